This is an optimization exercise on Yosys and OpenROAD, whose aim is small area and few clock cycles, not a production implementation.
Where RTL was checked, it was by simulation tests only, not by an equivalence proof against the original.
Runs are listed by start time; runs that overlapped did not see each other's results, and the first one shown may already differ from the original design.
Not every run is shown, and edits may drop behaviour that the tests do not exercise.
The RTL of runs 2, 4 to 9 and 20 was laid out without a check of its function.
The clock cells of runs 14 to 17 and 19 to 22 come from the design's own scripts or RTL, not from TritonCTS.
No driver is modelled on the clock port, so clock power and skew are understated where the tree is cut down; a real chip needs a root buffer or a tree.
Power is estimated from default activity; no workload was simulated.

==> design.v <==
module Fetch (
    input  logic        clk,
    input  logic        reset,
    input  logic        redirect_valid,
    input  logic [31:0] redirect_pc,
    input  logic        advance,       
    output logic [31:0] pc_o
);
    logic [31:2] pc;
    always_ff @(posedge clk) begin
        if (reset)
            pc <= '0;
        else if (redirect_valid)
            pc <= redirect_pc[31:2];
        else if (advance)
            pc <= pc + 30'd1;
    end
    assign pc_o = {pc, 2'b00};
endmodule
`timescale 1ns / 1ps
`timescale 1ns / 1ps
module decode (
    input logic [31:0] inst,  
    output logic [4:0]  rs1,
    output logic [4:0]  rs2,
    output logic [4:0]  rd, 
    output logic [31:0] imm,  
    output logic ALUSrc,
    output logic [2:0]  ALUOp,
    output logic branch,
    output logic jump,
    output logic MemRead,
    output logic MemWrite,
    output logic RegWrite,
    output logic MemToReg
);
    logic [6:0] opcode;
    logic [2:0] funct3;
    logic [6:0] funct7;
    logic [4:0]  inst_rd;
    logic [4:0]  inst_rs1;
    logic [4:0]  inst_rs2;
    assign opcode = inst[6:0];
    assign inst_rd = inst[11:7];  
    assign funct3 = inst[14:12];
    assign inst_rs1 = inst[19:15];  
    assign inst_rs2 = inst[24:20];  
    assign funct7 = inst[31:25];
    localparam opcode_LUI   = 7'b0110111;
    localparam opcode_ITYPE = 7'b0010011;
    localparam opcode_RTYPE = 7'b0110011;
    localparam opcode_LOAD  = 7'b0000011;
    localparam opcode_STORE = 7'b0100011;
    localparam opcode_BRANCH = 7'b1100011;
    localparam opcode_JALR  = 7'b1100111;
    localparam funct3_ADDI  = 3'b000;
    localparam funct3_SLTIU = 3'b011;
    localparam funct3_ORI   = 3'b110;
    always_comb begin
        ALUSrc    = 1'b0;
        ALUOp     = 3'b111;  
        branch    = 1'b0;
        jump      = 1'b0;
        MemRead   = 1'b0;
        MemWrite  = 1'b0;
        RegWrite  = 1'b0;
        MemToReg  = 1'b0;
        imm       = 32'b0;
        rs1       = 5'b0;
        rs2       = 5'b0;
        rd        = 5'b0;
        case (opcode)
            opcode_LUI: begin
                RegWrite  = 1'b1;
                ALUOp     = 3'b100;
                rd        = inst_rd;  
            end
            opcode_ITYPE: begin  
                RegWrite  = 1'b1;
                ALUSrc    = 1'b1;
                ALUOp     = 3'b010;
                rd        = inst_rd;  
                rs1       = inst_rs1;  
            end
            opcode_RTYPE: begin  
                RegWrite  = 1'b1;
                ALUSrc    = 1'b0;
                ALUOp     = 3'b001;
                rd        = inst_rd;  
                rs1       = inst_rs1;  
                rs2       = inst_rs2;  
            end
            opcode_LOAD: begin  
                RegWrite  = 1'b1;
                ALUSrc    = 1'b1;
                MemRead   = 1'b1;
                MemToReg  = 1'b1;
                ALUOp     = 3'b000;
                rd        = inst_rd;  
                rs1       = inst_rs1;  
            end
            opcode_STORE: begin  
                ALUSrc    = 1'b1;
                MemWrite  = 1'b1;
                ALUOp     = 3'b000;
                rs1       = inst_rs1;  
                rs2       = inst_rs2;  
            end
            opcode_BRANCH: begin  
                ALUSrc    = 1'b0;
                ALUOp     = 3'b011;
                rs1       = inst_rs1;  
                rs2       = inst_rs2;  
                if (funct3 == 3'b001) begin 
                    branch = 1'b1;
                end
            end
            opcode_JALR: begin
                RegWrite  = 1'b1;
                ALUSrc    = 1'b1;
                jump      = 1'b1;
                ALUOp     = 3'b101;
                rd        = inst_rd;  
                rs1       = inst_rs1;  
            end
            default: begin
            end
        endcase
        case (opcode)
            opcode_LUI:
                imm = { inst[31:12], 12'b0 };
            opcode_ITYPE:
                if (funct3 == funct3_ORI) begin
                    imm = { 20'b0, inst[31:20] };
                end else begin
                    imm = { {20{inst[31]}}, inst[31:20] };
                end
            opcode_LOAD,
            opcode_JALR:
                imm = { {20{inst[31]}}, inst[31:20] };
            opcode_STORE:
                imm = { {20{inst[31]}}, inst[31:25], inst[11:7] };
            opcode_BRANCH:
                imm = { {19{inst[31]}}, inst[31], inst[7], inst[30:25], inst[11:8], 1'b0 };
            default:
                imm = 32'b0;
        endcase
    end
endmodule
module frontend (
    input  logic        clk,
    input  logic        reset,
    input  logic        redirect_valid,
    input  logic [31:0] redirect_pc,
    output logic [8:0]  icache_addr,
    input  logic [31:0] icache_rdata,
    output logic        valid_out,
    input  logic        ready_out,
    output logic [31:0] pc_out,
    output logic [4:0]  rs1,
    output logic [4:0]  rs2,
    output logic [4:0]  rd,
    output logic [31:0] imm,
    output logic        ALUSrc,
    output logic [2:0]  ALUOp,
    output logic        branch,
    output logic        jump,
    output logic        MemRead,
    output logic        MemWrite,
    output logic        RegWrite,
    output logic        MemToReg
);
    Fetch u_fetch (
        .clk           (clk),
        .reset         (reset),
        .redirect_valid(redirect_valid),
        .redirect_pc   (redirect_pc),
        .advance       (ready_out),
        .pc_o          (pc_out)
    );
    assign icache_addr = pc_out[10:2];
    assign valid_out   = !reset;
    decode u_decode (
        .inst    (icache_rdata),
        .rs1     (rs1),
        .rs2     (rs2),
        .rd      (rd),
        .imm     (imm),
        .ALUSrc  (ALUSrc),
        .ALUOp   (ALUOp),
        .branch  (branch),
        .jump    (jump),
        .MemRead (MemRead),
        .MemWrite(MemWrite),
        .RegWrite(RegWrite),
        .MemToReg(MemToReg)
    );
endmodule
==> run.sh <==
#!/bin/bash
# synth_recipe.tcl (not shown) runs the flow's synth.tcl, then flattens the netlist and writes it again
# the make line also repeats each setting of config.mk as NAME=value (left out here)
make -C /OpenROAD-flow-scripts/flow DESIGN_CONFIG=/design/flow/config.mk WORK_HOME=/design/flow/orfs CLKGATE_MAP_FILE= SYNTH_SCRIPT=/design/flow/synth_recipe.tcl finish
==> config.mk <==
export PLATFORM = sky130hd
export DESIGN_NAME = frontend
export DESIGN_NICKNAME = frontend
export VERILOG_FILES = /design/flow/design.v
export SDC_FILE = /design/flow/constraint.sdc
export NUM_CORES = 4
export LEC_CHECK = 0
export CAP_MARGIN = 20
export CORE_MARGIN = 2
export CORE_UTILIZATION = 40
export SLEW_MARGIN = 20
==> constraint.sdc <==
create_clock -name core_clock -period 4.0 [get_ports {clk}]
set_input_delay 0.8000 -clock core_clock [delete_from_list [all_inputs] [get_ports {clk}]]
set_output_delay 0.8000 -clock core_clock [all_outputs]
set_load 0.01 [all_outputs]
==> summary.md, run 1 <==
| Metric | Value |
|---|---|
| Post-synth EDFFs | 0 |
| Largest Register | u_fetch.pc |
| Worst Path Required | about 3.2 ns |
| Reg2reg start | u_fetch.pc[2] |
| CTS Buffer Depth | 2 |
| Yosys top cell area share | between 20% and 30% |
| Final WL | approximately 8800 µm |
| Routed length per instance | between 15 and 20 µm |
| Cells on Worst Hold Path | 2 |
| # nets final | roughly 540 |
| Hold Path End | u_fetch.pc[28] |
| Pleak | 1.67 nW |
| CP arrival | just over 3 ns |
| Worst-path clk slew | about 0.06 ns |
| Post-Syn Area | 2540 µm² |
| Setup ws final | approximately 0.18 ns |
| Worst-Margin Slew | about 0.89 ns |
| # H-tree levels | 2 |
| Hold Vio Cnt, Final | 0 |
| Die W | ~84 µm |
| Die Y | 83.7 µm |
| Cts bufs inserted | 5 |
| Total inserted antenna cells | 0 |
| Register area share after synthesis | a little under a quarter |
| Worst stage delay on the critical path | 0.65 ns |
| Initial antenna violation count | 0 |
| Routed vias/inst | approximately 5.5 |
| Top FF cell, synth | dfxtp_1 |
| CTS resizes | 0 |
| Cells along the critical path | clkdlybuf4s50_1 -> nand2_1 -> a21o_1 -> a21oi_1 -> and2_1 -> clkdlybuf4s50_1 |
| Via count | roughly 3000 |
| CP Max Fanout | 9 |
| Post-layout minimum cycle time | roughly 3.8 ns |
| Later-pin clock latency in the skew report | 0.28 ns |
| FF-to-FF End | u_fetch.pc[18] |
| WS Path Type | in2out |
| Worst hold path type | reg2reg |
| Synth Warn # | 2 |
| #FFs+latches synth | 30 |
| Synthesized instance count | 328 |
| Largest register FFs | 30 |
| Status | timing/DRC/antenna clean |
| Cell with the most instances after synthesis | nor2_1 |
| Root Driver | clkbuf_8 |
| Final setup viols | 0 |
| Worst R2R Setup Slack | slightly above 2 ns |
| Tcrit/Tclk final | between 90% and 100% |
| Critical path startpoint category | input pin |
| Depth of the worst register-to-register path | 5 |
| # DRC | 0 |
| 1st-pass router iterations | 4 |
| Yosys cell types | between 60 and 70 |
| CTS Hold Buffers Added | 0 |
| Die ar. | approximately 7000 µm² |
| Grt total ovfl | 0 |
| Antenna Nets Post-Route | 0 |
| Post-synth ARST share | 0% |
| CP Launch Point | icache_rdata[4] |
| Vias in the first global route | between 2000 and 3000 |
| TritonCTS clock tree | yes |
| # IOs | 167 |
| PD cells | about 200 nW/µm² |
| Placer congestion estimate | 0.897 |
| Placed insts | between 500 and 600 |
| Gr usage total | between 20 and 25% |
| Clock skew | 0.00192 ns |
| Layout cells sized above 1 | 8.23% |
| Largest net degree at the start of global routing | 31 |
| Min Hold Slack | 0.571 ns |
| Postcts setup bufs | 0 |
| I/O Buffers | 162 |
| Cell mode on critical path | clkdlybuf4s50_1 |
| Max-Cap Viols | 0 |
| Initial core utilization | approximately two fifths |
| Finished Layout Cells | approximately 550 |
| Mean post-synth cell area | a little under 8 µm² |
| Cell Rows | 29 |
| Critical Path End Type | output port |
| Top flop regs | u_fetch.pc x30 |
| Initial DRC Count | around 170 |
| Max VDD drop | 0.000178 V |
| P&R area growth vs syn | 67.2% |
| Hpwl dp | roughly 7000 µm |
| Synth cell count leaders | 38 x nor2_1, 30 x dfxtp_1, 21 x a21o_1, 21 x and2_1, 19 x nand2_1 |
| Post-route setup TNS | 0 ns |
| RSZ-0062 raised after global routing | no |
| Dominant cell type by area after synthesis | dfxtp_1 |
| Slew Limit Headroom | about two fifths |
| Max Clk Rate | about 260 MHz |
| Max Slew Vio Count | 0 |
| Dpl ws | 0.226 ns |
| Slowest CP cell | clkdlybuf4s50_1 |
| CTS Sinks | 30 |
| Core box area | approximately 6200 µm² |
| Total power | ~0.86 mW |
| Dominant cells by area after synthesis | dfxtp_1 24%, a21o_1 6.2%, nor2_1 5.6% |
| Hold Crit Start | u_fetch.pc[28] |
| First-pass GRT wire length | around 14000 µm |
placed cells by master, fill, tap and decap left out, drive strengths merged, types with 5 or more instances in the layout:
cell type	instances
clkdlybuf4s50	162
nor2	38
dfxtp	30
and2	21
a21o	21
nand2	19
nand4	14
nand3	12
a211oi	10
buf	10
inv	9
and4	9
nor3	9
a311oi	9
o21ai	8
or3	7
xnor2	7
and3	7
clkbuf	6
a21oi	6
xor2	5
nor4	5
critical path, delay by kind of cell:
kind,cells,cell delay [ns]
buffers and inverters,2,1.18
AOI/OAI and AO/OA,2,0.61
and+or+nand+nor,2,0.43
worst max-delay path by stage:
stage	endpoint	slack [ns]	cells after the start
4_1_cts	imm[11]	0.23	6
3_3_place_gp	imm[11]	0.25	6
6_report	rd[1]	0.18	6
2_1_floorplan	imm[0]	1.18	5
3_5_place_dp	imm[11]	0.23	6
5_1_grt	imm[11]	0.09	6
logic make-up (layout without fill, tap and decap cells):
family | Yosys count | in the layout | synth area share, %
xor gates and xnor gates | 12 | 12 | 4.14
and+or+nand+nor | 159 | 159 | 36.4
muxes | 1 | 1 | 0.394
AOI/OAI and AO/OA | 82 | 82 | 26.2
other | 1 | 2 | 0.148
buffers and inverters | 42 | 187 | 8.57
adders and majority gates | 1 | 1 | 0.493
DFF | 30 | 30 | 23.6
per-stage QoR:
step                util (%)  cell area (µm²)
detailed placement      66.7             4160
finish                  68.0             4250
global route            68.0             4250
CTS                     68.0             4250
global placement        66.7             4160
floorplan                  -             2540
area by class of cell:
class                      count  area [µm²]
multi-input combinational    257        1740
timing repair buffer         172        1700
inverter                       9        33.8
fill                         566        1990
clock buffer                   6        82.6
tap                           77        96.3
sequential                    30         601
power by group:
group	total [mW]	internal (mW)	switching (mW)
Combinational	0.258	0.157	0.102
Clock	0.245	0.132	0.113
Sequential	0.354	0.320	0.0337
Total	0.857	0.610	0.248
layer usage:
metal	wire (µm)	GRT usage [%]	up-vias
met5	0	0	-
met4	108	5.87	0
met3	566	4.95	11
met2	4330	40.7	101
met1	3830	33.6	1407
li1	-	-	1502
Testbench counts, summed over its fixed seeds: cycles 30,511.
==> inputs of run 2 (changes only) <==
--- a/design.v
+++ b/design.v
@@ -7,13 +7,23 @@
     output logic [31:0] pc_o
 );
     logic [31:2] pc;
+    logic [32:2] carry;    
+    logic [31:2] pc_inc;
+    assign carry[2] = advance;
+    genvar i;
+    generate
+        for (i = 2; i < 32; i = i + 1) begin : g_inc
+            assign carry[i+1] = carry[i] & pc[i];
+            assign pc_inc[i]  = pc[i] ^ carry[i];
+        end
+    endgenerate
     always_ff @(posedge clk) begin
         if (reset)
             pc <= '0;
         else if (redirect_valid)
             pc <= redirect_pc[31:2];
-        else if (advance)
-            pc <= pc + 30'd1;
+        else
+            pc <= pc_inc;
     end
     assign pc_o = {pc, 2'b00};
 endmodule
==> flow/run.sh (new file) <==
#!/bin/bash
# Standard ORFS layout, except that the port buffers are the smallest
# buffer (buf_1) instead of the cell buffer_ports picks on its own.
set -euo pipefail
export BUFFER_PORTS_ARGS="-buffer_cell sky130_fd_sc_hd__buf_1"
bash standard.sh > standard.log 2>&1
==> standard.sh (new file) <==
#!/bin/bash
# synth_recipe.tcl (not shown) runs the flow's synth.tcl, then flattens the netlist and writes it again
# the make line also repeats each setting of config.mk as NAME=value (left out here)
make -C /OpenROAD-flow-scripts/flow DESIGN_CONFIG=/design/flow/config.mk WORK_HOME=/design/flow/orfs CLKGATE_MAP_FILE= SYNTH_SCRIPT=/design/flow/synth_recipe.tcl "${@:-finish}"
removed: run.sh
==> summary.md, run 2 <==
| Metric | Value |
|---|---|
| Status | finished with violations |
| SO Faults | negative setup slack |
| Worst R2R Setup Slack | -1.23 ns (-3.27 ns) |
| Sw power | 0.225 mW (-9.0%) |
| Worst hold path type | reg2reg |
| CP arrival | 5.65 ns (+2.63 ns) |
| Dominant cells by area after synthesis | dfxtp_1 26%, ha_1 16%, mux2i_1 13% |
| Top flop regs | u_fetch.pc x30 |
| Cts bufs inserted | 5 (unchanged) |
| # nets final | 495 (-9.0%) |
| Core box area | 5510 µm² (-12%) |
| Die ar. | 6300 µm² (-10%) |
| Slowest CP cell | ha_4 |
| Top FF cell, synth | dfxtp_1 |
| Cell mode on critical path | ha_4 |
| Initial DRC Count | 46 (-73%) |
| Mean post-synth cell area | 9.23 µm² (+19%) |
| Post-Syn Area | 2270 µm² (-11%) |
| Worst stage delay on the critical path | 0.16 ns (-0.49 ns) |
| Post-Place Cell Area | 3240 µm² (-22%) |
| Worst Path Required | 4.15 ns (+0.95 ns) |
| Die W | 79.3 µm (-5.2%) |
| Most common cell after layout, fill and taps aside | buf_1 |
| Multi-input logic area | 1820 µm² (+5.0%) |
| Yosys top cell area share | 26.4% (+2.8 points) |
| Max Slew Vio Count | 0 (unchanged) |
| Synthesized instance count | 246 (-25%) |
| Largest Register | u_fetch.pc |
| Max VDD drop | 0.000110 V (-38%) |
| CP Max Fanout | 1 (-8) |
| Via count | 2321 (-23%) |
| #FFs+latches synth | 30 (unchanged) |
| Dpl ws | -1.83 ns (-2.06 ns) |
| CTS Sinks | 30 (unchanged) |
| Crit path max-delay family | adder cells |
| Largest register FFs | 30 (unchanged) |
| Reg2reg start | u_fetch.pc[2] |
| Worst-path clk slew | 0.06 ns (about the same) |
| First-pass GRT wire length | 10000 µm (-29%) |
| Part of the power in registers | 44.8% (+3.5 points) |
| I/O Buffers | 162 (unchanged) |
| Register area share after synthesis | 26.4% (+2.8 points) |
| Post-layout minimum cycle time | 5.50 ns (+1.69 ns) |
| CTS Hold Buffers Added | 0 (unchanged) |
| Max Clk Rate | 182 MHz (-31%) |
| Critical Path End Type | register |
| Antenna Nets Post-Route | 0 (unchanged) |
| Post-route setup TNS | -8.73 ns (-8.73 ns) |
| Hold Crit Start | u_fetch.pc[31] |
| Setup ws final | -1.50 ns (-1.69 ns) |
| Final setup viols | 11 (+11) |
| Initial core utilization | 41.2% (+0.54 points) |
| Die Y | 79.3 µm (-5.2%) |
| Int Power | 0.528 mW (-13%) |
| # IOs | 167 (unchanged) |
| Gr usage total | 20.2% (-4.6 points) |
| TritonCTS clock tree | yes |
| Pleak | 1.29 nW (-23%) |
| Grt total ovfl | 0 (unchanged) |
| Total inserted antenna cells | 0 (unchanged) |
| # DRC | 0 (unchanged) |
| Final WL | 6400 µm (-28%) |
| Worst-Margin Slew | 1.01 ns (+0.112 ns) |
| P&R area growth vs syn | 46.8% |
| Placer congestion estimate | 0.786 (-12%) |
| Slew Limit Headroom | 33.0% (-7.4 points) |
| Initial antenna violation count | 0 (unchanged) |
| Post-synth ARST share | 0% (unchanged) |
| Later-pin clock latency in the skew report | 0.27 ns (about the same) |
| Post-layout util | 60.5% (-7.5 points) |
| PD cells | 226 nW/µm² (+12%) |
| Layout cells sized above 1 | 14.9% (+6.6 points) |
| Synth Warn # | 2 (unchanged) |
| Hpwl dp | 5150 µm (-26%) |
| Vias in the first global route | 2139 (-22%) |
| CP Launch Point | ready_out |
| Gate power share | 23.6% (-6.5 points) |
| Cell with the most instances after synthesis | nor2_1 |
| Tcrit/Tclk final | 138% (+42 points) |
| Dominant cell type by area after synthesis | dfxtp_1 |
| Routed length per instance | 13.7 µm (-15%) |
| Largest net degree at the start of global routing | 32 (+3.2%) |
| # H-tree levels | 2 (unchanged) |
| CTS Buffer Depth | 2 (unchanged) |
| Yosys cell types | 41 (-34%) |
| Register Area | 601 µm² (unchanged) |
| Post-route cell area | 3330 µm² (-22%) |
| Routed vias/inst | 4.95 (-9.7%) |
| Synth cell count leaders | 36 x nor2_1, 30 x dfxtp_1, 30 x mux2i_1 |
| Commonest non-fill, non-tap cells in the layout | 160 x buf_1, 36 x nor2_1, 30 x mux2i_1, 30 x dfxtp_1, 29 x ha_4 |
| RSZ-0062 raised after global routing | yes |
| Critical path startpoint category | input pin |
| Max-Cap Viols | 0 (unchanged) |
| Clk pwr share | 31.6% (+3.0 points) |
| 1st-pass router iterations | 4 (unchanged) |
| Cell Rows | 27 (-6.9%) |
| Post-synth EDFFs | 0 (unchanged) |
| Filler cell count | 533 (-5.8%) |
| Clock skew | 0.00997 ns (+0.00805 ns) |
| Hold Vio Cnt, Final | 0 (unchanged) |
| Switching share of power | 29.9% (+1.0 points) |
| WP buf/inv | 1 (-1) |
| Root Driver | clkbuf_8 |
| WS Path Type | in2reg |
[run 2: cell count changes in the layout (fill, tap and decap cells not counted), sizes merged, moves of 8 or more]
cell	previous run	this run
ha	1	29
and4	9	1
a21o	21	1
buf	10	173
nand2	19	1
a311oi	9	0
mux2i	1	30
nand3	12	0
o2bb2ai	0	19
nand4	14	0
clkdlybuf4s50	162	0
[run 2: worst paths after layout]
| path | depth (start not counted) | end |
|---|---|---|
| max | 33 | u_fetch.pc[31] |
| min | 3 | u_fetch.pc[31] |
| max reg2reg | 32 | u_fetch.pc[31] |
| min reg2reg | 3 | u_fetch.pc[31] |
[run 2: cell families (layout without fill, tap and decap cells)]
logic type	after synthesis	in the layout	share of synthesized area, %
AND/OR/NAND/NOR	74	74	18.8
AO/OA/AOI/OAI	43	43	15.6
buffers and inverters	38	188	9.42
multiplexers	30	30	13.2
flip-flops	30	30	26.4
adder cells (fa/ha/maj)	29	29	16.0
other	1	2	0.165
XOR/XNOR	1	1	0.386
[run 2: worst register-to-register path, delay by kind of cell (launching register included)]
kind                       cells  cell delay, ns
adders and majority gates     29            4.39
DFF                            1            0.33
xor gates and xnor gates       1            0.15
muxes                          1            0.12
and+or+nand+nor                1            0.05
[run 2: routing by layer]
metal	vias to the layer above	track usage, %	share of wire [%]
met4	0	4.66	0.91
met1	1055	24.1	41
met3	5	5.34	7.2
met2	95	36.0	51
met5	-	0	0
li1	1166	-	-
[run 2: power groups by stage]
stage | logic [mW] | registers (mW) | clock network, mW
2_1_floorplan | 0.103 | 0.353 | 0
3_3_place_gp | 0.178 | 0.344 | 0
3_5_place_dp | 0.179 | 0.345 | 0
4_1_cts | 0.181 | 0.338 | 0.246
5_1_grt | 0.201 | 0.340 | 0.261
6_report | 0.178 | 0.337 | 0.238
[run 2: through the flow]
| stage | std cells | hold slack [ns] | total power, mW |
|---|---|---|---|
| after floorplan | 247 | 0.620 | 0.455 |
| after global placement | 463 | 0.606 | 0.522 |
| after detailed placement | 463 | 0.634 | 0.524 |
| after CTS | 469 | 0.666 | 0.765 |
| after global routing | 469 | 0.689 | 0.801 |
| final | 469 | 0.639 | 0.753 |
[run 2: what timing repair did]
item,CTS,global route
pin swaps,1,7
setup buffers,0,0
resized for setup,2,0
setup endpoints to repair,11,11
[run 2: area by class of cell]
class | count | area share (%)
multi-input cells | 179 | 54.7
inverters | 8 | 0.901
repair buffers | 174 | 21.2
well taps | 72 | 2.70
clock buffers | 6 | 2.48
flip-flops and latches | 30 | 18.0
==> inputs of run 3 (changes only) <==
--- a/design.v
+++ b/design.v
@@ -7,23 +7,13 @@
     output logic [31:0] pc_o
 );
     logic [31:2] pc;
-    logic [32:2] carry;    
-    logic [31:2] pc_inc;
-    assign carry[2] = advance;
-    genvar i;
-    generate
-        for (i = 2; i < 32; i = i + 1) begin : g_inc
-            assign carry[i+1] = carry[i] & pc[i];
-            assign pc_inc[i]  = pc[i] ^ carry[i];
-        end
-    endgenerate
     always_ff @(posedge clk) begin
         if (reset)
             pc <= '0;
         else if (redirect_valid)
             pc <= redirect_pc[31:2];
-        else
-            pc <= pc_inc;
+        else if (advance)
+            pc <= pc + 30'd1;
     end
     assign pc_o = {pc, 2'b00};
 endmodule
==> summary.md, run 3 <==
| Metric | Value |
|---|---|
| Die W | 83.7 µm (+5.5%) |
| Hold Crit Start | u_fetch.pc[15] |
| Initial core utilization | 40.7% (-0.54 points) |
| Later-pin clock latency in the skew report | 0.28 ns (about the same) |
| Initial DRC Count | 151 (+230%) |
| Post-route setup TNS | 0 ns (+8.73 ns) |
| Cell with the most instances after synthesis | nor2_1 |
| CP Launch Point | icache_rdata[3] |
| Setup ws final | 0.717 ns (+2.22 ns) |
| Vias in the first global route | 2540 (+19%) |
| Antenna Nets Post-Route | 0 (unchanged) |
| Min Hold Slack | 0.564 ns (-0.0752 ns) |
| Yosys top cell area share | 23.6% (-2.8 points) |
| Routed vias/inst | 5.47 (+11%) |
| Largest net degree at the start of global routing | 28 (-13%) |
| CP Max Fanout | 14 (+13) |
| Most common cell after layout, fill and taps aside | buf_1 |
| Placer congestion estimate | 0.946 (+20%) |
| Worst hold path type | reg2reg |
| TritonCTS clock tree | yes |
| Via count | 3004 (+29%) |
| Critical path startpoint category | input pin |
| # H-tree levels | 2 (unchanged) |
| PD cells | 244 nW/µm² (+7.9%) |
| Largest register FFs | 30 (unchanged) |
| # DRC | 0 (unchanged) |
| First-pass GRT wire length | 12700 µm (+27%) |
| Synthesized instance count | 328 (+33%) |
| Gr usage total | 21.9% (+1.7 points) |
| Grt total ovfl | 0 (unchanged) |
| Total inserted antenna cells | 0 (unchanged) |
| Clock skew | 0.00693 ns (-0.00304 ns) |
| Final setup viols | 0 (-11) |
| Critical Path End Type | output port |
| Root Driver | clkbuf_8 |
| Top flop regs | u_fetch.pc x30 |
| Layout cells sized above 1 | 7.63% (-7.2 points) |
| Max-Cap Viols | 0 (unchanged) |
| Slew Limit Headroom | 54.1% (+21 points) |
| Mean post-synth cell area | 7.74 µm² (-16%) |
| CTS Hold Buffers Added | 0 (unchanged) |
| Pleak | 1.25 nW (-3.0%) |
| CTS Sinks | 30 (unchanged) |
| Post-route cell area | 3210 µm² (-3.6%) |
| Postcts setup bufs | 0 (unchanged) |
| # IOs | 167 (unchanged) |
| CP arrival | 2.48 ns (-3.17 ns) |
| Max Clk Rate | 305 MHz (+68%) |
| Commonest non-fill, non-tap cells in the layout | 162 x buf_1, 38 x nor2_1, 30 x dfxtp_1, 21 x and2_1, 21 x a21o_1 |
| Synth cell count leaders | 38 x nor2_1, 30 x dfxtp_1, 21 x a21o_1, 21 x and2_1, 19 x nand2_1 |
| Hpwl dp | 6180 µm (+20%) |
| WS Path Type | in2out |
| Post-layout minimum cycle time | 3.28 ns (-2.22 ns) |
| Max Slew Vio Count | 0 (unchanged) |
| Cell Rows | 29 (+7.4%) |
| Register area share after synthesis | 23.6% (-2.8 points) |
| Post-synth EDFFs | 0 (unchanged) |
| CTS resizes | 0 (-2) |
| Dominant cell type by area after synthesis | dfxtp_1 |
| CTS Buffer Depth | 2 (unchanged) |
| Largest Register | u_fetch.pc |
| Final WL | 8070 µm (+26%) |
| Dominant cells by area after synthesis | dfxtp_1 24%, a21o_1 6.2%, nor2_1 5.6% |
| Hold Vio Cnt, Final | 0 (unchanged) |
| Initial antenna violation count | 0 (unchanged) |
| Post-Syn Area | 2540 µm² (+12%) |
| Worst-path clk slew | 0.07 ns (about the same) |
| Tcrit/Tclk final | 82.1% (-55 points) |
| P&R area growth vs syn | 26.5% |
| I/O Buffers | 162 (unchanged) |
| Filler cell count | 688 (+29%) |
| Max VDD drop | 0.000178 V (+62%) |
| Die ar. | 7000 µm² (+11%) |
| # nets final | 540 (+9.1%) |
| Top FF cell, synth | dfxtp_1 |
| RSZ-0062 raised after global routing | no |
| Post-synth ARST share | 0% (unchanged) |
| Dpl ws | 0.766 ns (+2.60 ns) |
| Die Y | 83.7 µm (+5.5%) |
| Worst-Margin Slew | 0.683 ns (-0.322 ns) |
| Synth Warn # | 2 (unchanged) |
| Cts bufs inserted | 5 (unchanged) |
| Routed length per instance | 14.7 µm (+7.7%) |
| 1st-pass router iterations | 4 (unchanged) |
| #FFs+latches synth | 30 (unchanged) |
| Post-Place Cell Area | 3120 µm² (-3.8%) |
| Worst Path Required | 3.20 ns (-0.95 ns) |
| Status | timing/DRC/antenna clean |
| Yosys cell types | 62 (+51%) |
| Core box area | 6240 µm² (+13%) |
| Reg2reg start | u_fetch.pc[2] |
## run 3: cell types whose count changed after synthesis, moves of 8 or more
cell       change
mux2i_1       -29
ha_1          -28
a21o_1        +20
o2bb2ai_1     -19
nand2_1       +18
nand3_1       +11
nand4_1       +11
clkbuf_1      +10
buf_2          -9
and4_1         +8
## run 3: metrics by stage
step           utilization [%]  total power, mW  cells
2_1_floorplan                -            0.464    329
3_3_place_gp              50.0            0.529    541
3_5_place_dp              50.0            0.531    541
4_1_cts                   51.5            0.788    549
5_1_grt                   51.5            0.824    549
6_report                  51.5            0.783    549
## run 3: path summary, 6_finish.rpt
path,slack [ns],to,depth (start not counted)
worst min-delay path,0.56,u_fetch.pc[16],2
worst max register to register,2.07,u_fetch.pc[18],5
worst min register to register,0.56,u_fetch.pc[16],2
worst max-delay path,0.72,imm[1],5
## run 3: area by class of cell
type                    instances  area (µm²)  area share [%]
repair buffers                168         653            20.3
well taps                      77        96.3            3.00
flip-flops and latches         30         601            18.7
clock inverters                 1        5.00           0.156
multi-input cells             257        1740            54.1
inverters                       9        33.8            1.05
clock buffers                   7        86.3            2.69
## run 3: critical path: stages
cell      delay [ns]
buf_1           0.07
nand3b_1        0.45
nor3_1          0.72
a22o_1          0.28
buf_1           0.16
## run 3: routing by layer
| layer | up-vias | global-route usage [%] | part of all wire (%) |
|---|---|---|---|
| met3 | 8 | 4.45 | 4.9 |
| met2 | 93 | 32.9 | 46 |
| met4 | 0 | 4.69 | 1.1 |
| met1 | 1410 | 32.2 | 48 |
| met5 | - | 0 | 0 |
| li1 | 1493 | - | - |
## run 3: cells by family after synthesis
logic type	Yosys count	share of synthesized area, %
adder cells (fa/ha/maj)	1	0.493
AO/OA/AOI/OAI	82	26.2
AND/OR/NAND/NOR	159	36.4
multiplexers	1	0.394
flip-flops	30	23.6
buffers and inverters	42	8.57
XOR/XNOR	12	4.14
other	1	0.148
## run 3: report_power, final
group	switching, mW	total, mW	leakage, nW	internal, mW
Sequential	0.0335	0.354	0.249	0.320
Combinational	0.100	0.171	0.954	0.0709
Clock	0.120	0.258	0.0482	0.139
Total	0.253	0.783	1.25	0.530
Testbench counts for the RTL of run 3, summed over its fixed seeds: cycles 30,511.
==> inputs of run 4 (changes only) <==
==> design.v (replaced) <==
module Fetch (
    input  logic        clk,
    input  logic        reset,
    input  logic        redirect_valid,
    input  logic [31:0] redirect_pc,
    input  logic        advance,       
    output logic [31:0] pc_o
);
    logic [31:2] pc;
    logic [31:2] pc_d;
    logic s1, s0;
    assign s1 = redirect_valid & !reset;
    assign s0 = !redirect_valid & !reset;
    localparam NB = 8;
    logic [NB:0] bc;        
    logic [32:2] c;         
    assign bc[0] = advance;
    genvar b, i;
    generate
        for (b = 0; b < NB; b = b + 1) begin : g_blk
            localparam int S = 2 + 4*b;
            localparam int E = (S + 3 > 31) ? 31 : S + 3;
            assign c[S] = bc[b];
            for (i = S; i <= E; i = i + 1) begin : g_bit
                logic co;
                pc_bit u_bit (
                    .p (pc[i]),
                    .c (c[i]),
                    .r (redirect_pc[i]),
                    .s1(s1),
                    .s0(s0),
                    .d (pc_d[i]),
                    .co(co)
                );
                if (i < E) begin : g_c
                    assign c[i+1] = co;
                end
            end
            assign bc[b+1] = bc[b] & (&pc[E:S]);
        end
    endgenerate
    always_ff @(posedge clk) pc <= pc_d;
    assign pc_o = {pc, 2'b00};
endmodule
module pc_bit (
    input  logic p,
    input  logic c,
    input  logic r,
    input  logic s1,
    input  logic s0,
    output logic d,
    output logic co
);
    assign co = p & c;
    assign d  = (s1 & r) | (s0 & (p ^ c));
endmodule
module decode (
    input  logic [31:0] inst,
    output logic [4:0]  rs1,
    output logic [4:0]  rs2,
    output logic [4:0]  rd,
    output logic [31:0] imm,
    output logic        ALUSrc,
    output logic [2:0]  ALUOp,
    output logic        branch,
    output logic        jump,
    output logic        MemRead,
    output logic        MemWrite,
    output logic        RegWrite,
    output logic        MemToReg
);
    logic [6:0] op;
    logic [2:0] f3;
    assign op = inst[6:0];
    assign f3 = inst[14:12];
    logic lui, opi, opr, load, store, br, jalr;
    assign lui   = (op == 7'b0110111);
    assign opi   = (op == 7'b0010011);
    assign opr   = (op == 7'b0110011);
    assign load  = (op == 7'b0000011);
    assign store = (op == 7'b0100011);
    assign br    = (op == 7'b1100011);
    assign jalr  = (op == 7'b1100111);
    logic itype, sb, sext;
    assign itype = opi | load | jalr;                     
    assign sb    = store | br;                            
    assign sext  = inst[31] & ((opi & (f3 != 3'b110)) | load | jalr | sb);
    assign RegWrite = lui | opi | opr | load | jalr;
    assign ALUSrc   = itype | store;
    assign MemRead  = load;
    assign MemToReg = load;
    assign MemWrite = store;
    assign jump     = jalr;
    assign branch   = br & (f3 == 3'b001);
    assign ALUOp[2] = !(opi | opr | load | store | br);
    assign ALUOp[1] = !(lui | opr | load | store | jalr);
    assign ALUOp[0] = !(lui | opi | load | store);
    assign rd  = inst[11:7]  & {5{RegWrite}};
    assign rs1 = inst[19:15] & {5{itype | opr | sb}};
    assign rs2 = inst[24:20] & {5{opr | sb}};
    assign imm[31:12] = (inst[31:12] & {20{lui}}) | {20{sext}};
    assign imm[11]    = (inst[31] & (itype | store)) | (inst[7] & br);
    assign imm[10:5]  = inst[30:25] & {6{itype | sb}};
    assign imm[4:1]   = (inst[24:21] & {4{itype}}) | (inst[11:8] & {4{sb}});
    assign imm[0]     = (inst[20] & itype) | (inst[7] & store);
endmodule
module frontend (
    input  logic        clk,
    input  logic        reset,
    input  logic        redirect_valid,
    input  logic [31:0] redirect_pc,
    output logic [8:0]  icache_addr,
    input  logic [31:0] icache_rdata,
    output logic        valid_out,
    input  logic        ready_out,
    output logic [31:0] pc_out,
    output logic [4:0]  rs1,
    output logic [4:0]  rs2,
    output logic [4:0]  rd,
    output logic [31:0] imm,
    output logic        ALUSrc,
    output logic [2:0]  ALUOp,
    output logic        branch,
    output logic        jump,
    output logic        MemRead,
    output logic        MemWrite,
    output logic        RegWrite,
    output logic        MemToReg
);
    Fetch u_fetch (
        .clk           (clk),
        .reset         (reset),
        .redirect_valid(redirect_valid),
        .redirect_pc   (redirect_pc),
        .advance       (ready_out),
        .pc_o          (pc_out)
    );
    assign icache_addr = pc_out[10:2];
    assign valid_out   = !reset;
    decode u_decode (
        .inst    (icache_rdata),
        .rs1     (rs1),
        .rs2     (rs2),
        .rd      (rd),
        .imm     (imm),
        .ALUSrc  (ALUSrc),
        .ALUOp   (ALUOp),
        .branch  (branch),
        .jump    (jump),
        .MemRead (MemRead),
        .MemWrite(MemWrite),
        .RegWrite(RegWrite),
        .MemToReg(MemToReg)
    );
endmodule
--- a/config.mk
+++ b/config.mk
@@ -9,3 +9,4 @@
 export CORE_MARGIN = 2
 export CORE_UTILIZATION = 40
 export SLEW_MARGIN = 20
+export SYNTH_HIERARCHICAL = 1
==> summary.md, run 4 <==
| Metric | Value |
|---|---|
| Grt total ovfl | 0 (unchanged) |
| Die ar. | 6260 µm² (-11%) |
| Dominant cell type by area after synthesis | dfxtp_1 |
| Commonest non-fill, non-tap cells in the layout | 162 x buf_1, 35 x a22o_1, 30 x ha_1, 30 x dfxtp_1, 28 x nand2_1 |
| Max Slew Vio Count | 0 (unchanged) |
| Largest net degree at the start of global routing | 31 (+11%) |
| Top FF cell, synth | dfxtp_1 |
| Die Y | 79.1 µm (-5.4%) |
| Worst R2R Setup Slack | 1.62 ns (-0.45 ns) |
| Placer congestion estimate | 0.862 (-8.9%) |
| Register area share after synthesis | 26.6% (+2.9 points) |
| FF-to-FF End | u_fetch.pc[29] |
| Post-layout minimum cycle time | 3.36 ns (+0.0756 ns) |
| Clock skew | 0.00772 ns (+0.000790 ns) |
| Postcts setup bufs | 0 (unchanged) |
| CTS Buffer Depth | 2 (unchanged) |
| Hold Vio Cnt, Final | 0 (unchanged) |
| Filler cell count | 530 (-23%) |
| RSZ-0062 raised after global routing | no |
| Synth Warn # | 7 (+5) |
| Vias in the first global route | 2205 (-13%) |
| Worst Path Required | 3.20 ns (about the same) |
| Core box area | 5470 µm² (-12%) |
| Reg2reg start | u_fetch.pc[5] |
| Max VDD drop | 0.000184 V (+3.2%) |
| Final setup viols | 0 (unchanged) |
| WP buf/inv | 2 (unchanged) |
| Slowest CP cell | and4b_1 |
| Synthesized instance count | 254 (-23%) |
| I/O Buffers | 162 (unchanged) |
| # IOs | 167 (unchanged) |
| Cells along the critical path | buf_1 -> and4b_1 -> nand2_1 -> a21oi_4 -> buf_1 |
| CP Max Fanout | 20 (+6) |
| Root Driver | clkbuf_8 |
| Final WL | 6610 µm (-18%) |
| Worst-Margin Slew | 0.687 ns (+0.00330 ns) |
| CTS Sinks | 30 (unchanged) |
| Cts bufs inserted | 5 (unchanged) |
| Initial antenna violation count | 0 (unchanged) |
| CTS resizes | 0 (unchanged) |
| Cell with the most instances after synthesis | a22o_1 |
| PD cells | 272 nW/µm² (+12%) |
| Yosys cell types | 43 (-31%) |
| Mean post-synth cell area | 8.89 µm² (+15%) |
| CTS Hold Buffers Added | 0 (unchanged) |
| Initial DRC Count | 115 (-24%) |
| #FFs+latches synth | 30 (unchanged) |
| Later-pin clock latency in the skew report | 0.28 ns (about the same) |
| Slew Limit Headroom | 53.8% (-0.29 points) |
| Cell mode on critical path | buf_1 |
| TritonCTS clock tree | yes |
| First-pass GRT wire length | 10300 µm (-19%) |
| Hpwl dp | 5210 µm (-16%) |
| Hold Path End | u_fetch.pc[30] |
| Worst stage delay on the critical path | 0.75 ns (+0.03 ns) |
| Cell Rows | 27 (-6.9%) |
| Critical Path End Type | output port |
| Status | timing/DRC/antenna clean |
| P&R area growth vs syn | 30.2% |
| Gr usage total | 20.5% (-1.4 points) |
| Post-Syn Area | 2260 µm² (-11%) |
| Via count | 2473 (-18%) |
| Hold Crit Start | u_fetch.pc[30] |
| Dominant cells by area after synthesis | dfxtp_1 27%, ha_1 17%, a22o_1 14% |
| 1st-pass router iterations | 4 (unchanged) |
| Post-synth EDFFs | 0 (unchanged) |
| Worst hold path type | reg2reg |
| Routed vias/inst | 5.21 (-4.9%) |
| Largest register FFs | 30 (unchanged) |
| Die W | 79.1 µm (-5.4%) |
| Yosys top cell area share | 26.6% (+2.9 points) |
| Critical path startpoint category | input pin |
| Tcrit/Tclk final | 84.0% (+1.9 points) |
| Total inserted antenna cells | 0 (unchanged) |
| Cells on Worst Hold Path | 2 (unchanged) |
| Pleak | 1.20 nW (-4.1%) |
| # DRC | 0 (unchanged) |
| Max-Cap Viols | 0 (unchanged) |
| Layout cells sized above 1 | 7.20% (-0.43 points) |
| Worst-path clk slew | 0.07 ns (about the same) |
| Initial core utilization | 41.3% (+0.57 points) |
| Routed length per instance | 13.9 µm (-5.3%) |
| Post-layout util | 53.7% (+2.3 points) |
| Post-synth ARST share | 0% (unchanged) |
| WP depth | 5 (unchanged) |
| Top flop regs | u_fetch.pc x30 |
| Max Clk Rate | 298 MHz (-2.3%) |
| # H-tree levels | 2 (unchanged) |
| WS Path Type | in2out |
| Crit path max-delay family | simple AND/OR/NAND/NOR gates |
| Depth of the worst register-to-register path | 8 (+3) |
| Post-route setup TNS | 0 ns (unchanged) |
| # nets final | 501 (-7.2%) |
| CP arrival | 2.56 ns (+0.08 ns) |
| Most common cell after layout, fill and taps aside | buf_1 |
| Synth cell count leaders | 35 x a22o_1, 30 x dfxtp_1, 30 x ha_1 |
| Largest Register | u_fetch.pc |
| Antenna Nets Post-Route | 0 (unchanged) |
run 4: cell types whose count changed after synthesis, sizes merged, moves of 9 or more:
| cell | before | now |
|---|---|---|
| a22o | 4 | 35 |
| nor2 | 38 | 7 |
| ha | 1 | 30 |
| a21oi | 6 | 29 |
| a21o | 21 | 2 |
| a211oi | 10 | 0 |
| a311oi | 9 | 0 |
| clkbuf | 16 | 7 |
| nand2 | 19 | 28 |
| nand3 | 12 | 3 |
run 4: cell type report:
cell class / count / area (µm²) / area share (%)
Tap cell: 72 / 90.1 / 3.06
Clock inverter: 1 / 30.0 / 1.02
Inverter: 3 / 11.3 / 0.383
Timing Repair Buffer: 166 / 638 / 21.7
Clock buffer: 6 / 82.6 / 2.81
Sequential cell: 30 / 601 / 20.4
Multi-Input combinational cell: 197 / 1490 / 50.6
run 4: report_power, final:
| group | internal, mW | switching (mW) | total (mW) |
|---|---|---|---|
| clock | 0.199 | 0.111 | 0.310 |
| sequential | 0.317 | 0.0165 | 0.334 |
| combinational | 0.0623 | 0.0952 | 0.157 |
run 4: worst max path at each step:
stage              end            start  slack, ns
3_5_place_dp   imm[16]  icache_rdata[2]       0.67
3_3_place_gp   imm[16]  icache_rdata[2]       0.72
2_1_floorplan  imm[17]  icache_rdata[5]       1.27
4_1_cts        imm[16]  icache_rdata[2]       0.65
6_report       imm[16]  icache_rdata[2]       0.64
5_1_grt         imm[9]  icache_rdata[6]       0.50
run 4: tightest hold or removal path, cell delays in order (launching register included):
cell,delay (ns)
dfxtp_1,0.35
ha_1,0.13
a22o_1,0.11
run 4: metrics by stage:
stage / hold slack (ns) / cell area (µm²) / std cells / setup WS [ns] / total power, mW
final: 0.616 / 2940 / 475 / 0.642 / 0.801
after global routing: 0.649 / 2940 / 475 / 0.496 / 0.842
after CTS: 0.617 / 2940 / 475 / 0.651 / 0.810
after detailed placement: 0.602 / 2830 / 468 / 0.675 / 0.499
after global placement: 0.578 / 2830 / 468 / 0.720 / 0.496
after floorplan: 0.627 / 2260 / 255 / 1.27 / 0.439
run 4: kinds of logic after synthesis:
family / after synthesis / share of synthesized area, %
simple gates: 93 / 23.4
compound gates: 70 / 24.4
fa+ha+maj: 30 / 16.6
flops: 30 / 26.6
buf+inv: 28 / 7.87
other cells: 1 / 0.166
xor+xnor: 1 / 0.388
mux: 1 / 0.499
run 4: modules after synthesis, one instance, submodules excluded:
module    times used  cells  flops+latches  area, µm²
frontend           1     10              0       71.3
pc_bit            30      2              0       21.3
Fetch              1     52             30        743
decode             1    132              0        806
run 4: layer usage:
metal	track usage, %	part of all wire [%]	vias up
li1	-	-	1220
met2	35.3	48	123
met1	25.1	41	1119
met4	7.41	2.0	0
met3	4.43	8.6	11
met5	0	0	-
==> inputs of run 5 (changes only) <==
--- a/design.v
+++ b/design.v
@@ -81,10 +81,13 @@
     assign store = (op == 7'b0100011);
     assign br    = (op == 7'b1100011);
     assign jalr  = (op == 7'b1100111);
-    logic itype, sb, sext;
-    assign itype = opi | load | jalr;                     
-    assign sb    = store | br;                            
-    assign sext  = inst[31] & ((opi & (f3 != 3'b110)) | load | jalr | sb);
+    logic itype, sb, sext, rs1_en, rs2_en, mid_en;
+    assign itype  = opi | load | jalr;                    
+    assign sb     = store | br;                           
+    assign sext   = inst[31] & ((opi & (f3 != 3'b110)) | load | jalr | sb);
+    assign rs1_en = itype | opr | sb;
+    assign rs2_en = opr | sb;
+    assign mid_en = itype | sb;
     assign RegWrite = lui | opi | opr | load | jalr;
     assign ALUSrc   = itype | store;
     assign MemRead  = load;
@@ -95,14 +98,47 @@
     assign ALUOp[2] = !(opi | opr | load | store | br);
     assign ALUOp[1] = !(lui | opr | load | store | jalr);
     assign ALUOp[0] = !(lui | opi | load | store);
-    assign rd  = inst[11:7]  & {5{RegWrite}};
-    assign rs1 = inst[19:15] & {5{itype | opr | sb}};
-    assign rs2 = inst[24:20] & {5{opr | sb}};
-    assign imm[31:12] = (inst[31:12] & {20{lui}}) | {20{sext}};
-    assign imm[11]    = (inst[31] & (itype | store)) | (inst[7] & br);
-    assign imm[10:5]  = inst[30:25] & {6{itype | sb}};
-    assign imm[4:1]   = (inst[24:21] & {4{itype}}) | (inst[11:8] & {4{sb}});
-    assign imm[0]     = (inst[20] & itype) | (inst[7] & store);
+    dec_mask #(5) u_rd  (.a(inst[11:7]),  .en(RegWrite), .o(rd));
+    dec_mask #(5) u_rs1 (.a(inst[19:15]), .en(rs1_en),   .o(rs1));
+    dec_mask #(5) u_rs2 (.a(inst[24:20]), .en(rs2_en),   .o(rs2));
+    dec_mask_or #(20) u_imm_hi (.a(inst[31:12]), .en(lui), .s(sext), .o(imm[31:12]));
+    dec_sel2 #(1) u_imm_11 (.a(inst[31]), .ea(itype | store), .b(inst[7]), .eb(br),
+                            .o(imm[11]));
+    dec_mask #(6) u_imm_mid (.a(inst[30:25]), .en(mid_en), .o(imm[10:5]));
+    dec_sel2 #(4) u_imm_lo (.a(inst[24:21]), .ea(itype), .b(inst[11:8]), .eb(sb),
+                            .o(imm[4:1]));
+    dec_sel2 #(1) u_imm_0 (.a(inst[20]), .ea(itype), .b(inst[7]), .eb(store),
+                           .o(imm[0]));
+endmodule
+module dec_mask #(
+    parameter W = 1
+) (
+    input  logic [W-1:0] a,
+    input  logic         en,
+    output logic [W-1:0] o
+);
+    assign o = a & {W{en}};
+endmodule
+module dec_mask_or #(
+    parameter W = 1
+) (
+    input  logic [W-1:0] a,
+    input  logic         en,
+    input  logic         s,
+    output logic [W-1:0] o
+);
+    assign o = (a & {W{en}}) | {W{s}};
+endmodule
+module dec_sel2 #(
+    parameter W = 1
+) (
+    input  logic [W-1:0] a,
+    input  logic         ea,
+    input  logic [W-1:0] b,
+    input  logic         eb,
+    output logic [W-1:0] o
+);
+    assign o = (a & {W{ea}}) | (b & {W{eb}});
 endmodule
 module frontend (
     input  logic        clk,
==> summary.md, run 5 <==
| Metric | Value |
|---|---|
| Routed length per instance | 12.8 µm (-8.4%) |
| # IOs | 167 (unchanged) |
| Clock skew | 0.00790 ns (+0.000175 ns) |
| Yosys top cell area share | 28.5% (+1.9 points) |
| Core box area | 5110 µm² (-6.7%) |
| Synth cell count leaders | 36 x a22o_1, 30 x dfxtp_1, 30 x ha_1 |
| Status | timing/DRC/antenna clean |
| TritonCTS clock tree | yes |
| Placed insts | 435 (-7.1%) |
| # nets final | 470 (-6.2%) |
| Worst Path Required | 3.20 ns (about the same) |
| Tcrit/Tclk final | 85.0% (+1.0 points) |
| Die Y | 76.6 µm (-3.2%) |
| Later-pin clock latency in the skew report | 0.28 ns (about the same) |
| Initial core utilization | 41.3% (about the same) |
| Final WL | 5650 µm (-15%) |
| # H-tree levels | 2 (unchanged) |
| Cell with the most instances after synthesis | a22o_1 |
| Antenna Nets Post-Route | 0 (unchanged) |
| Worst-Margin Slew | 0.730 ns (+0.0435 ns) |
| Initial DRC Count | 60 (-48%) |
| Post-route setup TNS | 0 ns (unchanged) |
| Hold Crit Start | u_fetch.pc[30] |
| CP arrival | 2.60 ns (+0.04 ns) |
| Post-layout minimum cycle time | 3.40 ns (+0.0418 ns) |
| Max Slew Vio Count | 0 (unchanged) |
| Max VDD drop | 0.000239 V (+30%) |
| CTS resizes | 0 (unchanged) |
| Worst hold path type | reg2reg |
| Gr usage total | 19.0% (-1.5 points) |
| Worst stage delay on the critical path | 0.66 ns (-0.09 ns) |
| Sw power | 0.202 mW (-9.3%) |
| #FFs+latches synth | 30 (unchanged) |
| Top flop regs | u_fetch.pc x30 |
| Post-Syn Area | 2110 µm² (-6.6%) |
| CTS Buffer Depth | 2 (unchanged) |
| Part of the power in registers | 46.7% (+5.0 points) |
| Vias in the first global route | 1993 (-9.6%) |
| RSZ-0062 raised after global routing | no |
| Gate power share | 18.8% (-0.9 points) |
| Critical Path End Type | output port |
| Worst R2R Setup Slack | 1.63 ns (about the same) |
| First-pass GRT wire length | 9300 µm (-9.8%) |
| Yosys cell types | 39 (-9.3%) |
| Largest Register | u_fetch.pc |
| Hold Vio Cnt, Final | 0 (unchanged) |
| Postcts setup bufs | 0 (unchanged) |
| Pleak | 1.38 nW (+15%) |
| # DRC | 0 (unchanged) |
| I/O Buffers | 162 (unchanged) |
| Worst-path clk slew | 0.07 ns (about the same) |
| Placer congestion estimate | 0.779 (-9.6%) |
| Critical path startpoint category | input pin |
| Cells along the critical path | buf_1 -> or3_4 -> o22ai_1 -> and3_1 -> a21o_1 -> buf_1 |
| Total inserted antenna cells | 0 (unchanged) |
| Synthesized instance count | 217 (-15%) |
| Most common cell after layout, fill and taps aside | buf_1 |
| Routed vias/inst | 4.87 (-6.4%) |
| Clk pwr share | 34.5% (-4.1 points) |
| Synth Warn # | 7 (unchanged) |
| Hpwl dp | 4440 µm (-15%) |
| Die ar. | 5870 µm² (-6.3%) |
| Mean post-synth cell area | 9.72 µm² (+9.3%) |
| Cts bufs inserted | 5 (unchanged) |
| Max Clk Rate | 294 MHz (-1.2%) |
| Grt total ovfl | 0 (unchanged) |
| CP Launch Point | icache_rdata[6] |
| P&R area growth vs syn | 32.1% |
| 1st-pass router iterations | 4 (unchanged) |
| PD cells | 256 nW/µm² (-5.9%) |
| Reg2reg start | u_fetch.pc[5] |
| Max-Cap Viols | 0 (unchanged) |
| Cell mode on critical path | buf_1 |
| Die W | 76.6 µm (-3.2%) |
| Filler cell count | 510 (-3.8%) |
| Cell Rows | 26 (-3.7%) |
| Post-synth ARST share | 0% (unchanged) |
| Dominant cells by area after synthesis | dfxtp_1 28%, ha_1 18%, a22o_1 15% |
| Final setup viols | 0 (unchanged) |
| Slowest CP cell | and3_1 |
| Via count | 2159 (-13%) |
| Initial antenna violation count | 0 (unchanged) |
| Root Driver | clkbuf_8 |
| Finished Layout Cells | 443 (-6.7%) |
| CTS Sinks | 30 (unchanged) |
| Commonest non-fill, non-tap cells in the layout | 162 x buf_1, 36 x a22o_1, 30 x ha_1, 30 x dfxtp_1 |
| Slew Limit Headroom | 51.3% (-2.5 points) |
| Layout cells sized above 1 | 6.17% (-1.0 points) |
| Register area share after synthesis | 28.5% (+1.9 points) |
| WS Path Type | in2out |
| Int Power | 0.513 mW (-11%) |
| CTS Hold Buffers Added | 0 (unchanged) |
| Largest register FFs | 30 (unchanged) |
| CP Max Fanout | 20 (unchanged) |
| Top FF cell, synth | dfxtp_1 |
| Post-synth EDFFs | 0 (unchanged) |
| Switching share of power | 28.2% (+0.47 points) |
| Dominant cell type by area after synthesis | dfxtp_1 |
| Largest net degree at the start of global routing | 31 (unchanged) |
## run 5: cell type report
type / count / area (µm²) / share of cell area [%]
multi-input combinational: 164 / 1350 / 48.5
timing repair buffer: 166 / 638 / 22.9
sequential: 30 / 601 / 21.5
tap: 70 / 87.6 / 3.14
clock buffer: 7 / 86.3 / 3.10
inverter: 5 / 18.8 / 0.673
clock inverter: 1 / 5.00 / 0.180
## run 5: power by group through the flow
stage	logic, mW	registers (mW)	clock network [mW]
4_1_cts	0.135	0.334	0.256
5_1_grt	0.151	0.337	0.271
2_1_floorplan	0.0722	0.347	0
6_report	0.134	0.334	0.246
3_3_place_gp	0.134	0.340	0
3_5_place_dp	0.135	0.340	0
## run 5: worst max-delay path: cells and delay by family
family	cells	cell delay, ns
simple gates	2	1.11
buf+inv	2	0.38
compound gates	2	0.31
## run 5: modules after synthesis (local to each module, per instance), a selection
module	area [µm²]	cells	flip-flops and latches
Fetch	743	52	30
pc_bit	21.3	2	0
frontend	71.3	10	0
decode	278	44	0
## run 5: cell families after synthesis
family / Yosys count / share of synthesized area, %
AO/OA/AOI/OAI: 64 / 24.4
XOR/XNOR: 1 / 0.415
adder cells (fa/ha/maj): 30 / 17.8
buffers and inverters: 24 / 8.18
flip-flops: 30 / 28.5
other: 1 / 0.178
AND/OR/NAND/NOR: 67 / 20.5
## run 5: path summary, 6_finish.rpt
path | to | depth (start not counted)
worst max register to register | u_fetch.pc[29] | 8
worst max-delay path | imm[24] | 6
worst min-delay path | u_fetch.pc[30] | 2
worst min register to register | u_fetch.pc[30] | 2
## run 5: layer usage
layer | wire (µm) | track usage (%) | vias to the layer above
met1 | 2530 | 23.6 | 976
met5 | 0 | 0 | -
met4 | 27 | 4.00 | 0
met3 | 370 | 5.45 | 2
li1 | - | - | 1107
met2 | 2720 | 32.7 | 74
## run 5: through the flow
step                total power [mW]  util [%]  area, µm²  hold slack [ns]  worst slack [ns]
finish                         0.714      54.6       2790            0.610             0.600
CTS                            0.726      54.6       2790            0.616             0.619
global route                   0.759      54.6       2790            0.642             0.482
detailed placement             0.476      52.8       2700            0.600             0.620
floorplan                      0.419         -       2110            0.627              1.21
global placement               0.474      52.8       2700            0.569             0.656
==> inputs of run 6 (changes only) <==
--- a/config.mk
+++ b/config.mk
@@ -8,5 +8,8 @@
 export CAP_MARGIN = 20
 export CORE_MARGIN = 2
 export CORE_UTILIZATION = 40
+export CTS_BUF_LIST = sky130_fd_sc_hd__clkbuf_4
+export CTS_CLUSTER_DIAMETER = 200
+export CTS_CLUSTER_SIZE = 30
 export SLEW_MARGIN = 20
 export SYNTH_HIERARCHICAL = 1
==> summary.md, run 6 <==
| Metric | Value |
|---|---|
| Pleak | 1.37 nW (-1.1%) |
| Post-route setup TNS | 0 ns (unchanged) |
| Tcrit/Tclk final | 84.7% (-0.31 points) |
| Antenna Nets Post-Route | 0 (unchanged) |
| Worst stage delay on the critical path | 0.64 ns (-0.02 ns) |
| Final WL | 5630 µm (-0.32%) |
| Hold Path End | u_fetch.pc[30] |
| Hpwl dp | 4440 µm (unchanged) |
| Yosys cell types | 39 (unchanged) |
| Top flop regs | u_fetch.pc x30 |
| Yosys top cell area share | 28.5% (unchanged) |
| Worst hold path type | reg2reg |
| WP buf/inv | 2 (unchanged) |
| Critical path startpoint category | input pin |
| Worst-Margin Slew | 0.713 ns (-0.0171 ns) |
| 1st-pass router iterations | 4 (unchanged) |
| Cts bufs inserted | 5 (unchanged) |
| Critical Path End Type | output port |
| Filler cell count | 517 (+1.4%) |
| Post-synth ARST share | 0% (unchanged) |
| Postcts setup bufs | 0 (unchanged) |
| Worst R2R Setup Slack | 1.62 ns (about the same) |
| CTS Buffer Depth | 2 (unchanged) |
| Depth of the worst register-to-register path | 8 (unchanged) |
| Routed length per instance | 12.7 µm (-0.32%) |
| Later-pin clock latency in the skew report | 0.32 ns (+0.04 ns) |
| Via count | 2168 (+0.42%) |
| Crit path max-delay family | simple AND/OR/NAND/NOR gates |
| Register area share after synthesis | 28.5% (unchanged) |
| Max VDD drop | 0.000179 V (-25%) |
| Dominant cell type by area after synthesis | dfxtp_1 |
| Initial core utilization | 41.3% (unchanged) |
| Initial antenna violation count | 0 (unchanged) |
| # nets final | 470 (unchanged) |
| Root Driver | clkbuf_4 |
| Die Y | 76.6 µm (unchanged) |
| Slowest CP cell | and3_1 |
| Hold Vio Cnt, Final | 0 (unchanged) |
| I/O Buffers | 162 (unchanged) |
| Clock skew | 0.00517 ns (-0.00272 ns) |
| Status | timing/DRC/antenna clean |
| Max-Cap Viols | 0 (unchanged) |
| Cell mode on critical path | buf_1 |
| Largest register FFs | 30 (unchanged) |
| Worst Path Required | 3.20 ns (about the same) |
| CTS Sinks | 30 (unchanged) |
| Slew Limit Headroom | 52.5% (+1.1 points) |
| WS Path Type | in2out |
| CP Launch Point | icache_rdata[6] |
| RSZ-0062 raised after global routing | no |
| Largest Register | u_fetch.pc |
| Post-layout minimum cycle time | 3.39 ns (-0.0123 ns) |
| Placer congestion estimate | 0.779 (unchanged) |
| Die W | 76.6 µm (unchanged) |
| Mean post-synth cell area | 9.72 µm² (unchanged) |
| Cells on Worst Hold Path | 2 (unchanged) |
| Max Clk Rate | 295 MHz (+0.36%) |
| PD cells | 234 nW/µm² (-8.7%) |
| CTS Hold Buffers Added | 0 (unchanged) |
| Gr usage total | 19.1% (+0.11 points) |
| Max Slew Vio Count | 0 (unchanged) |
| Post-route cell area | 2750 µm² (-1.3%) |
| Die ar. | 5870 µm² (unchanged) |
| Initial DRC Count | 52 (-13%) |
| Largest net degree at the start of global routing | 31 (unchanged) |
| FF-to-FF End | u_fetch.pc[29] |
| TritonCTS clock tree | yes |
| Core box area | 5110 µm² (unchanged) |
| Cells along the critical path | buf_1 -> or3_4 -> o22ai_1 -> and3_1 -> a21o_1 -> buf_1 |
| Synth cell count leaders | 36 x a22o_1, 30 x dfxtp_1, 30 x ha_1 |
| CTS resizes | 0 (unchanged) |
| Synthesized instance count | 217 (unchanged) |
| Final setup viols | 0 (unchanged) |
| Most common cell after layout, fill and taps aside | buf_1 |
| # DRC | 0 (unchanged) |
| Post-Place Cell Area | 2700 µm² (unchanged) |
| Hold Crit Start | u_fetch.pc[30] |
| # IOs | 167 (unchanged) |
| Routed vias/inst | 4.89 (+0.42%) |
| First-pass GRT wire length | 9340 µm (+0.37%) |
| Total power | 0.643 mW (-10%) |
| CP arrival | 2.59 ns (about the same) |
| Post-Syn Area | 2110 µm² (unchanged) |
| Total inserted antenna cells | 0 (unchanged) |
| Post-synth EDFFs | 0 (unchanged) |
| # H-tree levels | 2 (unchanged) |
| Dominant cells by area after synthesis | dfxtp_1 28%, ha_1 18%, a22o_1 15% |
| Top FF cell, synth | dfxtp_1 |
| Post-layout util | 53.8% (-0.73 points) |
| CP Max Fanout | 20 (unchanged) |
| Cell Rows | 26 (unchanged) |
| Synth Warn # | 7 (unchanged) |
| #FFs+latches synth | 30 (unchanged) |
| Grt total ovfl | 0 (unchanged) |
| Reg2reg start | u_fetch.pc[5] |
| Worst-path clk slew | 0.10 ns (+0.03 ns) |
| Layout cells sized above 1 | 6.17% (unchanged) |
| P&R area growth vs syn | 30.4% |
| Vias in the first global route | 1995 (+0.10%) |
| Commonest non-fill, non-tap cells in the layout | 162 x buf_1, 36 x a22o_1, 30 x ha_1, 30 x dfxtp_1 |
| Cell with the most instances after synthesis | a22o_1 |
run 6: cell counts after synthesis:
Identical to the previous run, type by type.
run 6: worst max path at each step:
stage / to / slack (ns) / cells after the start
floorplan: imm[12] / 1.21 / 5
global placement: imm[22] / 0.66 / 6
detailed placement: imm[24] / 0.62 / 6
CTS: imm[24] / 0.62 / 6
global route: imm[21] / 0.48 / 6
finish: imm[24] / 0.61 / 6
run 6: final cells by class:
cell class | instances | area (µm²) | share of cell area (%)
timing repair buffer | 166 | 638 | 23.2
clock buffer | 6 | 45.0 | 1.64
tap | 70 | 87.6 | 3.18
inverter | 5 | 18.8 | 0.682
multi-input combinational | 164 | 1350 | 49.1
sequential | 30 | 601 | 21.8
clock inverter | 2 | 8.76 | 0.318
run 6: logic make-up after synthesis:
kind of cell | after synthesis | share of synthesized area (%)
xor+xnor | 1 | 0.415
buf+inv | 24 | 8.18
simple gates | 67 | 20.5
compound gates | 64 | 24.4
flops | 30 | 28.5
other cells | 1 | 0.178
fa+ha+maj | 30 | 17.8
run 6: stage by stage:
| stage | cells | hold slack [ns] | worst slack (ns) |
|---|---|---|---|
| 6_report | 443 | 0.620 | 0.612 |
| 5_1_grt | 443 | 0.652 | 0.482 |
| 4_1_cts | 443 | 0.624 | 0.619 |
| 3_5_place_dp | 435 | 0.600 | 0.620 |
| 2_1_floorplan | 218 | 0.627 | 1.21 |
| 3_3_place_gp | 435 | 0.569 | 0.656 |
run 6: worst min-delay path: cells and delay by family (launching register included):
family / cells / cell delay, ns
adders and majority gates: 1 / 0.12
DFF: 1 / 0.35
AOI/OAI and AO/OA: 1 / 0.12
run 6: where the power goes:
part	switching, mW	total (mW)	internal [mW]
Combinational	0.0778	0.134	0.0565
Sequential	0.0160	0.333	0.317
Clock	0.103	0.176	0.0727
Total	0.197	0.643	0.446
run 6: per-module statistics from Yosys, one instance, submodules excluded, excerpt:
| module | flops+latches | area (µm²) |
|---|---|---|
| Fetch | 30 | 743 |
| pc_bit | 0 | 21.3 |
| frontend | 0 | 71.3 |
| decode | 0 | 278 |
run 6: per-layer routing:
layer  global-route usage, %  share of wire [%]  vias to the layer above
li1                        -                  -                     1110
met1                    23.7                 44                      980
met2                    32.5                 48                       74
met3                    5.92                6.8                        4
met4                    4.18               0.83                        0
met5                       0                  0                        -
==> inputs of run 7 (changes only) <==
==> flow/run.sh (replaced) <==
#!/bin/bash
# Standard ORFS layout with two changes:
#  - the port buffers are the smallest buffer (buf_1) instead of the cell
#    buffer_ports picks on its own;
#  - the clock tree is built from clkbuf_8 in a single cluster, without
#    dummy loads (the design has only a few dozen flip-flops).
set -euo pipefail
export BUFFER_PORTS_ARGS="-buffer_cell sky130_fd_sc_hd__buf_1"
export CTS_ARGS="-sink_clustering_enable -repair_clock_nets -dont_use_dummy_load -buf_list sky130_fd_sc_hd__clkbuf_8 -root_buf sky130_fd_sc_hd__clkbuf_8 -sink_clustering_size 50 -sink_clustering_max_diameter 500"
bash standard.sh > standard.log 2>&1
--- a/config.mk
+++ b/config.mk
@@ -8,8 +8,5 @@
 export CAP_MARGIN = 20
 export CORE_MARGIN = 2
 export CORE_UTILIZATION = 40
-export CTS_BUF_LIST = sky130_fd_sc_hd__clkbuf_4
-export CTS_CLUSTER_DIAMETER = 200
-export CTS_CLUSTER_SIZE = 30
 export SLEW_MARGIN = 20
 export SYNTH_HIERARCHICAL = 1
==> summary.md, run 7 <==
| Metric | Value |
|---|---|
| Worst stage delay on the critical path | 0.65 ns (about the same) |
| PD cells | 245 nW/µm² (+4.7%) |
| Yosys cell types | 39 (unchanged) |
| Placer congestion estimate | 0.779 (unchanged) |
| Post-route setup TNS | 0 ns (unchanged) |
| WS Path Type | in2out |
| Initial antenna violation count | 0 (unchanged) |
| Max Slew Vio Count | 0 (unchanged) |
| First-pass GRT wire length | 9340 µm (unchanged) |
| Routed length per instance | 12.8 µm (+0.93%) |
| # H-tree levels | 2 (unchanged) |
| Vias in the first global route | 2001 (+0.30%) |
| Post-synth EDFFs | 0 (unchanged) |
| FF-to-FF End | u_fetch.pc[29] |
| Largest register FFs | 30 (unchanged) |
| I/O Buffers | 162 (unchanged) |
| Depth of the worst register-to-register path | 8 (unchanged) |
| Most common cell after layout, fill and taps aside | buf_1 |
| Initial DRC Count | 63 (+21%) |
| Synthesized instance count | 217 (unchanged) |
| Synth cell count leaders | 36 x a22o_1, 30 x dfxtp_1, 30 x ha_1 |
| Reg2reg start | u_fetch.pc[2] |
| Worst hold path type | reg2reg |
| Mean post-synth cell area | 9.72 µm² (unchanged) |
| Total inserted antenna cells | 0 (unchanged) |
| Grt total ovfl | 0 (unchanged) |
| Antenna Nets Post-Route | 0 (unchanged) |
| 1st-pass router iterations | 4 (unchanged) |
| Final setup viols | 0 (unchanged) |
| Status | timing/DRC/antenna clean |
| Tcrit/Tclk final | 84.9% (+0.16 points) |
| P&R area growth vs syn | 31.1% |
| Die W | 76.6 µm (unchanged) |
| Pleak | 1.37 nW (+0.21%) |
| # DRC | 0 (unchanged) |
| Worst Path Required | 3.20 ns (about the same) |
| TritonCTS clock tree | yes |
| Hold Crit Start | u_fetch.pc[30] |
| CTS Hold Buffers Added | 0 (unchanged) |
| Cells on Worst Hold Path | 2 (unchanged) |
| CTS resizes | 0 (unchanged) |
| Post-synth ARST share | 0% (unchanged) |
| Cell Rows | 26 (unchanged) |
| Gr usage total | 19.0% (-0.070 points) |
| Max-Cap Viols | 0 (unchanged) |
| Post-layout minimum cycle time | 3.39 ns (+0.00634 ns) |
| Cells along the critical path | buf_1 -> or3_4 -> o22ai_1 -> and3_1 -> a21o_1 -> buf_1 |
| # nets final | 470 (unchanged) |
| Final WL | 5650 µm (+0.25%) |
| Register area share after synthesis | 28.5% (unchanged) |
| CP Launch Point | icache_rdata[6] |
| Largest Register | u_fetch.pc |
| # IOs | 167 (unchanged) |
| Die ar. | 5870 µm² (unchanged) |
| Hold Path End | u_fetch.pc[30] |
| Total power | 0.677 mW (+5.3%) |
| Yosys top cell area share | 28.5% (unchanged) |
| Critical path startpoint category | input pin |
| Commonest non-fill, non-tap cells in the layout | 162 x buf_1, 36 x a22o_1, 30 x ha_1, 30 x dfxtp_1 |
| Postcts setup bufs | 0 (unchanged) |
| Cts bufs inserted | 5 (unchanged) |
| Dominant cell type by area after synthesis | dfxtp_1 |
| CTS Buffer Depth | 2 (unchanged) |
| Cell with the most instances after synthesis | a22o_1 |
| Die Y | 76.6 µm (unchanged) |
| Root Driver | clkbuf_8 |
| Later-pin clock latency in the skew report | 0.27 ns (-0.05 ns) |
| Dominant cells by area after synthesis | dfxtp_1 28%, ha_1 18%, a22o_1 15% |
| Slowest CP cell | and3_1 |
| Largest net degree at the start of global routing | 31 (unchanged) |
| Routed vias/inst | 4.91 (+0.31%) |
| CTS Sinks | 30 (unchanged) |
| Clock skew | 0.0138 ns (+0.00867 ns) |
| Top flop regs | u_fetch.pc x30 |
| Via count | 2160 (-0.37%) |
| Max VDD drop | 0.000230 V (+28%) |
| Top FF cell, synth | dfxtp_1 |
| Max Clk Rate | 295 MHz (-0.19%) |
| Hpwl dp | 4440 µm (unchanged) |
| RSZ-0062 raised after global routing | no |
| Hold Vio Cnt, Final | 0 (unchanged) |
| Synth Warn # | 7 (unchanged) |
| CP arrival | 2.59 ns (about the same) |
| CP Max Fanout | 20 (unchanged) |
| Post-Syn Area | 2110 µm² (unchanged) |
| Layout cells sized above 1 | 5.68% (-0.49 points) |
| Initial core utilization | 41.3% (unchanged) |
| Worst-Margin Slew | 0.722 ns (+0.00893 ns) |
| Core box area | 5110 µm² (unchanged) |
| Critical Path End Type | output port |
| #FFs+latches synth | 30 (unchanged) |
| Slew Limit Headroom | 51.9% (-0.60 points) |
| Cell mode on critical path | buf_1 |
| Worst-path clk slew | 0.07 ns (-0.03 ns) |
| Worst R2R Setup Slack | 1.62 ns (about the same) |
## run 7: cell counts after synthesis
Identical to the previous run, type by type.
## run 7: layout make-up
cell class / instances / area [µm²]
flip-flops and latches: 30 / 601
fillers: 512 / 2340
well taps: 70 / 87.6
repair buffers: 166 / 638
inverters: 5 / 18.8
multi-input cells: 164 / 1350
clock buffers: 5 / 68.8
## run 7: stage by stage
| step | hold WS (ns) | instances | setup slack (ns) | util, % | instance area [µm²] |
|---|---|---|---|---|---|
| 6_report | 0.609 | 440 | 0.606 | 54.1 | 2770 |
| 5_1_grt | 0.642 | 440 | 0.482 | 54.1 | 2770 |
| 4_1_cts | 0.616 | 440 | 0.619 | 54.1 | 2770 |
| 3_5_place_dp | 0.600 | 435 | 0.620 | 52.8 | 2700 |
| 3_3_place_gp | 0.569 | 435 | 0.656 | 52.8 | 2700 |
| 2_1_floorplan | 0.627 | 218 | 1.21 | - | 2110 |
## run 7: how the worst max path moves through the flow
| stage | to | slack [ns] | cells after the start |
|---|---|---|---|
| 5_1_grt | imm[21] | 0.48 | 6 |
| 3_3_place_gp | imm[22] | 0.66 | 6 |
| 2_1_floorplan | imm[12] | 1.21 | 5 |
| 3_5_place_dp | imm[24] | 0.62 | 6 |
| 6_report | imm[24] | 0.61 | 6 |
| 4_1_cts | imm[24] | 0.62 | 6 |
## run 7: routing by layer
metal / GRT usage [%] / wire length [µm] / part of all wire (%) / vias to the layer above
li1: - / - / - / 1105
met1: 23.5 / 2510 / 44 / 980
met2: 32.7 / 2740 / 49 / 73
met3: 5.57 / 368 / 6.5 / 2
met4: 4.18 / 27 / 0.48 / 0
met5: 0 / 0 / 0 / -
## run 7: logic make-up after synthesis
kind of cell	after synthesis	synth area share [%]
buf+inv	24	8.18
simple gates	67	20.5
other cells	1	0.178
fa+ha+maj	30	17.8
compound gates	64	24.4
flops	30	28.5
xor+xnor	1	0.415
## run 7: Yosys stat by module (local to each module, per instance), excerpt
| module | flops+latches | cells inside | copies in the design |
|---|---|---|---|
| Fetch | 30 | 52 | 1 |
| frontend | 0 | 10 | 1 |
| decode | 0 | 44 | 1 |
| pc_bit | 0 | 2 | 30 |
## run 7: worst max-delay path: cells and delay by family
| family | cells | cell delay (ns) |
|---|---|---|
| compound gates | 2 | 0.31 |
| buf+inv | 2 | 0.38 |
| simple gates | 2 | 1.10 |
## run 7: report_power, final
group	total, mW	internal [mW]	switching, mW
registers	0.334	0.318	0.0161
clock network	0.209	0.112	0.0974
logic	0.134	0.0565	0.0778
total	0.677	0.486	0.191
==> inputs of run 8 (changes only) <==
--- a/design.v
+++ b/design.v
@@ -11,15 +11,15 @@
     logic s1, s0;
     assign s1 = redirect_valid & !reset;
     assign s0 = !redirect_valid & !reset;
-    localparam NB = 8;
+    localparam NB = 3;
     logic [NB:0] bc;        
     logic [32:2] c;         
     assign bc[0] = advance;
     genvar b, i;
     generate
         for (b = 0; b < NB; b = b + 1) begin : g_blk
-            localparam int S = 2 + 4*b;
-            localparam int E = (S + 3 > 31) ? 31 : S + 3;
+            localparam int S = 2 + 10*b;
+            localparam int E = (S + 9 > 31) ? 31 : S + 9;
             assign c[S] = bc[b];
             for (i = S; i <= E; i = i + 1) begin : g_bit
                 logic co;
==> flow/run.sh (replaced) <==
#!/bin/bash
# Standard ORFS layout with two changes:
#  - the port buffers are the smallest buffer (buf_1) instead of the cell
#    buffer_ports picks on its own;
#  - the clock tree is built from clkbuf_8 in a single cluster, without
#    dummy loads (the design has only a few dozen flip-flops).
set -euo pipefail
export BUFFER_PORTS_ARGS="-buffer_cell sky130_fd_sc_hd__buf_1"
export CTS_ARGS="-sink_clustering_enable -repair_clock_nets -dont_use_dummy_load -buf_list sky130_fd_sc_hd__clkbuf_8 -root_buf sky130_fd_sc_hd__clkbuf_8 -sink_buffer_max_cap_derate 1.0 -sink_clustering_size 50 -sink_clustering_max_diameter 500"
bash standard.sh > standard.log 2>&1
==> summary.md, run 8 <==
| Metric | Value |
|---|---|
| Register Area | 601 µm² (unchanged) |
| Post-synth ARST share | 0% (unchanged) |
| Multi-input logic area | 1300 µm² (-4.1%) |
| Most common cell after layout, fill and taps aside | buf_1 |
| Layout cells sized above 1 | 5.75% (+0.078 points) |
| Die W | 75.6 µm (-1.3%) |
| CTS resizes | 0 (unchanged) |
| Gr usage total | 18.7% (-0.30 points) |
| P&R area growth vs syn | 33.1% |
| CTS Hold Buffers Added | 0 (unchanged) |
| Vias in the first global route | 1877 (-6.2%) |
| Status | timing/DRC/antenna clean |
| Final setup viols | 0 (unchanged) |
| Initial antenna violation count | 0 (unchanged) |
| Placer congestion estimate | 0.919 (+18%) |
| Worst-Margin Slew | 0.696 ns (-0.0261 ns) |
| Top FF cell, synth | dfxtp_1 |
| Hpwl dp | 4580 µm (+3.2%) |
| Dpl ws | 0.433 ns (-0.187 ns) |
| Antenna Nets Post-Route | 0 (unchanged) |
| Synth cell count leaders | 36 x a22o_1, 30 x dfxtp_1, 30 x ha_1 |
| Post-route setup TNS | 0 ns (unchanged) |
| Routed vias/inst | 5.00 (+1.9%) |
| Worst-path clk slew | 0.06 ns (about the same) |
| Slew Limit Headroom | 53.2% (+1.4 points) |
| Largest register FFs | 30 (unchanged) |
| Post-route cell area | 2730 µm² (-1.3%) |
| Yosys top cell area share | 29.3% (+0.82 points) |
| WS Path Type | in2out |
| Dominant cells by area after synthesis | dfxtp_1 29%, ha_1 18%, a22o_1 15% |
| #FFs+latches synth | 30 (unchanged) |
| Routed length per instance | 13.0 µm (+1.5%) |
| Register area share after synthesis | 29.3% (+0.82 points) |
| Via count | 2175 (+0.69%) |
| Post-Place Cell Area | 2660 µm² (-1.3%) |
| PD cells | 249 nW/µm² (+1.7%) |
| Post-layout minimum cycle time | 3.32 ns (-0.0699 ns) |
| Dominant cell type by area after synthesis | dfxtp_1 |
| Max Clk Rate | 301 MHz (+2.1%) |
| Cts bufs inserted | 5 (unchanged) |
| Later-pin clock latency in the skew report | 0.28 ns (about the same) |
| CTS Buffer Depth | 2 (unchanged) |
| 1st-pass router iterations | 4 (unchanged) |
| Initial core utilization | 40.7% (-0.63 points) |
| # H-tree levels | 2 (unchanged) |
| Placed insts | 430 (-1.1%) |
| # nets final | 465 (-1.1%) |
| Filler cell count | 507 (-0.98%) |
| Cell Rows | 26 (unchanged) |
| I/O Buffers | 162 (unchanged) |
| Top flop regs | u_fetch.pc x30 |
| Postcts setup bufs | 0 (unchanged) |
| Critical path startpoint category | input pin |
| # IOs | 167 (unchanged) |
| Commonest non-fill, non-tap cells in the layout | 162 x buf_1, 36 x a22o_1, 30 x ha_1, 30 x dfxtp_1, 22 x and2_1 |
| Die ar. | 5720 µm² (-2.6%) |
| Cell with the most instances after synthesis | a22o_1 |
| Die Y | 75.6 µm (-1.3%) |
| Synthesized instance count | 209 (-3.7%) |
| Mean post-synth cell area | 9.81 µm² (+0.93%) |
| Critical Path End Type | output port |
| Max Slew Vio Count | 0 (unchanged) |
| Total inserted antenna cells | 0 (unchanged) |
| Worst Path Required | 3.20 ns (about the same) |
| Pleak | 1.36 nW (-0.38%) |
| Max-Cap Viols | 0 (unchanged) |
| CP Max Fanout | 12 (-40%) |
| Setup ws final | 0.676 ns (+0.0699 ns) |
| Yosys cell types | 35 (-10%) |
| First-pass GRT wire length | 8330 µm (-11%) |
| TritonCTS clock tree | yes |
| Final WL | 5660 µm (+0.30%) |
| Hold Vio Cnt, Final | 0 (unchanged) |
| Post-Syn Area | 2050 µm² (-2.8%) |
| RSZ-0062 raised after global routing | no |
| Tcrit/Tclk final | 83.1% (-1.7 points) |
| Root Driver | clkbuf_8 |
| Post-synth EDFFs | 0 (unchanged) |
| Largest Register | u_fetch.pc |
| Grt total ovfl | 0 (unchanged) |
| Initial DRC Count | 73 (+16%) |
| Core box area | 5040 µm² (-1.3%) |
| Synth Warn # | 7 (unchanged) |
| Finished Layout Cells | 435 (-1.1%) |
| CTS Sinks | 30 (unchanged) |
| # DRC | 0 (unchanged) |
| Total power | 0.679 mW (+0.35%) |
| Worst hold path type | reg2reg |
| Max VDD drop | 0.000141 V (-39%) |
| Clock skew | 0.0189 ns (+0.00508 ns) |
| CP arrival | 2.52 ns (-0.07 ns) |
| Largest net degree at the start of global routing | 31 (unchanged) |
[run 8: worst max-delay path: stages]
cell	delay, ns
buf_1	0.22
or3_4	0.44
o22ai_1	0.16
and3_1	0.40
buf_4	0.25
a21o_1	0.09
buf_1	0.15
[run 8: per-module statistics from Yosys (local to each module, per instance), a selection]
module | cell area [µm²] | times used
Fetch | 684 | 1
decode | 278 | 1
pc_bit | 21.3 | 30
frontend | 71.3 | 1
[run 8: cell families after synthesis]
family	count (synthesis)	share of synthesized area, %
AOI/OAI and AO/OA	64	25.1
and+or+nand+nor	60	18.4
buffers and inverters	23	8.24
DFF	30	29.3
other	1	0.183
adders and majority gates	30	18.3
xor gates and xnor gates	1	0.427
[run 8: area by class of cell]
type	instances	area share, %
multi-input combinational	157	47.5
timing repair buffer	169	24.2
sequential	30	22.0
tap	70	3.21
clock buffer	5	2.52
inverter	4	0.550
[run 8: final timing paths]
kind / startpoint / to / slack [ns] / cells past startpoint
max reg2reg: u_fetch.pc[9] / u_fetch.pc[31] / 1.00 / 14
min: u_fetch.pc[23] / u_fetch.pc[23] / 0.59 / 2
max: icache_rdata[6] / imm[15] / 0.68 / 7
min reg2reg: u_fetch.pc[23] / u_fetch.pc[23] / 0.59 / 2
[run 8: stage by stage]
| step | hold WS [ns] | util, % |
|---|---|---|
| after floorplan | 0.627 | - |
| after global placement | 0.567 | 52.8 |
| after detailed placement | 0.577 | 52.8 |
| after CTS | 0.593 | 54.1 |
| after global routing | 0.614 | 54.1 |
| final | 0.588 | 54.1 |
[run 8: layer usage]
| metal | vias to the layer above | GRT usage, % | wire length, µm |
|---|---|---|---|
| li1 | 1087 | - | - |
| met1 | 979 | 23.2 | 2460 |
| met2 | 101 | 32.2 | 2750 |
| met3 | 8 | 4.23 | 384 |
| met4 | 0 | 6.04 | 69 |
| met5 | - | 0 | 0 |
[run 8: where the power goes]
part	leakage, nW	internal, mW	switching (mW)
combinational	1.08	0.0569	0.0785
clock	0.0359	0.111	0.100
sequential	0.248	0.318	0.0144
total	1.36	0.486	0.193
==> inputs of run 9 (changes only) <==
==> flow/run.sh (replaced) <==
#!/bin/bash
# Standard ORFS layout with two changes:
#  - the port buffers are the smallest buffer (buf_1) instead of the cell
#    buffer_ports picks on its own;
#  - the clock tree is built from clkbuf_8 in a single cluster, without
#    dummy loads (the design has only a few dozen flip-flops).
set -euo pipefail
export BUFFER_PORTS_ARGS="-buffer_cell sky130_fd_sc_hd__buf_1"
export CTS_ARGS="-sink_clustering_enable -repair_clock_nets -dont_use_dummy_load -buf_list sky130_fd_sc_hd__clkbuf_4 -root_buf sky130_fd_sc_hd__clkbuf_4"
bash standard.sh > standard.log 2>&1
==> summary.md, run 9 <==
| Metric | Value |
|---|---|
| Vias in the first global route | 1881 (+0.21%) |
| Cells on Worst Hold Path | 2 (unchanged) |
| TritonCTS clock tree | yes |
| Worst Path Required | 3.20 ns (about the same) |
| Via count | 2179 (+0.18%) |
| CTS Buffer Depth | 2 (unchanged) |
| Register area share after synthesis | 29.3% (unchanged) |
| Top FF cell, synth | dfxtp_1 |
| Post-route setup TNS | 0 ns (unchanged) |
| Largest Register | u_fetch.pc |
| Max-Cap Viols | 0 (unchanged) |
| CTS Hold Buffers Added | 0 (unchanged) |
| Cell mode on critical path | buf_1 |
| Cell with the most instances after synthesis | a22o_1 |
| Die Y | 75.6 µm (unchanged) |
| Dominant cells by area after synthesis | dfxtp_1 29%, ha_1 18%, a22o_1 15% |
| Yosys top cell area share | 29.3% (unchanged) |
| 1st-pass router iterations | 4 (unchanged) |
| Largest register FFs | 30 (unchanged) |
| Reg2reg start | u_fetch.pc[9] |
| Clock skew | 0.0258 ns (+0.00688 ns) |
| P&R area growth vs syn | 31.5% |
| FF-to-FF End | u_fetch.pc[31] |
| Placer congestion estimate | 0.919 (unchanged) |
| Final setup viols | 0 (unchanged) |
| Crit path max-delay family | simple AND/OR/NAND/NOR gates |
| RSZ-0062 raised after global routing | no |
| #FFs+latches synth | 30 (unchanged) |
| Total power | 0.617 mW (-9.1%) |
| Grt total ovfl | 0 (unchanged) |
| Top flop regs | u_fetch.pc x30 |
| Hold Path End | u_fetch.pc[30] |
| Max Clk Rate | 301 MHz (about the same) |
| Final WL | 5620 µm (-0.78%) |
| Pleak | 1.35 nW (-0.95%) |
| Die W | 75.6 µm (unchanged) |
| Routed vias/inst | 5.01 (+0.18%) |
| Tcrit/Tclk final | 83.0% (about the same) |
| Most common cell after layout, fill and taps aside | buf_1 |
| Worst stage delay on the critical path | 0.44 ns (about the same) |
| # nets final | 465 (unchanged) |
| Yosys cell types | 35 (unchanged) |
| WP buf/inv | 3 (unchanged) |
| Worst R2R Setup Slack | 1.01 ns (about the same) |
| Synthesized instance count | 209 (unchanged) |
| Initial DRC Count | 90 (+23%) |
| Max VDD drop | 0.0000841 V (-40%) |
| Routed length per instance | 12.9 µm (-0.78%) |
| Gr usage total | 18.6% (-0.082 points) |
| Root Driver | clkbuf_4 |
| Total inserted antenna cells | 0 (unchanged) |
| Postcts setup bufs | 0 (unchanged) |
| Synth cell count leaders | 36 x a22o_1, 30 x dfxtp_1, 30 x ha_1 |
| Slew Limit Headroom | 53.5% (+0.30 points) |
| Largest net degree at the start of global routing | 31 (unchanged) |
| Initial core utilization | 40.7% (unchanged) |
| Worst-path clk slew | 0.07 ns (about the same) |
| CTS Sinks | 30 (unchanged) |
| Slowest CP cell | or3_4 |
| Mean post-synth cell area | 9.81 µm² (unchanged) |
| I/O Buffers | 162 (unchanged) |
| # H-tree levels | 2 (unchanged) |
| Hold Vio Cnt, Final | 0 (unchanged) |
| Hpwl dp | 4580 µm (unchanged) |
| Depth of the worst register-to-register path | 14 (unchanged) |
| Initial antenna violation count | 0 (unchanged) |
| Cts bufs inserted | 5 (unchanged) |
| WS Path Type | in2out |
| Post-Syn Area | 2050 µm² (unchanged) |
| Post-synth ARST share | 0% (unchanged) |
| Worst hold path type | reg2reg |
| Dominant cell type by area after synthesis | dfxtp_1 |
| CTS resizes | 0 (unchanged) |
| Layout cells sized above 1 | 5.75% (unchanged) |
| # IOs | 167 (unchanged) |
| Critical path startpoint category | input pin |
| Synth Warn # | 7 (unchanged) |
| Post-synth EDFFs | 0 (unchanged) |
| Status | timing/DRC/antenna clean |
| Hold Crit Start | u_fetch.pc[30] |
| Cells along the critical path | buf_1 -> or3_4 -> o22ai_1 -> and3_1 -> buf_4 -> a21o_1 -> buf_1 |
| # DRC | 0 (unchanged) |
| CP arrival | 2.52 ns (about the same) |
| Core box area | 5040 µm² (unchanged) |
| Later-pin clock latency in the skew report | 0.32 ns (+0.04 ns) |
| Cell Rows | 26 (unchanged) |
| Critical Path End Type | output port |
| PD cells | 229 nW/µm² (-8.0%) |
| First-pass GRT wire length | 8320 µm (about the same) |
| Antenna Nets Post-Route | 0 (unchanged) |
| Die ar. | 5720 µm² (unchanged) |
| Max Slew Vio Count | 0 (unchanged) |
| Worst-Margin Slew | 0.692 ns (-0.00446 ns) |
| CP Max Fanout | 12 (unchanged) |
| Commonest non-fill, non-tap cells in the layout | 162 x buf_1, 36 x a22o_1, 30 x ha_1, 30 x dfxtp_1, 22 x and2_1 |
| Post-layout minimum cycle time | 3.32 ns (-0.00274 ns) |
run 9: cell counts after synthesis:
No cell type changed its count.
run 9: final cells by class:
type	count	area [µm²]
Tap cell	70	87.6
Multi-Input combinational cell	157	1300
Inverter	4	15.0
Sequential cell	30	601
Timing Repair Buffer	169	661
Fill cell	511	2340
Clock buffer	5	37.5
run 9: Yosys stat by module, one instance, submodules excluded, a selection:
module,flip-flops and latches,area [µm²],cells inside,copies in the design
pc_bit,0,21.3,2,30
Fetch,30,684,44,1
frontend,0,71.3,10,1
decode,0,278,44,1
run 9: worst register-to-register path: cells and delay by family (launching register included):
family | cells | cell delay (ns)
AO/OA/AOI/OAI | 1 | 0.20
adder cells (fa/ha/maj) | 10 | 2.02
flip-flops | 1 | 0.35
AND/OR/NAND/NOR | 3 | 0.33
run 9: per-layer routing:
metal  GRT usage [%]  part of all wire [%]  vias to the layer above
met1            23.3                    44                      980
li1                -                     -                     1087
met2            31.7                    48                      104
met3            4.37                   7.0                        8
met4            5.85                   1.3                        0
met5               0                     0                        -
run 9: cell families after synthesis:
family,count (synthesis),synth area share (%)
xor+xnor,1,0.427
other cells,1,0.183
buf+inv,23,8.24
fa+ha+maj,30,18.3
simple gates,60,18.4
compound gates,64,25.1
flops,30,29.3
run 9: worst max-delay path by stage:
stage,depth (start not counted),startpoint,slack (ns),to
2_1_floorplan,14,ready_out,0.66,u_fetch.pc[31]
3_3_place_gp,15,ready_out,0.45,u_fetch.pc[31]
5_1_grt,7,icache_rdata[6],0.54,imm[16]
4_1_cts,7,icache_rdata[6],0.69,imm[15]
6_report,7,icache_rdata[6],0.68,imm[15]
3_5_place_dp,15,ready_out,0.43,u_fetch.pc[31]
run 9: through the flow:
stage,instance area (µm²),setup slack [ns],utilization (%),hold slack (ns),instances
finish,2700,0.679,53.5,0.595,435
global route,2700,0.540,53.5,0.623,435
CTS,2700,0.686,53.5,0.600,435
detailed placement,2660,0.433,52.8,0.577,430
global placement,2660,0.451,52.8,0.567,430
floorplan,2050,0.657,-,0.627,210
run 9: power breakdown:
group / switching [mW] / internal, mW
combinational: 0.0784 / 0.0570
clock: 0.0921 / 0.0586
sequential: 0.0144 / 0.317
==> inputs of run 10 (changes only) <==
--- a/design.v
+++ b/design.v
@@ -69,40 +69,34 @@
     output logic        RegWrite,
     output logic        MemToReg
 );
-    logic [6:0] op;
-    logic [2:0] f3;
-    assign op = inst[6:0];
-    assign f3 = inst[14:12];
-    logic lui, opi, opr, load, store, br, jalr;
-    assign lui   = (op == 7'b0110111);
-    assign opi   = (op == 7'b0010011);
-    assign opr   = (op == 7'b0110011);
-    assign load  = (op == 7'b0000011);
-    assign store = (op == 7'b0100011);
-    assign br    = (op == 7'b1100011);
-    assign jalr  = (op == 7'b1100111);
-    logic itype, sb, sext, rs1_en, rs2_en, mid_en;
-    assign itype  = opi | load | jalr;                    
-    assign sb     = store | br;                           
-    assign sext   = inst[31] & ((opi & (f3 != 3'b110)) | load | jalr | sb);
-    assign rs1_en = itype | opr | sb;
-    assign rs2_en = opr | sb;
-    assign mid_en = itype | sb;
-    assign RegWrite = lui | opi | opr | load | jalr;
-    assign ALUSrc   = itype | store;
-    assign MemRead  = load;
-    assign MemToReg = load;
-    assign MemWrite = store;
-    assign jump     = jalr;
-    assign branch   = br & (f3 == 3'b001);
-    assign ALUOp[2] = !(opi | opr | load | store | br);
-    assign ALUOp[1] = !(lui | opr | load | store | jalr);
-    assign ALUOp[0] = !(lui | opi | load | store);
+    logic lui, itype, store, br, sb, sext, rs1_en, rs2_en, mid_en;
+    dec_ctrl u_ctrl (
+        .op      (inst[6:0]),
+        .f3      (inst[14:12]),
+        .i31     (inst[31]),
+        .lui     (lui),
+        .itype   (itype),
+        .store   (store),
+        .br      (br),
+        .sb      (sb),
+        .sext    (sext),
+        .rs1_en  (rs1_en),
+        .rs2_en  (rs2_en),
+        .mid_en  (mid_en),
+        .ALUSrc  (ALUSrc),
+        .ALUOp   (ALUOp),
+        .branch  (branch),
+        .jump    (jump),
+        .MemRead (MemRead),
+        .MemWrite(MemWrite),
+        .RegWrite(RegWrite),
+        .MemToReg(MemToReg)
+    );
     dec_mask #(5) u_rd  (.a(inst[11:7]),  .en(RegWrite), .o(rd));
     dec_mask #(5) u_rs1 (.a(inst[19:15]), .en(rs1_en),   .o(rs1));
     dec_mask #(5) u_rs2 (.a(inst[24:20]), .en(rs2_en),   .o(rs2));
     dec_mask_or #(20) u_imm_hi (.a(inst[31:12]), .en(lui), .s(sext), .o(imm[31:12]));
-    dec_sel2 #(1) u_imm_11 (.a(inst[31]), .ea(itype | store), .b(inst[7]), .eb(br),
+    dec_sel2 #(1) u_imm_11 (.a(inst[31]), .ea(ALUSrc), .b(inst[7]), .eb(br),
                             .o(imm[11]));
     dec_mask #(6) u_imm_mid (.a(inst[30:25]), .en(mid_en), .o(imm[10:5]));
     dec_sel2 #(4) u_imm_lo (.a(inst[24:21]), .ea(itype), .b(inst[11:8]), .eb(sb),
@@ -139,6 +133,61 @@
     output logic [W-1:0] o
 );
     assign o = (a & {W{ea}}) | (b & {W{eb}});
+endmodule
+module dec_ctrl (
+    input  logic [6:0] op,
+    input  logic [2:0] f3,
+    input  logic       i31,
+    output logic       lui,
+    output logic       itype,      
+    output logic       store,
+    output logic       br,
+    output logic       sb,         
+    output logic       sext,       
+    output logic       rs1_en,
+    output logic       rs2_en,
+    output logic       mid_en,     
+    output logic       ALUSrc,
+    output logic [2:0] ALUOp,
+    output logic       branch,
+    output logic       jump,
+    output logic       MemRead,
+    output logic       MemWrite,
+    output logic       RegWrite,
+    output logic       MemToReg
+);
+    logic v, o6, o5, o4, o2;
+    assign v  = op[1] & op[0] & !op[3];
+    assign o6 = op[6];
+    assign o5 = op[5];
+    assign o4 = op[4];
+    assign o2 = op[2];
+    logic opi, opr, load, jalr, n62, b11;
+    assign n62   = v & !o6 & !o2;                  
+    assign b11   = v & o6 & o5 & !o4;              
+    assign lui   = v & !o6 & o5 & o4 & o2;
+    assign opi   = n62 & !o5 & o4;
+    assign opr   = n62 & o5 & o4;
+    assign load  = n62 & !o5 & !o4;
+    assign store = n62 & o5 & !o4;
+    assign br    = b11 & !o2;
+    assign jalr  = b11 & o2;
+    assign itype  = (n62 & !o5) | jalr;
+    assign sb     = v & o5 & !o4 & !o2;
+    assign sext   = i31 & ((opi & (f3 != 3'b110)) | load | b11 | store);
+    assign rs1_en = n62 | b11;
+    assign rs2_en = (n62 & o5) | br;
+    assign mid_en = (n62 & !opr) | b11;
+    assign RegWrite = (n62 & !store) | lui | jalr;
+    assign ALUSrc   = (n62 & !opr) | jalr;
+    assign MemRead  = load;
+    assign MemToReg = load;
+    assign MemWrite = store;
+    assign jump     = jalr;
+    assign branch   = br & (f3 == 3'b001);
+    assign ALUOp[2] = !(n62 | br);
+    assign ALUOp[1] = !(lui | opr | load | store | jalr);
+    assign ALUOp[0] = !(lui | opi | load | store);
 endmodule
 module frontend (
     input  logic        clk,
==> flow/run.sh (replaced) <==
#!/bin/bash
# Standard ORFS layout with two changes:
#  - the port buffers are the smallest buffer (buf_1) instead of the cell
#    buffer_ports picks on its own;
#  - the clock tree is built from clkbuf_4, without
#    dummy loads (the design has only 30 flip-flops).
set -euo pipefail
export BUFFER_PORTS_ARGS="-buffer_cell sky130_fd_sc_hd__buf_1"
export CTS_ARGS="-sink_clustering_enable -repair_clock_nets -dont_use_dummy_load -buf_list sky130_fd_sc_hd__clkbuf_4 -root_buf sky130_fd_sc_hd__clkbuf_4"
bash standard.sh > standard.log 2>&1
==> summary.md, run 10 <==
| Metric | Value |
|---|---|
| WS Path Type | in2reg |
| Yosys top cell area share | 29.2% (-0.071 points) |
| Yosys cell types | 33 (-5.7%) |
| CP Max Fanout | 2 (-10) |
| Max-Cap Viols | 0 (unchanged) |
| Mux cell area share after synthesis | 0% (unchanged) |
| Post-synth EDFFs | 0 (unchanged) |
| Worst hold path type | reg2reg |
| CTS Buffer Depth | 2 (unchanged) |
| Slew Limit Headroom | 54.0% (+0.49 points) |
| CP Launch Point | ready_out |
| Later-pin clock latency in the skew report | 0.32 ns (about the same) |
| I/O Buffers | 162 (unchanged) |
| Grt total ovfl | 0 (unchanged) |
| Commonest non-fill, non-tap cells in the layout | 162 x buf_1, 36 x a22o_1, 30 x ha_1, 30 x dfxtp_1, 24 x and2_1 |
| Critical path startpoint category | input pin |
| Antenna Nets Post-Route | 0 (unchanged) |
| Finished Layout Cells | 437 (+0.46%) |
| # IOs | 167 (unchanged) |
| Initial antenna violation count | 0 (unchanged) |
| Clock skew | 0.0154 ns (-0.0104 ns) |
| CP arrival | 3.45 ns (+0.93 ns) |
| Root Driver | clkbuf_4 |
| Pleak | 1.34 nW (-0.37%) |
| Routed vias/inst | 4.97 (-0.82%) |
| Via count | 2171 (-0.37%) |
| Critical Path End Type | register |
| Worst-Margin Slew | 0.688 ns (-0.00349 ns) |
| Post-layout minimum cycle time | 3.23 ns (-0.0937 ns) |
| Synth cell count leaders | 36 x a22o_1, 30 x dfxtp_1, 30 x ha_1 |
| Placed insts | 432 (+0.47%) |
| Tcrit/Tclk final | 80.7% (-2.3 points) |
| Synth Area in Compound Gates | 25.5% (+0.36 points) |
| RSZ-0062 raised after global routing | no |
| Most common cell after layout, fill and taps aside | buf_1 |
| Max Slew Vio Count | 0 (unchanged) |
| Top flop regs | u_fetch.pc x30 |
| # nets final | 467 (+0.43%) |
| Routed length per instance | 12.9 µm (-0.33%) |
| Worst Path Required | 4.22 ns (+1.02 ns) |
| Reg2reg start | u_fetch.pc[7] |
| Dpl ws | 0.406 ns (-0.0266 ns) |
| Worst-path clk slew | 0.09 ns (+0.02 ns) |
| Post-route setup TNS | 0 ns (unchanged) |
| Final setup viols | 0 (unchanged) |
| Die ar. | 5730 µm² (+0.24%) |
| Die Y | 75.7 µm (+0.12%) |
| First-pass GRT wire length | 8030 µm (-3.5%) |
| Setup ws final | 0.772 ns (+0.0937 ns) |
| Dominant cells by area after synthesis | dfxtp_1 29%, ha_1 18%, a22o_1 15% |
| CTS Hold Buffers Added | 0 (unchanged) |
| Mean post-synth cell area | 9.65 µm² (-1.6%) |
| Die W | 75.7 µm (+0.12%) |
| Largest net degree at the start of global routing | 31 (unchanged) |
| Post-Synth Adder-Cell Area | 18.3% (-0.045 points) |
| Filler cell count | 515 (+0.78%) |
| Placer congestion estimate | 0.913 (-0.69%) |
| Initial DRC Count | 69 (-23%) |
| # H-tree levels | 2 (unchanged) |
| P&R area growth vs syn | 30.8% |
| Largest family of logic cells by synthesized area | compound AO/OA/AOI/OAI gates |
| Layout cells sized above 1 | 4.90% (-0.85 points) |
| Core box area | 5040 µm² (unchanged) |
| Hpwl dp | 4580 µm (about the same) |
| PD cells | 229 nW/µm² (+0.25%) |
| Top FF cell, synth | dfxtp_1 |
| Synth Warn # | 7 (unchanged) |
| Post-synth ARST share | 0% (unchanged) |
| Synthesized instance count | 213 (+1.9%) |
| CTS Sinks | 30 (unchanged) |
| Register area share after synthesis | 29.2% (-0.071 points) |
| Largest Register | u_fetch.pc |
| Max VDD drop | 0.000139 V (+65%) |
| Post-layout util | 53.3% (-0.17 points) |
| Post-Synth XOR/XNOR Area | 0.426% (-0.0010 points) |
| Vias in the first global route | 1817 (-3.4%) |
| Largest register FFs | 30 (unchanged) |
| Initial core utilization | 40.8% (+0.099 points) |
| Gr usage total | 18.0% (-0.63 points) |
| Post-Syn Area | 2060 µm² (+0.24%) |
| Synth Area in Simple Gates | 17.7% (-0.78 points) |
| Hold Vio Cnt, Final | 0 (unchanged) |
| Cts bufs inserted | 5 (unchanged) |
| Cell Rows | 26 (unchanged) |
| CTS resizes | 0 (unchanged) |
| Status | timing/DRC/antenna clean |
| TritonCTS clock tree | yes |
| Final WL | 5630 µm (+0.12%) |
| Max Clk Rate | 310 MHz (+2.9%) |
| Hold Crit Start | u_fetch.pc[23] |
| 1st-pass router iterations | 6 (+2) |
| Dominant cell type by area after synthesis | dfxtp_1 |
| # DRC | 0 (unchanged) |
| Cell with the most instances after synthesis | a22o_1 |
| Total inserted antenna cells | 0 (unchanged) |
| #FFs+latches synth | 30 (unchanged) |
| Postcts setup bufs | 0 (unchanged) |
run 10: power breakdown:
part / internal, mW / total (mW) / switching (mW)
Combinational: 0.0570 / 0.134 / 0.0773
Clock: 0.0586 / 0.151 / 0.0925
Sequential: 0.317 / 0.332 / 0.0146
Total: 0.433 / 0.617 / 0.184
run 10: metrics by stage:
stage,hold slack [ns],power (mW),instance area [µm²]
3_3_place_gp,0.570,0.472,2650
2_1_floorplan,0.627,0.416,2060
6_report,0.594,0.617,2690
5_1_grt,0.619,0.662,2690
4_1_cts,0.598,0.626,2690
3_5_place_dp,0.579,0.474,2650
run 10: path summary, 6_finish.rpt:
path | endpoint | slack (ns) | cells past startpoint
worst max-delay path | u_fetch.pc[31] | 0.77 | 15
worst max register to register | u_fetch.pc[31] | 1.00 | 14
worst min register to register | u_fetch.pc[23] | 0.59 | 2
worst min-delay path | u_fetch.pc[23] | 0.59 | 2
run 10: critical path: stages:
cell and delay [ns]:
buf_1 0.09, nand4_1 0.10, nor3_2 0.07, and2_1 0.14
ha_1 0.20, ha_1 0.20, ha_1 0.20, ha_1 0.20
ha_1 0.19, ha_1 0.19, ha_1 0.19, ha_1 0.19
ha_1 0.19, ha_1 0.28, a22o_1 0.20
run 10: cell families (layout without fill, tap and decap cells):
group,count (synthesis),in the layout
other,1,2
AO/OA/AOI/OAI,66,66
adder cells (fa/ha/maj),30,30
flip-flops,30,30
buffers and inverters,24,177
AND/OR/NAND/NOR,61,61
XOR/XNOR,1,1
run 10: final cells by class:
type	count	area [µm²]	area share (%)
flip-flops and latches	30	601	22.3
inverters	4	15.0	0.558
multi-input cells	160	1290	48.2
clock buffers	5	37.5	1.40
repair buffers	168	653	24.3
well taps	70	87.6	3.26
run 10: Yosys stat by module, one instance, submodules excluded, excerpt:
module	cell area, µm²	cells inside
Fetch	684	44
frontend	71.3	10
pc_bit	21.3	2
dec_ctrl	283	48
run 10: routing by layer:
layer / vias up / wire [µm] / track usage [%]
met2: 93 / 2760 / 31.3
met3: 4 / 411 / 4.76
li1: 1094 / - / -
met5: - / 0 / 0
met1: 980 / 2400 / 22.0
met4: 0 / 52 / 4.87
Testbench counts for the RTL of run 10, summed over its fixed seeds: cycles 30,511.
==> inputs of run 11 (changes only) <==
--- a/config.mk
+++ b/config.mk
@@ -5,8 +5,8 @@
 export SDC_FILE = /design/flow/constraint.sdc
 export NUM_CORES = 4
 export LEC_CHECK = 0
-export CAP_MARGIN = 20
+export CAP_MARGIN = 0
 export CORE_MARGIN = 2
 export CORE_UTILIZATION = 40
-export SLEW_MARGIN = 20
+export SLEW_MARGIN = 0
 export SYNTH_HIERARCHICAL = 1
==> summary.md, run 11 <==
| Metric | Value |
|---|---|
| Final setup viols | 0 (unchanged) |
| Largest Register | u_fetch.pc |
| RSZ-0062 raised after global routing | no |
| First-pass GRT wire length | 8080 µm (+0.60%) |
| Top flop regs | u_fetch.pc x30 |
| Cts bufs inserted | 5 (unchanged) |
| Clock skew | 0.0275 ns (+0.0121 ns) |
| Status | timing/DRC/antenna clean |
| Initial core utilization | 40.8% (unchanged) |
| Vias in the first global route | 1764 (-2.9%) |
| Synth Warn # | 7 (unchanged) |
| WS Path Type | in2reg |
| Routed vias/inst | 5.00 (+0.64%) |
| Max Slew Vio Count | 0 (unchanged) |
| Critical Path End Type | register |
| Worst Path Required | 4.23 ns (about the same) |
| Post-layout minimum cycle time | 3.22 ns (-0.00632 ns) |
| Synthesized instance count | 213 (unchanged) |
| Worst stage delay on the critical path | 0.28 ns (about the same) |
| Cell mode on critical path | ha_1 |
| Max-Cap Viols | 0 (unchanged) |
| Die Y | 75.7 µm (unchanged) |
| Largest register FFs | 30 (unchanged) |
| Die W | 75.7 µm (unchanged) |
| Min Hold Slack | 0.598 ns (+0.00352 ns) |
| Max Clk Rate | 310 MHz (+0.20%) |
| CTS Buffer Depth | 2 (unchanged) |
| Worst hold path type | reg2reg |
| Later-pin clock latency in the skew report | 0.33 ns (about the same) |
| #FFs+latches synth | 30 (unchanged) |
| Hold Path End | u_fetch.pc[31] |
| Final WL | 5580 µm (-0.80%) |
| Yosys top cell area share | 29.2% (unchanged) |
| Cells on Worst Hold Path | 2 (unchanged) |
| Grt total ovfl | 0 (unchanged) |
| Root Driver | clkbuf_4 |
| # IOs | 167 (unchanged) |
| WP buf/inv | 1 (unchanged) |
| Total power | 0.615 mW (-0.33%) |
| Placer congestion estimate | 0.913 (unchanged) |
| Top FF cell, synth | dfxtp_1 |
| Worst R2R Setup Slack | 1.00 ns (about the same) |
| Cells along the critical path | buf_1 -> nand4_1 -> nor3_2 -> and2_1 -> ha_1 -> ha_1 -> ha_1 -> ha_1 -> ha_1 -> ha_1 -> ha_1 -> ha_1 -> ha_1 -> ha_1 -> a22o_1 |
| Hpwl dp | 4580 µm (about the same) |
| CP Max Fanout | 2 (unchanged) |
| Layout cells sized above 1 | 4.90% (unchanged) |
| # nets final | 467 (unchanged) |
| Die ar. | 5730 µm² (unchanged) |
| # H-tree levels | 2 (unchanged) |
| CTS Hold Buffers Added | 0 (unchanged) |
| # DRC | 0 (unchanged) |
| Worst-path clk slew | 0.09 ns (about the same) |
| CTS resizes | 0 (unchanged) |
| Postcts setup bufs | 0 (unchanged) |
| Most common cell after layout, fill and taps aside | buf_1 |
| Dominant cells by area after synthesis | dfxtp_1 29%, ha_1 18%, a22o_1 15% |
| Reg2reg start | u_fetch.pc[14] |
| 1st-pass router iterations | 4 (-2) |
| Dominant cell type by area after synthesis | dfxtp_1 |
| CTS Sinks | 30 (unchanged) |
| Mean post-synth cell area | 9.65 µm² (unchanged) |
| Cell Rows | 26 (unchanged) |
| Total inserted antenna cells | 0 (unchanged) |
| Synth cell count leaders | 36 x a22o_1, 30 x dfxtp_1, 30 x ha_1 |
| Initial antenna violation count | 0 (unchanged) |
| Slew Limit Headroom | 20.6% (-33 points) |
| Commonest non-fill, non-tap cells in the layout | 162 x buf_1, 36 x a22o_1, 30 x ha_1, 30 x dfxtp_1, 24 x and2_1 |
| Max VDD drop | 0.0000895 V (-36%) |
| Register area share after synthesis | 29.2% (unchanged) |
| Worst-Margin Slew | 1.19 ns (+0.498 ns) |
| Largest net degree at the start of global routing | 31 (unchanged) |
| TritonCTS clock tree | yes |
| Depth of the worst register-to-register path | 14 (unchanged) |
| Yosys cell types | 33 (unchanged) |
| Filler cell count | 505 (-1.9%) |
| CP arrival | 3.45 ns (about the same) |
| Placed insts | 432 (unchanged) |
| Core box area | 5040 µm² (unchanged) |
| I/O Buffers | 162 (unchanged) |
| FF-to-FF End | u_fetch.pc[31] |
| Hold Vio Cnt, Final | 0 (unchanged) |
| Initial DRC Count | 44 (-36%) |
| Post-synth ARST share | 0% (unchanged) |
| Slowest CP cell | ha_1 |
| Post-synth EDFFs | 0 (unchanged) |
| Routed length per instance | 12.8 µm (-0.80%) |
| Critical path startpoint category | input pin |
| Tcrit/Tclk final | 80.5% (-0.16 points) |
| Crit path max-delay family | adder cells |
| Cell with the most instances after synthesis | a22o_1 |
| Pleak | 1.34 nW (-0.30%) |
| PD cells | 229 nW/µm² (-0.15%) |
| Gr usage total | 18.2% (+0.21 points) |
| Antenna Nets Post-Route | 0 (unchanged) |
| Hold Crit Start | u_fetch.pc[31] |
| Via count | 2185 (+0.64%) |
| Post-Syn Area | 2060 µm² (unchanged) |
| Post-route setup TNS | 0 ns (unchanged) |
| P&R area growth vs syn | 30.6% |
| Finished Layout Cells | 437 (unchanged) |
[run 11: cell types whose count changed in the layout (fill, tap and decap cells not counted)]
cell | previous run | this run
nor2b_2 | 0 | 1
nor2b_4 | 1 | 0
[run 11: per-layer routing]
metal	vias up	wire length, µm	track usage [%]
met1	999	2390	23.1
met5	-	0	0
met2	90	2730	30.5
met3	6	407	5.16
met4	0	44	4.68
li1	1090	-	-
[run 11: kinds of logic (layout without fill, tap and decap cells)]
kind of cell,after synthesis,count (layout),synth area share (%)
AOI/OAI and AO/OA,66,66,25.5
xor gates and xnor gates,1,1,0.426
adders and majority gates,30,30,18.3
buffers and inverters,24,177,8.76
DFF,30,30,29.2
other,1,2,0.182
and+or+nand+nor,61,61,17.7
[run 11: final cells by class]
type | instances | area, µm² | share of cell area (%)
clock buffers | 5 | 37.5 | 1.40
inverters | 4 | 15.0 | 0.559
multi-input cells | 160 | 1290 | 48.1
flip-flops and latches | 30 | 601 | 22.4
well taps | 70 | 87.6 | 3.26
repair buffers | 168 | 653 | 24.3
[run 11: where the power goes]
group          total, mW  internal [mW]  switching [mW]
Clock              0.150         0.0585          0.0910
Sequential         0.332          0.317          0.0146
Combinational      0.134         0.0566          0.0772
[run 11: stage by stage]
stage / worst slack (ns) / utilization, % / instance area [µm²]
finish: 0.779 / 53.2 / 2680
global route: 0.692 / 53.2 / 2680
CTS: 0.757 / 53.2 / 2680
detailed placement: 0.409 / 52.5 / 2650
floorplan: 0.657 / - / 2060
global placement: 0.441 / 52.5 / 2650
[run 11: how the worst max path moves through the flow]
stage / startpoint / to / cells past startpoint
after global routing: ready_out / u_fetch.pc[31] / 15
after global placement: ready_out / u_fetch.pc[31] / 15
after detailed placement: ready_out / u_fetch.pc[31] / 15
after floorplan: ready_out / u_fetch.pc[31] / 14
after CTS: ready_out / u_fetch.pc[31] / 15
final: ready_out / u_fetch.pc[31] / 15
[run 11: modules after synthesis, one instance, submodules excluded, excerpt]
module	copies in the design	cells inside	cell area [µm²]	flops+latches
dec_ctrl	1	48	283	0
pc_bit	30	2	21.3	0
Fetch	1	44	684	30
frontend	1	10	71.3	0
[run 11: worst reg2reg max path: cells and delay by family, from the launching register on]
family	cells	cell delay [ns]
AO/OA/AOI/OAI	1	0.20
AND/OR/NAND/NOR	3	0.32
adder cells (fa/ha/maj)	10	2.03
flip-flops	1	0.34
==> inputs of run 12 (changes only) <==
==> flow/run.sh (replaced) <==
#!/bin/bash
# Standard ORFS layout with three changes:
#  - synthesis maps the logic with ABC script flow/abc_deep.script (deepsyn
#    restructuring, then area-aware mapping) in place of ORFS's
#    abc_speed.script; everything else in synthesis is the standard
#    synthesis (synth_recipe.tcl), so the registers are the same;
#  - the port buffers are the smallest buffer (buf_1) instead of the cell
#    buffer_ports picks on its own;
#  - the clock tree is built from clkbuf_4, without dummy loads (the design
#    has only 30 flip-flops).
# Each step's full log is in orfs/logs/; this script's own output goes to
# synth.log and standard.log.
set -euo pipefail
here=$(pwd)

# private copy of the ORFS scripts, used for synthesis only
rm -rf "$here/synth_scripts"
cp -r "$FLOW_HOME/scripts" "$here/synth_scripts"
cp "$here/flow/abc_deep.script" "$here/synth_scripts/abc_speed.script"
SCRIPTS_DIR="$here/synth_scripts" bash standard.sh synth > synth.log 2>&1

export BUFFER_PORTS_ARGS="-buffer_cell sky130_fd_sc_hd__buf_1"
export CTS_ARGS="-sink_clustering_enable -repair_clock_nets -dont_use_dummy_load -buf_list sky130_fd_sc_hd__clkbuf_4 -root_buf sky130_fd_sc_hd__clkbuf_4"
bash standard.sh > standard.log 2>&1
==> flow/abc_deep.script (new file) <==
strash
&get -n
&deepsyn -T 3
&dch
&nf
&put
topo
stime -c
--- a/config.mk
+++ b/config.mk
@@ -5,8 +5,8 @@
 export SDC_FILE = /design/flow/constraint.sdc
 export NUM_CORES = 4
 export LEC_CHECK = 0
-export CAP_MARGIN = 0
+export CAP_MARGIN = 20
 export CORE_MARGIN = 2
 export CORE_UTILIZATION = 40
-export SLEW_MARGIN = 0
+export SLEW_MARGIN = 20
 export SYNTH_HIERARCHICAL = 1
==> summary.md, run 12 <==
| Metric | Value |
|---|---|
| Status | timing/DRC/antenna clean |
| CP endpoint | imm[16] |
| Slew Limit Headroom | 53.6% (+33 points) |
| Die W | 72.9 µm (-3.7%) |
| CTS Sinks | 30 (unchanged) |
| Multi-input logic area | 1200 µm² (-6.7%) |
| Core box area | 4660 µm² (-7.6%) |
| Pleak | 1.29 nW (-4.2%) |
| CTS resizes | 0 (unchanged) |
| Placer congestion estimate | 0.881 (-3.5%) |
| Hold Vio Cnt, Final | 0 (unchanged) |
| Top FF cell, synth | dfxtp_1 |
| First-pass GRT wire length | 8870 µm (+9.8%) |
| Postcts setup bufs | 0 (unchanged) |
| Gr usage total | 21.1% (+2.8 points) |
| Met2 wire length | 2780 µm (+1.8%) |
| Initial DRC Count | 89 (+100%) |
| CP arrival | 2.57 ns (-0.88 ns) |
| CP Launch Point | icache_rdata[3] |
| Final WL | 5540 µm (-0.81%) |
| FF-to-FF End | u_fetch.pc[31] |
| Cell with the most instances after synthesis | a22o_1 |
| Cts bufs inserted | 5 (unchanged) |
| Dpl ws | 0.454 ns (+0.0447 ns) |
| Final setup viols | 0 (unchanged) |
| 1st-pass router iterations | 4 (unchanged) |
| Max-Cap Viols | 0 (unchanged) |
| Most common cell after layout, fill and taps aside | buf_1 |
| Register Area | 601 µm² (unchanged) |
| Setup ws final | 0.630 ns (-0.149 ns) |
| Met1 WL | 2240 µm (-6.6%) |
| Commonest non-fill, non-tap cells in the layout | 162 x buf_1, 36 x a22o_1, 30 x ha_1, 30 x dfxtp_1, 24 x and2_0 |
| # IOs | 167 (unchanged) |
| Worst-Margin Slew | 0.695 ns (-0.491 ns) |
| Reg2reg start | u_fetch.pc[21] |
| Largest register FFs | 30 (unchanged) |
| Root Driver | clkbuf_4 |
| Tcrit/Tclk final | 84.3% (+3.7 points) |
| Dominant cell type by area after synthesis | dfxtp_1 |
| Dominant cells by area after synthesis | dfxtp_1 32%, ha_1 20%, a22o_1 17% |
| Yosys cell types | 24 (-27%) |
| Total power | 0.608 mW (-1.2%) |
| Initial antenna violation count | 0 (unchanged) |
| Synthesized instance count | 192 (-9.9%) |
| Post-synth EDFFs | 0 (unchanged) |
| Yosys top cell area share | 31.6% (+2.4 points) |
| RSZ-0062 raised after global routing | no |
| # nets final | 452 (-3.2%) |
| WS Path Type | in2out |
| CTS Buffer Depth | 2 (unchanged) |
| Synth cell count leaders | 36 x a22o_1, 30 x dfxtp_1, 30 x ha_1 |
| P&R area growth vs syn | 35.1% |
| # H-tree levels | 2 (unchanged) |
| Post-synth ARST share | 0% (unchanged) |
| Total inserted antenna cells | 0 (unchanged) |
| Post-layout util | 55.1% (+1.8 points) |
| Worst Path Required | 3.20 ns (-1.03 ns) |
| Die ar. | 5320 µm² (-7.2%) |
| Synth Warn # | 7 (unchanged) |
| Max Used Layer | met4 |
| Largest net degree at the start of global routing | 31 (unchanged) |
| CTS Hold Buffers Added | 0 (unchanged) |
| CP Max Fanout | 20 (+18) |
| Hpwl dp | 4440 µm (-3.1%) |
| Later-pin clock latency in the skew report | 0.31 ns (-0.02 ns) |
| Worst R2R Setup Slack | 1.02 ns (+0.02 ns) |
| Post-route setup TNS | 0 ns (unchanged) |
| Register area share after synthesis | 31.6% (+2.4 points) |
| Largest Register | u_fetch.pc |
| Worst hold path type | reg2reg |
| Depth of the worst register-to-register path | 14 (unchanged) |
| Grt total ovfl | 0 (unchanged) |
| Cell Rows | 25 (-3.8%) |
| Max Slew Vio Count | 0 (unchanged) |
| Filler cell count | 470 (-6.9%) |
| Layout cells sized above 1 | 3.41% (-1.5 points) |
| Worst-path clk slew | 0.09 ns (about the same) |
| Initial core utilization | 40.8% (about the same) |
| Antenna Nets Post-Route | 0 (unchanged) |
| Mean post-synth cell area | 9.89 µm² (+2.5%) |
| Post-layout minimum cycle time | 3.37 ns (+0.149 ns) |
| Placed insts | 401 (-7.2%) |
| Max VDD drop | 0.000100 V (+12%) |
| Top flop regs | u_fetch.pc x30 |
| #FFs+latches synth | 30 (unchanged) |
| I/O Buffers | 162 (unchanged) |
| Critical path startpoint category | input pin |
| Routed length per instance | 13.6 µm (+6.8%) |
| Routed vias/inst | 5.18 (+3.5%) |
| Critical Path End Type | output port |
| Post-Syn Area | 1900 µm² (-7.6%) |
| # DRC | 0 (unchanged) |
| Die Y | 72.9 µm (-3.7%) |
| Met3 WL | 465 µm (+14%) |
| Via count | 2102 (-3.8%) |
| Max Clk Rate | 297 MHz (-4.4%) |
| TritonCTS clock tree | yes |
| PD cells | 237 nW/µm² (+3.4%) |
| Vias in the first global route | 2006 (+14%) |
| Finished Layout Cells | 406 (-7.1%) |
| Clock skew | 0.0222 ns (-0.00528 ns) |
-- run 12: worst min-delay path by stage --
| stage | cells past startpoint | slack, ns | to | start |
|---|---|---|---|---|
| 2_1_floorplan | 2 | 0.63 | u_fetch.pc[22] | u_fetch.pc[22] |
| 3_3_place_gp | 2 | 0.57 | u_fetch.pc[29] | u_fetch.pc[29] |
| 3_5_place_dp | 2 | 0.58 | u_fetch.pc[24] | u_fetch.pc[24] |
| 4_1_cts | 2 | 0.60 | u_fetch.pc[31] | u_fetch.pc[31] |
| 5_1_grt | 2 | 0.63 | u_fetch.pc[30] | u_fetch.pc[30] |
| 6_report | 2 | 0.60 | u_fetch.pc[28] | u_fetch.pc[28] |
-- run 12: stage by stage --
step | hold WS, ns | instance area, µm²
after global routing | 0.633 | 2570
after global placement | 0.573 | 2520
after detailed placement | 0.578 | 2530
final | 0.595 | 2570
after floorplan | 0.627 | 1900
after CTS | 0.603 | 2570
-- run 12: critical path: stages --
cell      delay [ns]
buf_1           0.06
nand3b_1        0.27
nor3_1          0.26
buf_4           0.19
a221o_1         0.24
and3_1          0.20
buf_4           0.24
a21o_1          0.13
buf_1           0.17
-- run 12: layout make-up --
cell class,instances,share of cell area (%)
Multi-Input combinational cell,147,46.9
Tap cell,54,2.63
Inverter,3,0.439
Clock buffer,5,1.46
Sequential cell,30,23.4
Timing Repair Buffer,167,25.2
-- run 12: per-layer routing --
| layer | GRT usage [%] | vias to the layer above |
|---|---|---|
| li1 | - | 1037 |
| met1 | 24.1 | 960 |
| met2 | 37.8 | 100 |
| met3 | 6.08 | 5 |
| met4 | 6.17 | 0 |
| met5 | 0 | - |
-- run 12: kinds of logic (layout without fill, tap and decap cells) --
| logic type | after synthesis | count (layout) | synth area share [%] |
|---|---|---|---|
| flip-flops | 30 | 30 | 31.6 |
| AO/OA/AOI/OAI | 61 | 61 | 26.5 |
| adder cells (fa/ha/maj) | 30 | 30 | 19.8 |
| buffers and inverters | 16 | 175 | 5.73 |
| other | 1 | 2 | 0.197 |
| AND/OR/NAND/NOR | 54 | 54 | 16.2 |
-- run 12: modules after synthesis, one instance, submodules excluded, excerpt --
module / times used / area [µm²] / cells / flops+latches
Fetch: 1 / 679 / 44 / 30
dec_ctrl: 1 / 176 / 31 / 0
frontend: 1 / 71.3 / 10 / 0
pc_bit: 30 / 21.3 / 2 / 0
-- run 12: power by group --
group	total (mW)	leakage [nW]	switching (mW)	internal, mW
logic	0.128	1.01	0.0743	0.0542
registers	0.331	0.248	0.0143	0.317
clock network	0.148	0.0230	0.0894	0.0586
==> inputs of run 13 (changes only) <==
--- a/design.v
+++ b/design.v
@@ -23,15 +23,27 @@
             assign c[S] = bc[b];
             for (i = S; i <= E; i = i + 1) begin : g_bit
                 logic co;
-                pc_bit u_bit (
-                    .p (pc[i]),
-                    .c (c[i]),
-                    .r (redirect_pc[i]),
-                    .s1(s1),
-                    .s0(s0),
-                    .d (pc_d[i]),
-                    .co(co)
-                );
+                if (i < E) begin : g_mid
+                    pc_bit u_bit (
+                        .p (pc[i]),
+                        .c (c[i]),
+                        .r (redirect_pc[i]),
+                        .s1(s1),
+                        .s0(s0),
+                        .d (pc_d[i]),
+                        .co(co)
+                    );
+                end else begin : g_last
+                    pc_bit_last u_bit (
+                        .p (pc[i]),
+                        .c (c[i]),
+                        .r (redirect_pc[i]),
+                        .s1(s1),
+                        .s0(s0),
+                        .d (pc_d[i])
+                    );
+                    assign co = 1'b0;
+                end
                 if (i < E) begin : g_c
                     assign c[i+1] = co;
                 end
@@ -53,6 +65,16 @@
 );
     assign co = p & c;
     assign d  = (s1 & r) | (s0 & (p ^ c));
+endmodule
+module pc_bit_last (
+    input  logic p,
+    input  logic c,
+    input  logic r,
+    input  logic s1,
+    input  logic s0,
+    output logic d
+);
+    assign d = (s1 & r) | (s0 & (p ^ c));
 endmodule
 module decode (
     input  logic [31:0] inst,
==> flow/run.sh (replaced) <==
#!/bin/bash
# Standard ORFS layout with four changes:
#  - synthesis maps the logic with ABC script flow/abc_deep.script (deepsyn
#    restructuring, then area-aware mapping) in place of ORFS's
#    abc_speed.script; everything else in synthesis is the standard
#    synthesis (synth_recipe.tcl), so the registers are the same;
#  - the port buffers are the smallest buffer (buf_1) instead of the cell
#    buffer_ports picks on its own;
#  - the clock is distributed by a single clkbuf_8 (flow/clock_buffer.tcl)
#    instead of TritonCTS's H-tree: the design has only 30 flip-flops.
# The ORFS scripts are used from a private copy with those two scripts
# changed. Each step's full log is in orfs/logs/; this script's own output
# goes to standard.log.
set -euo pipefail
here=$(pwd)

rm -rf "$here/scripts"
cp -r "$FLOW_HOME/scripts" "$here/scripts"
cp "$here/flow/abc_deep.script" "$here/scripts/abc_speed.script"
sed -i "s|^log_cmd clock_tree_synthesis .*|source $here/flow/clock_buffer.tcl|" "$here/scripts/cts.tcl"
grep -q "clock_buffer.tcl" "$here/scripts/cts.tcl"

export SCRIPTS_DIR="$here/scripts"
export BUFFER_PORTS_ARGS="-buffer_cell sky130_fd_sc_hd__buf_1"
bash standard.sh > standard.log 2>&1
==> flow/clock_buffer.tcl (new file) <==
# Clock "tree" for a design with a few dozen flip-flops: one clkbuf_8 at the
# centre of the flip-flops drives every clock pin; the clock port drives only
# that buffer. Sourced by cts.tcl in place of clock_tree_synthesis.
set block [ord::get_db_block]
set sx 0.0
set sy 0.0
set n 0
foreach inst [$block getInsts] {
  if { [[$inst getMaster] isSequential] } {
    set bb [$inst getBBox]
    set sx [expr { $sx + ([$bb xMin] + [$bb xMax]) / 2.0 }]
    set sy [expr { $sy + ([$bb yMin] + [$bb yMax]) / 2.0 }]
    incr n
  }
}
set dbu [$block getDbUnitsPerMicron]
set x [expr { $sx / $n / $dbu }]
set y [expr { $sy / $n / $dbu }]
puts "clock_buffer: $n flip-flops, buffer at ($x, $y) um"
set clk_port [lindex [get_property [lindex [all_clocks] 0] sources] 0]
set clk_net [get_name [get_nets -of_objects $clk_port]]
insert_buffer -buffer_cell sky130_fd_sc_hd__clkbuf_8 -net $clk_net \
  -location [list $x $y] -buffer_name clkbuf_root -net_name clknet_root
foreach name [list $clk_net clknet_root] {
  [$block findNet $name] setSigType CLOCK
}
set_propagated_clock [all_clocks]
==> summary.md, run 13 <==
| Metric | Value |
|---|---|
| Post-synth ARST share | 0% (unchanged) |
| Synth Area in Simple Gates | 16.3% (+0.097 points) |
| Dominant cells by area after synthesis | dfxtp_1 32%, ha_1 18%, a22o_1 17% |
| Cell Rows | 24 (-4.0%) |
| Cell with the most instances after synthesis | a22o_1 |
| Synth cell count leaders | 36 x a22o_1, 30 x dfxtp_1, 27 x ha_1 |
| Post-Synth XOR/XNOR Area | 1.39% (+1.4 points) |
| Yosys top cell area share | 31.8% (+0.19 points) |
| Register area share after synthesis | 31.8% (+0.19 points) |
| Dominant cell type by area after synthesis | dfxtp_1 |
| Last stage | clock tree synthesis |
| Dpl ws | 0.525 ns (+0.0718 ns) |
| Hpwl dp | 4580 µm (+3.1%) |
| Post-synth EDFFs | 0 (unchanged) |
| #FFs+latches synth | 30 (unchanged) |
| Top FF cell, synth | dfxtp_1 |
| Die W | 72.7 µm (-0.27%) |
| Mux cell area share after synthesis | 0% (unchanged) |
| I/O Buffers | 162 (unchanged) |
| Placer congestion estimate | 0.877 (-0.48%) |
| # IOs | 167 (unchanged) |
| Synth Warn # | 7 (unchanged) |
| Yosys cell types | 25 (+4.2%) |
| Mean post-synth cell area | 9.83 µm² (-0.59%) |
| Post-Synth Adder-Cell Area | 17.9% (-1.9 points) |
| Post-Place Cell Area | 2520 µm² (-0.45%) |
| Post-Syn Area | 1890 µm² (-0.59%) |
| Status | stopped before the end |
| Largest family of logic cells by synthesized area | compound AO/OA/AOI/OAI gates |
| Synthesized instance count | 192 (unchanged) |
| First reported error | [ERROR STA-2204] get_property NULL is not an object. |
| Synth Area in Compound Gates | 26.6% (+0.16 points) |
| Die Y | 72.7 µm (-0.27%) |
| Initial core utilization | 42.5% (+1.7 points) |
| Placed insts | 400 (-0.25%) |
run 13: power by group through the flow:
stage	combinational [mW]	sequential, mW	clock, mW
3_5_place_dp	0.130	0.339	0
3_3_place_gp	0.129	0.339	0
2_1_floorplan	0.0629	0.345	0
run 13: logic make-up after synthesis:
group	count (synthesis)
AO/OA/AOI/OAI	61
XOR/XNOR	3
adder cells (fa/ha/maj)	27
buffers and inverters	16
flip-flops	30
other	1
AND/OR/NAND/NOR	54
run 13: per-module statistics from Yosys (local to each module, per instance), a selection:
module / times used / cell area (µm²) / flip-flops and latches
frontend: 1 / 71.3 / 0
dec_ctrl: 1 / 176 / 0
pc_bit: 27 / 21.3 / 0
pc_bit_last: 3 / 17.5 / 0
Fetch: 1 / 679 / 30
run 13: per-stage QoR:
stage,util [%],power [mW]
after floorplan,-,0.408
after detailed placement,56.6,0.469
after global placement,56.6,0.467
run 13: how the worst max path moves through the flow:
| stage | endpoint | cells after the start |
|---|---|---|
| floorplan | imm[12] | 5 |
| global placement | u_fetch.pc[31] | 15 |
| detailed placement | u_fetch.pc[31] | 15 |
Testbench counts for the RTL of run 13, summed over its fixed seeds: cycles 30,511.
==> inputs of run 14 (changes only) <==
--- a/flow/run.sh
+++ b/flow/run.sh
@@ -6,7 +6,7 @@
 #    synthesis (synth_recipe.tcl), so the registers are the same;
 #  - the port buffers are the smallest buffer (buf_1) instead of the cell
 #    buffer_ports picks on its own;
-#  - the clock is distributed by a single clkbuf_8 (flow/clock_buffer.tcl)
+#  - the clock is distributed by a single buf_12 (flow/clock_buffer.tcl)
 #    instead of TritonCTS's H-tree: the design has only 30 flip-flops.
 # The ORFS scripts are used from a private copy with those two scripts
 # changed. Each step's full log is in orfs/logs/; this script's own output
==> flow/clock_buffer.tcl (replaced) <==
# Clock "tree" for a design with a few dozen flip-flops: one buf_12 at the
# centre of the flip-flops drives every clock pin; the clock port drives only
# that buffer. Sourced by cts.tcl in place of clock_tree_synthesis.
set block [ord::get_db_block]
set sx 0.0
set sy 0.0
set n 0
foreach inst [$block getInsts] {
  if { [[$inst getMaster] isSequential] } {
    set bb [$inst getBBox]
    set sx [expr { $sx + ([$bb xMin] + [$bb xMax]) / 2.0 }]
    set sy [expr { $sy + ([$bb yMin] + [$bb yMax]) / 2.0 }]
    incr n
  }
}
set dbu [$block getDbUnitsPerMicron]
set x [expr { $sx / $n / $dbu }]
set y [expr { $sy / $n / $dbu }]
puts "clock_buffer: $n flip-flops, buffer at ($x, $y) um"
set clk_port [get_full_name [get_property [lindex [all_clocks] 0] sources]]
set clk_net [[$block findBTerm $clk_port] getNet]
insert_buffer -buffer_cell sky130_fd_sc_hd__buf_12 -net [$clk_net getName] \
  -location [list $x $y] -buffer_name clkbuf_root -net_name clknet_root
# mark the port's net and the buffer's output net as clock nets
set clk_net [[$block findBTerm $clk_port] getNet]
$clk_net setSigType CLOCK
foreach it [$clk_net getITerms] {
  foreach o [[$it getInst] getITerms] {
    if { [$o isOutputSignal] && [$o getNet] ne "NULL" } {
      [$o getNet] setSigType CLOCK
      puts "clock_buffer: [[$it getInst] getName] drives [llength [[$o getNet] getITerms]] pins"
    }
  }
}
set_propagated_clock [all_clocks]
==> summary.md, run 14 <==
| Metric | Value |
|---|---|
| # IOs | 167 (unchanged) |
| 1st-pass router iterations | 4 |
| Hold Path End | u_fetch.pc[28] |
| Register Area | roughly 600 µm² |
| Die ar. | between 5000 and 6000 µm² |
| Later-pin clock latency in the skew report | roughly 0.15 ns |
| Hold Vio Cnt, Final | 0 |
| Largest net degree at the start of global routing | 31 |
| Initial core utilization | 42.5% (unchanged) |
| Multi-input logic area | around 1200 µm² |
| Max Slew Vio Count | 0 |
| Synth Warn # | 7 (unchanged) |
| CTS resizes | 0 |
| Post-layout minimum cycle time | about 3.3 ns |
| Max VDD drop | approximately 0.00018 V |
| Finished Layout Cells | approximately 400 |
| Via count | between 2000 and 2500 |
| Hpwl dp | 4580 µm (unchanged) |
| CP arrival | ~2.5 ns |
| Post-synth EDFFs | 0 (unchanged) |
| Yosys top cell area share | 31.8% (unchanged) |
| Worst R2R Setup Slack | 1.08 ns |
| WS Path Type | in2out |
| Layout cells sized above 1 | about 2.6% |
| Total inserted antenna cells | 0 |
| Top flop regs | u_fetch.pc x30 |
| CTS Hold Buffers Added | 0 |
| Initial DRC Count | 52 |
| CP Launch Point | icache_rdata[4] |
| Placed insts | 400 (unchanged) |
| Most common cell after layout, fill and taps aside | buf_1 |
| Die W | 72.7 µm (unchanged) |
| Depth of the worst register-to-register path | 14 |
| Final WL | roughly 5500 µm |
| Cells on Worst Hold Path | 2 |
| First-pass GRT wire length | 8700 µm |
| Gr usage total | 19.6% |
| Filler cell count | roughly 430 |
| Register area share after synthesis | 31.8% (unchanged) |
| Initial antenna violation count | 0 |
| Placer congestion estimate | 0.877 (unchanged) |
| Final setup viols | 0 |
| Top FF cell, synth | dfxtp_1 |
| Hold Crit Start | u_fetch.pc[28] |
| Pleak | roughly 1.3 nW |
| Min Hold Slack | around 0.60 ns |
| Routed vias/inst | 5.12 |
| # DRC | 0 |
| Reg2reg start | u_fetch.pc[5] |
| Largest Register | u_fetch.pc |
| Core box area | roughly 4400 µm² |
| Max Clk Rate | between 300 and 400 MHz |
| RSZ-0062 raised after global routing | no |
| Largest register FFs | 30 |
| Mean post-synth cell area | 9.83 µm² (unchanged) |
| Post-Syn Area | 1890 µm² (unchanged) |
| FF-to-FF End | u_fetch.pc[31] |
| PD cells | between 200 and 250 nW/µm² |
| Worst Path Required | ~3.2 ns |
| Dominant cells by area after synthesis | dfxtp_1 32%, ha_1 18%, a22o_1 17% |
| Worst-path clk slew | ~0.12 ns |
| Post-synth ARST share | 0% (unchanged) |
| Commonest non-fill, non-tap cells in the layout | 162 x buf_1, 36 x a22o_1, 30 x dfxtp_1, 27 x ha_1, 24 x and2_0 |
| Antenna Nets Post-Route | 0 |
| Critical path startpoint category | input pin |
| Cell Rows | 24 (unchanged) |
| Tcrit/Tclk final | around 82% |
| CP Max Fanout | 19 |
| Critical Path End Type | output port |
| Routed length per instance | ~14 µm |
| Max-Cap Viols | 0 |
| Yosys cell types | 25 (unchanged) |
| Post-route setup TNS | 0 ns |
| Grt total ovfl | 0 |
| Worst hold path type | reg2reg |
| # nets final | between 400 and 500 |
| Synthesized instance count | 192 (unchanged) |
| Vias in the first global route | just under 2000 |
| Die Y | 72.7 µm (unchanged) |
| P&R area growth vs syn | 34.4% |
| Postcts setup bufs | 0 |
| I/O Buffers | 162 (unchanged) |
| Cell with the most instances after synthesis | a22o_1 |
| Synth cell count leaders | 36 x a22o_1, 30 x dfxtp_1, 27 x ha_1 |
| Status | timing/DRC/antenna clean |
| Dominant cell type by area after synthesis | dfxtp_1 |
| Clock skew | 0.00812 ns |
| #FFs+latches synth | 30 (unchanged) |
-- run 14: routing by layer --
| metal | global-route usage, % | vias to the layer above | part of all wire (%) |
|---|---|---|---|
| met2 | 38.3 | 96 | 51 |
| met1 | 23.8 | 927 | 42 |
| met4 | 0.617 | 0 | 0.47 |
| li1 | - | 1030 | - |
| met3 | 2.76 | 2 | 7.2 |
| met5 | 0 | - | 0 |
-- run 14: worst max-delay path, stage by stage --
cell      delay [ns]
buf_1           0.19
nand2b_1        0.22
nor3_1          0.06
buf_4           0.17
a221o_1         0.34
and3_1          0.21
buf_4           0.20
a21o_1          0.17
buf_1           0.13
-- run 14: metrics by stage --
step | power [mW] | utilization (%) | cell area (µm²) | worst slack, ns
3_5_place_dp | 0.469 | 56.6 | 2520 | 0.525
2_1_floorplan | 0.408 | - | 1890 | 0.789
6_report | 0.579 | 57.1 | 2540 | 0.703
3_3_place_gp | 0.467 | 56.6 | 2520 | 0.577
4_1_cts | 0.585 | 57.1 | 2540 | 0.701
5_1_grt | 0.613 | 57.1 | 2540 | 0.563
-- run 14: worst max-delay path by stage --
stage / to / slack, ns / cells after the start
4_1_cts: u_fetch.pc[31] / 0.70 / 15
3_3_place_gp: u_fetch.pc[31] / 0.58 / 15
2_1_floorplan: imm[12] / 0.79 / 5
3_5_place_dp: u_fetch.pc[31] / 0.53 / 15
5_1_grt: imm[19] / 0.56 / 9
6_report: imm[15] / 0.70 / 9
-- run 14: Yosys stat by module (local to each module, per instance), a selection --
module,copies in the design,cells inside,cell area [µm²]
dec_ctrl,1,31,176
Fetch,1,44,679
frontend,1,10,71.3
pc_bit,27,2,21.3
pc_bit_last,3,2,17.5
-- run 14: logic make-up (layout without fill, tap and decap cells) --
group	after synthesis	count (layout)	synth area share, %
AO/OA/AOI/OAI	61	61	26.6
AND/OR/NAND/NOR	54	54	16.3
XOR/XNOR	3	3	1.39
other	1	2	0.199
adder cells (fa/ha/maj)	27	27	17.9
flip-flops	30	30	31.8
buffers and inverters	16	172	5.77
-- run 14: cell type report, without the clock buffers --
class                   instances  share of cell area, %
inverters                       3                  0.444
multi-input cells             147                   46.8
flip-flops and latches         30                   23.7
well taps                      52                   2.56
repair buffers                168                   25.7
-- run 14: power breakdown --
group	switching (mW)	internal, mW
Combinational	0.0742	0.0545
Sequential	0.0149	0.317
Clock	0.0771	0.0409
==> inputs of run 15 (changes only) <==
--- a/flow/run.sh
+++ b/flow/run.sh
@@ -6,7 +6,7 @@
 #    synthesis (synth_recipe.tcl), so the registers are the same;
 #  - the port buffers are the smallest buffer (buf_1) instead of the cell
 #    buffer_ports picks on its own;
-#  - the clock is distributed by a single buf_12 (flow/clock_buffer.tcl)
+#  - the clock is distributed by a single clkbuf_16 (flow/clock_buffer.tcl)
 #    instead of TritonCTS's H-tree: the design has only 30 flip-flops.
 # The ORFS scripts are used from a private copy with those two scripts
 # changed. Each step's full log is in orfs/logs/; this script's own output
--- a/flow/clock_buffer.tcl
+++ b/flow/clock_buffer.tcl
@@ -1,4 +1,4 @@
-# Clock "tree" for a design with a few dozen flip-flops: one buf_12 at the
+# Clock "tree" for a design with a few dozen flip-flops: one clkbuf_16 at the
 # centre of the flip-flops drives every clock pin; the clock port drives only
 # that buffer. Sourced by cts.tcl in place of clock_tree_synthesis.
 set block [ord::get_db_block]
@@ -19,7 +19,7 @@
 puts "clock_buffer: $n flip-flops, buffer at ($x, $y) um"
 set clk_port [get_full_name [get_property [lindex [all_clocks] 0] sources]]
 set clk_net [[$block findBTerm $clk_port] getNet]
-insert_buffer -buffer_cell sky130_fd_sc_hd__buf_12 -net [$clk_net getName] \
+insert_buffer -buffer_cell sky130_fd_sc_hd__clkbuf_16 -net [$clk_net getName] \
   -location [list $x $y] -buffer_name clkbuf_root -net_name clknet_root
 # mark the port's net and the buffer's output net as clock nets
 set clk_net [[$block findBTerm $clk_port] getNet]
==> summary.md, run 15 <==
| Metric | Value |
|---|---|
| Status | timing/DRC/antenna clean |
| Placer congestion estimate | 0.877 (unchanged) |
| Max Clk Rate | 303 MHz (about the same) |
| Top flop regs | u_fetch.pc x30 |
| Final setup viols | 0 (unchanged) |
| Register area share after synthesis | 31.8% (unchanged) |
| Largest Register | u_fetch.pc |
| Gr usage total | 19.6% (unchanged) |
| Die Y | 72.7 µm (unchanged) |
| Largest register FFs | 30 (unchanged) |
| Met2 wire length | 2780 µm (about the same) |
| CP arrival | 2.50 ns (about the same) |
| CP Max Fanout | 19 (unchanged) |
| Finished Layout Cells | 401 (unchanged) |
| Synth cell count leaders | 36 x a22o_1, 30 x dfxtp_1, 27 x ha_1 |
| Largest net degree at the start of global routing | 31 (unchanged) |
| Initial core utilization | 42.5% (unchanged) |
| Critical path startpoint category | input pin |
| Final WL | 5500 µm (about the same) |
| Die W | 72.7 µm (unchanged) |
| CTS Hold Buffers Added | 0 (unchanged) |
| Dominant cells by area after synthesis | dfxtp_1 32%, ha_1 18%, a22o_1 17% |
| Pleak | 1.27 nW (+0.23%) |
| Dominant cell type by area after synthesis | dfxtp_1 |
| PD cells | 230 nW/µm² (+0.85%) |
| Grt total ovfl | 0 (unchanged) |
| Filler cell count | 424 (-0.24%) |
| Routed length per instance | 13.7 µm (about the same) |
| Worst-path clk slew | 0.11 ns (about the same) |
| Sw power | 0.166 mW (+0.13%) |
| Most common cell after layout, fill and taps aside | buf_1 |
| # IOs | 167 (unchanged) |
| Routed vias/inst | 5.12 (about the same) |
| Core box area | 4440 µm² (unchanged) |
| # DRC | 0 (unchanged) |
| Hold Vio Cnt, Final | 0 (unchanged) |
| Met1 WL | 2310 µm (+0.30%) |
| Post-synth ARST share | 0% (unchanged) |
| Later-pin clock latency in the skew report | 0.17 ns (+0.02 ns) |
| WS Path Type | in2out |
| Yosys top cell area share | 31.8% (unchanged) |
| Layout cells sized above 1 | 2.58% (unchanged) |
| Initial DRC Count | 52 (unchanged) |
| Post-route setup TNS | 0 ns (unchanged) |
| I/O Buffers | 162 (unchanged) |
| Gate power share | 22.0% (-0.2 points) |
| P&R area growth vs syn | 34.7% |
| Die ar. | 5290 µm² (unchanged) |
| Int Power | 0.418 mW (+1.4%) |
| Max Used Layer | met4 |
| Post-Syn Area | 1890 µm² (unchanged) |
| Yosys cell types | 25 (unchanged) |
| Placed insts | 400 (unchanged) |
| Mean post-synth cell area | 9.83 µm² (unchanged) |
| Tcrit/Tclk final | 82.5% (about the same) |
| Critical Path End Type | output port |
| Worst hold path type | reg2reg |
| Cell Rows | 24 (unchanged) |
| Top FF cell, synth | dfxtp_1 |
| Total inserted antenna cells | 0 (unchanged) |
| #FFs+latches synth | 30 (unchanged) |
| Post-layout minimum cycle time | 3.30 ns (+0.00284 ns) |
| Synth Warn # | 7 (unchanged) |
| 1st-pass router iterations | 4 (unchanged) |
| Clk pwr share | 21.2% (+0.8 points) |
| Antenna Nets Post-Route | 0 (unchanged) |
| Cell with the most instances after synthesis | a22o_1 |
| Met3 WL | 386 µm (-2.0%) |
| Clock skew | 0.00848 ns (+0.000363 ns) |
| # nets final | 446 (unchanged) |
| Initial antenna violation count | 0 (unchanged) |
| Max Slew Vio Count | 0 (unchanged) |
| Postcts setup bufs | 0 (unchanged) |
| Max-Cap Viols | 0 (unchanged) |
| Vias in the first global route | 1978 (unchanged) |
| Commonest non-fill, non-tap cells in the layout | 162 x buf_1, 36 x a22o_1, 30 x dfxtp_1, 27 x ha_1, 24 x and2_0 |
| RSZ-0062 raised after global routing | no |
| Hpwl dp | 4580 µm (unchanged) |
| Worst Path Required | 3.20 ns (about the same) |
| First-pass GRT wire length | 8700 µm (unchanged) |
| CTS resizes | 0 (unchanged) |
| Max VDD drop | 0.000182 V (-1.3%) |
| Via count | 2053 (-0.097%) |
| Post-synth EDFFs | 0 (unchanged) |
| Synthesized instance count | 192 (unchanged) |
| Switching share of power | 28.5% (-0.26 points) |
| Part of the power in registers | 56.8% (-0.6 points) |
## run 15: critical path, cell delays in order
cell and delay [ns]:
buf_1 0.19, nand2b_1 0.22, nor3_1 0.07, buf_4 0.17, a221o_1 0.34, and3_1 0.21
buf_4 0.20, a21o_1 0.17, buf_1 0.13
## run 15: power by group through the flow
stage               clock network [mW]  registers [mW]  logic [mW]
CTS                              0.129           0.332       0.130
floorplan                            0           0.345      0.0629
global placement                     0           0.339       0.129
detailed placement                   0           0.339       0.130
finish                           0.124           0.332       0.129
global route                     0.139           0.335       0.145
## run 15: kinds of logic (layout without fill, tap and decap cells)
group           count (synthesis)  count (layout)  synth area share, %
flops                          30              30                 31.8
fa+ha+maj                      27              27                 17.9
buf+inv                        16             172                 5.77
compound gates                 61              61                 26.6
xor+xnor                        3               3                 1.39
other cells                     1               2                0.199
simple gates                   54              54                 16.3
## run 15: final timing paths
check / startpoint / endpoint / slack (ns) / cells after the start
worst max-delay path: icache_rdata[4] / imm[15] / 0.70 / 9
worst min-delay path: u_fetch.pc[28] / u_fetch.pc[28] / 0.60 / 2
worst max register to register: u_fetch.pc[5] / u_fetch.pc[31] / 1.09 / 14
worst min register to register: u_fetch.pc[28] / u_fetch.pc[28] / 0.60 / 2
## run 15: layout make-up, without the clock buffers
| class | count | area, µm² | area share, % |
|---|---|---|---|
| repair buffers | 168 | 653 | 25.7 |
| multi-input cells | 147 | 1190 | 46.7 |
| well taps | 52 | 65.1 | 2.56 |
| flip-flops and latches | 30 | 601 | 23.6 |
| inverters | 3 | 11.3 | 0.443 |
## run 15: Yosys stat by module (local to each module, per instance), excerpt
module       copies in the design  area (µm²)
dec_ctrl                        1         176
Fetch                           1         679
frontend                        1        71.3
pc_bit_last                     3        17.5
pc_bit                         27        21.3
## run 15: metrics by stage
stage	util, %	setup WS [ns]	hold slack, ns	instance area (µm²)	total power [mW]
global route	57.2	0.563	0.623	2540	0.619
global placement	56.6	0.577	0.569	2520	0.467
floorplan	-	0.789	0.603	1890	0.408
detailed placement	56.6	0.525	0.578	2520	0.469
finish	57.2	0.700	0.597	2540	0.585
CTS	57.2	0.719	0.606	2540	0.591
## run 15: routing by layer
layer / vias to the layer above / GRT usage (%)
met5: - / 0
met1: 928 / 23.8
met3: 2 / 2.76
met4: 0 / 0.617
li1: 1030 / -
met2: 93 / 38.3
==> inputs of run 16 (changes only) <==
--- a/config.mk
+++ b/config.mk
@@ -7,6 +7,6 @@
 export LEC_CHECK = 0
 export CAP_MARGIN = 20
 export CORE_MARGIN = 2
-export CORE_UTILIZATION = 40
+export CORE_UTILIZATION = 60
 export SLEW_MARGIN = 20
 export SYNTH_HIERARCHICAL = 1
==> summary.md, run 16 <==
| Metric | Value |
|---|---|
| Post-synth EDFFs | 0 (unchanged) |
| Dominant cell type by area after synthesis | dfxtp_1 |
| RSZ-0062 raised after global routing | no |
| Cell with the most instances after synthesis | a22o_1 |
| Sw power | 0.164 mW (-1.6%) |
| CTS Hold Buffers Added | 0 (unchanged) |
| Post-layout minimum cycle time | 3.59 ns (+0.289 ns) |
| Hpwl dp | 4300 µm (-6.1%) |
| Placer congestion estimate | 0.900 (+2.7%) |
| Largest Register | u_fetch.pc |
| Top FF cell, synth | dfxtp_1 |
| Mean post-synth cell area | 9.83 µm² (unchanged) |
| Post-Place Cell Area | 2480 µm² (-1.3%) |
| #FFs+latches synth | 30 (unchanged) |
| Depth of the worst register-to-register path | 14 (unchanged) |
| Die W | 60.1 µm (-17%) |
| Routed length per instance | 13.6 µm (-0.75%) |
| Antenna Nets Post-Route | 0 (unchanged) |
| Commonest non-fill, non-tap cells in the layout | 162 x buf_1, 36 x a22o_1, 30 x dfxtp_1, 27 x ha_1, 24 x and2_0 |
| P&R area growth vs syn | 33.5% |
| Slew Limit Headroom | 53.9% |
| Synth Warn # | 7 (unchanged) |
| Max Slew Vio Count | 0 (unchanged) |
| Vias in the first global route | 1762 (-11%) |
| Dominant cells by area after synthesis | dfxtp_1 32%, ha_1 18%, a22o_1 17% |
| # IOs | 167 (unchanged) |
| Int Power | 0.418 mW (-0.16%) |
| Post-route setup TNS | 0 ns (unchanged) |
| Hold Vio Cnt, Final | 0 (unchanged) |
| Synth cell count leaders | 36 x a22o_1, 30 x dfxtp_1, 27 x ha_1 |
| Critical Path End Type | output port |
| I/O Buffers | 162 (unchanged) |
| Synthesized instance count | 192 (unchanged) |
| Total inserted antenna cells | 0 (unchanged) |
| Die Y | 60.1 µm (-17%) |
| Largest register FFs | 30 (unchanged) |
| Tcrit/Tclk final | 89.7% (+7.2 points) |
| Status | timing/DRC/antenna clean |
| Max VDD drop | 0.000202 V (+11%) |
| Placed insts | 389 (-2.8%) |
| Worst Path Required | 3.20 ns (about the same) |
| Worst R2R Setup Slack | 1.10 ns (about the same) |
| WS Path Type | in2out |
| Final setup viols | 0 (unchanged) |
| Clk pwr share | 20.6% (-0.6 points) |
| Yosys cell types | 25 (unchanged) |
| Initial core utilization | 62.4% (+20 points) |
| Switching share of power | 28.2% (-0.30 points) |
| Dpl ws | 0.436 ns (-0.0893 ns) |
| Gr usage total | 27.2% (+7.6 points) |
| Clock skew | 0.00530 ns (-0.00318 ns) |
| Pleak | 1.26 nW (-0.86%) |
| 1st-pass router iterations | 4 (unchanged) |
| CP Max Fanout | 20 (+1) |
| CP arrival | 2.79 ns (+0.29 ns) |
| # DRC | 0 (unchanged) |
| Post-synth ARST share | 0% (unchanged) |
| Post-Syn Area | 1890 µm² (unchanged) |
| Max-Cap Viols | 0 (unchanged) |
| Filler cell count | 221 (-48%) |
| Hold Path End | u_fetch.pc[24] |
| Grt total ovfl | 0 (unchanged) |
| Worst hold path type | reg2reg |
| Reg2reg start | u_fetch.pc[6] |
| CTS resizes | 0 (unchanged) |
| Critical path startpoint category | input pin |
| # nets final | 443 (-0.67%) |
| Most common cell after layout, fill and taps aside | buf_1 |
| First-pass GRT wire length | 7760 µm (-11%) |
| Via count | 2118 (+3.2%) |
| Post-route cell area | 2520 µm² (-0.89%) |
| Worst-path clk slew | 0.11 ns (about the same) |
| Routed vias/inst | 5.43 (+6.1%) |
| Gate power share | 22.1% (about the same) |
| Hold Crit Start | u_fetch.pc[24] |
| Initial antenna violation count | 0 (unchanged) |
| Final WL | 5310 µm (-3.5%) |
| Finished Layout Cells | 390 (-2.7%) |
| Postcts setup bufs | 0 (unchanged) |
| Largest net degree at the start of global routing | 31 (unchanged) |
| Register area share after synthesis | 31.8% (unchanged) |
| Initial DRC Count | 89 (+71%) |
| Die ar. | 3610 µm² (-32%) |
| Core box area | 3030 µm² (-32%) |
| Cells on Worst Hold Path | 2 (unchanged) |
| Yosys top cell area share | 31.8% (unchanged) |
| Layout cells sized above 1 | 1.73% (-0.84 points) |
| Max Clk Rate | 279 MHz (-8.0%) |
| PD cells | 231 nW/µm² (+0.31%) |
| Worst-Margin Slew | a little under 0.7 ns |
| Cell Rows | 20 (-17%) |
| Later-pin clock latency in the skew report | 0.17 ns (about the same) |
| Top flop regs | u_fetch.pc x30 |
| FF-to-FF End | u_fetch.pc[31] |
| Setup ws final | 0.411 ns (-0.289 ns) |
| Part of the power in registers | 57.3% (+0.5 points) |
## run 16: cell counts after synthesis
Identical to the previous run, type by type.
## run 16: worst max-delay path by stage
stage                         start  endpoint  cells after the start
floorplan           icache_rdata[3]   imm[12]                      5
global placement    icache_rdata[3]   imm[28]                      7
detailed placement  icache_rdata[3]   imm[23]                      7
CTS                 icache_rdata[3]   imm[23]                      7
global route        icache_rdata[3]   imm[17]                      7
finish              icache_rdata[3]   imm[24]                      7
## run 16: layer usage
layer | vias to the layer above | track usage [%] | share of wire, % | wire length (µm)
li1 | 1022 | - | - | -
met1 | 968 | 36.2 | 40 | 2130
met2 | 116 | 46.6 | 50 | 2660
met3 | 12 | 3.68 | 8.0 | 426
met4 | 0 | 5.71 | 1.8 | 98
met5 | - | 0 | 0 | 0
## run 16: per-stage QoR
| step | hold WS (ns) | total power, mW | utilization (%) |
|---|---|---|---|
| global route | 0.635 | 0.611 | 83.2 |
| detailed placement | 0.578 | 0.466 | 82.1 |
| finish | 0.604 | 0.581 | 83.2 |
| global placement | 0.567 | 0.462 | 82.1 |
| CTS | 0.604 | 0.581 | 82.9 |
| floorplan | 0.603 | 0.408 | - |
## run 16: cell type report, without the clock buffers
type | instances | area (µm²) | area share, %
Sequential cell | 30 | 601 | 23.8
Inverter | 3 | 11.3 | 0.447
Tap cell | 44 | 55.1 | 2.18
Timing Repair Buffer | 165 | 631 | 25.0
Multi-Input combinational cell | 147 | 1200 | 47.5
## run 16: modules after synthesis (local to each module, per instance), excerpt
module | cells | flip-flops and latches | times used
pc_bit_last | 2 | 0 | 3
pc_bit | 2 | 0 | 27
frontend | 10 | 0 | 1
dec_ctrl | 31 | 0 | 1
Fetch | 44 | 30 | 1
## run 16: worst max-delay path: stages
cell and delay (ns):
buf_1 0.06, nand3b_1 0.26, nor3_1 0.37, a221o_1 0.33, and3_1 0.65, a21o_1 0.15
buf_1 0.16
## run 16: cell families after synthesis
group                      after synthesis  share of synthesized area (%)
adders and majority gates               27                           17.9
xor gates and xnor gates                 3                           1.39
buffers and inverters                   16                           5.77
and+or+nand+nor                         54                           16.3
AOI/OAI and AO/OA                       61                           26.6
other                                    1                          0.199
DFF                                     30                           31.8
## run 16: power by group through the flow
stage          clock network, mW  registers, mW  logic (mW)
2_1_floorplan                  0          0.345      0.0629
5_1_grt                    0.132          0.336       0.144
6_report                   0.120          0.333       0.129
4_1_cts                    0.121          0.333       0.127
3_3_place_gp                   0          0.338       0.123
3_5_place_dp                   0          0.340       0.126
==> inputs of run 17 (changes only) <==
--- a/config.mk
+++ b/config.mk
@@ -5,8 +5,8 @@
 export SDC_FILE = /design/flow/constraint.sdc
 export NUM_CORES = 4
 export LEC_CHECK = 0
-export CAP_MARGIN = 20
+export CAP_MARGIN = 0
 export CORE_MARGIN = 2
 export CORE_UTILIZATION = 60
-export SLEW_MARGIN = 20
+export SLEW_MARGIN = 0
 export SYNTH_HIERARCHICAL = 1
==> summary.md, run 17 <==
| Metric | Value |
|---|---|
| Grt total ovfl | 0 (unchanged) |
| Total power | 0.583 mW (+0.25%) |
| Worst hold path type | reg2reg |
| Later-pin clock latency in the skew report | 0.17 ns (about the same) |
| Core box area | 3030 µm² (unchanged) |
| Vias in the first global route | 1762 (unchanged) |
| Critical path startpoint category | input pin |
| Gr usage total | 27.2% (unchanged) |
| Synthesized instance count | 192 (unchanged) |
| WS Path Type | in2out |
| Commonest non-fill, non-tap cells in the layout | 162 x buf_1, 36 x a22o_1, 30 x dfxtp_1, 27 x ha_1, 24 x and2_0 |
| Worst-Margin Slew | 1.17 ns (+0.478 ns) |
| Mean post-synth cell area | 9.83 µm² (unchanged) |
| Antenna Nets Post-Route | 0 (unchanged) |
| Via count | 2107 (-0.52%) |
| Tcrit/Tclk final | 90.1% (+0.37 points) |
| Dominant cells by area after synthesis | dfxtp_1 32%, ha_1 18%, a22o_1 17% |
| # DRC | 0 (unchanged) |
| Yosys top cell area share | 31.8% (unchanged) |
| #FFs+latches synth | 30 (unchanged) |
| Cell with the most instances after synthesis | a22o_1 |
| # nets final | 443 (unchanged) |
| First-pass GRT wire length | 7760 µm (unchanged) |
| Max Clk Rate | 277 MHz (-0.41%) |
| Post-synth ARST share | 0% (unchanged) |
| Post-layout util | 82.9% (-0.33 points) |
| RSZ-0062 raised after global routing | no |
| Largest Register | u_fetch.pc |
| CTS resizes | 0 (unchanged) |
| Final WL | 5280 µm (-0.68%) |
| Die Y | 60.1 µm (unchanged) |
| Initial DRC Count | 76 (-15%) |
| Routed length per instance | 13.5 µm (-0.68%) |
| Post-synth EDFFs | 0 (unchanged) |
| CTS Hold Buffers Added | 0 (unchanged) |
| Top flop regs | u_fetch.pc x30 |
| CP arrival | 2.80 ns (about the same) |
| Critical Path End Type | output port |
| Synth Warn # | 7 (unchanged) |
| Worst stage delay on the critical path | 0.65 ns (about the same) |
| Post-route setup TNS | 0 ns (unchanged) |
| Pleak | 1.25 nW (-0.38%) |
| Worst-path clk slew | 0.11 ns (about the same) |
| Initial antenna violation count | 0 (unchanged) |
| Slowest CP cell | and3_1 |
| Top FF cell, synth | dfxtp_1 |
| Total inserted antenna cells | 0 (unchanged) |
| Layout cells sized above 1 | 1.73% (unchanged) |
| Max VDD drop | 0.000204 V (+0.91%) |
| 1st-pass router iterations | 4 (unchanged) |
| Clock skew | 0.00687 ns (+0.00157 ns) |
| Status | timing/DRC/antenna clean |
| Final setup viols | 0 (unchanged) |
| Largest register FFs | 30 (unchanged) |
| Hpwl dp | 4300 µm (unchanged) |
| Placer congestion estimate | 0.900 (unchanged) |
| Hold Vio Cnt, Final | 0 (unchanged) |
| Cells along the critical path | buf_1 -> nand3b_1 -> nor3_1 -> a221o_1 -> and3_1 -> a21o_1 -> buf_1 |
| Initial core utilization | 62.4% (unchanged) |
| Dpl ws | 0.436 ns (unchanged) |
| Min Hold Slack | 0.604 ns (-0.0000250 ns) |
| Dominant cell type by area after synthesis | dfxtp_1 |
| I/O Buffers | 162 (unchanged) |
| CP Max Fanout | 20 (unchanged) |
| Synth cell count leaders | 36 x a22o_1, 30 x dfxtp_1, 27 x ha_1 |
| Routed vias/inst | 5.40 (-0.52%) |
| PD cells | 232 nW/µm² (+0.65%) |
| Largest net degree at the start of global routing | 31 (unchanged) |
| Max-Cap Viols | 0 (unchanged) |
| Cell mode on critical path | buf_1 |
| Slew Limit Headroom | 21.7% (-32 points) |
| Post-layout minimum cycle time | 3.60 ns (+0.0148 ns) |
| Cell Rows | 20 (unchanged) |
| Max Slew Vio Count | 0 (unchanged) |
| Die W | 60.1 µm (unchanged) |
| Setup ws final | 0.396 ns (-0.0148 ns) |
| Worst Path Required | 3.20 ns (about the same) |
| # IOs | 167 (unchanged) |
| Die ar. | 3610 µm² (unchanged) |
| Yosys cell types | 25 (unchanged) |
| Register area share after synthesis | 31.8% (unchanged) |
| Post-Syn Area | 1890 µm² (unchanged) |
| Postcts setup bufs | 0 (unchanged) |
| P&R area growth vs syn | 32.9% |
| Most common cell after layout, fill and taps aside | buf_1 |
run 17: cell types whose count changed in the layout (fill, tap and decap cells not counted):
cell | previous run | this run
nor2b_2 | 0 | 1
nor2b_4 | 1 | 0
nor2_4 | 1 | 0
nor2_2 | 0 | 1
run 17: kinds of logic after synthesis:
logic type               after synthesis  synth area share, %
AO/OA/AOI/OAI                         61                 26.6
XOR/XNOR                               3                 1.39
adder cells (fa/ha/maj)               27                 17.9
buffers and inverters                 16                 5.77
flip-flops                            30                 31.8
other                                  1                0.199
AND/OR/NAND/NOR                       54                 16.3
run 17: modules after synthesis (local to each module, per instance), a selection:
| module | flops+latches | cells |
|---|---|---|
| pc_bit | 0 | 2 |
| frontend | 0 | 10 |
| pc_bit_last | 0 | 2 |
| Fetch | 30 | 44 |
| dec_ctrl | 0 | 31 |
run 17: critical path: cells and delay by family:
family,cells,cell delay (ns)
AOI/OAI and AO/OA,2,0.48
buffers and inverters,2,0.22
and+or+nand+nor,3,1.30
run 17: path summary, 6_finish.rpt:
kind | start | depth (start not counted) | slack, ns | to
setup reg to reg | u_fetch.pc[9] | 14 | 1.10 | u_fetch.pc[31]
setup / recovery | icache_rdata[3] | 7 | 0.40 | imm[24]
hold reg to reg | u_fetch.pc[24] | 2 | 0.60 | u_fetch.pc[24]
hold / removal | u_fetch.pc[24] | 2 | 0.60 | u_fetch.pc[24]
run 17: where the power goes:
group          total (mW)  switching, mW  internal (mW)  leakage, nW
Clock               0.123         0.0760         0.0466       0.0123
Combinational       0.127         0.0737         0.0536        0.992
Sequential          0.333         0.0159          0.317        0.248
Total               0.583          0.166          0.417         1.25
run 17: layout make-up, without the clock buffers:
class	count	area [µm²]
Multi-Input combinational cell	147	1190
Tap cell	44	55.1
Timing Repair Buffer	165	631
Sequential cell	30	601
Fill cell	226	518
Inverter	3	11.3
run 17: through the flow:
stage | instance area (µm²) | std cells
floorplan | 1890 | 193
global placement | 2480 | 389
detailed placement | 2480 | 389
CTS | 2510 | 390
global route | 2510 | 390
finish | 2510 | 390
run 17: metal layers:
metal,part of all wire (%),track usage (%),wire (µm)
met5,0,0,0
met1,41,36.2,2180
met2,48,46.6,2550
met3,8.5,3.68,450
met4,1.9,5.71,98
==> inputs of run 18 (changes only) <==
--- a/config.mk
+++ b/config.mk
@@ -7,6 +7,6 @@
 export LEC_CHECK = 0
 export CAP_MARGIN = 0
 export CORE_MARGIN = 2
-export CORE_UTILIZATION = 60
+export CORE_UTILIZATION = 75
 export SLEW_MARGIN = 0
 export SYNTH_HIERARCHICAL = 1
==> summary.md, run 18 <==
| Metric | Value |
|---|---|
| Register area share after synthesis | 31.8% (unchanged) |
| Last stage | global placement |
| First reported error | [ERROR GPL-0301] Utilization 106.815 % exceeds 100%. |
| # IOs | 167 (unchanged) |
| Yosys top cell area share | 31.8% (unchanged) |
| Synth Warn # | 7 (unchanged) |
| Status | stopped before the end |
| Cell with the most instances after synthesis | a22o_1 |
| I/O Buffers | 162 (unchanged) |
| Die W | 54.2 µm (-9.9%) |
| Synthesized instance count | 192 (unchanged) |
| Post-synth ARST share | 0% (unchanged) |
| Top FF cell, synth | dfxtp_1 |
| Yosys cell types | 25 (unchanged) |
| #FFs+latches synth | 30 (unchanged) |
| Post-synth EDFFs | 0 (unchanged) |
| Dominant cell type by area after synthesis | dfxtp_1 |
| Mean post-synth cell area | 9.83 µm² (unchanged) |
| Dominant cells by area after synthesis | dfxtp_1 32%, ha_1 18%, a22o_1 17% |
| Initial core utilization | 77.6% (+15 points) |
| Post-Syn Area | 1890 µm² (unchanged) |
| Synth cell count leaders | 36 x a22o_1, 30 x dfxtp_1, 27 x ha_1 |
| Cell Rows | 18 (-10%) |
| Die Y | 54.2 µm (-9.9%) |
-- run 18: logic make-up after synthesis --
group	share of synthesized area [%]
simple gates	16.3
fa+ha+maj	17.9
buf+inv	5.77
compound gates	26.6
xor+xnor	1.39
other cells	0.199
flops	31.8
-- run 18: per-module statistics from Yosys (local to each module, per instance), excerpt --
module       cell area [µm²]  cells inside
Fetch                    679            44
dec_ctrl                 176            31
frontend                71.3            10
pc_bit                  21.3             2
pc_bit_last             17.5             2
==> inputs of run 19 (changes only) <==
--- a/config.mk
+++ b/config.mk
@@ -7,6 +7,6 @@
 export LEC_CHECK = 0
 export CAP_MARGIN = 0
 export CORE_MARGIN = 2
-export CORE_UTILIZATION = 75
+export CORE_UTILIZATION = 66
 export SLEW_MARGIN = 0
 export SYNTH_HIERARCHICAL = 1
==> summary.md, run 19 <==
| Metric | Value |
|---|---|
| Dominant cell type by area after synthesis | dfxtp_1 |
| Post-layout minimum cycle time | 3.64 ns |
| Postcts setup bufs | 0 |
| WS Path Type | in2out |
| P&R area growth vs syn | 32.1% |
| Routed vias/inst | approximately 6.0 |
| First-pass GRT wire length | 9630 µm |
| Met2 wire length | 3340 µm |
| Slew Limit Headroom | 20.1% |
| Post-route setup TNS | 0 ns |
| Cell mode on critical path | buf_1 |
| Max Slew Vio Count | 0 |
| Worst-Margin Slew | about 1.2 ns |
| Yosys cell types | 25 (unchanged) |
| PD cells | roughly 240 nW/µm² |
| Post-synth EDFFs | 0 (unchanged) |
| Max VDD drop | around 0.00036 V |
| Final WL | approximately 6600 µm |
| Cell with the most instances after synthesis | a22o_1 |
| Post-Syn Area | 1890 µm² (unchanged) |
| Tcrit/Tclk final | 91.0% |
| Cell Rows | 19 (+1) |
| Max-Cap Viols | 0 |
| Met1 WL | 2290 µm |
| Commonest non-fill, non-tap cells in the layout | 162 x buf_1, 36 x a22o_1, 30 x dfxtp_1, 27 x ha_1, 24 x and2_0 |
| #FFs+latches synth | 30 (unchanged) |
| Top FF cell, synth | dfxtp_1 |
| CTS resizes | 0 |
| Crit path max-delay family | simple AND/OR/NAND/NOR gates |
| Clock skew | 0.00276 ns |
| Total power | between 0.5 and 0.6 mW |
| Worst Path Required | 3.20 ns |
| Synth Warn # | 7 (unchanged) |
| Final setup viols | 0 |
| Max Used Layer | met4 |
| Slowest CP cell | and3_1 |
| # DRC | 0 |
| Antenna Nets Post-Route | 0 |
| RSZ-0062 raised after global routing | no |
| Filler cell count | around 130 |
| Initial DRC Count | 160 |
| Yosys top cell area share | 31.8% (unchanged) |
| Synthesized instance count | 192 (unchanged) |
| Worst stage delay on the critical path | just under 0.7 ns |
| # nets final | between 400 and 500 |
| Grt total ovfl | 0 |
| Cells along the critical path | buf_1 -> nand3b_1 -> nor3_1 -> a221o_1 -> and3_1 -> a21o_1 -> buf_1 |
| WP buf/inv | 2 |
| Multi-input logic area | ~1200 µm² |
| Status | timing/DRC/antenna clean |
| Post-synth ARST share | 0% (unchanged) |
| Worst-path clk slew | 0.11 ns |
| Initial core utilization | 69.1% (-8.6 points) |
| Top flop regs | u_fetch.pc x30 |
| Largest Register | u_fetch.pc |
| Later-pin clock latency in the skew report | 0.17 ns |
| Die W | 57.5 µm (+6.1%) |
| Mean post-synth cell area | 9.83 µm² (unchanged) |
| Placer congestion estimate | between 0.8 and 0.9 |
| Vias in the first global route | ~2000 |
| CP arrival | between 2 and 3 ns |
| I/O Buffers | 162 (unchanged) |
| CP Max Fanout | 20 |
| Register Area | 601 µm² |
| Via count | ~2300 |
| CTS Hold Buffers Added | 0 |
| Hpwl dp | about 5200 µm |
| Met3 WL | 600 µm |
| Synth cell count leaders | 36 x a22o_1, 30 x dfxtp_1, 27 x ha_1 |
| Gr usage total | 37.1% |
| Largest net degree at the start of global routing | 31 |
| Critical path startpoint category | input pin |
| Max Clk Rate | ~270 MHz |
| Largest register FFs | 30 |
| Initial antenna violation count | 0 |
| Routed length per instance | 17.4 µm |
| Total inserted antenna cells | 0 |
| Worst hold path type | reg2reg |
| Pleak | around 1.3 nW |
| # IOs | 167 (unchanged) |
| Most common cell after layout, fill and taps aside | buf_1 |
| 1st-pass router iterations | 5 |
| Core box area | 2730 µm² |
| Critical Path End Type | output port |
| Layout cells sized above 1 | approximately 1.7% |
| Dominant cells by area after synthesis | dfxtp_1 32%, ha_1 18%, a22o_1 17% |
| Register area share after synthesis | 31.8% (unchanged) |
| Die ar. | 3300 µm² |
| Die Y | 57.5 µm (+6.1%) |
| Hold Vio Cnt, Final | 0 |
-- run 19: cell counts after synthesis --
No cell type changed its count.
-- run 19: power by group --
group	switching (mW)	leakage (nW)	internal (mW)
clock	0.0792	0.0123	0.0468
sequential	0.0173	0.248	0.317
combinational	0.0795	0.992	0.0546
total	0.176	1.25	0.419
-- run 19: metal layers --
| layer | vias up | track usage, % |
|---|---|---|
| li1 | 1026 | - |
| met1 | 1023 | 40.4 |
| met2 | 173 | 69.5 |
| met3 | 34 | 5.44 |
| met4 | 0 | 17.3 |
| met5 | - | 0 |
-- run 19: cell type report, without the clock buffers --
class | count | area share [%]
inverter | 3 | 0.452
tap | 31 | 1.56
timing repair buffer | 165 | 25.3
multi-input combinational | 147 | 47.6
sequential | 30 | 24.1
-- run 19: worst reg2reg max path: cells and delay by family, from the launching register on --
kind	cells	cell delay (ns)
and+or+nand+nor	3	0.35
DFF	1	0.39
xor gates and xnor gates	1	0.16
AOI/OAI and AO/OA	1	0.19
adders and majority gates	9	1.79
-- run 19: logic make-up after synthesis --
| logic type | after synthesis | synth area share [%] |
|---|---|---|
| AO/OA/AOI/OAI | 61 | 26.6 |
| AND/OR/NAND/NOR | 54 | 16.3 |
| flip-flops | 30 | 31.8 |
| adder cells (fa/ha/maj) | 27 | 17.9 |
| buffers and inverters | 16 | 5.77 |
| XOR/XNOR | 3 | 1.39 |
| other | 1 | 0.199 |
-- run 19: worst paths after layout --
path / depth (start not counted) / slack, ns / endpoint / from
worst max-delay path: 7 / 0.36 / imm[29] / icache_rdata[3]
worst min-delay path: 2 / 0.61 / u_fetch.pc[28] / u_fetch.pc[28]
worst max register to register: 14 / 1.01 / u_fetch.pc[31] / u_fetch.pc[6]
worst min register to register: 2 / 0.61 / u_fetch.pc[28] / u_fetch.pc[28]
-- run 19: per-module statistics from Yosys, one instance, submodules excluded, a selection --
module       flip-flops and latches  area, µm²
Fetch                            30        679
dec_ctrl                          0        176
frontend                          0       71.3
pc_bit                            0       21.3
pc_bit_last                       0       17.5
-- run 19: metrics by stage --
| stage | cells | area (µm²) | hold WS, ns | worst slack (ns) | util, % |
|---|---|---|---|---|---|
| 4_1_cts | 377 | 2490 | 0.610 | 0.453 | 91.2 |
| 5_1_grt | 377 | 2490 | 0.640 | 0.245 | 91.2 |
| 6_report | 377 | 2490 | 0.612 | 0.361 | 91.2 |
| 2_1_floorplan | 193 | 1890 | 0.603 | 0.789 | - |
| 3_3_place_gp | 376 | 2470 | 0.567 | 0.556 | 90.3 |
| 3_5_place_dp | 376 | 2470 | 0.584 | 0.449 | 90.3 |
==> inputs of run 20 (changes only) <==
--- a/design.v
+++ b/design.v
@@ -18,8 +18,8 @@
     genvar b, i;
     generate
         for (b = 0; b < NB; b = b + 1) begin : g_blk
-            localparam int S = 2 + 10*b;
-            localparam int E = (S + 9 > 31) ? 31 : S + 9;
+            localparam int S = (b == 0) ? 2 : (b == 1) ? 10 : 18;
+            localparam int E = (b == 0) ? 9 : (b == 1) ? 17 : 31;
             assign c[S] = bc[b];
             for (i = S; i <= E; i = i + 1) begin : g_bit
                 logic co;
--- a/config.mk
+++ b/config.mk
@@ -7,6 +7,6 @@
 export LEC_CHECK = 0
 export CAP_MARGIN = 0
 export CORE_MARGIN = 2
-export CORE_UTILIZATION = 66
+export CORE_UTILIZATION = 60
 export SLEW_MARGIN = 0
 export SYNTH_HIERARCHICAL = 1
==> summary.md, run 20 <==
| Metric | Value |
|---|---|
| Synth Warn # | 7 (unchanged) |
| Most common cell after layout, fill and taps aside | buf_1 |
| Int Power | 0.418 mW (about the same) |
| Max Slew Vio Count | 0 (unchanged) |
| Worst stage delay on the critical path | 0.20 ns (-0.49 ns) |
| Largest register FFs | 30 (unchanged) |
| Die ar. | 3600 µm² (+8.9%) |
| Register area share after synthesis | 31.9% (+0.13 points) |
| Cell Rows | 20 (+1) |
| Clk pwr share | 20.6% (-0.6 points) |
| Post-Syn Area | 1880 µm² (-0.40%) |
| Top flop regs | u_fetch.pc x30 |
| Largest net degree at the start of global routing | 31 (unchanged) |
| Max Clk Rate | 257 MHz (-6.4%) |
| Post-layout minimum cycle time | 3.89 ns (+0.251 ns) |
| CP arrival | 3.96 ns (+1.12 ns) |
| Part of the power in registers | 57.2% (+0.9 points) |
| #FFs+latches synth | 30 (unchanged) |
| Worst-path clk slew | 0.11 ns (about the same) |
| Cells along the critical path | buf_1 -> nand3_1 -> nor3_1 -> and2_1 -> ha_2 -> ha_2 -> ha_1 -> ha_2 -> ha_2 -> ha_1 -> ha_1 -> ha_2 -> ha_2 -> ha_1 -> ha_2 -> ha_2 -> ha_1 -> xor2_1 -> a22o_1 |
| Gr usage total | 27.1% (-10 points) |
| # DRC | 0 (unchanged) |
| Status | timing/DRC/antenna clean |
| Post-synth ARST share | 0% (unchanged) |
| WS Path Type | in2reg |
| Final setup viols | 0 (unchanged) |
| Later-pin clock latency in the skew report | 0.17 ns (about the same) |
| Antenna Nets Post-Route | 0 (unchanged) |
| Max VDD drop | 0.000185 V (-49%) |
| Dominant cells by area after synthesis | dfxtp_1 32%, ha_1 18%, a22o_1 17% |
| CP Max Fanout | 2 (-90%) |
| Layout cells sized above 1 | 4.89% (+3.2 points) |
| Total inserted antenna cells | 0 (unchanged) |
| Switching share of power | 27.8% (-1.8 points) |
| Routed length per instance | 13.2 µm (-24%) |
| Yosys cell types | 25 (unchanged) |
| Cell with the most instances after synthesis | a22o_1 |
| Post-route setup TNS | 0 ns (unchanged) |
| Initial antenna violation count | 0 (unchanged) |
| # nets final | 445 (+0.45%) |
| Routed vias/inst | 5.40 (-9.8%) |
| Worst-Margin Slew | 1.20 ns (+0.00816 ns) |
| Post-synth EDFFs | 0 (unchanged) |
| Initial DRC Count | 65 (-59%) |
| Dominant cell type by area after synthesis | dfxtp_1 |
| PD cells | 228 nW/µm² (-4.4%) |
| WP buf/inv | 1 (-1) |
| P&R area growth vs syn | 35.3% |
| # IOs | 167 (unchanged) |
| Cell mode on critical path | ha_2 |
| 1st-pass router iterations | 4 (-1) |
| Commonest non-fill, non-tap cells in the layout | 162 x buf_1, 36 x a22o_1, 30 x dfxtp_1, 23 x and2_0, 21 x a21o_1 |
| Die Y | 60.0 µm (+4.3%) |
| Core box area | 3030 µm² (+11%) |
| Critical path startpoint category | input pin |
| Via count | 2116 (-6.2%) |
| Critical Path End Type | register |
| Slowest CP cell | ha_1 |
| Grt total ovfl | 0 (unchanged) |
| Filler cell count | 199 (+52%) |
| Multi-input logic area | 1200 µm² (+1.1%) |
| Yosys top cell area share | 31.9% (+0.13 points) |
| Placer congestion estimate | 0.939 (+8.2%) |
| RSZ-0062 raised after global routing | no |
| Sw power | 0.161 mW (-8.2%) |
| Hpwl dp | 4320 µm (-18%) |
| Placed insts | 391 (+4.0%) |
| Pleak | 1.25 nW (-0.45%) |
| Synth cell count leaders | 36 x a22o_1, 30 x dfxtp_1, 27 x ha_1 |
| Slew Limit Headroom | 19.6% (-0.55 points) |
| Die W | 60.0 µm (+4.3%) |
| Worst hold path type | reg2reg |
| Vias in the first global route | 1775 (-13%) |
| I/O Buffers | 162 (unchanged) |
| Clock skew | 0.00298 ns (+0.000219 ns) |
| Finished Layout Cells | 392 (+4.0%) |
| Register Area | 601 µm² (unchanged) |
| Mean post-synth cell area | 9.85 µm² (+0.12%) |
| Min Hold Slack | 0.606 ns (-0.00528 ns) |
| Largest Register | u_fetch.pc |
| Max-Cap Viols | 0 (unchanged) |
| Synthesized instance count | 191 (-0.52%) |
| Gate power share | 22.2% (-0.3 points) |
| Initial core utilization | 62.1% (-7.0 points) |
| Tcrit/Tclk final | 97.2% (+6.3 points) |
| Worst Path Required | 4.07 ns (+0.87 ns) |
| Final WL | 5190 µm (-21%) |
| Top FF cell, synth | dfxtp_1 |
| First-pass GRT wire length | 7670 µm (-20%) |
| Hold Vio Cnt, Final | 0 (unchanged) |
| Crit path max-delay family | adder cells |
-- run 20: final cells by class, without the clock buffers --
cell class              instances  area share, %
well taps                      44           2.16
repair buffers                168           25.7
multi-input cells             146           47.1
inverters                       3          0.442
flip-flops and latches         30           23.6
-- run 20: final timing paths --
kind / start / to / slack, ns / cells after the start
setup reg to reg: u_fetch.pc[7] / u_fetch.pc[31] / 0.46 / 18
hold reg to reg: u_fetch.pc[24] / u_fetch.pc[24] / 0.61 / 2
setup / recovery: ready_out / u_fetch.pc[31] / 0.11 / 19
hold / removal: u_fetch.pc[24] / u_fetch.pc[24] / 0.61 / 2
-- run 20: stage by stage --
stage          util (%)  worst slack (ns)  total power, mW  area (µm²)
3_5_place_dp       82.6            -0.280            0.467        2500
6_report           84.0             0.110            0.580        2540
5_1_grt            84.0            0.0201            0.610        2540
2_1_floorplan         -            0.0444            0.408        1880
4_1_cts            83.8            0.0206            0.579        2540
3_3_place_gp       82.6            -0.161            0.462        2500
-- run 20: power by group through the flow --
stage	clock [mW]	sequential, mW	combinational [mW]
floorplan	0	0.345	0.0629
global placement	0	0.337	0.125
detailed placement	0	0.338	0.128
CTS	0.119	0.331	0.129
global route	0.131	0.334	0.145
finish	0.120	0.332	0.129
-- run 20: tightest hold or removal path: cells and delay by family, from the launching register on --
family	cells	cell delay (ns)
DFF	1	0.35
adders and majority gates	1	0.12
AOI/OAI and AO/OA	1	0.11
-- run 20: modules after synthesis, one instance, submodules excluded, excerpt --
module | flops+latches | copies in the design
pc_bit | 0 | 27
frontend | 0 | 1
Fetch | 30 | 1
pc_bit_last | 0 | 3
dec_ctrl | 0 | 1
-- run 20: logic make-up after synthesis --
group | Yosys count | share of synthesized area [%]
fa+ha+maj | 27 | 18.0
other cells | 1 | 0.199
flops | 30 | 31.9
xor+xnor | 3 | 1.40
simple gates | 53 | 16.0
compound gates | 61 | 26.7
buf+inv | 16 | 5.79
-- run 20: metal layers --
layer  up-vias  track usage (%)  share of wire [%]
met2       115             50.5                 51
met5         -                0                  0
met1       964             33.4                 39
met4         0             5.71                2.1
met3        10             2.60                7.6
li1       1027                -                  -
-- run 20: what timing repair did --
| action | in CTS | in global routing |
|---|---|---|
| endpoints found under the setup margin | 2 | 2 |
| pin swaps | 1 | 1 |
| hold buffers | 0 | 0 |
| setup buffers | 0 | 0 |
| resized for setup | 6 | 3 |
==> inputs of run 21 (changes only) <==
--- a/design.v
+++ b/design.v
@@ -18,8 +18,8 @@
     genvar b, i;
     generate
         for (b = 0; b < NB; b = b + 1) begin : g_blk
-            localparam int S = (b == 0) ? 2 : (b == 1) ? 10 : 18;
-            localparam int E = (b == 0) ? 9 : (b == 1) ? 17 : 31;
+            localparam int S = 2 + 10*b;
+            localparam int E = (S + 9 > 31) ? 31 : S + 9;
             assign c[S] = bc[b];
             for (i = S; i <= E; i = i + 1) begin : g_bit
                 logic co;
==> flow/abc_deep.script (replaced) <==
strash
&get -n
&deepsyn -T 3
&dch
&nf -R 1000
&put
topo
stime -c
==> summary.md, run 21 <==
| Metric | Value |
|---|---|
| Status | timing/DRC/antenna clean |
| Total power | 0.576 mW (-0.69%) |
| Die Y | 60.0 µm (about the same) |
| Register area share after synthesis | 31.9% (about the same) |
| Gr usage total | 26.1% (-1.0 points) |
| PD cells | 229 nW/µm² (+0.65%) |
| Vias in the first global route | 1790 (+0.85%) |
| # IOs | 167 (unchanged) |
| # nets final | 447 (+0.45%) |
| Worst Path Required | 3.20 ns (-0.87 ns) |
| Initial DRC Count | 99 (+52%) |
| Register Area | 601 µm² (unchanged) |
| Antenna Nets Post-Route | 0 (unchanged) |
| RSZ-0062 raised after global routing | no |
| Clock skew | 0.00789 ns (+0.00491 ns) |
| Largest net degree at the start of global routing | 31 (unchanged) |
| Hpwl dp | 4220 µm (-2.3%) |
| First-pass GRT wire length | 7530 µm (-1.8%) |
| Cells on Worst Hold Path | 2 (unchanged) |
| Hold Vio Cnt, Final | 0 (unchanged) |
| Worst hold path type | reg2reg |
| Post-Syn Area | 1880 µm² (about the same) |
| Pleak | 1.27 nW (+1.9%) |
| Total inserted antenna cells | 0 (unchanged) |
| Initial antenna violation count | 0 (unchanged) |
| P&R area growth vs syn | 33.4% |
| Critical Path End Type | output port |
| Synth cell count leaders | 33 x a22o_1, 30 x dfxtp_1, 27 x ha_1 |
| WS Path Type | in2out |
| CTS resizes | 0 (-6) |
| Max Clk Rate | 272 MHz (+5.8%) |
| #FFs+latches synth | 30 (unchanged) |
| Multi-input logic area | 1180 µm² (-1.3%) |
| Dominant cell type by area after synthesis | dfxtp_1 |
| 1st-pass router iterations | 4 (unchanged) |
| Mean post-synth cell area | 9.65 µm² (-2.0%) |
| Worst-path clk slew | 0.11 ns (about the same) |
| Yosys top cell area share | 31.9% (about the same) |
| Max-Cap Viols | 0 (unchanged) |
| I/O Buffers | 162 (unchanged) |
| Routed length per instance | 12.9 µm (-2.6%) |
| Most common cell after layout, fill and taps aside | buf_1 |
| Cell Rows | 20 (unchanged) |
| CP Max Fanout | 20 (+18) |
| Layout cells sized above 1 | 2.00% (-2.9 points) |
| Max Slew Vio Count | 0 (unchanged) |
| Cell with the most instances after synthesis | a22o_1 |
| Initial core utilization | 62.1% (about the same) |
| Dominant cells by area after synthesis | dfxtp_1 32%, ha_1 18%, a22o_1 15% |
| # DRC | 0 (unchanged) |
| Post-synth EDFFs | 0 (unchanged) |
| Via count | 2068 (-2.3%) |
| Commonest non-fill, non-tap cells in the layout | 162 x buf_1, 33 x a22o_1, 30 x dfxtp_1, 27 x ha_1 |
| Filler cell count | 221 (+11%) |
| Depth of the worst register-to-register path | 15 (-3) |
| Post-route setup TNS | 0 ns (unchanged) |
| Core box area | 3030 µm² (unchanged) |
| Final WL | 5080 µm (-2.1%) |
| Top FF cell, synth | dfxtp_1 |
| Yosys cell types | 22 (-12%) |
| Post-synth ARST share | 0% (unchanged) |
| Slew Limit Headroom | 23.2% (+3.6 points) |
| Grt total ovfl | 0 (unchanged) |
| Finished Layout Cells | 394 (+0.51%) |
| Later-pin clock latency in the skew report | 0.17 ns (about the same) |
| CTS Hold Buffers Added | 0 (unchanged) |
| Routed vias/inst | 5.25 (-2.8%) |
| Largest Register | u_fetch.pc |
| Largest register FFs | 30 (unchanged) |
| Placer congestion estimate | 0.912 (-2.9%) |
| Final setup viols | 0 (unchanged) |
| Synth Warn # | 7 (unchanged) |
| Critical path startpoint category | input pin |
| Postcts setup bufs | 0 (unchanged) |
| Die W | 60.0 µm (about the same) |
| Post-layout minimum cycle time | 3.68 ns (-0.212 ns) |
| CP arrival | 2.88 ns (-1.08 ns) |
| Max VDD drop | 0.000257 V (+39%) |
| Tcrit/Tclk final | 91.9% (-5.3 points) |
| Placed insts | 393 (+0.51%) |
| Top flop regs | u_fetch.pc x30 |
| Synthesized instance count | 195 (+2.1%) |
| Die ar. | 3600 µm² (about the same) |
| Worst-Margin Slew | 1.15 ns (-0.0543 ns) |
-- run 21: where the power goes --
| group | internal, mW | total, mW | switching (mW) |
|---|---|---|---|
| Combinational | 0.0536 | 0.126 | 0.0720 |
| Sequential | 0.317 | 0.332 | 0.0149 |
| Clock | 0.0464 | 0.118 | 0.0719 |
| Total | 0.417 | 0.576 | 0.159 |
-- run 21: cell families after synthesis --
| kind of cell | after synthesis | synth area share, % |
|---|---|---|
| buffers and inverters | 15 | 5.59 |
| AO/OA/AOI/OAI | 65 | 27.1 |
| adder cells (fa/ha/maj) | 27 | 18.0 |
| flip-flops | 30 | 31.9 |
| AND/OR/NAND/NOR | 57 | 17.3 |
| other | 1 | 0.199 |
-- run 21: final timing paths --
kind,from,to,slack [ns]
worst max-delay path,icache_rdata[3],imm[22],0.32
worst min-delay path,u_fetch.pc[31],u_fetch.pc[31],0.59
worst max register to register,u_fetch.pc[21],u_fetch.pc[31],1.08
worst min register to register,u_fetch.pc[31],u_fetch.pc[31],0.59
-- run 21: metrics by stage --
step | instance area (µm²) | util, % | setup WS (ns) | hold slack (ns)
finish | 2510 | 82.9 | 0.322 | 0.588
global route | 2510 | 82.9 | 0.171 | 0.627
CTS | 2510 | 82.9 | 0.363 | 0.589
detailed placement | 2490 | 82.1 | 0.357 | 0.562
global placement | 2490 | 82.1 | 0.392 | 0.544
floorplan | 1890 | - | 0.760 | 0.574
-- run 21: area by class of cell, without the clock buffers --
type | count | share of cell area [%]
multi-input combinational | 151 | 47.2
timing repair buffer | 166 | 25.4
sequential | 30 | 23.9
tap | 44 | 2.19
inverter | 2 | 0.299
-- run 21: Yosys stat by module, one instance, submodules excluded, excerpt --
module | flops+latches | cell area [µm²] | copies in the design
frontend | 0 | 71.3 | 1
Fetch | 30 | 679 | 1
pc_bit_last | 0 | 17.5 | 3
dec_ctrl | 0 | 170 | 1
pc_bit | 0 | 21.3 | 27
-- run 21: routing by layer --
layer / vias up / global-route usage (%) / part of all wire (%)
li1: 1037 / - / -
met1: 940 / 29.3 / 39
met2: 85 / 51.9 / 53
met3: 6 / 3.68 / 7.2
met4: 0 / 4.13 / 1.0
met5: - / 0 / 0
-- run 21: worst max-delay path, cell delays in order --
cell and delay (ns):
buf_1 0.07, nand3b_1 0.22, nor3_1 0.33, a21o_1 0.21, or2_0 0.27, and3_1 0.67, a21o_1 0.15, buf_1 0.16
Testbench counts for the RTL of run 21, summed over its fixed seeds: cycles 30,511.
==> inputs of run 22 (changes only) <==
--- a/flow/run.sh
+++ b/flow/run.sh
@@ -6,7 +6,7 @@
 #    synthesis (synth_recipe.tcl), so the registers are the same;
 #  - the port buffers are the smallest buffer (buf_1) instead of the cell
 #    buffer_ports picks on its own;
-#  - the clock is distributed by a single clkbuf_16 (flow/clock_buffer.tcl)
+#  - the clock is distributed by a single buf_12 (flow/clock_buffer.tcl)
 #    instead of TritonCTS's H-tree: the design has only 30 flip-flops.
 # The ORFS scripts are used from a private copy with those two scripts
 # changed. Each step's full log is in orfs/logs/; this script's own output
==> flow/abc_deep.script (replaced) <==
strash
&get -n
&deepsyn -T 3
&dch
&nf
&put
topo
stime -c
--- a/flow/clock_buffer.tcl
+++ b/flow/clock_buffer.tcl
@@ -1,4 +1,4 @@
-# Clock "tree" for a design with a few dozen flip-flops: one clkbuf_16 at the
+# Clock "tree" for a design with a few dozen flip-flops: one buf_12 at the
 # centre of the flip-flops drives every clock pin; the clock port drives only
 # that buffer. Sourced by cts.tcl in place of clock_tree_synthesis.
 set block [ord::get_db_block]
@@ -19,7 +19,7 @@
 puts "clock_buffer: $n flip-flops, buffer at ($x, $y) um"
 set clk_port [get_full_name [get_property [lindex [all_clocks] 0] sources]]
 set clk_net [[$block findBTerm $clk_port] getNet]
-insert_buffer -buffer_cell sky130_fd_sc_hd__clkbuf_16 -net [$clk_net getName] \
+insert_buffer -buffer_cell sky130_fd_sc_hd__buf_12 -net [$clk_net getName] \
   -location [list $x $y] -buffer_name clkbuf_root -net_name clknet_root
 # mark the port's net and the buffer's output net as clock nets
 set clk_net [[$block findBTerm $clk_port] getNet]
==> summary.md, run 22 <==
| Metric | Value |
|---|---|
| Postcts setup bufs | 0 (unchanged) |
| P&R area growth vs syn | 32.7% |
| Vias in the first global route | 1741 (-2.7%) |
| Largest register FFs | 30 (unchanged) |
| Status | timing/DRC/antenna clean |
| Routed vias/inst | 5.34 (+1.8%) |
| Via count | 2083 (+0.73%) |
| Antenna Nets Post-Route | 0 (unchanged) |
| #FFs+latches synth | 30 (unchanged) |
| I/O Buffers | 162 (unchanged) |
| Routed length per instance | 13.4 µm (+4.3%) |
| Register Area | 601 µm² (unchanged) |
| Max Used Layer | met4 |
| Cell Rows | 20 (unchanged) |
| Mean post-synth cell area | 9.83 µm² (+1.9%) |
| RSZ-0062 raised after global routing | no |
| Finished Layout Cells | 390 (-1.0%) |
| Cell with the most instances after synthesis | a22o_1 |
| Yosys top cell area share | 31.8% (-0.11 points) |
| Max Slew Vio Count | 0 (unchanged) |
| Top flop regs | u_fetch.pc x30 |
| CP Max Fanout | 20 (unchanged) |
| Total inserted antenna cells | 0 (unchanged) |
| Slowest CP cell | and3_1 |
| Post-Syn Area | 1890 µm² (+0.33%) |
| Initial DRC Count | 98 (-1.0%) |
| Pleak | 1.25 nW (-1.6%) |
| Initial antenna violation count | 0 (unchanged) |
| Worst hold path type | reg2reg |
| Layout cells sized above 1 | 1.73% (-0.27 points) |
| WP depth | 7 (-1) |
| Met3 WL | 445 µm (+23%) |
| Later-pin clock latency in the skew report | 0.14 ns (-0.03 ns) |
| Most common cell after layout, fill and taps aside | buf_1 |
| PD cells | 230 nW/µm² (+0.11%) |
| Post-layout util | 82.7% (-0.21 points) |
| CTS resizes | 0 (unchanged) |
| Dominant cells by area after synthesis | dfxtp_1 32%, ha_1 18%, a22o_1 17% |
| Critical Path End Type | output port |
| Placed insts | 389 (-1.0%) |
| Die W | 60.1 µm (+0.15%) |
| Max-Cap Viols | 0 (unchanged) |
| Depth of the worst register-to-register path | 14 (-1) |
| Tcrit/Tclk final | 90.0% (-2.0 points) |
| Yosys cell types | 25 (+14%) |
| Synth Warn # | 7 (unchanged) |
| # nets final | 443 (-0.89%) |
| Placer congestion estimate | 0.900 (-1.3%) |
| Hold Vio Cnt, Final | 0 (unchanged) |
| Post-Place Cell Area | 2480 µm² (about the same) |
| # DRC | 0 (unchanged) |
| Die ar. | 3610 µm² (+0.30%) |
| Synthesized instance count | 192 (-1.5%) |
| Register area share after synthesis | 31.8% (-0.11 points) |
| Post-synth ARST share | 0% (unchanged) |
| Worst Path Required | 3.20 ns (about the same) |
| Worst stage delay on the critical path | 0.66 ns (about the same) |
| Worst-Margin Slew | 1.17 ns (+0.0222 ns) |
| Post-route cell area | 2500 µm² (-0.25%) |
| Largest net degree at the start of global routing | 31 (unchanged) |
| Max Clk Rate | 278 MHz (+2.2%) |
| 1st-pass router iterations | 4 (unchanged) |
| Slew Limit Headroom | 22.0% (-1.2 points) |
| Grt total ovfl | 0 (unchanged) |
| Final WL | 5240 µm (+3.3%) |
| Synth cell count leaders | 36 x a22o_1, 30 x dfxtp_1, 27 x ha_1 |
| Die Y | 60.1 µm (+0.15%) |
| WP buf/inv | 2 (unchanged) |
| Worst-path clk slew | 0.11 ns (about the same) |
| Hpwl dp | 4300 µm (+1.8%) |
| Largest Register | u_fetch.pc |
| Top FF cell, synth | dfxtp_1 |
| Initial core utilization | 62.4% (+0.21 points) |
| Post-synth EDFFs | 0 (unchanged) |
| Crit path max-delay family | simple AND/OR/NAND/NOR gates |
| Core box area | 3030 µm² (unchanged) |
| CTS Hold Buffers Added | 0 (unchanged) |
| Met1 WL | 2180 µm (+11%) |
| # IOs | 167 (unchanged) |
| WS Path Type | in2out |
| Cells on Worst Hold Path | 2 (unchanged) |
| Filler cell count | 226 (+2.3%) |
| Cells along the critical path | buf_1 -> nand3b_1 -> nor3_1 -> a221o_1 -> and3_1 -> a21o_1 -> buf_1 |
| Multi-input logic area | 1190 µm² (+0.21%) |
| First-pass GRT wire length | 7670 µm (+1.8%) |
| Cell mode on critical path | buf_1 |
| Clock skew | 0.00531 ns (-0.00258 ns) |
| Commonest non-fill, non-tap cells in the layout | 162 x buf_1, 36 x a22o_1, 30 x dfxtp_1, 27 x ha_1, 24 x and2_0 |
| Post-layout minimum cycle time | 3.60 ns (-0.0793 ns) |
| Post-route setup TNS | 0 ns (unchanged) |
| Met2 wire length | 2550 µm (-5.3%) |
| Dominant cell type by area after synthesis | dfxtp_1 |
| Final setup viols | 0 (unchanged) |
| Max VDD drop | 0.000179 V (-30%) |
| Min Hold Slack | 0.605 ns (+0.0169 ns) |
| Critical path startpoint category | input pin |
| Gr usage total | 26.9% (+0.80 points) |
| CP arrival | 2.80 ns (-0.08 ns) |
[run 22: cell count changes in the layout (fill, tap and decap cells not counted), sizes merged, moves of 2 or more]
| cell | before | now |
|---|---|---|
| a21oi | 5 | 1 |
| nand2 | 4 | 2 |
| a21o | 24 | 21 |
| or2 | 3 | 0 |
| a22o | 33 | 36 |
| xor2 | 0 | 3 |
| o21ai | 3 | 0 |
[run 22: worst paths after layout]
check / start / to / slack (ns)
hold reg to reg: u_fetch.pc[24] / u_fetch.pc[24] / 0.61
setup / recovery: icache_rdata[3] / imm[24] / 0.40
hold / removal: u_fetch.pc[24] / u_fetch.pc[24] / 0.61
setup reg to reg: u_fetch.pc[6] / u_fetch.pc[31] / 1.10
[run 22: logic make-up after synthesis]
group	Yosys count	share of synthesized area [%]
AO/OA/AOI/OAI	61	26.6
XOR/XNOR	3	1.39
adder cells (fa/ha/maj)	27	17.9
buffers and inverters	16	5.77
flip-flops	30	31.8
other	1	0.199
AND/OR/NAND/NOR	54	16.3
[run 22: worst min-delay path: stages, from the launching register on]
cell and delay (ns):
dfxtp_1 0.35, ha_1 0.12, a22o_1 0.11
[run 22: routing by layer]
layer | up-vias | GRT usage (%)
met5 | - | 0
li1 | 1021 | -
met1 | 941 | 35.8
met3 | 8 | 3.90
met2 | 113 | 46.9
met4 | 0 | 3.81
[run 22: metrics by stage]
step / power (mW) / setup WS [ns]
2_1_floorplan: 0.408 / 0.789
3_3_place_gp: 0.462 / 0.498
3_5_place_dp: 0.466 / 0.436
4_1_cts: 0.575 / 0.439
5_1_grt: 0.603 / 0.201
6_report: 0.575 / 0.401
[run 22: final cells by class, without the clock buffers]
cell class / instances / area share [%]
inverters: 3 / 0.450
well taps: 44 / 2.20
repair buffers: 165 / 25.2
flip-flops and latches: 30 / 24.0
multi-input cells: 147 / 47.4
[run 22: power breakdown]
part	total [mW]	leakage, nW	switching, mW	internal [mW]
clock network	0.116	0.00940	0.0746	0.0409
registers	0.333	0.248	0.0161	0.317
logic	0.126	0.992	0.0730	0.0534
[run 22: Yosys stat by module (local to each module, per instance), a selection]
module,area (µm²),copies in the design,flops+latches
Fetch,679,1,30
pc_bit_last,17.5,3,0
pc_bit,21.3,27,0
dec_ctrl,176,1,0
frontend,71.3,1,0

## re-timing with driven ports
How much do the figures lean on ideal ports? The routed layouts below were timed once more, with nothing changed but the port constraints.
Step 1 sets driving cells, clkbuf_16 on the clock port and buf_2 on the other inputs (assumed; they add their load-dependent delay and slew).
Step 2 also shifts input and output timing later by t, the mid clock arrival at the registers, as if the neighbouring blocks saw the same clock.
Slacks: no drivers / after step 1 / after step 2; pairs: no drivers / after step 1.
run | shift t [ns] | setup slack, ns | clock arrival spread, ns
run 1 | 0.310 | 0.185 / 0.150 / 0.150 | 0.001 / 0.002
run 2 | 0.298 | -1.502 / -1.504 / -1.802 | 0.010 / 0.010
run 3 | 0.307 | 0.717 / 0.698 / 0.698 | 0.007 / 0.007
run 4 | 0.305 | 0.642 / 0.618 / 0.618 | 0.008 / 0.008
run 5 | 0.295 | 0.600 / 0.570 / 0.570 | 0.008 / 0.008
run 6 | 0.341 | 0.612 / 0.582 / 0.582 | 0.005 / 0.005
run 7 | 0.289 | 0.606 / 0.575 / 0.575 | 0.014 / 0.014
run 8 | 0.296 | 0.676 / 0.656 / 0.444 | 0.019 / 0.019
run 9 | 0.333 | 0.679 / 0.659 / 0.456 | 0.025 / 0.026
run 10 | 0.337 | 0.772 / 0.773 / 0.436 | 0.015 / 0.015
run 11 | 0.336 | 0.779 / 0.778 / 0.442 | 0.027 / 0.028
run 12 | 0.329 | 0.630 / 0.611 / 0.481 | 0.022 / 0.022
run 14 | 0.175 | 0.703 / 0.677 / 0.547 | 0.008 / 0.008
run 15 | 0.197 | 0.700 / 0.674 / 0.547 | 0.009 / 0.008
run 16 | 0.195 | 0.411 / 0.389 / 0.389 | 0.005 / 0.006
run 17 | 0.197 | 0.396 / 0.375 / 0.375 | 0.007 / 0.007
run 19 | 0.204 | 0.361 / 0.342 / 0.342 | 0.003 / 0.003
run 20 | 0.199 | 0.110 / 0.119 / -0.080 | 0.003 / 0.003
run 21 | 0.195 | 0.322 / 0.303 / 0.303 | 0.008 / 0.007
run 22 | 0.173 | 0.401 / 0.380 / 0.380 | 0.005 / 0.005
Met with ideal ports but missed after step 2: setup timing in run 20. For run 11, which loses most, drivers alone change the setup slack by -0.001 ns; drivers and shift together by -0.337 ns.
